What follows belongs to an exercise in optimizing a design on an open flow for small area and a short achievable clock period; a production flow would make more cautious choices.
RTL that was checked went through simulation tests only; none was proved equivalent to the original.
Order is by start time. A run may have started before the one above it ended, and the first run may already hold edits.
Some runs may be left out. An edit can pass the tests and still lose a function that they never use.
Function not checked in runs 5 and 6: the RTL went through the layout flow alone.

$ cat flow/run.sh
#!/bin/bash
# synth_recipe.tcl (not shown) runs the flow's synth.tcl, then flattens the netlist and writes it again
# the make line also repeats each setting of config.mk as NAME=value (left out here)
make -C /OpenROAD-flow-scripts/flow DESIGN_CONFIG=/design/flow/config.mk WORK_HOME=/design/flow/orfs CLKGATE_MAP_FILE= SYNTH_SCRIPT=/design/flow/synth_recipe.tcl finish
$ cat flow/config.mk
export PLATFORM = sky130hd
export DESIGN_NAME = ArquitecturaHybridARMIPS
export DESIGN_NICKNAME = ArquitecturaHybridARMIPS
export VERILOG_FILES = /design/flow/design.v
export SDC_FILE = /design/flow/constraint.sdc
export NUM_CORES = 4
export LEC_CHECK = 0
export CAP_MARGIN = 20
export CORE_MARGIN = 5
export CORE_UTILIZATION = 40
export SLEW_MARGIN = 20
$ cat flow/constraint.sdc
create_clock -name core_clock -period 14.0 [get_ports {clk}]
set_input_delay 2.8000 -clock core_clock [delete_from_list [all_inputs] [get_ports {clk}]]
set_output_delay 2.8000 -clock core_clock [all_outputs]
set_load 0.01 [all_outputs]
$ cat flow/design.v
module fullAdder(input logic a,b,cin,
					  output logic out,cout);
	assign out = (a ^ b) ^ cin;
	assign cout = ( b & cin) | (a & b) | (a & cin);
endmodule
module nBitsADD #(parameter N=32)
					  (input logic [N-1:0] a,b,
					   input logic cin,
					   output logic [N-1:0] out,
					   output logic overflow,cout);
	logic [N-1:0] carry;  
   genvar i;
   generate 
		for(i=0;i<N;i=i+1)
			begin: generateNbitAdder
				if(i==0)
					fullAdder f(a[0],b[0],cin,out[0],carry[0]); 
				else
					fullAdder f(a[i],b[i],carry[i-1],out[i],carry[i]);
			end
   endgenerate
	assign cout = carry[N-1];
	assign overflow = (carry[N-1] ^ carry[N-2]) | 1'b0;  
endmodule 
module Register #(parameter N=32)
					  (input logic [N-1:0] in,
						input logic clk, rst, enable,
						output logic [N-1:0] out);
	always_ff @ (posedge clk) begin
		if (rst) out<={N{1'b0}};
		else if (enable) out<=in;
		else out<=out;
	end	
endmodule 
module mux4 #(parameter N=32)
				 (input logic [N-1:0]in0,in1,in2,in3,in4,in5,in6,in7,in8,in9,in10,in11,in12,in13,in14,in15,
				  input logic [3:0] sel,
				  output logic [N-1:0]out);
	assign out=(sel == 4'b0)? in0 : (sel == 4'b1)? in1 : (sel == 4'b10)? in2 : (sel == 4'b11)? in3 :
				  (sel == 4'b100)? in4 : (sel == 4'b101)? in5 : (sel == 4'b110)? in6 : (sel == 4'b111)? in7 :
				  (sel == 4'b1000)? in8 : (sel == 4'b1001)? in9 : (sel == 4'b1010)? in10 : (sel == 4'b1011)? in11 :
				  (sel == 4'b1100)? in12 : (sel == 4'b1101)? in13 : (sel == 4'b1110)? in14 : in15;				
endmodule
module nBitsAND #(parameter N=32)
					  (input logic [N-1:0]a,b,
						output logic [N-1:0]out);
	assign out = a & b;
endmodule 
module nBitsOR #(parameter N=32)
					 (input logic [N-1:0]a,b,
					  output logic [N-1:0]out);
	assign out = a | b;
endmodule 
module nBitsNOT #(parameter N=32)
					  (input logic [N-1:0]a,
						output logic [N-1:0]out);
	assign out = ~a;
endmodule 
module nBitsC2 #(parameter N=32)
					 (input logic [N-1:0]a,
					  output logic [N-1:0]out);
	assign out = (~a) + 1'b1;
endmodule 
module nBitsShift	#(parameter N=32)
						 (input logic [N-1:0] a,
						  input logic [N-1:0]shamt,
						  input logic sel,  
						  output logic [N-1:0] out);
	logic [N-1:0] outIzq, outDer;
	assign outDer = a>>shamt;		
	assign outIzq = a<<shamt;
	assign out = (sel == 1'b0) ? outDer : outIzq;
endmodule
module ALU #(parameter N=32)
				(input logic [N-1:0] a, b,
				 input logic [3:0] sel,
				 output logic z, n, v,  
				 output logic [N-1:0] result);
	logic [N-1:0] outAND, outOR, outADD, selB, outC2, outShift, nLO, nHI, Ra, Rb;
	logic HI, LO, selShift, cout; 
	assign HI = 1'b1;
	assign LO = 1'b0;
	assign nLO = {N{LO}};
	assign nHI = {N{HI}};
	assign selShift = (sel == 4'b11) ? HI : LO;  
	assign selB = (sel == 4'b1) ? Rb : outC2;  
	assign n = result[N-1];
	assign z = (result == nLO) ? 1'b1 : 1'b0;
	assign Ra = (sel != 4'b1001)? a : b;
	assign Rb = (sel != 4'b1001)? b : a;
	nBitsAND #(N) AND (Ra, Rb, outAND);
	nBitsADD #(N) ADD (Ra, selB, LO, outADD, v, cout);
	nBitsOR #(N) OR (Ra, Rb, outOR);
	nBitsC2 #(N) C2 (Rb, outC2);
	nBitsShift #(N) SHIFT (Ra, Rb, selShift, outShift);
	mux4 #(N) MUX (nLO, outADD, outADD, outShift, outShift, outAND, outOR, Rb, Ra, outADD, nHI, nHI, nHI, nHI, nHI, nHI,
						sel, result);
endmodule
module AverageUnit #(parameter N=32)
						  (input logic [N-1:0] pixel,
							output logic [N-1:0] out);
	logic [9:0] outADD1, outADD2, etapa1, etapa2, etapa3;
	nBitsADD #(10) ADD1 ({2'b0,pixel[7:0]},{2'b0,pixel[15:8]},1'b0,outADD1);
	nBitsADD #(10) ADD2 ({2'b0,pixel[23:16]}, outADD1, 1'b0, outADD2);
	nBitsADD #(10) ADD3 (outADD2, outADD2>>2'b10, 1'b0, etapa1);
	nBitsADD #(10) ADD4 (etapa1, etapa1>>3'b100, 1'b0, etapa2);
	nBitsADD #(10) ADD5 (etapa2, etapa2>>4'b1000, 1'b0, etapa3);
	assign out = etapa3>>2'b10;
endmodule 
module UmbralUnit #(parameter N=32)
						 (input logic [N-1:0] pixel,
						  input logic [N-1:0] umbral,
						  output logic  out);
	assign out = (pixel[7:0]>=umbral)? 1 : 0;
endmodule 
module PAU #(parameter N=32)
				(input logic [N-1:0] pix, umbral,
				 input logic sel,
				 output logic [N-1:0] out);
	logic [N-1:0] outProm, outUmb;
	logic umb;
	AverageUnit #(N) Prom (pix, outProm);
	UmbralUnit #(N) Umb (pix, umbral, umb);
	assign outUmb = {{(N-1){1'b0}}, umb};  
	assign out = (sel)?  outUmb : outProm;  
endmodule 
module mux3 #(parameter N=32)
				 (input logic [N-1:0] in1, in2, in3, in4, in5, in6, in7, in8,
				  input logic [2:0] sel,
				  output logic [N-1:0] out);
	assign out = (sel == 3'b0) ? in1 : (sel == 3'b1) ? in2 : (sel == 3'b10) ? in3 : (sel == 3'b11) ? in4 : 
					 (sel == 3'b100) ? in5 : (sel == 3'b101) ? in6 : (sel == 3'b110) ? in7 : in8;
endmodule
module ConditionalUnit (input logic z, v, n, enable1, enable2, clk, rst,  
								input logic [2:0] cond,  
								output logic out);  
	logic [2:0] regMem, regFlags;
	logic outCond;
	assign regFlags[0]=z;
	assign regFlags[1]=v;
	assign regFlags[2]=n;
	Register #(3) REG (regFlags, clk, rst, enable1, regMem);
	mux3 #(1) MUX (regMem[0] & 1'b1,  
					 ~(regMem[0] ^ 1'b0),  
					 ~(regMem[2] ^ regMem[1]),  
						regMem[2] ^ regMem[1],  
					 ~(regMem[0] ^ 1'b0) & ~(regMem[2] ^ regMem[1]),  
						(regMem[0] & 1'b1) | (regMem[2] ^ regMem[1]),  
						1'b0,  
						1'b1,  
						cond, outCond);
	assign out = (enable2) ? outCond : 1'b0 ;
endmodule 
module ControlUnit(input logic [9:0] InstHeader,
						 output logic RnSrc, ImmSrc, RsSrc, ResultSrc, IOFlag, PAUOp, ImmExt, FlagWrite, ALUSrc, BranchInst, MemWrite, RegWrite, MemPWrite,
						 output logic [3:0] ALUControl,
						 output logic [2:0] CondFlag,
						 output logic [1:0] MemToReg);
	always_comb begin
		if (InstHeader[6:5] == 2'b0) begin  
			if (InstHeader[4]) begin  
				if(InstHeader[3:0] == 4'b1) begin  
					RnSrc = 1'b0;
					ImmSrc = 1'b0;
					ImmExt = 1'b1;
					RegWrite = 1'b1;
					RsSrc = 1'b0;
					PAUOp = 1'b0;
					FlagWrite = 1'b0;
					ALUSrc = 1'b1;
					BranchInst = 1'b0;
					ALUControl = 4'b10;
					CondFlag = InstHeader[9:7];  
					ResultSrc = 1'b0;
					MemWrite = 1'b0;
					MemPWrite = 1'b0;
					IOFlag = 1'b0;
					MemToReg = 2'b1;
				end
				else if(InstHeader[3:0] == 4'b10) begin  
					RnSrc = 1'b0;
					ImmSrc = 1'b0;
					ImmExt = 1'b1;
					RegWrite = 1'b1;
					RsSrc = 1'b0;
					PAUOp = 1'b0;
					FlagWrite = 1'b0;
					ALUSrc = 1'b1;
					BranchInst = 1'b0;
					ALUControl = 4'b1;
					CondFlag = InstHeader[9:7];  
					ResultSrc = 1'b0;
					MemWrite = 1'b0;
					MemPWrite = 1'b0;
					IOFlag = 1'b0;
					MemToReg = 2'b1;
				end
				else if(InstHeader[3:0] == 4'b11) begin 
					RnSrc = 1'b0;
					ImmSrc = 1'b0;
					ImmExt = 1'b1;
					RegWrite = 1'b1;
					RsSrc = 1'b0;
					PAUOp = 1'b0;
					FlagWrite = 1'b0;
					ALUSrc = 1'b1;
					BranchInst = 1'b0;
					ALUControl = 4'b0111;
					CondFlag = InstHeader[9:7];  
					ResultSrc = 1'b0;
					MemWrite = 1'b0;
					MemPWrite = 1'b0;
					IOFlag = 1'b0;
					MemToReg = 2'b01;
				end
				else if(InstHeader[3:0] == 4'b110) begin 
					RnSrc = 1'b0;
					ImmSrc = 1'b0;
					ImmExt = 1'b0;
					RegWrite = 1'b1;
					RsSrc = 1'b0;
					PAUOp = 1'b0;
					FlagWrite = 1'b0;
					ALUSrc = 1'b1;
					BranchInst = 1'b0;
					ALUControl = 4'b110;
					CondFlag = InstHeader[9:7];  
					ResultSrc = 1'b0;
					MemWrite = 1'b0;
					MemPWrite = 1'b0;
					IOFlag = 1'b0;
					MemToReg = 2'b1;
				end
				else if(InstHeader[3:0] == 4'b111) begin 
					RnSrc = 1'b1;
					ImmSrc = 1'b0;
					ImmExt = 1'b1;
					RegWrite = 1'b0;
					RsSrc = 1'b0;
					PAUOp = 1'b0;
					FlagWrite = 1'b1;
					ALUSrc = 1'b1;
					BranchInst = 1'b0;
					ALUControl = 4'b10;
					CondFlag = InstHeader[9:7];  
					ResultSrc = 1'b0;
					MemWrite = 1'b0;
					MemPWrite = 1'b0;
					IOFlag = 1'b0;
					MemToReg = 2'b01;
				end
				else if(InstHeader[3:0] == 4'b1000) begin 
					RnSrc = 1'b0;
					ImmSrc = 1'b0;
					ImmExt = 1'b0;
					RegWrite = 1'b1;
					RsSrc = 1'b0;
					PAUOp = 1'b0;
					FlagWrite = 1'b0;
					ALUSrc = 1'b1;
					BranchInst = 1'b0;
					ALUControl = 4'b11;
					CondFlag = InstHeader[9:7];  
					ResultSrc = 1'b0;
					MemWrite = 1'b0;
					MemPWrite = 1'b0;
					IOFlag = 1'b0;
					MemToReg = 2'b1;
				end
				else if(InstHeader[3:0] == 4'b1001) begin 
					RnSrc = 1'b0;
					ImmSrc = 1'b0;
					ImmExt = 1'b0;
					RegWrite = 1'b1;
					RsSrc = 1'b0;
					PAUOp = 1'b0;
					FlagWrite = 1'b0;
					ALUSrc = 1'b1;
					BranchInst = 1'b0;
					ALUControl = 4'b100;
					CondFlag = InstHeader[9:7];  
					ResultSrc = 1'b0;
					MemWrite = 1'b0;
					MemPWrite = 1'b0;
					IOFlag = 1'b0;
					MemToReg = 2'b1;
				end
				else begin 
					RnSrc = 1'b0;
					ImmSrc = 1'b0;
					ImmExt = 1'b0;
					RegWrite = 1'b0;
					RsSrc = 1'b0;
					PAUOp = 1'b0;
					FlagWrite = 1'b0;
					ALUSrc = 1'b0;
					BranchInst = 1'b0;
					ALUControl = 4'b0;
					CondFlag = 3'b0;
					ResultSrc = 1'b0;
					MemWrite = 1'b0;
					MemPWrite = 1'b0;
					IOFlag = 1'b0;
					MemToReg = 2'b0;
				end
			end
			else begin  
				if(InstHeader[3:0] == 4'b1) begin  
					RnSrc = 1'b0;
					ImmSrc = 1'b0;
					ImmExt = 1'b0;
					RegWrite = 1'b1;
					RsSrc = 1'b0;
					PAUOp = 1'b0;
					FlagWrite = 1'b0;
					ALUSrc = 1'b0;
					BranchInst = 1'b0;
					ALUControl = 4'b10;
					CondFlag = InstHeader[9:7];  
					ResultSrc = 1'b0;
					MemWrite = 1'b0;
					MemPWrite = 1'b0;
					IOFlag = 1'b0;
					MemToReg = 2'b1;
				end
				else if(InstHeader[3:0] == 4'b10) begin  
					RnSrc = 1'b0;
					ImmSrc = 1'b0;
					ImmExt = 1'b0;
					RegWrite = 1'b1;
					RsSrc = 1'b0;
					PAUOp = 1'b0;
					FlagWrite = 1'b0;
					ALUSrc = 1'b0;
					BranchInst = 1'b0;
					ALUControl = 4'b1;
					CondFlag = InstHeader[9:7];  
					ResultSrc = 1'b0;
					MemWrite = 1'b0;
					MemPWrite = 1'b0;
					IOFlag = 1'b0;
					MemToReg = 2'b1;
				end
				else if (InstHeader[3:0] == 4'b11) begin  
					RnSrc = 1'b0;
					ImmSrc = 1'b0;
					ImmExt = 1'b0;
					RegWrite = 1'b1;
					RsSrc = 1'b1;
					PAUOp = 1'b0;
					FlagWrite = 1'b0;
					ALUSrc = 1'b0;
					BranchInst = 1'b0;
					ALUControl = 4'b1000;
					CondFlag = InstHeader[9:7];  
					ResultSrc = 1'b0;
					MemWrite = 1'b0;
					MemPWrite = 1'b0;
					IOFlag = 1'b0;
					MemToReg = 2'b01;
				end
				else if (InstHeader[3:0] == 4'b110) begin  
					RnSrc = 1'b0;
					ImmSrc = 1'b0;
					ImmExt = 1'b0;
					RegWrite = 1'b1;
					RsSrc = 1'b0;
					PAUOp = 1'b0;
					FlagWrite = 1'b0;
					ALUSrc = 1'b0;
					BranchInst = 1'b0;
					ALUControl = 4'b110;
					CondFlag = InstHeader[9:7];  
					ResultSrc = 1'b0;
					MemWrite = 1'b0;
					MemPWrite = 1'b0;
					IOFlag = 1'b0;
					MemToReg = 2'b1;
				end
				else if (InstHeader[3:0] == 4'b111) begin  
					RnSrc = 1'b0;
					ImmSrc = 1'b0;
					ImmExt = 1'b0;
					RegWrite = 1'b0;
					RsSrc = 1'b1;
					PAUOp = 1'b0;
					FlagWrite = 1'b1;
					ALUSrc = 1'b0;
					BranchInst = 1'b0;
					ALUControl = 4'b1001;
					CondFlag = InstHeader[9:7];  
					ResultSrc = 1'b0;
					MemWrite = 1'b0;
					MemPWrite = 1'b0;
					IOFlag = 1'b0;
					MemToReg = 2'b0;
				end
				else if (InstHeader[3:0] == 4'b1000) begin  
					RnSrc = 1'b0;
					ImmSrc = 1'b0;
					ImmExt = 1'b0;
					RegWrite = 1'b1;
					RsSrc = 1'b0;
					PAUOp = 1'b0;
					FlagWrite = 1'b0;
					ALUSrc = 1'b0;
					BranchInst = 1'b0;
					ALUControl = 4'b11;
					CondFlag = InstHeader[9:7];  
					ResultSrc = 1'b0;
					MemWrite = 1'b0;
					MemPWrite = 1'b0;
					IOFlag = 1'b0;
					MemToReg = 2'b1;
				end
				else if (InstHeader[3:0] == 4'b1001) begin  
					RnSrc = 1'b0;
					ImmSrc = 1'b0;
					ImmExt = 1'b0;
					RegWrite = 1'b1;
					RsSrc = 1'b0;
					PAUOp = 1'b0;
					FlagWrite = 1'b0;
					ALUSrc = 1'b0;
					BranchInst = 1'b0;
					ALUControl = 4'b100;
					CondFlag = InstHeader[9:7];  
					ResultSrc = 1'b0;
					MemWrite = 1'b0;
					MemPWrite = 1'b0;
					IOFlag = 1'b0;
					MemToReg = 2'b1;
				end
				else if (InstHeader[3:0] == 4'b1010) begin  
					RnSrc = 1'b0;
					ImmSrc = 1'b0;
					ImmExt = 1'b0;
					RegWrite = 1'b1;
					RsSrc = 1'b0;
					PAUOp = 1'b0;
					FlagWrite = 1'b0;
					ALUSrc = 1'b0;
					BranchInst = 1'b0;
					ALUControl = 4'b0;
					CondFlag = InstHeader[9:7];  
					ResultSrc = 1'b1;
					MemWrite = 1'b0;
					MemPWrite = 1'b0;
					IOFlag = 1'b0;
					MemToReg = 2'b1;
				end
				else if (InstHeader[3:0] == 4'b1011) begin  
					RnSrc = 1'b0;
					ImmSrc = 1'b0;
					ImmExt = 1'b0;
					RegWrite = 1'b1;
					RsSrc = 1'b0;
					PAUOp = 1'b1;
					FlagWrite = 1'b0;
					ALUSrc = 1'b0;
					BranchInst = 1'b0;
					ALUControl = 4'b0;
					CondFlag = InstHeader[9:7];  
					ResultSrc = 1'b1;
					MemWrite = 1'b0;
					MemPWrite = 1'b0;
					IOFlag = 1'b0;
					MemToReg = 2'b1;
				end
				else begin  
					RnSrc = 1'b0;
					ImmSrc = 1'b0;
					ImmExt = 1'b0;
					RegWrite = 1'b0;
					RsSrc = 1'b0;
					PAUOp = 1'b0;
					FlagWrite = 1'b0;
					ALUSrc = 1'b0;
					BranchInst = 1'b0;
					ALUControl = 4'b0;
					CondFlag = 3'b0;
					ResultSrc = 1'b0;
					MemWrite = 1'b0;
					MemPWrite = 1'b0;
					IOFlag = 1'b0;
					MemToReg = 2'b0;
				end
			end
		end
		else if(InstHeader[6:5] == 2'b1) begin  
			if (InstHeader[4:3] == 2'b0) begin  
				RnSrc = 1'b0;
				ImmSrc = 1'b0;
				ImmExt = 1'b1;
				RegWrite = 1'b0;
				RsSrc = 1'b1;
				PAUOp = 1'b0;
				FlagWrite = 1'b0;
				ALUSrc = 1'b1;
				BranchInst = 1'b0;
				ALUControl = 4'b1;
				CondFlag = 3'b0;
				ResultSrc = 1'b0;
				MemWrite = 1'b1;
				MemPWrite = 1'b0;
				IOFlag = 1'b0;
				MemToReg = 2'b0;
			end
			else if (InstHeader[4:3] == 2'b1) begin  
				RnSrc = 1'b0;
				ImmSrc = 1'b0;
				ImmExt = 1'b0;
				RegWrite = 1'b1;
				RsSrc = 1'b1;
				PAUOp = 1'b0;
				FlagWrite = 1'b0;
				ALUSrc = 1'b0;
				BranchInst = 1'b0;
				ALUControl = 4'b1000;
				CondFlag = InstHeader[9:7];  
				ResultSrc = 1'b0;
				MemWrite = 1'b0;
				MemPWrite = 1'b0;
				IOFlag = 1'b0;
				MemToReg = 2'b10;
			end
			else if (InstHeader[4:3] == 2'b10) begin  
				RnSrc = 1'b0;
				ImmSrc = 1'b0;
				ImmExt = 1'b0;
				RegWrite = 1'b0;
				RsSrc = 1'b1;
				PAUOp = 1'b0;
				FlagWrite = 1'b0;
				ALUSrc = 1'b0;
				BranchInst = 1'b0;
				ALUControl = 4'b1000;
				CondFlag = InstHeader[9:7];  
				ResultSrc = 1'b0;
				MemWrite = 1'b0;
				MemPWrite = 1'b1;
				IOFlag = 1'b0;
				MemToReg = 2'b1;
			end
			else if (InstHeader[4:3] == 2'b11) begin  
				RnSrc = 1'b0;
				ImmSrc = 1'b0;
				ImmExt = 1'b1;
				RegWrite = 1'b1;
				RsSrc = 1'b1;
				PAUOp = 1'b0;
				FlagWrite = 1'b0;
				ALUSrc = 1'b1;
				BranchInst = 1'b0;
				ALUControl = 4'b1;
				CondFlag = InstHeader[9:7];  
				ResultSrc = 1'b0;
				MemWrite = 1'b0;
				MemPWrite = 1'b0;
				IOFlag = 1'b0;
				MemToReg = 2'b0;
			end
			else begin  
				RnSrc = 1'b0;
				ImmSrc = 1'b0;
				ImmExt = 1'b0;
				RegWrite = 1'b0;
				RsSrc = 1'b0;
				PAUOp = 1'b0;
				FlagWrite = 1'b0;
				ALUSrc = 1'b0;
				BranchInst = 1'b0;
				ALUControl = 4'b0;
				CondFlag = 3'b0;
				ResultSrc = 1'b0;
				MemWrite = 1'b0;
				MemPWrite = 1'b0;
				IOFlag = 1'b0;
				MemToReg = 2'b0;
			end
		end
		else if (InstHeader[6:5] == 2'b10) begin  
			RnSrc = 1'b0;
			ImmSrc = 1'b1;
			ImmExt = 1'b0;
			RegWrite = 1'b0;
			RsSrc = 1'b0;
			PAUOp = 1'b0;
			FlagWrite = 1'b0;
			ALUSrc = 1'b1;
			BranchInst = 1'b1;
			ALUControl = 4'b111;
			CondFlag = InstHeader[9:7];
			ResultSrc = 1'b0;
			MemWrite = 1'b0;
			MemPWrite = 1'b0;
			IOFlag = 1'b0;
			MemToReg = 2'b1;
		end
		else begin  
			RnSrc = 1'b0;
			ImmSrc = 1'b0;
			ImmExt = 1'b0;
			RegWrite = 1'b0;
			RsSrc = 1'b0;
			PAUOp = 1'b0;
			FlagWrite = 1'b0;
			ALUSrc = 1'b0;
			BranchInst = 1'b0;
			ALUControl = 4'b0;
			CondFlag = 3'b0;
			ResultSrc = 1'b0;
			MemWrite = 1'b0;
			MemPWrite = 1'b0;
			IOFlag = 1'b0;
			MemToReg = 2'b0;
		end
	end 
endmodule 
module Extend (input logic [26:0] imm,
					input logic ImmSrc, ImmExt,
					output logic [31:0] ExtImm);
	logic [31:0] ext14, ext27;
	assign ext14 = (ImmExt) ? { {18{ imm[13] }} , imm[13:0]} : { {18{ 1'b0 }} , imm[13:0]};  
	assign ext27 = (ImmExt) ? { {5{ imm[26] }} , imm} : { {5{ 1'b0 }} , imm };  
	assign ExtImm = (ImmSrc) ? ext27 : ext14;
endmodule 
module RegisterFile #(parameter N=4, M=32)
			(input logic clk,
			input logic rst,
			input logic WE3,
			input logic [N-1:0] A1,
			input logic [N-1:0] A2,
			input logic [N-1:0] A3,
			input logic [M-1:0] WD3,
			input logic [M-1:0] R15,
			output logic [M-1:0] RD1,
			output logic [M-1:0] RD2);
logic [31:0]rf[16];  
logic [31:0] rd1f, rd2f;
always_ff@(posedge clk)
	if (rst) begin
		for (int k = 0; k < 16; k++) rf[k] <= 32'b0;
	end
	else if (WE3) rf[A3] <= WD3;
	assign rd1f = (WE3 && A3 == A1) ? WD3 : rf[A1];
	assign rd2f = (WE3 && A3 == A2) ? WD3 : rf[A2];
	assign RD1 = (A1==4'b1111)? R15:rd1f;
	assign RD2 = (A1==4'b1111)? R15:rd2f;
endmodule
module Fetch #(parameter N = 32)
              (input  logic clk, rst, PCsrc,
		  		   input  logic [N-1:0] PCalu,
				   input  logic [N-1:0] imem_rdata,
				   output logic [N-1:0] inst,
					output logic [N-1:0] PCout);
	logic [N-1:0] PCin, PCplus1;
	Register #(N) PC (PCin, clk, rst, 1'b1, PCout);
	nBitsADD #(N) Sumador (PCout, 32'b1, 1'b0, PCplus1);
	assign inst = imem_rdata;  
	assign PCin = (PCsrc)? PCalu : PCplus1;
endmodule
module Decode #(parameter N=32)
					(input logic [N-1:0] inst, PC, DataWrite,
					 input logic [3:0] Rd,
					 input logic clk, rst, RegWrite,
					 output logic [N-1:0] Ra, Rb, ExtImm,
					 output logic [3:0] RdOut,
					 output logic MemPWrite, RegWriteOut, MemWrite, BranchInst, ALUSrc, FlagWrite, PAUOp, IOFlag, ResultSrc,
					 output logic [3:0] ALUControl,
					 output logic [2:0] CondFlag,
					 output logic [1:0] MemToReg);
	logic RnSrc, ImmSrc, RsSrc, ImmExt;
	logic [3:0] A1, A2;
	logic [26:0] ImmMux;
	ControlUnit UnidadControl (inst[31:22], RnSrc, ImmSrc, RsSrc, ResultSrc, IOFlag, PAUOp, ImmExt, FlagWrite, ALUSrc, 
										BranchInst, MemWrite, RegWriteOut, MemPWrite, ALUControl, CondFlag, MemToReg);
	RegisterFile #(4, N) BancoRegistro (clk, rst, RegWrite, A1, A2, Rd,	DataWrite, PC, Ra, Rb);
	Extend Extension (ImmMux, ImmSrc, ImmExt, ExtImm);
	assign ImmMux = (ImmSrc) ? inst[26:0] : { {13{1'b0}},inst[13:0]};
	assign A1 = (RnSrc) ? inst[17:14] : inst[21:18];
	assign A2 = (RsSrc) ? inst[17:14] : inst[13:10];
	assign RdOut = inst[17:14];
endmodule 
module Execute #(parameter N=32)
					(input logic MemPWrite, RegWrite, MemWrite, BranchInst, ALUSrc, FlagWrite, PAUOp, IOFlag, ResultSrc, clk, rst,
					 input logic [1:0] MemToReg,
					 input logic [3:0] ALUControl,
					 input logic [2:0] CondFlag,
					 input logic [31:0] Ra, Rb, ExtIm,
					 input logic [3:0] Rd,
					 output logic PCSrc, RegWriteOut, MemWriteOut, MemPWriteOut, IOFlagOut,
					 output logic [1:0] MemToRegOut,
					 output logic [N-1:0] ALUResult, WriteData, 
					 output logic [3:0] RdOut);
	logic z, v, n, enable2, condi;
	logic [31:0] ALUOut, APUout, RbMux;
	assign MemPWriteOut = MemPWrite;
	assign MemToRegOut = MemToReg;
	assign MemWriteOut = MemWrite;
	assign IOFlagOut = IOFlag;
	assign RdOut = Rd;
	assign WriteData = Rb;
	assign enable2 = BranchInst | RegWrite;  
	assign RegWriteOut = condi & RegWrite;  
	assign PCSrc = condi & BranchInst;  
	ConditionalUnit UniCondicion (z, v, n, FlagWrite, enable2, clk, rst, CondFlag, condi);
	ALU #(32) ALUnit (Ra, RbMux, ALUControl, z, n, v, ALUOut);
	PAU #(32) PAUnit (Ra, Rb,PAUOp, APUout);
	assign RbMux = (ALUSrc) ? ExtIm : Rb;
	assign ALUResult = (ResultSrc) ? APUout : ALUOut;
endmodule 
module MemoryStage #(parameter N = 32) 
						  (input logic clk, MEMWrite, MemPWrite, PCSrc, RegWrite, IOFlag,
							input logic [1:0] MemToReg,
							input logic [N-1:0] address, WriteData,
							input logic [3:0] RdIn,
							input logic [N-1:0] dmem_rdata,
							input logic [1:0] pmem_rdata,
							output logic [N-1:0] ReadDataDataMem, ReadDataPixMem, ALUresultOut,
							output logic [3:0]  RdOut,
							output logic PCSrcOut, RegWriteOut, IOFlagOut,
							output logic [1:0] MemToRegOut);
	assign ReadDataDataMem = dmem_rdata;
	assign ReadDataPixMem = {{(N-2){1'b0}}, pmem_rdata};
	assign ALUresultOut = address;
	assign RdOut = RdIn;
	assign PCSrcOut = PCSrc;
	assign RegWriteOut = RegWrite;
	assign IOFlagOut = IOFlag;
	assign MemToRegOut = MemToReg;
endmodule
module WriteBack #(parameter N=32)
						(input logic PCSrc, RegWrite, IOFlag,
						 input logic [1:0] MemToReg,
						 input logic [N-1:0] IOIn, ReadData, ReadDataP, ALUOut, 
						 input logic [3:0] Rd,
						 output logic [N-1:0] OutData, 
						 output logic [3:0] RdOut,
						 output logic PCSrcOut, RegWriteOut);
	logic [N-1:0] Result;
	assign Result = (MemToReg == 2'b0) ? ReadData : (MemToReg == 2'b1) ? ALUOut : (MemToReg == 2'b10) ? ReadDataP : 32'b0;
	assign OutData = (IOFlag) ? IOIn : Result;
	assign PCSrcOut = PCSrc;
	assign RegWriteOut = RegWrite;
	assign RdOut = Rd;
endmodule   
module ArquitecturaHybridARMIPS(input logic clk, reset,
										  output logic [31:0] imem_addr,
										  input logic [31:0] imem_rdata,
										  output logic [31:0] mem_addr,
										  output logic dmem_we,
										  output logic [31:0] dmem_wdata,
										  input logic [31:0] dmem_rdata,
										  output logic pmem_we,
										  output logic [1:0] pmem_wdata,
										  input logic [1:0] pmem_rdata,
										  output logic rf_we,
										  output logic [3:0] rf_waddr,
										  output logic [31:0] rf_wdata);
	logic enable;
	logic [31:0] inDE, PC, DataWrite, PCalu, IOIn, outFE;
	logic [3:0] Rd;
	logic PCSrc, RegWrite;
	logic [117:0] outDE, inEXE;
	logic [74:0] outEXE, inMEM;
	logic [104:0] outMEM, inWB;
	assign enable = 1'b1;
	assign IOIn = 32'b0;
	assign imem_addr = PC;
	assign mem_addr = inMEM[31:0];
	assign dmem_we = inMEM[72];
	assign dmem_wdata = inMEM[63:32];
	assign pmem_we = inMEM[73];
	assign pmem_wdata = inMEM[33:32];
	assign rf_we = RegWrite;
	assign rf_waddr = Rd;
	assign rf_wdata = DataWrite;
	Fetch #(32) IF (clk, reset, PCSrc,
		  		   DataWrite,
				   imem_rdata,
				   outFE, PC);
	Decode #(32) DE (inDE, PC, DataWrite,
					 Rd,
					 clk, reset, RegWrite,
					 outDE[95:64], outDE[63:32], outDE[31:0],  
					 outDE[99:96],  
					 outDE[100], outDE[101], outDE[102], outDE[103], outDE[104],  
					 outDE[105], outDE[106], outDE[107], outDE[108],   
					 outDE[112:109],  
					 outDE[115:113],  
					 outDE[117:116]);  
	Execute #(32) EXE (inEXE[100], inEXE[101], inEXE[102], inEXE[103], inEXE[104],  
					  inEXE[105], inEXE[106], inEXE[107], inEXE[108],  
					  clk, reset,
					  inEXE[117:116],  
					  inEXE[112:109],  
					  inEXE[115:113],  
					  inEXE[95:64], inEXE[63:32], inEXE[31:0],  
					  inEXE[99:96],  
					  outEXE[70], outEXE[71], outEXE[72], outEXE[73], outEXE[74],  
					  outEXE[69:68],  
					  outEXE[31:0], outEXE[63:32],  
					  outEXE[67:64]);  
	MemoryStage #(32) MEM (clk,
							inMEM[72], inMEM[73], inMEM[70], inMEM[71], inMEM[74],  
							inMEM[69:68],  
							inMEM[31:0], inMEM[63:32],  
							inMEM[67:64],  
							dmem_rdata, pmem_rdata,
							outMEM[31:0], outMEM[63:32], outMEM[95:64],  
							outMEM[99:96],  
							outMEM[102], outMEM[103], outMEM[104],  
							outMEM[101:100]);  
	WriteBack #(32) WB (inWB[102], inWB[103], inWB[104],  
						 inWB[101:100],  
						 IOIn, inWB[31:0], inWB[63:32], inWB[95:64],  
						 inWB[99:96],  
						 DataWrite, 
						 Rd,
						 PCSrc, RegWrite);
	Register #(32) IF_DE (outFE, clk, reset, enable, inDE);
	Register #(118) DE_EXE (outDE, clk, reset, enable, inEXE);
	Register #(75) EXE_MEM (outEXE, clk, reset, enable, inMEM);
	Register #(105) MEM_WB (outMEM, clk, reset, enable, inWB);
endmodule
==> out/qor.json, run 1 <==
{
  "routed_wirelength": {"value": 237, "unit": "mm"},
  "max_clock_freq": {"value": 74.1, "unit": "MHz"},
  "rows": {"value": 129},
  "finalCritPeriodShare": {"value": 0.965},
  "synth_flop_cell": {"value": "edfxtp_1"},
  "syn_avg_cell_area": {"value": 9.37, "unit": "sq um"},
  "number_of_enable_type_register_cells_in_the_synthesized_netlist": {"value": 512},
  "rd_place_congestion": {"value": 1.05},
  "route.vias.total": {"value": 44700},
  "design.core.area": {"value": 0.124, "unit": "sq mm"},
  "synth-async-reset-ratio": {"value": 0},
  "grt_pass1_wl": {"value": 328, "unit": "mm"},
  "worstSkewPairLatency": {"value": 0.74, "unit": "ns"},
  "critPathCaptureType": {"value": "flop"},
  "synth_area": {"value": 0.0499, "unit": "sq mm"},
  "cp_slowest_cell": {"value": "fa_1"},
  "timing.critical_path.from_type": {"value": "flop"},
  "grt_max_degree": {"value": 131},
  "depth_of_the_cts_h_tree": {"value": 3},
  "finClkSkew": {"value": 0.0498, "unit": "ns"},
  "cpMostUsedCell": {"value": "fa_1"},
  "synth.yosys.seq_area_share": {"value": 0.440},
  "setup_viol": {"value": 0},
  "regToRegSetupSlack": {"value": 0.50, "unit": "ns"},
  "critPathArrivalTime": {"value": 14.16, "unit": "ns"},
  "worst_pin_slew": {"value": 1.31, "unit": "ns"},
  "fillers": {"value": 11800},
  "clkSlewWorstSetupHoldPaths": {"value": 0.07, "unit": "ns"},
  "preCtsSetupSlack": {"value": 0.195, "unit": "ns"},
  "cts_buffers": {"value": 93},
  "floorplan.die.width": {"value": 363, "unit": "microns"},
  "ys_seq_elements": {"value": 840},
  "synth_cells": {"value": 5322},
  "area.growth.synth_to_final": {"value": 12.4, "unit": "%"},
  "slowest_delay": {"value": 0.44, "unit": "ns"},
  "critical_path_required": {"value": 14.66, "unit": "ns"},
  "unique_cell_type_count_in_the_yosys_netlist": {"value": 90},
  "hold-path-endpoint": {"value": "DE_EXE.out[113]"},
  "min_from": {"value": "IF_DE.out[29]"},
  "drtIter0Drc": {"value": 6063},
  "drive_gt1_frac": {"value": 0.122},
  "setup_total_negative_slack": {"value": 0, "unit": "ns"},
  "final-hold-violation-count": {"value": 0},
  "fp.dieH": {"value": 363, "unit": "microns"},
  "gr-usage-all-layers": {"value": 0.348},
  "crit-reg2reg-capture": {"value": "EXE.UniCondicion.REG.out[0]"},
  "ctsHoldBuffers": {"value": 0},
  "regToRegStartpoint": {"value": "DE_EXE.out[110]"},
  "outcome": {"value": "timing/DRC/antenna clean"},
  "clock_tree_from_tritoncts": {"value": "done"},
  "criticalPathCategory": {"value": "reg2reg"},
  "finalWorstPathRequiredPeriod": {"value": 13.50, "unit": "ns"},
  "grt_remaining_overflow": {"value": 0},
  "crit_path_max_fanout": {"value": 5},
  "worstHoldPathType": {"value": "reg2reg"},
  "timing.final.max_slew_violations": {"value": 0},
  "die_area": {"value": 0.132, "unit": "sq mm"},
  "drc": {"value": 0},
  "clk_root_buffer_cell": {"value": "clkbuf_16"},
  "first_global_vias": {"value": 42800},
  "postRouteAntennaNets": {"value": 0},
  "dr.pass1.iters": {"value": 6},
  "count_of_input_and_output_buffers": {"value": 204},
  "worst-r2r-cell-count": {"value": 48},
  "nets": {"value": 5415},
  "hpwlAfterDp": {"value": 162, "unit": "mm"},
  "unrepaired_setup_endpoints_after_global_routing": {"value": "no"},
  "postSynthNetCount": {"value": 5507},
  "grt_antenna_before_repair": {"value": 24},
  "floorplan.initialDensity": {"value": 0.403},
  "timing.max_slew.rel_slack": {"value": 0.119},
  "via_per_inst": {"value": 6.41},
  "clock_sinks": {"value": 840},
  "boundaryPins": {"value": 205},
  "route.detailed.wl_per_inst": {"value": 34.0, "unit": "microns"},
  "fin_ws": {"value": 0.496, "unit": "ns"},
  "max-cap-violations": {"value": 0},
  "clockBufferDepth": {"value": 3},
  "synth-warning-count": {"value": 7},
  "worstHoldPathCells": {"value": 2}
}
-- registers in the layout, summed over array words and instances, names as in the netlist --
name,cells
DE.BancoRegistro.rf,512
DE_EXE.out,113
IF_DE.out,32
MEM_WB.out,74
IF.PC.out,32
EXE.UniCondicion.REG.out,3
EXE_MEM.out,74
-- Yosys cell counts (all sizes together) (23+ instances only) --
cell type	n	share of area
mux4	147	0.066
a311oi	102	0.018
or2	35	0.0044
nor2b	169	0.021
buf	228	0.028
and2	49	0.0061
a31oi	92	0.012
nor2	796	0.060
xnor2	23	0.0040
nand2	755	0.057
mux2	48	0.011
o21bai	35	0.0053
fa	58	0.023
nor4	25	0.0031
mux2i	209	0.044
o22ai	48	0.0060
inv	119	0.0090
and3	72	0.0090
ha	59	0.015
nand3	175	0.018
o32ai	30	0.0056
dfxtp	328	0.13
nand2b	37	0.0046
o211ai	23	0.0035
a211oi	97	0.015
o21ai	139	0.014
edfxtp	512	0.31
nor3	93	0.0093
clkbuf	347	0.026
a21oi	239	0.024
-- layout make-up --
cell class	instances	area (sq um)	area share
diodes	21	52.6	0.000937
well taps	1637	2050	0.0365
clock inverters	39	358	0.00638
clock buffers	134	2640	0.0471
multi-input cells	3787	25100	0.448
repair buffers	388	3450	0.0616
flip-flops and latches	840	21900	0.391
inverters	120	450	0.00803
-- worst max-delay path by stage --
| stage | start | end | slack, ns | cells after the start |
|---|---|---|---|---|
| after detailed placement | DE_EXE.out[104] | EXE.UniCondicion.REG.out[0] | 0.19 | 47 |
| after global placement | DE_EXE.out[104] | EXE.UniCondicion.REG.out[0] | 0.39 | 47 |
| final | DE_EXE.out[110] | EXE.UniCondicion.REG.out[0] | 0.50 | 48 |
| after CTS | DE_EXE.out[104] | EXE.UniCondicion.REG.out[0] | 0.20 | 47 |
| after global routing | DE_EXE.out[110] | EXE.UniCondicion.REG.out[0] | 0.03 | 48 |
| after floorplan | DE_EXE.out[104] | EXE.UniCondicion.REG.out[0] | 0.02 | 53 |
-- layout by cell type (no fill, tap or decap), types with 42 or more instances in the layout --
cell type	synthesis	routed
clkdlybuf4s50_1	0	203
mux4_2	147	147
a31oi_1	92	92
a311oi_1	102	102
nor2b_1	169	168
edfxtp_1	512	512
nor2_1	796	795
o22ai_1	48	48
nand2_1	754	752
dfxtp_1	328	323
o21ai_0	135	130
buf_4	111	182
inv_1	118	118
nor3_1	93	92
nand3_1	175	171
mux2_2	45	42
mux2i_1	198	183
a211oi_1	97	97
a21oi_1	239	237
and3_1	72	72
fa_1	58	46
ha_1	59	59
clkbuf_16	0	95
and2_1	48	48
-- timing repair --
| action | CTS | global route |
|---|---|---|
| gates resized for setup | 0 | 12 |
| endpoints found under the setup margin | 0 | 2 |
| setup buffers | 0 | 3 |
-- kinds of logic after synthesis --
kind of cell	count (synthesis)	share of synthesized area
xor gates and xnor gates	45	0.00790
DFF	840	0.440
muxes	404	0.121
buffers and inverters	695	0.0634
and+or+nand+nor	2256	0.200
AOI/OAI and AO/OA	965	0.129
adders and majority gates	117	0.0381
-- worst max-delay path: cells and delay by family (launching register included) --
family                   cells  cell delay [ns]
flip-flops                   1             0.34
multiplexers                 1             0.25
buffers and inverters        7             0.49
adder cells (fa/ha/maj)     32            10.73
AND/OR/NAND/NOR              3             0.69
AO/OA/AOI/OAI                5             0.92
-- layer usage --
| layer | vias to the layer above | GRT usage | share of wire |
|---|---|---|---|
| met4 | 10 | 0.245 | 0.084 |
| li1 | 18800 | - | - |
| met2 | 3195 | 0.540 | 0.44 |
| met3 | 803 | 0.0858 | 0.11 |
| met1 | 21900 | 0.428 | 0.36 |
| met5 | - | 0 | 0.00029 |
-- per-stage QoR --
step                      cells  area [sq um]  utilization  hold slack, ns
after global routing       6960         56100        0.453           0.425
after global placement     6769         53000        0.428           0.403
after detailed placement   6769         53000        0.428           0.407
final                      6966         56100        0.453           0.411
after floorplan            5322         50000            -           0.394
after CTS                  6942         56000        0.452           0.416
Power of run 1 is not shown: the default activity estimate is doubtful for this run.
==> run 2: changes to the inputs <==
==> flow/design.v (replaced) <==
module ArquitecturaHybridARMIPS(input logic clk, reset,
										  output logic [31:0] imem_addr,
										  input logic [31:0] imem_rdata,
										  output logic [31:0] mem_addr,
										  output logic dmem_we,
										  output logic [31:0] dmem_wdata,
										  input logic [31:0] dmem_rdata,
										  output logic pmem_we,
										  output logic [1:0] pmem_wdata,
										  input logic [1:0] pmem_rdata,
										  output logic rf_we,
										  output logic [3:0] rf_waddr,
										  output logic [31:0] rf_wdata);
	logic [31:0] pc, pc_d;             
	logic [31:0] ir;                   
	logic        ir_v;
	logic [3:0]  e_a1, e_a2, e_rd;
	logic        e_a_en, e_pc, e_pca, e_bimm, e_br2, e_sub;
	logic        e_add, e_shl, e_shr, e_or, e_avr, e_cum;
	logic        e_rw, e_br, e_cmp, e_mw, e_mpw, e_ldr, e_lpx;
	logic [2:0]  e_cond;
	logic [13:0] e_imm_lo;
	logic [12:0] e_imm_mid;
	logic        e_imm_top;
	logic [31:0] m_res, m_wd;
	logic [3:0]  m_rd;
	logic        m_rw, m_br, m_mw, m_mpw, m_ldr, m_lpx, m_cmp, m_a31, m_nb31;
	logic [31:0] w_res;
	logic [3:0]  w_rd;
	logic        w_rw, w_br;
	logic        f_z, f_n, f_v;
	logic [31:0] rf [16];
	logic [15:0] rf_v;
	always_ff @(posedge clk) begin
		if (reset) pc <= 32'b0;
		else if (w_br) pc <= w_res;
		else pc <= pc + 32'd1;
		pc_d <= pc;
		ir <= imem_rdata;
		ir_v <= ~reset;
	end
	assign imem_addr = pc;
	logic [1:0] cls;
	logic       immf;
	logic [3:0] op, Rn, Rd, Rs;
	logic       isD, isM, isB;
	logic       dSUB, dADD, dMOV, dORR, dCMP, dLSL, dLSR, dAVR, dCUM;
	logic       mSTR, mLPX, mSPX, mLDR;
	logic       d_sx;
	assign cls  = ir[28:27];
	assign immf = ir[26];
	assign op   = ir[25:22];
	assign Rn   = ir[21:18];
	assign Rd   = ir[17:14];
	assign Rs   = ir[13:10];
	assign isD  = ir_v & (cls == 2'd0);
	assign isM  = ir_v & (cls == 2'd1);
	assign isB  = ir_v & (cls == 2'd2);
	assign dSUB = isD & (op == 4'd1);
	assign dADD = isD & (op == 4'd2);
	assign dMOV = isD & (op == 4'd3);
	assign dORR = isD & (op == 4'd6);
	assign dCMP = isD & (op == 4'd7);
	assign dLSL = isD & (op == 4'd8);
	assign dLSR = isD & (op == 4'd9);
	assign dAVR = isD & ~immf & (op == 4'd10);
	assign dCUM = isD & ~immf & (op == 4'd11);
	assign mSTR = isM & (ir[26:25] == 2'd0);
	assign mLPX = isM & (ir[26:25] == 2'd1);
	assign mSPX = isM & (ir[26:25] == 2'd2);
	assign mLDR = isM & (ir[26:25] == 2'd3);
	assign d_sx = ~(dORR | dLSL | dLSR);
	always_ff @(posedge clk) begin
		e_a1   <= dCMP ? Rd : Rn;
		e_a2   <= isM ? Rd : ((dCMP & ~immf) ? Rn : Rs);
		e_rd   <= Rd;
		e_pc   <= ((dCMP & immf) ? Rd : Rn) == 4'hf;
		e_pca  <= (((dCMP & immf) ? Rd : Rn) == 4'hf) & ~((dMOV & immf) | isB);
		e_a_en <= ~((dMOV & immf) | isB);
		e_bimm <= (immf & (dSUB | dADD | dMOV | dORR | dCMP | dLSL | dLSR)) | mSTR | mLDR | isB;
		e_br2  <= ~immf & (dSUB | dADD | dORR | dCMP | dLSL | dLSR);
		e_sub  <= dSUB | dCMP;
		e_imm_lo  <= ir[13:0];
		e_imm_mid <= (cls == 2'd2) ? ir[26:14] : {13{d_sx & ir[13]}};
		e_imm_top <= (cls != 2'd2) & d_sx & ir[13];
		e_cond <= ir[31:29];
		e_ldr  <= mLDR;
		e_lpx  <= mLPX;
		if (reset) begin
			e_add <= 1'b0; e_shl <= 1'b0; e_shr <= 1'b0; e_or <= 1'b0;
			e_avr <= 1'b0; e_cum <= 1'b0;
			e_rw <= 1'b0; e_br <= 1'b0; e_cmp <= 1'b0; e_mw <= 1'b0; e_mpw <= 1'b0;
		end else begin
			e_add <= dSUB | dADD | dMOV | dCMP | isM | isB;
			e_shl <= dLSL;
			e_shr <= dLSR;
			e_or  <= dORR;
			e_avr <= dAVR;
			e_cum <= dCUM;
			e_rw  <= dSUB | dADD | dMOV | dORR | dLSL | dLSR | dAVR | dCUM | mLPX | mLDR;
			e_br  <= isB;
			e_cmp <= dCMP;
			e_mw  <= mSTR;
			e_mpw <= mSPX;
		end
	end
	logic [31:0] R1, R2, b, bx, imm32, sum, shl, shr, res;
	logic [9:0]  s0, e1, e2, e3;
	logic        cum, big, nb31;
	logic        z, n, v, condi;
	assign imm32 = {{5{e_imm_top}}, e_imm_mid, e_imm_lo};
	always_comb begin
		R1 = e_pca ? pc_d : 32'b0;
		R2 = e_pc ? pc_d : 32'b0;
		for (int k = 0; k < 16; k++) begin
			if (e_a_en && !e_pc && rf_v[k] && e_a1 == k[3:0]) R1 = R1 | rf[k];
			if (!e_pc && rf_v[k] && e_a2 == k[3:0]) R2 = R2 | rf[k];
		end
	end
	assign b   = (e_bimm ? imm32 : 32'b0) | (e_br2 ? R2 : 32'b0);
	assign bx  = b ^ {32{e_sub}};
	assign sum = R1 + bx + {31'b0, e_sub};
	assign big = |b[31:5];
	assign shl = big ? 32'b0 : (R1 << b[4:0]);
	assign shr = big ? 32'b0 : (R1 >> b[4:0]);
	assign s0  = {2'b0, R1[7:0]} + {2'b0, R1[15:8]} + {2'b0, R1[23:16]};
	assign e1  = s0 + (s0 >> 2);
	assign e2  = e1 + (e1 >> 4);
	assign e3  = e2 + (e2 >> 8);
	assign cum = (R2[31:8] == 24'b0) & (R1[7:0] >= R2[7:0]);
	assign nb31 = (b[30:0] == 31'b0) ? b[31] : ~b[31];
	logic g;
	assign g = ~reset;
	assign res = ((g & e_add) ? sum : 32'b0)
	           | ((g & e_shl) ? shl : 32'b0)
	           | ((g & e_shr) ? shr : 32'b0)
	           | ((g & e_or)  ? (R1 | b) : 32'b0)
	           | ((g & e_avr) ? {24'b0, e3[9:2]} : 32'b0)
	           | ((g & e_cum) ? {31'b0, cum} : 32'b0);
	assign z = m_cmp ? (m_res == 32'b0) : f_z;
	assign n = m_cmp ? m_res[31] : f_n;
	assign v = m_cmp ? ((m_a31 == m_nb31) & (m_res[31] != m_a31)) : f_v;
	always_comb
		case (e_cond)
			3'd0: condi = z;
			3'd1: condi = ~z;
			3'd2: condi = (n == v);
			3'd3: condi = (n != v);
			3'd4: condi = ~z & (n == v);
			3'd5: condi = z | (n != v);
			3'd6: condi = 1'b0;
			default: condi = 1'b1;
		endcase
	always_ff @(posedge clk) begin
		m_res  <= res;
		m_wd   <= R2;
		m_rd   <= e_rd;
		m_ldr  <= e_ldr;
		m_lpx  <= e_lpx;
		m_a31  <= R1[31];
		m_nb31 <= nb31;
		if (reset) begin
			m_rw <= 1'b0; m_br <= 1'b0; m_mw <= 1'b0; m_mpw <= 1'b0; m_cmp <= 1'b0;
			f_z <= 1'b0; f_n <= 1'b0; f_v <= 1'b0;
		end else begin
			m_rw  <= e_rw & condi;
			m_br  <= e_br & condi;
			m_mw  <= e_mw;
			m_mpw <= e_mpw;
			m_cmp <= e_cmp;
			f_z <= z; f_n <= n; f_v <= v;
		end
	end
	assign mem_addr   = m_res;
	assign dmem_we    = m_mw;
	assign dmem_wdata = m_wd;
	assign pmem_we    = m_mpw;
	assign pmem_wdata = m_wd[1:0];
	always_ff @(posedge clk) begin
		w_res <= m_ldr ? dmem_rdata : (m_lpx ? {30'b0, pmem_rdata} : m_res);
		w_rd  <= m_rd;
		if (reset) begin
			w_rw <= 1'b0; w_br <= 1'b0;
		end else begin
			w_rw <= m_rw;
			w_br <= m_br;
		end
	end
	assign rf_we    = w_rw;
	assign rf_waddr = w_rd;
	assign rf_wdata = w_res;
	always_ff @(posedge clk) begin
		for (int k = 0; k < 16; k++)
			if (w_rw && w_rd == k[3:0]) rf[k] <= w_res;
		if (reset) rf_v <= 16'b0;
		else for (int k = 0; k < 16; k++)
			if (w_rw && w_rd == k[3:0]) rf_v[k] <= 1'b1;
	end
endmodule
==> run 2 against run 1 <==
Still clean on timing, DRC and antenna; worst hold slack got worse by 0.087 ns; synthesized area is 18% lower; global-route usage grew 3.8 points; count of clock-buffer cells in the layout decreased by 29; die area shrank 18%; sequential cell count shrank 35; critical path type unchanged; critical endpoint is now m_res[6].
==> out/qor.json, run 2 <==
{
  "outcome": {"value": "timing/DRC/antenna clean"},
  "grt_remaining_overflow": {"value": 0},
  "drive_gt1_frac": {"value": 0.107},
  "route.layer.met1.wl": {"value": 82.3, "unit": "mm"},
  "syn_avg_cell_area": {"value": 10.9, "unit": "sq um"},
  "ys_seq_elements": {"value": 805},
  "clockBufferDepth": {"value": 3},
  "unique_cell_type_count_in_the_yosys_netlist": {"value": 111},
  "worst_pin_slew": {"value": 1.30, "unit": "ns"},
  "grt_antenna_before_repair": {"value": 20},
  "met3_length": {"value": 31.7, "unit": "mm"},
  "finalCritPeriodShare": {"value": 0.755},
  "largest_register_ff_count": {"value": 512},
  "critical_path_required": {"value": 14.59, "unit": "ns"},
  "timing.final.max_slew_violations": {"value": 0},
  "layout_common_cells": {"value": "512 x edfxtp_1, 284 x dfxtp_1, 253 x nand2_1"},
  "first_global_vias": {"value": 35000},
  "synthTopCellsByCount": {"value": "512 x edfxtp_1, 293 x dfxtp_1, 253 x nand2_1, 246 x nor2_1, 229 x a22oi_1"},
  "fillers": {"value": 9445},
  "synth.yosys.seq_area_share": {"value": 0.521},
  "setup_total_negative_slack": {"value": 0, "unit": "ns"},
  "drc": {"value": 0},
  "number_of_enable_type_register_cells_in_the_synthesized_netlist": {"value": 512},
  "postSynthNetCount": {"value": 3899},
  "timing.critical_path.from_type": {"value": "flop"},
  "worstHoldPathType": {"value": "reg2reg"},
  "mostFrequentLayoutCell": {"value": "edfxtp_1"},
  "cts_buffers": {"value": 88},
  "route.detailed.wl_per_inst": {"value": 40.5, "unit": "microns"},
  "critPathCaptureType": {"value": "flop"},
  "drtIter0Drc": {"value": 7511},
  "grt_max_degree": {"value": 65},
  "synthTopCellsByArea": {"value": "edfxtp_1 38%, dfxtp_1 14%, a22oi_1 4.2%"},
  "met2_length": {"value": 86.8, "unit": "mm"},
  "hpwlAfterDp": {"value": 149, "unit": "mm"},
  "depth_of_the_cts_h_tree": {"value": 3},
  "postCtsResizedCells": {"value": 0},
  "rd_place_congestion": {"value": 1.03},
  "rows": {"value": 117},
  "cts_post_setup_buffers_inserted": {"value": 0},
  "final-hold-violation-count": {"value": 0},
  "floorplan.initialDensity": {"value": 0.402},
  "critical-path-top-delay-family": {"value": "compound AO/OA/AOI/OAI gates"},
  "slowest_delay": {"value": 0.77, "unit": "ns"},
  "synth_flop_cell": {"value": "edfxtp_1"},
  "unrepaired_setup_endpoints_after_global_routing": {"value": "no"},
  "clk_root_buffer_cell": {"value": "clkbuf_16"},
  "netlist.area_leader.share": {"value": 0.377},
  "setup_viol": {"value": 0},
  "fp.dieH": {"value": 329, "unit": "microns"},
  "finalWorstPathRequiredPeriod": {"value": 10.57, "unit": "ns"},
  "criticalPathCategory": {"value": "reg2reg"},
  "nets": {"value": 4058},
  "area.growth.synth_to_final": {"value": 16.5, "unit": "%"},
  "clkSlewWorstSetupHoldPaths": {"value": 0.06, "unit": "ns"},
  "synth_area": {"value": 0.0408, "unit": "sq mm"},
  "postRouteAntennaNets": {"value": 0},
  "synth-warning-count": {"value": 2},
  "crit_path_max_fanout": {"value": 57},
  "synth-async-reset-ratio": {"value": 0},
  "boundaryPins": {"value": 205},
  "critPathArrivalTime": {"value": 11.16, "unit": "ns"},
  "synth_top_area_cell": {"value": "edfxtp_1"},
  "timing.critical_path.buf_inv": {"value": 7},
  "gr-usage-all-layers": {"value": 0.386},
  "cpMostUsedCell": {"value": "inv_1"},
  "max_clock_freq": {"value": 94.6, "unit": "MHz"},
  "timing.max_slew.rel_slack": {"value": 0.111},
  "max-cap-violations": {"value": 0},
  "ctsHoldBuffers": {"value": 0},
  "count_of_input_and_output_buffers": {"value": 204},
  "route.vias.total": {"value": 38000},
  "clock_sinks": {"value": 805},
  "clock_tree_from_tritoncts": {"value": "done"},
  "cp_slowest_cell": {"value": "and3_1"},
  "routed_wirelength": {"value": 218, "unit": "mm"},
  "via_per_inst": {"value": 7.07},
  "dr.pass1.iters": {"value": 10},
  "die_area": {"value": 0.108, "unit": "sq mm"},
  "floorplan.die.width": {"value": 329, "unit": "microns"},
  "maxUsedRoutingLayer": {"value": "met5"},
  "design.core.area": {"value": 0.102, "unit": "sq mm"},
  "synth_most_common_cell": {"value": "edfxtp_1"},
  "finClkSkew": {"value": 0.0407, "unit": "ns"},
  "grt_pass1_wl": {"value": 291, "unit": "mm"},
  "worstSkewPairLatency": {"value": 0.69, "unit": "ns"},
  "regMostFlops": {"value": "rf"},
  "synth_cells": {"value": 3759}
}
==> run 2: cell types whose count changed after synthesis, sizes merged, moves of 97 or more <==
cell and delta:
nor2 -550, nand2 -501, a22oi +212, clkbuf -190, nor2b -141, mux4 -139, a311oi -101, buf -97
==> run 2: kinds of logic (layout without fill, tap and decap cells) <==
family	Yosys count	in the layout	share of synthesized area
AOI/OAI and AO/OA	1030	1030	0.185
xor gates and xnor gates	115	115	0.0247
adders and majority gates	74	74	0.0248
buffers and inverters	344	575	0.0392
DFF	805	805	0.521
muxes	176	176	0.0467
other	0	22	0
and+or+nand+nor	1215	1215	0.159
==> run 2: metal layers <==
metal  vias to the layer above  global-route usage
met5                         -                   0
met4                         8               0.238
met3                       864               0.126
met2                      3607               0.537
met1                     18600               0.519
li1                      14900                   -
==> run 2: final timing paths <==
path / from / to / slack (ns) / depth (start not counted)
max: e_a1[3] / m_res[6] / 3.43 / 34
min reg2reg: ir[8] / e_imm_lo[8] / 0.32 / 0
min: ir[8] / e_imm_lo[8] / 0.32 / 0
max reg2reg: e_a1[3] / m_res[6] / 3.43 / 34
==> run 2: stage by stage <==
step,setup WS [ns],cells,utilization,hold slack [ns],instance area [sq um]
3_3_place_gp,3.94,5195,0.438,0.311,44500
3_5_place_dp,3.69,5195,0.438,0.312,44500
5_1_grt,3.01,5361,0.467,0.331,47500
6_report,3.43,5380,0.468,0.323,47500
2_1_floorplan,5.87,3759,-,0.310,40800
4_1_cts,3.68,5357,0.467,0.322,47400
==> run 2: cell type report <==
type	instances	area (sq um)	share of cell area
Tap cell	1368	1710	0.0360
Inverter	56	210	0.00442
Clock inverter	57	548	0.0115
Sequential cell	805	21300	0.447
Multi-Input combinational cell	2610	18200	0.383
Clock buffer	105	2340	0.0493
Timing Repair Buffer	357	3190	0.0672
Antenna cell	22	55.1	0.00116
==> run 2: worst register-to-register path, delay by kind of cell (launching register included) <==
kind	cells	cell delay, ns
buf+inv	7	1.56
xor+xnor	2	0.31
simple gates	6	2.00
fa+ha+maj	8	2.94
flops	1	0.72
compound gates	11	2.96
Power of run 2 is not shown: the default activity estimate is doubtful for this run.
==> run 3: changes to the inputs <==
--- a/flow/design.v
+++ b/flow/design.v
@@ -1,2 +1,40 @@
+module AverageUnit (input logic [9:0] s,
+                    output logic [7:0] out);
+	localparam logic [8191:0] TABLE = {
+		256'h4343434242424141414040403f3f3e3e3e3d3d3d3c3c3c3c3b3b3a3a3a393939,
+		256'h383838383737363636353535343434343333333232313131303030302f2f2f2e,
+		256'h2e2d2d2d2c2c2c2c2b2b2b2a2a29292928282828272727262625252524242424,
+		256'h2323232222222121202020201f1f1f1e1e1e1d1d1c1c1c1c1b1b1b1a1a1a1919,
+		256'h181818181717171616161515141414141313131212121111111010100f0f0f0e,
+		256'h0e0e0d0d0d0c0c0c0b0b0b0a0a0a090909080808070707060606050505040404,
+		256'h0303030202020101010000000f0f0f0e0e0e0d0d0d0c0c0c0b0b0b0a0a0a0909,
+		256'h09080808070707060606050505040404030303020202010101000000000000ff,
+		256'hfffefefefdfdfdfdfcfcfcfbfbfafafaf9f9f9f9f8f8f8f7f7f6f6f6f5f5f5f5,
+		256'hf4f4f4f3f3f3f2f2f1f1f1f1f0f0f0efefefeeeeededededecececebebebeaea,
+		256'he9e9e9e9e8e8e8e7e7e7e6e6e5e5e5e5e4e4e4e3e3e3e2e2e2e1e1e1e0e0e0df,
+		256'hdfdfdedededddddddcdcdcdbdbdbdadadad9d9d9d8d8d8d7d7d7d6d6d6d5d5d5,
+		256'hd4d4d4d3d3d3d2d2d2d1d1d1d0d0d0cfcfcfcecececdcdcdcccccccbcbcbcaca,
+		256'hcac9c9c9c8c8c8c7c7c7c6c6c6c5c5c5c4c4c4c3c3c3c2c2c2c1c1c1c0c0c0bf,
+		256'hbfbebebebdbdbdbdbcbcbcbbbbbababab9b9b9b9b8b8b8b7b7b6b6b6b5b5b5b5,
+		256'hb4b4b4b3b3b3b2b2b1b1b1b1b0b0b0afafafaeaeadadadadacacacabababaaaa,
+		256'ha9a9a9a9a8a8a8a7a7a7a6a6a5a5a5a5a4a4a4a3a3a3a2a2a2a1a1a1a0a0a09f,
+		256'h9f9f9e9e9e9d9d9d9c9c9c9b9b9b9a9a9a999999989898979797969696959595,
+		256'h9494949393939292929191919090908f8f8f8e8e8e8d8d8d8c8c8c8b8b8b8a8a,
+		256'h8a8989898888888787878686868585858484848383838282828181818080807f,
+		256'h7f7e7e7e7d7d7d7d7c7c7c7b7b7a7a7a79797979787878777776767675757575,
+		256'h7474747373737272717171717070706f6f6f6e6e6d6d6d6d6c6c6c6b6b6b6a6a,
+		256'h696969696868686767676666656565656464646363636262626161616060605f,
+		256'h5f5f5e5e5e5d5d5d5c5c5c5b5b5b5a5a5a595959585858575757565656555555,
+		256'h5454545353535252525151515050504f4f4f4e4e4e4d4d4d4c4c4c4b4b4b4a4a,
+		256'h4a4949494848484747474646464545454444444343434242424141414040403f,
+		256'h3f3e3e3e3d3d3d3d3c3c3c3b3b3a3a3a39393939383838373736363635353535,
+		256'h3434343333333232313131313030302f2f2f2e2e2d2d2d2d2c2c2c2b2b2b2a2a,
+		256'h292929292828282727272626252525252424242323232222222121212020201f,
+		256'h1f1f1e1e1e1d1d1d1c1c1c1b1b1b1a1a1a191919181818171717161616151515,
+		256'h1414141313131212121111111010100f0f0f0e0e0e0d0d0d0c0c0c0b0b0b0a0a,
+		256'h0a09090908080807070706060605050504040403030302020201010100000000
+	};
+	assign out = TABLE[{s, 3'b000} +: 8];
+endmodule
 module ArquitecturaHybridARMIPS(input logic clk, reset,
 										  output logic [31:0] imem_addr,
@@ -12,15 +50,13 @@
 										  output logic [3:0] rf_waddr,
 										  output logic [31:0] rf_wdata);
-	logic [31:0] pc, pc_d;             
+	logic [31:0] pc;                   
 	logic [31:0] ir;                   
 	logic        ir_v;
-	logic [3:0]  e_a1, e_a2, e_rd;
-	logic        e_a_en, e_pc, e_pca, e_bimm, e_br2, e_sub;
+	logic [31:0] e_a, e_b, e_wd;
+	logic [3:0]  e_rd;
+	logic        e_sub;
 	logic        e_add, e_shl, e_shr, e_or, e_avr, e_cum;
 	logic        e_rw, e_br, e_cmp, e_mw, e_mpw, e_ldr, e_lpx;
 	logic [2:0]  e_cond;
-	logic [13:0] e_imm_lo;
-	logic [12:0] e_imm_mid;
-	logic        e_imm_top;
 	logic [31:0] m_res, m_wd;
 	logic [3:0]  m_rd;
@@ -36,5 +72,4 @@
 		else if (w_br) pc <= w_res;
 		else pc <= pc + 32'd1;
-		pc_d <= pc;
 		ir <= imem_rdata;
 		ir_v <= ~reset;
@@ -43,9 +78,11 @@
 	logic [1:0] cls;
 	logic       immf;
-	logic [3:0] op, Rn, Rd, Rs;
+	logic [3:0] op, Rn, Rd, Rs, p1, p2;
 	logic       isD, isM, isB;
 	logic       dSUB, dADD, dMOV, dORR, dCMP, dLSL, dLSR, dAVR, dCUM;
 	logic       mSTR, mLPX, mSPX, mLDR;
-	logic       d_sx;
+	logic       d_sx, pcq, a_en, bimm, br2, sub;
+	logic [31:0] imm32, R1, R2, B;
+	logic [7:0]  cs_s, cs_c;
 	assign cls  = ir[28:27];
 	assign immf = ir[26];
@@ -71,17 +108,35 @@
 	assign mLDR = isM & (ir[26:25] == 2'd3);
 	assign d_sx = ~(dORR | dLSL | dLSR);
-	always_ff @(posedge clk) begin
-		e_a1   <= dCMP ? Rd : Rn;
-		e_a2   <= isM ? Rd : ((dCMP & ~immf) ? Rn : Rs);
+	assign imm32 = (cls == 2'd2) ? {5'b0, ir[26:0]} : {{18{d_sx & ir[13]}}, ir[13:0]};
+	assign p1  = dCMP ? Rd : Rn;
+	assign p2  = isM ? Rd : ((dCMP & ~immf) ? Rn : Rs);
+	assign pcq = ((dCMP & immf) ? Rd : Rn) == 4'hf;
+	always_comb begin
+		R1 = 32'b0;
+		R2 = 32'b0;
+		for (int k = 0; k < 16; k++) begin
+			if (rf_v[k] && p1 == k[3:0]) R1 = R1 | rf[k];
+			if (rf_v[k] && p2 == k[3:0]) R2 = R2 | rf[k];
+		end
+		if (w_rw && w_rd == p1) R1 = w_res;
+		if (w_rw && w_rd == p2) R2 = w_res;
+		if (pcq) begin
+			R1 = pc;
+			R2 = pc;
+		end
+	end
+	assign a_en = ~((dMOV & immf) | isB);
+	assign bimm = (immf & (dSUB | dADD | dMOV | dORR | dCMP | dLSL | dLSR)) | mSTR | mLDR | isB;
+	assign br2  = (~immf & (dSUB | dADD | dORR | dCMP | dLSL | dLSR)) | dCUM;
+	assign sub  = dSUB | dCMP;
+	assign cs_s = R1[7:0] ^ R1[15:8] ^ R1[23:16];
+	assign cs_c = (R1[7:0] & R1[15:8]) | (R1[7:0] & R1[23:16]) | (R1[15:8] & R1[23:16]);
+	assign B = (bimm ? imm32 : 32'b0) | (br2 ? R2 : 32'b0) | (dAVR ? {16'b0, cs_c, cs_s} : 32'b0);
+	always_ff @(posedge clk) begin
+		e_a    <= a_en ? R1 : 32'b0;
+		e_b    <= B ^ {32{sub}};
+		e_wd   <= R2;
+		e_sub  <= sub;
 		e_rd   <= Rd;
-		e_pc   <= ((dCMP & immf) ? Rd : Rn) == 4'hf;
-		e_pca  <= (((dCMP & immf) ? Rd : Rn) == 4'hf) & ~((dMOV & immf) | isB);
-		e_a_en <= ~((dMOV & immf) | isB);
-		e_bimm <= (immf & (dSUB | dADD | dMOV | dORR | dCMP | dLSL | dLSR)) | mSTR | mLDR | isB;
-		e_br2  <= ~immf & (dSUB | dADD | dORR | dCMP | dLSL | dLSR);
-		e_sub  <= dSUB | dCMP;
-		e_imm_lo  <= ir[13:0];
-		e_imm_mid <= (cls == 2'd2) ? ir[26:14] : {13{d_sx & ir[13]}};
-		e_imm_top <= (cls != 2'd2) & d_sx & ir[13];
 		e_cond <= ir[31:29];
 		e_ldr  <= mLDR;
@@ -105,29 +160,17 @@
 		end
 	end
-	logic [31:0] R1, R2, b, bx, imm32, sum, shl, shr, res;
-	logic [9:0]  s0, e1, e2, e3;
+	logic [31:0] sum, shl, shr, res;
+	logic [9:0]  csum;
+	logic [7:0]  avr;
 	logic        cum, big, nb31;
 	logic        z, n, v, condi;
-	assign imm32 = {{5{e_imm_top}}, e_imm_mid, e_imm_lo};
-	always_comb begin
-		R1 = e_pca ? pc_d : 32'b0;
-		R2 = e_pc ? pc_d : 32'b0;
-		for (int k = 0; k < 16; k++) begin
-			if (e_a_en && !e_pc && rf_v[k] && e_a1 == k[3:0]) R1 = R1 | rf[k];
-			if (!e_pc && rf_v[k] && e_a2 == k[3:0]) R2 = R2 | rf[k];
-		end
-	end
-	assign b   = (e_bimm ? imm32 : 32'b0) | (e_br2 ? R2 : 32'b0);
-	assign bx  = b ^ {32{e_sub}};
-	assign sum = R1 + bx + {31'b0, e_sub};
-	assign big = |b[31:5];
-	assign shl = big ? 32'b0 : (R1 << b[4:0]);
-	assign shr = big ? 32'b0 : (R1 >> b[4:0]);
-	assign s0  = {2'b0, R1[7:0]} + {2'b0, R1[15:8]} + {2'b0, R1[23:16]};
-	assign e1  = s0 + (s0 >> 2);
-	assign e2  = e1 + (e1 >> 4);
-	assign e3  = e2 + (e2 >> 8);
-	assign cum = (R2[31:8] == 24'b0) & (R1[7:0] >= R2[7:0]);
-	assign nb31 = (b[30:0] == 31'b0) ? b[31] : ~b[31];
+	assign sum  = e_a + e_b + {31'b0, e_sub};
+	assign big  = |e_b[31:5];
+	assign shl  = big ? 32'b0 : (e_a << e_b[4:0]);
+	assign shr  = big ? 32'b0 : (e_a >> e_b[4:0]);
+	assign csum = {2'b0, e_b[7:0]} + {1'b0, e_b[15:8], 1'b0};
+	AverageUnit avg (csum, avr);
+	assign cum  = (e_b[31:8] == 24'b0) & (e_a[7:0] >= e_b[7:0]);
+	assign nb31 = (e_b[30:0] == {31{1'b1}}) ? ~e_b[31] : e_b[31];
 	logic g;
 	assign g = ~reset;
@@ -135,6 +178,6 @@
 	           | ((g & e_shl) ? shl : 32'b0)
 	           | ((g & e_shr) ? shr : 32'b0)
-	           | ((g & e_or)  ? (R1 | b) : 32'b0)
-	           | ((g & e_avr) ? {24'b0, e3[9:2]} : 32'b0)
+	           | ((g & e_or)  ? (e_a | e_b) : 32'b0)
+	           | ((g & e_avr) ? {24'b0, avr} : 32'b0)
 	           | ((g & e_cum) ? {31'b0, cum} : 32'b0);
 	assign z = m_cmp ? (m_res == 32'b0) : f_z;
@@ -154,9 +197,9 @@
 	always_ff @(posedge clk) begin
 		m_res  <= res;
-		m_wd   <= R2;
+		m_wd   <= e_wd;
 		m_rd   <= e_rd;
 		m_ldr  <= e_ldr;
 		m_lpx  <= e_lpx;
-		m_a31  <= R1[31];
+		m_a31  <= e_a[31];
 		m_nb31 <= nb31;
 		if (reset) begin
==> run 3 against run 2 <==
Count of clock-buffer cells in the layout is 2 higher; sequential share of layout area shrank 0.36 points; synthesized cell count is 4.5% higher; synthesized area grew 2.4%; sequential cell count up 23; non-clock buffer count down 17; first-iteration DRC count is 16% lower; final cell count grew 2.6%; register-to-register slack gained 4.3 ns; critical path depth is 20 lower; via count down 3.3%.
==> out/qor.json, run 3 <==
{
  "preCtsSetupSlack": {"value": 8.17, "unit": "ns"},
  "setup_viol": {"value": 0},
  "count_of_input_and_output_buffers": {"value": 204},
  "post_dp_cell_area": {"value": 0.0458, "unit": "sq mm"},
  "clockBufferDepth": {"value": 3},
  "route.vias.total": {"value": 36800},
  "floorplan.initialDensity": {"value": 0.403},
  "unrepaired_setup_endpoints_after_global_routing": {"value": "no"},
  "hpwlAfterDp": {"value": 117, "unit": "mm"},
  "worstHoldPathType": {"value": "reg2reg"},
  "grt_antenna_before_repair": {"value": 7},
  "finalCritPeriodShare": {"value": 0.451},
  "clk_root_buffer_cell": {"value": "clkbuf_16"},
  "outcome": {"value": "timing/DRC/antenna clean"},
  "largest_register_ff_count": {"value": 512},
  "area.growth.synth_to_final": {"value": 17.1, "unit": "%"},
  "postRouteAntennaNets": {"value": 0},
  "grt_remaining_overflow": {"value": 0},
  "fp.dieH": {"value": 333, "unit": "microns"},
  "layout_common_cells": {"value": "512 x edfxtp_1, 337 x nor2_1, 311 x dfxtp_1"},
  "synth_cells": {"value": 3928},
  "finished_core_util": {"value": 0.472},
  "layout.cell_area.non_filler": {"value": 0.0489, "unit": "sq mm"},
  "drc": {"value": 0},
  "routed_wirelength": {"value": 178, "unit": "mm"},
  "unique_cell_type_count_in_the_yosys_netlist": {"value": 95},
  "cp_slowest_cell": {"value": "nor4_1"},
  "finalWorstPathRequiredPeriod": {"value": 6.32, "unit": "ns"},
  "clkSlewWorstSetupHoldPaths": {"value": 0.06, "unit": "ns"},
  "postCtsResizedCells": {"value": 0},
  "fillers": {"value": 9525},
  "final-hold-violation-count": {"value": 0},
  "regMostFlops": {"value": "rf"},
  "floorplan.die.width": {"value": 333, "unit": "microns"},
  "worst_pin_slew": {"value": 1.26, "unit": "ns"},
  "drive_gt1_frac": {"value": 0.103},
  "critPathCaptureType": {"value": "flop"},
  "grt_max_degree": {"value": 79},
  "netlist.area_leader.share": {"value": 0.368},
  "rows": {"value": 118},
  "critical_path_required": {"value": 14.54, "unit": "ns"},
  "drtIter0Drc": {"value": 6314},
  "synth_most_common_cell": {"value": "edfxtp_1"},
  "dr.pass1.iters": {"value": 10},
  "grt_pass1_wl": {"value": 251, "unit": "mm"},
  "timing.final.max_slew_violations": {"value": 0},
  "max-cap-violations": {"value": 0},
  "worstSkewPairLatency": {"value": 0.69, "unit": "ns"},
  "boundaryPins": {"value": 205},
  "design.core.area": {"value": 0.104, "unit": "sq mm"},
  "ctsHoldBuffers": {"value": 0},
  "crit_path_max_fanout": {"value": 23},
  "cp_cell_sequence": {"value": "nand3b_1 > o21ai_0 > nand2_1 > buf_4 > and2_1 > a221oi_1 > nand3_1 > nor4_1 > o21ai_0 > fa_1 > a22o_1 > a21oi_1 > o31ai_1 > xnor2_1"},
  "criticalPathCategory": {"value": "reg2reg"},
  "critical-path-top-delay-family": {"value": "simple AND/OR/NAND/NOR gates"},
  "number_of_enable_type_register_cells_in_the_synthesized_netlist": {"value": 512},
  "nets": {"value": 4221},
  "depth_of_the_cts_h_tree": {"value": 3},
  "postSynthNetCount": {"value": 4086},
  "synth-async-reset-ratio": {"value": 0},
  "timing.critical_path.from_type": {"value": "flop"},
  "ant_diodes": {"value": 0},
  "timing.critical_path.buf_inv": {"value": 1},
  "setup_total_negative_slack": {"value": 0, "unit": "ns"},
  "syn_avg_cell_area": {"value": 10.6, "unit": "sq um"},
  "gr-usage-all-layers": {"value": 0.305},
  "critPathArrivalTime": {"value": 6.86, "unit": "ns"},
  "timing.max_slew.rel_slack": {"value": 0.154},
  "cpMostUsedCell": {"value": "o21ai_0"},
  "max_clock_freq": {"value": 158, "unit": "MHz"},
  "die_area": {"value": 0.111, "unit": "sq mm"},
  "clock_sinks": {"value": 828},
  "fin_ws": {"value": 7.68, "unit": "ns"},
  "first_global_vias": {"value": 35000},
  "route.detailed.wl_per_inst": {"value": 32.3, "unit": "microns"},
  "rd_place_congestion": {"value": 0.955},
  "cts_buffers": {"value": 90},
  "synth_flop_cell": {"value": "edfxtp_1"},
  "mostFrequentLayoutCell": {"value": "edfxtp_1"},
  "cts_post_setup_buffers_inserted": {"value": 0},
  "ys_seq_elements": {"value": 828},
  "synth-warning-count": {"value": 2},
  "via_per_inst": {"value": 6.66},
  "clock_tree_from_tritoncts": {"value": "done"},
  "synth.yosys.seq_area_share": {"value": 0.520},
  "finClkSkew": {"value": 0.0438, "unit": "ns"},
  "synthTopCellsByArea": {"value": "edfxtp_1 37%, dfxtp_1 15%, a22oi_1 5.1%"},
  "synthTopCellsByCount": {"value": "512 x edfxtp_1, 350 x nor2_1, 316 x dfxtp_1, 285 x a22oi_1, 262 x nand2_1"},
  "slowest_delay": {"value": 0.96, "unit": "ns"},
  "synth_area": {"value": 0.0418, "unit": "sq mm"},
  "synth_top_area_cell": {"value": "edfxtp_1"}
}
==> run 3: logic make-up after synthesis <==
logic type	count (synthesis)	share of synthesized area
adders and majority gates	93	0.0297
buffers and inverters	398	0.0383
AOI/OAI and AO/OA	1294	0.224
xor gates and xnor gates	109	0.0230
muxes	119	0.0415
and+or+nand+nor	1087	0.124
DFF	828	0.520
==> run 3: worst paths after layout <==
check                             start  endpoint  slack (ns)  cells past startpoint
worst max-delay path             ir[23]    e_b[3]        7.68                     14
worst min-delay path            e_rd[1]   m_rd[1]        0.32                      0
worst max register to register   ir[23]    e_b[3]        7.68                     14
worst min register to register  e_rd[1]   m_rd[1]        0.32                      0
==> run 3: metal layers <==
metal | global-route usage | vias to the layer above | wire, microns
li1 | - | 15600 | -
met1 | 0.386 | 17700 | 65700
met2 | 0.483 | 2852 | 79800
met3 | 0.0827 | 605 | 21800
met4 | 0.153 | 6 | 10700
met5 | 0 | - | 45
==> run 3: layout make-up <==
cell class | instances | area [sq um] | area share
sequential | 828 | 21700 | 0.444
multi-input combinational | 2702 | 18900 | 0.386
timing repair buffer | 340 | 3060 | 0.0625
clock buffer | 107 | 2410 | 0.0492
tap | 1380 | 1730 | 0.0353
clock inverter | 62 | 737 | 0.0151
inverter | 101 | 379 | 0.00775
==> run 3: through the flow <==
| step | std cells | hold WS (ns) |
|---|---|---|
| finish | 5520 | 0.323 |
| CTS | 5520 | 0.323 |
| floorplan | 3928 | 0.310 |
| global route | 5520 | 0.329 |
| detailed placement | 5351 | 0.312 |
| global placement | 5351 | 0.311 |
Power of run 3 is not shown: the default activity estimate is doubtful for this run.
==> run 4: changes to the inputs <==
--- a/flow/design.v
+++ b/flow/design.v
@@ -119,6 +119,4 @@
 			if (rf_v[k] && p2 == k[3:0]) R2 = R2 | rf[k];
 		end
-		if (w_rw && w_rd == p1) R1 = w_res;
-		if (w_rw && w_rd == p2) R2 = w_res;
 		if (pcq) begin
 			R1 = pc;
@@ -173,12 +171,10 @@
 	assign cum  = (e_b[31:8] == 24'b0) & (e_a[7:0] >= e_b[7:0]);
 	assign nb31 = (e_b[30:0] == {31{1'b1}}) ? ~e_b[31] : e_b[31];
-	logic g;
-	assign g = ~reset;
-	assign res = ((g & e_add) ? sum : 32'b0)
-	           | ((g & e_shl) ? shl : 32'b0)
-	           | ((g & e_shr) ? shr : 32'b0)
-	           | ((g & e_or)  ? (e_a | e_b) : 32'b0)
-	           | ((g & e_avr) ? {24'b0, avr} : 32'b0)
-	           | ((g & e_cum) ? {31'b0, cum} : 32'b0);
+	assign res = (e_add ? sum : 32'b0)
+	           | (e_shl ? shl : 32'b0)
+	           | (e_shr ? shr : 32'b0)
+	           | (e_or  ? (e_a | e_b) : 32'b0)
+	           | (e_avr ? {24'b0, avr} : 32'b0)
+	           | (e_cum ? {31'b0, cum} : 32'b0);
 	assign z = m_cmp ? (m_res == 32'b0) : f_z;
 	assign n = m_cmp ? m_res[31] : f_n;
@@ -196,5 +192,4 @@
 		endcase
 	always_ff @(posedge clk) begin
-		m_res  <= res;
 		m_wd   <= e_wd;
 		m_rd   <= e_rd;
@@ -204,7 +199,9 @@
 		m_nb31 <= nb31;
 		if (reset) begin
+			m_res <= 32'b0;
 			m_rw <= 1'b0; m_br <= 1'b0; m_mw <= 1'b0; m_mpw <= 1'b0; m_cmp <= 1'b0;
 			f_z <= 1'b0; f_n <= 1'b0; f_v <= 1'b0;
 		end else begin
+			m_res <= res;
 			m_rw  <= e_rw & condi;
 			m_br  <= e_br & condi;
@@ -220,6 +217,8 @@
 	assign pmem_we    = m_mpw;
 	assign pmem_wdata = m_wd[1:0];
-	always_ff @(posedge clk) begin
-		w_res <= m_ldr ? dmem_rdata : (m_lpx ? {30'b0, pmem_rdata} : m_res);
+	logic [31:0] m_out;
+	assign m_out = m_ldr ? dmem_rdata : (m_lpx ? {30'b0, pmem_rdata} : m_res);
+	always_ff @(posedge clk) begin
+		w_res <= m_out;
 		w_rd  <= m_rd;
 		if (reset) begin
@@ -235,8 +234,8 @@
 	always_ff @(posedge clk) begin
 		for (int k = 0; k < 16; k++)
-			if (w_rw && w_rd == k[3:0]) rf[k] <= w_res;
+			if (m_rw && m_rd == k[3:0]) rf[k] <= m_out;
 		if (reset) rf_v <= 16'b0;
 		else for (int k = 0; k < 16; k++)
-			if (w_rw && w_rd == k[3:0]) rf_v[k] <= 1'b1;
+			if (m_rw && m_rd == k[3:0]) rf_v[k] <= 1'b1;
 	end
 endmodule
==> run 4 against run 3 <==
Clock skew grew 0.0020 ns; critical path depth is 1 lower; register-to-register slack better by 0.71 ns; non-clock buffer count fell by 11; routed wire length rose by 0.25%; final cell count fell by 2.9%; sequential cell count did not move; synthesized area down 2.4%; maximum frequency up 13%; critical path type unchanged; critical endpoint unchanged.
==> out/qor.json, run 4 <==
{
  "outcome": {"value": "timing/DRC/antenna clean"},
  "synth_cells": {"value": 3785},
  "worstSkewPairLatency": {"value": 0.69, "unit": "ns"},
  "drtIter0Drc": {"value": 6397},
  "area.growth.synth_to_final": {"value": 16.4, "unit": "%"},
  "synth-async-reset-ratio": {"value": 0},
  "postSynthNetCount": {"value": 3943},
  "clock_tree_from_tritoncts": {"value": "done"},
  "unrepaired_setup_endpoints_after_global_routing": {"value": "no"},
  "postRouteAntennaNets": {"value": 0},
  "synth_flop_cell": {"value": "edfxtp_1"},
  "floorplan.die.width": {"value": 329, "unit": "microns"},
  "rows": {"value": 117},
  "synthTopCellsByArea": {"value": "edfxtp_1 38%, dfxtp_1 16%, a22oi_1 5.9%"},
  "ctsHoldBuffers": {"value": 0},
  "clk_root_buffer_cell": {"value": "clkbuf_16"},
  "cts_post_setup_buffers_inserted": {"value": 0},
  "finalCritPeriodShare": {"value": 0.401},
  "clock_sinks": {"value": 828},
  "timing.critical_path.from_type": {"value": "flop"},
  "dr.pass1.iters": {"value": 12},
  "layout_common_cells": {"value": "512 x edfxtp_1, 361 x nor2_1, 323 x a22oi_1"},
  "ys_seq_elements": {"value": 828},
  "synth_area": {"value": 0.0408, "unit": "sq mm"},
  "critPathCaptureType": {"value": "flop"},
  "synthTopCellsByCount": {"value": "512 x edfxtp_1, 373 x nor2_1, 323 x a22oi_1, 316 x dfxtp_1, 254 x a21oi_1"},
  "postCtsResizedCells": {"value": 0},
  "fin_hold_ws": {"value": 0.324, "unit": "ns"},
  "fp.dieH": {"value": 329, "unit": "microns"},
  "setup_total_negative_slack": {"value": 0, "unit": "ns"},
  "routed_wirelength": {"value": 179, "unit": "mm"},
  "drive_gt1_frac": {"value": 0.104},
  "number_of_enable_type_register_cells_in_the_synthesized_netlist": {"value": 512},
  "criticalPathCategory": {"value": "reg2reg"},
  "clkSlewWorstSetupHoldPaths": {"value": 0.06, "unit": "ns"},
  "boundaryPins": {"value": 205},
  "cp_cell_sequence": {"value": "or3b_1 > nor3_4 > a31oi_4 > buf_4 > and3b_2 > a22oi_1 > o2111ai_1 > nor3_1 > a21oi_1 > fa_1 > a22o_1 > a21oi_1 > xnor2_1"},
  "route.detailed.wl_per_inst": {"value": 33.3, "unit": "microns"},
  "worst-r2r-cell-count": {"value": 13},
  "rd_place_congestion": {"value": 1.00},
  "area_occupied_by_multi_input_gates": {"value": 0.0177, "unit": "sq mm"},
  "depth_of_the_cts_h_tree": {"value": 3},
  "critPathArrivalTime": {"value": 6.14, "unit": "ns"},
  "finalWorstPathRequiredPeriod": {"value": 5.61, "unit": "ns"},
  "nets": {"value": 4069},
  "syn_avg_cell_area": {"value": 10.8, "unit": "sq um"},
  "max-cap-violations": {"value": 0},
  "setup_viol": {"value": 0},
  "worst_pin_slew": {"value": 1.30, "unit": "ns"},
  "cp_slowest_cell": {"value": "and3b_2"},
  "design.core.area": {"value": 0.101, "unit": "sq mm"},
  "first_global_vias": {"value": 33800},
  "mostFrequentLayoutCell": {"value": "edfxtp_1"},
  "cpMostUsedCell": {"value": "a21oi_1"},
  "register_area": {"value": 0.0217, "unit": "sq mm"},
  "netlist.area_leader.share": {"value": 0.377},
  "grt_max_degree": {"value": 76},
  "drc": {"value": 0},
  "regMostFlops": {"value": "rf"},
  "grt_remaining_overflow": {"value": 0},
  "finClkSkew": {"value": 0.0458, "unit": "ns"},
  "synth-warning-count": {"value": 2},
  "clockBufferDepth": {"value": 3},
  "synth.yosys.seq_area_share": {"value": 0.532},
  "slowest_delay": {"value": 1.19, "unit": "ns"},
  "unique_cell_type_count_in_the_yosys_netlist": {"value": 103},
  "cts_buffers": {"value": 87},
  "route.vias.total": {"value": 35900},
  "gr-usage-all-layers": {"value": 0.314},
  "grt_antenna_before_repair": {"value": 8},
  "via_per_inst": {"value": 6.70},
  "count_of_input_and_output_buffers": {"value": 204},
  "synth_most_common_cell": {"value": "edfxtp_1"},
  "synth_top_area_cell": {"value": "edfxtp_1"},
  "largest_register_ff_count": {"value": 512},
  "max_clock_freq": {"value": 178, "unit": "MHz"},
  "floorplan.initialDensity": {"value": 0.402},
  "timing.final.max_slew_violations": {"value": 0},
  "hpwlAfterDp": {"value": 116, "unit": "mm"},
  "timing.max_slew.rel_slack": {"value": 0.134},
  "grt_pass1_wl": {"value": 247, "unit": "mm"},
  "worstHoldPathCells": {"value": 0},
  "final-hold-violation-count": {"value": 0},
  "fillers": {"value": 9252},
  "worstHoldPathType": {"value": "reg2reg"},
  "die_area": {"value": 0.108, "unit": "sq mm"},
  "critical_path_required": {"value": 14.53, "unit": "ns"},
  "crit_path_max_fanout": {"value": 32}
}
[run 4: changes by cell type after synthesis, moves of 24 or more]
cell,previous run,this run
o221ai_1,32,8
o21ai_0,228,171
nand2_1,262,191
and2_1,17,41
a22oi_1,285,323
nand4_1,71,40
nor2b_1,49,23
a21oi_1,166,254
o31ai_1,45,10
[run 4: metrics by stage]
| stage | cells | utilization | setup slack [ns] | instance area [sq um] |
|---|---|---|---|---|
| floorplan | 3785 | - | 10.09 | 40800 |
| global placement | 5189 | 0.438 | 8.78 | 44500 |
| detailed placement | 5190 | 0.439 | 8.64 | 44500 |
| CTS | 5353 | 0.467 | 8.61 | 47400 |
| global route | 5353 | 0.467 | 8.34 | 47400 |
| finish | 5362 | 0.467 | 8.39 | 47400 |
[run 4: path summary, 6_finish.rpt]
| check | start | to | slack, ns |
|---|---|---|---|
| max | ir_v | e_b[3] | 8.39 |
| min | e_ldr | m_ldr | 0.32 |
| max reg2reg | ir_v | e_b[3] | 8.39 |
| min reg2reg | e_ldr | m_ldr | 0.32 |
[run 4: per-layer routing]
layer | vias up | GRT usage | wire [microns]
li1 | 14900 | - | -
met1 | 17200 | 0.392 | 64400
met3 | 790 | 0.0908 | 22900
met4 | 0 | 0.190 | 13100
met2 | 3048 | 0.485 | 78100
met5 | - | 0 | 0
[run 4: cell type report]
class,instances,share of cell area
multi-input combinational,2563,0.374
clock buffer,121,0.0538
sequential,828,0.458
timing repair buffer,329,0.0628
antenna,9,0.000475
clock inverter,42,0.00733
inverter,102,0.00807
tap,1368,0.0361
[run 4: worst max-delay path: cells and delay by family, from the launching register on]
family	cells	cell delay [ns]
AOI/OAI and AO/OA	6	1.35
DFF	1	0.45
buffers and inverters	1	0.34
adders and majority gates	1	0.51
and+or+nand+nor	4	2.69
xor gates and xnor gates	1	0.10
[run 4: kinds of logic after synthesis]
group	synth area share
AOI/OAI and AO/OA	0.217
xor gates and xnor gates	0.0228
buffers and inverters	0.0402
and+or+nand+nor	0.122
DFF	0.532
muxes	0.0351
adders and majority gates	0.0304
Power of run 4 is not shown: the default activity estimate is doubtful for this run.
==> run 5: changes to the inputs <==
--- a/flow/design.v
+++ b/flow/design.v
@@ -53,4 +53,6 @@
 	logic [31:0] ir;                   
 	logic        ir_v;
+	logic [15:0] ir_s1, ir_s2;         
+	logic        ir_pc;                
 	logic [31:0] e_a, e_b, e_wd;
 	logic [3:0]  e_rd;
@@ -74,13 +76,25 @@
 		ir <= imem_rdata;
 		ir_v <= ~reset;
+		for (int k = 0; k < 16; k++) begin
+			ir_s1[k] <= ~f_pcq & (f_p1 == k[3:0]);
+			ir_s2[k] <= ~f_pcq & (f_p2 == k[3:0]);
+		end
+		ir_pc <= f_pcq;
 	end
 	assign imem_addr = pc;
+	logic [3:0] f_p1, f_p2;
+	logic       f_cmp, f_pcq;
+	assign f_cmp = (imem_rdata[28:27] == 2'd0) & (imem_rdata[25:22] == 4'd7);
+	assign f_p1  = f_cmp ? imem_rdata[17:14] : imem_rdata[21:18];
+	assign f_p2  = (imem_rdata[28:27] == 2'd1) ? imem_rdata[17:14] :
+	               ((f_cmp & ~imem_rdata[26]) ? imem_rdata[21:18] : imem_rdata[13:10]);
+	assign f_pcq = ((f_cmp & imem_rdata[26]) ? imem_rdata[17:14] : imem_rdata[21:18]) == 4'hf;
 	logic [1:0] cls;
 	logic       immf;
-	logic [3:0] op, Rn, Rd, Rs, p1, p2;
+	logic [3:0] op, Rn, Rd, Rs;
 	logic       isD, isM, isB;
 	logic       dSUB, dADD, dMOV, dORR, dCMP, dLSL, dLSR, dAVR, dCUM;
 	logic       mSTR, mLPX, mSPX, mLDR;
-	logic       d_sx, pcq, a_en, bimm, br2, sub;
+	logic       d_sx, a_en, bimm, br2, sub;
 	logic [31:0] imm32, R1, R2, B;
 	logic [7:0]  cs_s, cs_c;
@@ -109,17 +123,14 @@
 	assign d_sx = ~(dORR | dLSL | dLSR);
 	assign imm32 = (cls == 2'd2) ? {5'b0, ir[26:0]} : {{18{d_sx & ir[13]}}, ir[13:0]};
-	assign p1  = dCMP ? Rd : Rn;
-	assign p2  = isM ? Rd : ((dCMP & ~immf) ? Rn : Rs);
-	assign pcq = ((dCMP & immf) ? Rd : Rn) == 4'hf;
 	always_comb begin
 		R1 = 32'b0;
 		R2 = 32'b0;
 		for (int k = 0; k < 16; k++) begin
-			if (rf_v[k] && p1 == k[3:0]) R1 = R1 | rf[k];
-			if (rf_v[k] && p2 == k[3:0]) R2 = R2 | rf[k];
-		end
-		if (pcq) begin
-			R1 = pc;
-			R2 = pc;
+			if (rf_v[k] && ir_s1[k]) R1 = R1 | rf[k];
+			if (rf_v[k] && ir_s2[k]) R2 = R2 | rf[k];
+		end
+		if (ir_pc) begin
+			R1 = R1 | pc;
+			R2 = R2 | pc;
 		end
 	end
==> flow/flow/run.sh (new file) <==
#!/bin/bash
# The standard synthesis and layout (standard.sh), with two changes in
# how the layout is made:
#  - timing repair aims at a tighter setup target (a slack margin) than the
#    clock period alone asks for;
#  - the port buffers are plain buf_2 cells instead of delay buffers.
set -o pipefail
bash standard.sh SETUP_SLACK_MARGIN=10 "BUFFER_PORTS_ARGS=-buffer_cell sky130_fd_sc_hd__buf_2" finish > standard.log 2>&1
==> flow/standard.sh (new file) <==
#!/bin/bash
# synth_recipe.tcl (not shown) runs the flow's synth.tcl, then flattens the netlist and writes it again
# the make line also repeats each setting of config.mk as NAME=value (left out here)
make -C /OpenROAD-flow-scripts/flow DESIGN_CONFIG=/design/flow/config.mk WORK_HOME=/design/flow/orfs CLKGATE_MAP_FILE= SYNTH_SCRIPT=/design/flow/synth_recipe.tcl "${@:-finish}"
removed: flow/run.sh
==> run 5 against run 4 <==
Still clean on timing, DRC and antenna; maximum frequency is 37% higher; register-to-register slack better by 1.6 ns; first-iteration DRC count is 3.1% lower; setup slack better by 1.5 ns; synthesized cell count is 0.50% lower; critical endpoint is now ir_s2[1]; highest routed layer unchanged.
==> out/qor.json, run 5 <==
{
  "route.vias.total": {"value": 35700},
  "gr-usage-met1": {"value": 0.407},
  "finClkSkew": {"value": 0.0646, "unit": "ns"},
  "number_of_enable_type_register_cells_in_the_synthesized_netlist": {"value": 512},
  "worstHoldPathType": {"value": "reg2reg"},
  "syn_avg_cell_area": {"value": 10.9, "unit": "sq um"},
  "grt_max_degree": {"value": 73},
  "setup_total_negative_slack": {"value": 0, "unit": "ns"},
  "cts_buffers": {"value": 92},
  "drc": {"value": 0},
  "dp_cells": {"value": 5170},
  "synth_top_area_cell": {"value": "edfxtp_1"},
  "critPathArrivalTime": {"value": 4.68, "unit": "ns"},
  "boundaryPins": {"value": 205},
  "synth_area": {"value": 0.0410, "unit": "sq mm"},
  "timing.critical_path.from_type": {"value": "input port"},
  "regToRegStartpoint": {"value": "e_b[0]"},
  "postSynthNetCount": {"value": 3924},
  "unrepaired_setup_endpoints_after_global_routing": {"value": "yes"},
  "grt_remaining_overflow": {"value": 0},
  "netlist.area_leader.share": {"value": 0.375},
  "clkSlewWorstSetupHoldPaths": {"value": 0.06, "unit": "ns"},
  "fin_hold_ws": {"value": 0.304, "unit": "ns"},
  "fp.dieH": {"value": 330, "unit": "microns"},
  "die_area": {"value": 0.109, "unit": "sq mm"},
  "final-hold-violation-count": {"value": 0},
  "synth.yosys.seq_area_share": {"value": 0.545},
  "unique_cell_type_count_in_the_yosys_netlist": {"value": 99},
  "synth-warning-count": {"value": 2},
  "critical_path_required": {"value": 14.58, "unit": "ns"},
  "drive_gt1_frac": {"value": 0.198},
  "clock_sinks": {"value": 861},
  "setup_viol": {"value": 0},
  "postRouteAntennaNets": {"value": 0},
  "floorplan.initialDensity": {"value": 0.403},
  "ys_seq_elements": {"value": 861},
  "via_per_inst": {"value": 6.58},
  "largest_register_ff_count": {"value": 512},
  "dr.pass1.iters": {"value": 9},
  "rd_place_congestion": {"value": 0.989},
  "count_of_input_and_output_buffers": {"value": 204},
  "synth-async-reset-ratio": {"value": 0},
  "grt_antenna_before_repair": {"value": 6},
  "outcome": {"value": "timing/DRC/antenna clean"},
  "routed_wirelength": {"value": 177, "unit": "mm"},
  "synthTopCellsByCount": {"value": "512 x edfxtp_1, 372 x nor2_1, 349 x dfxtp_1, 323 x a22oi_1, 257 x nand2_1"},
  "timing.critical_path.from": {"value": "imem_rdata[25]"},
  "crit_path_max_fanout": {"value": 4},
  "design.core.area": {"value": 0.102, "unit": "sq mm"},
  "grtUsageMet3": {"value": 0.0798},
  "rows": {"value": 117},
  "hpwlAfterDp": {"value": 109, "unit": "mm"},
  "stdcell_count": {"value": 5427},
  "clockBufferDepth": {"value": 3},
  "floorplan.die.width": {"value": 330, "unit": "microns"},
  "clk_root_buffer_cell": {"value": "clkbuf_16"},
  "grtUsageMet2": {"value": 0.487},
  "synth_flop_cell": {"value": "edfxtp_1"},
  "min_from": {"value": "e_wd[13]"},
  "first_global_vias": {"value": 33800},
  "regMostFlops": {"value": "rf"},
  "mostFrequentLayoutCell": {"value": "edfxtp_1"},
  "timing.final.max_slew_violations": {"value": 0},
  "grt_pass1_wl": {"value": 246, "unit": "mm"},
  "synth_most_common_cell": {"value": "edfxtp_1"},
  "drtIter0Drc": {"value": 6200},
  "criticalPathCategory": {"value": "in2reg"},
  "clock_tree_from_tritoncts": {"value": "done"},
  "nets": {"value": 4131},
  "depth_of_the_cts_h_tree": {"value": 3},
  "synthTopCellsByArea": {"value": "edfxtp_1 37%, dfxtp_1 17%, a22oi_1 5.9%"},
  "timing.max_slew.rel_slack": {"value": 0.221},
  "global_route.peak_usage_layer": {"value": "met2"},
  "finalCritPeriodShare": {"value": 0.292},
  "finalWorstPathRequiredPeriod": {"value": 4.09, "unit": "ns"},
  "synth_cells": {"value": 3766},
  "route.detailed.wl_per_inst": {"value": 32.6, "unit": "microns"},
  "worstSkewPairLatency": {"value": 0.69, "unit": "ns"},
  "max-cap-violations": {"value": 0},
  "area.growth.synth_to_final": {"value": 17.8, "unit": "%"},
  "worst_pin_slew": {"value": 1.17, "unit": "ns"},
  "gr-usage-all-layers": {"value": 0.311},
  "critPathCaptureType": {"value": "flop"},
  "layout_common_cells": {"value": "512 x edfxtp_1, 353 x nor2_1, 323 x a22oi_1"},
  "max_clock_freq": {"value": 244, "unit": "MHz"}
}
run 5: area by class of cell:
cell class,instances,area (sq um)
antenna,6,15.0
timing repair buffer,379,2720
inverter,110,420
sequential,861,22600
clock inverter,47,579
multi-input combinational,2529,17600
tap,1368,1710
clock buffer,127,2600
fill,9273,53400
run 5: cells by family (layout without fill, tap and decap cells):
logic type | count (synthesis) | count (layout) | share of synthesized area
compound gates | 1130 | 1130 | 0.200
simple gates | 1095 | 1095 | 0.125
flops | 861 | 861 | 0.545
buf+inv | 377 | 663 | 0.0362
mux | 120 | 120 | 0.0434
fa+ha+maj | 92 | 92 | 0.0300
xor+xnor | 91 | 92 | 0.0205
other cells | 0 | 6 | 0
run 5: critical path: stages:
cell      delay (ns)
buf_6           0.09
nand4b_1        0.17
buf_6           0.15
or3_4           0.35
nor2_4          0.18
mux2i_2         0.25
o21ai_2         0.08
or3_4           0.43
nor3b_2         0.18
run 5: stage by stage:
step	setup WS, ns	area (sq um)	util
global route	9.85	48300	0.475
finish	9.91	48300	0.475
CTS	9.91	47900	0.471
detailed placement	8.93	43700	0.430
global placement	9.04	43700	0.429
floorplan	9.57	41000	-
run 5: final timing paths:
| kind | end | slack (ns) | cells past startpoint |
|---|---|---|---|
| worst max-delay path | ir_s2[1] | 9.91 | 9 |
| worst min register to register | m_wd[13] | 0.30 | 0 |
| worst min-delay path | m_wd[13] | 0.30 | 0 |
| worst max register to register | m_res[0] | 9.99 | 9 |
run 5: timing repair:
| item | CTS | global route |
|---|---|---|
| setup endpoints to repair | 114 | 46 |
| resized for setup | 209 | 40 |
| gates cloned | 1 | 1 |
| pin swaps | 6 | 17 |
| setup buffers | 59 | 13 |
| hold buffers | 0 | 0 |
run 5: layer usage:
metal	part of all wire	vias up
met4	0.056	0
met3	0.13	565
met1	0.37	17400
met2	0.45	2749
met5	0	-
li1	-	15000
Power of run 5 is not shown: the default activity estimate is doubtful for this run.
==> run 6: changes to the inputs <==
--- a/flow/config.mk
+++ b/flow/config.mk
@@ -8,4 +8,4 @@
 export CAP_MARGIN = 20
 export CORE_MARGIN = 5
-export CORE_UTILIZATION = 40
+export CORE_UTILIZATION = 65
 export SLEW_MARGIN = 20
==> run 6 against run 5 <==
First-iteration DRC count increased by 38%; global-route usage grew 17 points; final cell count shrank 10%; sequential cell count unchanged; worst hold slack improved by 0.021 ns; register-to-register slack improved by 0.06 ns; critical path depth unchanged; count of clock-buffer cells in the layout is 14 lower; die area down 37%.
==> out/qor.json, run 6 <==
{
  "worst_pin_slew": {"value": 1.33, "unit": "ns"},
  "layout_common_cells": {"value": "512 x edfxtp_1, 347 x nor2_1, 323 x a22oi_1"},
  "postRouteAntennaNets": {"value": 0},
  "crit_path_max_fanout": {"value": 7},
  "timing.critical_path.from": {"value": "imem_rdata[25]"},
  "clk_root_buffer_cell": {"value": "clkbuf_16"},
  "dr.pass1.iters": {"value": 13},
  "clockBufferDepth": {"value": 3},
  "synth_cells": {"value": 3766},
  "number_of_enable_type_register_cells_in_the_synthesized_netlist": {"value": 512},
  "ys_seq_elements": {"value": 861},
  "cts_buffers": {"value": 83},
  "design.core.area": {"value": 0.0627, "unit": "sq mm"},
  "clock_tree_from_tritoncts": {"value": "done"},
  "grt_max_degree": {"value": 72},
  "area.growth.synth_to_final": {"value": 14.5, "unit": "%"},
  "grt_pass1_wl": {"value": 242, "unit": "mm"},
  "clkSlewWorstSetupHoldPaths": {"value": 0.06, "unit": "ns"},
  "timing.final.max_slew_violations": {"value": 0},
  "drc": {"value": 0},
  "grt_antenna_before_repair": {"value": 13},
  "critical_path_required": {"value": 14.58, "unit": "ns"},
  "regToRegSetupSlack": {"value": 10.05, "unit": "ns"},
  "floorplan.die.width": {"value": 261, "unit": "microns"},
  "rows": {"value": 92},
  "outcome": {"value": "timing/DRC/antenna clean"},
  "synthTopCellsByArea": {"value": "edfxtp_1 37%, dfxtp_1 17%, a22oi_1 5.9%"},
  "worst-r2r-cell-count": {"value": 9},
  "criticalPathCategory": {"value": "in2reg"},
  "synth_area": {"value": 0.0410, "unit": "sq mm"},
  "regMostFlops": {"value": "rf"},
  "fillers": {"value": 3873},
  "finished_core_util": {"value": 0.749},
  "depth_of_the_cts_h_tree": {"value": 3},
  "worstSkewPairLatency": {"value": 0.65, "unit": "ns"},
  "preCtsSetupSlack": {"value": 8.79, "unit": "ns"},
  "finalWorstPathRequiredPeriod": {"value": 4.26, "unit": "ns"},
  "route.vias.total": {"value": 38400},
  "synth-async-reset-ratio": {"value": 0},
  "postSynthNetCount": {"value": 3924},
  "unique_cell_type_count_in_the_yosys_netlist": {"value": 99},
  "finalCritPeriodShare": {"value": 0.304},
  "max_clock_freq": {"value": 235, "unit": "MHz"},
  "routed_wirelength": {"value": 174, "unit": "mm"},
  "floorplan.initialDensity": {"value": 0.654},
  "worstHoldPathType": {"value": "reg2reg"},
  "count_of_input_and_output_buffers": {"value": 204},
  "critPathArrivalTime": {"value": 4.83, "unit": "ns"},
  "fp.dieH": {"value": 261, "unit": "microns"},
  "unrepaired_setup_endpoints_after_global_routing": {"value": "yes"},
  "synth_most_common_cell": {"value": "edfxtp_1"},
  "boundaryPins": {"value": 205},
  "area_occupied_by_multi_input_gates": {"value": 0.0177, "unit": "sq mm"},
  "mostFrequentLayoutCell": {"value": "edfxtp_1"},
  "setup_viol": {"value": 0},
  "critPathCaptureType": {"value": "flop"},
  "timing.critical_path.from_type": {"value": "input port"},
  "synth_top_area_cell": {"value": "edfxtp_1"},
  "nets": {"value": 4106},
  "netlist.area_leader.share": {"value": 0.375},
  "rd_place_congestion": {"value": 1.05},
  "drive_gt1_frac": {"value": 0.181},
  "synth_flop_cell": {"value": "edfxtp_1"},
  "syn_avg_cell_area": {"value": 10.9, "unit": "sq um"},
  "fin_ws": {"value": 9.74, "unit": "ns"},
  "first_global_vias": {"value": 36400},
  "clock_sinks": {"value": 861},
  "synth-warning-count": {"value": 2},
  "drtIter0Drc": {"value": 8564},
  "gr-usage-all-layers": {"value": 0.484},
  "grt_remaining_overflow": {"value": 0},
  "final-hold-violation-count": {"value": 0},
  "synth.yosys.seq_area_share": {"value": 0.545},
  "crit-reg2reg-capture": {"value": "m_rw"},
  "hpwlAfterDp": {"value": 104, "unit": "mm"},
  "die_area": {"value": 0.0682, "unit": "sq mm"},
  "regToRegStartpoint": {"value": "m_res[28]"},
  "setup_total_negative_slack": {"value": 0, "unit": "ns"},
  "ctsHoldBuffers": {"value": 0},
  "via_per_inst": {"value": 7.89},
  "synthTopCellsByCount": {"value": "512 x edfxtp_1, 372 x nor2_1, 349 x dfxtp_1, 323 x a22oi_1, 257 x nand2_1"},
  "timing.max_slew.rel_slack": {"value": 0.105},
  "max-cap-violations": {"value": 0},
  "largest_register_ff_count": {"value": 512},
  "finClkSkew": {"value": 0.0331, "unit": "ns"},
  "endpoint": {"value": "ir_s2[0]"},
  "route.detailed.wl_per_inst": {"value": 35.7, "unit": "microns"},
  "register_area": {"value": 0.0226, "unit": "sq mm"}
}
[run 6: cell counts after synthesis]
Identical to the previous run, type by type.
[run 6: kinds of logic (layout without fill, tap and decap cells)]
logic type | count (synthesis) | count (layout) | share of synthesized area
simple gates | 1095 | 1095 | 0.125
other cells | 0 | 4 | 0
xor+xnor | 91 | 93 | 0.0205
compound gates | 1130 | 1130 | 0.200
buf+inv | 377 | 627 | 0.0362
flops | 861 | 861 | 0.545
mux | 120 | 120 | 0.0434
fa+ha+maj | 92 | 92 | 0.0300
[run 6: metal layers]
| layer | part of all wire | track usage | vias up |
|---|---|---|---|
| li1 | - | - | 14900 |
| met1 | 0.31 | 0.591 | 17600 |
| met2 | 0.41 | 0.702 | 4413 |
| met3 | 0.18 | 0.207 | 1423 |
| met4 | 0.096 | 0.324 | 18 |
| met5 | 0.00073 | 0 | - |
[run 6: critical path, cell delays in order]
cell and delay (ns):
buf_6 0.09, nand4b_1 0.32, buf_4 0.25, nor3_4 0.29, nand2_1 0.12, mux2_4 0.29, inv_2 0.07, or3_4 0.41
nor3_2 0.18
[run 6: what timing repair did]
| action | 4_1_cts | 5_1_grt |
|---|---|---|
| gates cloned | 2 | 2 |
| setup buffers | 37 | 13 |
| resized for setup | 137 | 74 |
| setup endpoints to repair | 114 | 70 |
| pin swaps | 17 | 17 |
[run 6: cell type report]
type / count / area share
timing repair inverter: 1 / 0.000107
antenna: 4 / 0.000213
clock inverter: 42 / 0.0118
multi-input combinational: 2530 / 0.378
tap: 846 / 0.0225
clock buffer: 113 / 0.0482
timing repair buffer: 361 / 0.0503
inverter: 110 / 0.00903
sequential: 861 / 0.480
[run 6: through the flow]
step / area [sq um] / instances / hold WS, ns
floorplan: 41000 / 3766 / 0.310
global placement: 43000 / 4654 / 0.311
detailed placement: 43000 / 4654 / 0.312
CTS: 46500 / 4848 / 0.326
global route: 47000 / 4865 / 0.332
finish: 47000 / 4868 / 0.325
[run 6: worst min path at each step]
stage | slack, ns | cells past startpoint | end | from
after floorplan | 0.31 | 0 | e_cond[0] | ir[29]
after global placement | 0.31 | 0 | m_rd[2] | e_rd[2]
after detailed placement | 0.31 | 0 | m_ldr | e_ldr
after CTS | 0.33 | 0 | m_ldr | e_ldr
after global routing | 0.33 | 0 | m_wd[24] | e_wd[24]
final | 0.33 | 0 | m_wd[12] | e_wd[12]
Power of run 6 is not shown: the default activity estimate is doubtful for this run.
==> run 7: changes to the inputs <==
--- a/flow/design.v
+++ b/flow/design.v
@@ -77,6 +77,6 @@
 		ir_v <= ~reset;
 		for (int k = 0; k < 16; k++) begin
-			ir_s1[k] <= ~f_pcq & (f_p1 == k[3:0]);
-			ir_s2[k] <= ~f_pcq & (f_p2 == k[3:0]);
+			ir_s1[k] <= rf_v_next[k] & ~f_pcq & (f_p1 == k[3:0]);
+			ir_s2[k] <= rf_v_next[k] & ~f_pcq & (f_p2 == k[3:0]);
 		end
 		ir_pc <= f_pcq;
@@ -127,6 +127,6 @@
 		R2 = 32'b0;
 		for (int k = 0; k < 16; k++) begin
-			if (rf_v[k] && ir_s1[k]) R1 = R1 | rf[k];
-			if (rf_v[k] && ir_s2[k]) R2 = R2 | rf[k];
+			if (ir_s1[k]) R1 = R1 | rf[k];
+			if (ir_s2[k]) R2 = R2 | rf[k];
 		end
 		if (ir_pc) begin
@@ -182,10 +182,12 @@
 	assign cum  = (e_b[31:8] == 24'b0) & (e_a[7:0] >= e_b[7:0]);
 	assign nb31 = (e_b[30:0] == {31{1'b1}}) ? ~e_b[31] : e_b[31];
-	assign res = (e_add ? sum : 32'b0)
-	           | (e_shl ? shl : 32'b0)
-	           | (e_shr ? shr : 32'b0)
-	           | (e_or  ? (e_a | e_b) : 32'b0)
-	           | (e_avr ? {24'b0, avr} : 32'b0)
-	           | (e_cum ? {31'b0, cum} : 32'b0);
+	logic g;
+	assign g = ~reset;
+	assign res = ((g & e_add) ? sum : 32'b0)
+	           | ((g & e_shl) ? shl : 32'b0)
+	           | ((g & e_shr) ? shr : 32'b0)
+	           | ((g & e_or)  ? (e_a | e_b) : 32'b0)
+	           | ((g & e_avr) ? {24'b0, avr} : 32'b0)
+	           | ((g & e_cum) ? {31'b0, cum} : 32'b0);
 	assign z = m_cmp ? (m_res == 32'b0) : f_z;
 	assign n = m_cmp ? m_res[31] : f_n;
@@ -203,4 +205,5 @@
 		endcase
 	always_ff @(posedge clk) begin
+		m_res  <= res;
 		m_wd   <= e_wd;
 		m_rd   <= e_rd;
@@ -210,9 +213,7 @@
 		m_nb31 <= nb31;
 		if (reset) begin
-			m_res <= 32'b0;
 			m_rw <= 1'b0; m_br <= 1'b0; m_mw <= 1'b0; m_mpw <= 1'b0; m_cmp <= 1'b0;
 			f_z <= 1'b0; f_n <= 1'b0; f_v <= 1'b0;
 		end else begin
-			m_res <= res;
 			m_rw  <= e_rw & condi;
 			m_br  <= e_br & condi;
@@ -243,10 +244,12 @@
 	assign rf_waddr = w_rd;
 	assign rf_wdata = w_res;
+	logic [15:0] rf_v_next;
+	always_comb
+		for (int k = 0; k < 16; k++)
+			rf_v_next[k] = ~reset & (rf_v[k] | (m_rw && m_rd == k[3:0]));
 	always_ff @(posedge clk) begin
 		for (int k = 0; k < 16; k++)
 			if (m_rw && m_rd == k[3:0]) rf[k] <= m_out;
-		if (reset) rf_v <= 16'b0;
-		else for (int k = 0; k < 16; k++)
-			if (m_rw && m_rd == k[3:0]) rf_v[k] <= 1'b1;
+		rf_v <= rf_v_next;
 	end
 endmodule
==> run 7 against run 6 <==
Still clean; sequential share of layout area rose by 0.56 points; non-clock buffer count rose by 6; sequential cell count did not move; die area fell by 1.8%; design area fell by 1.1%.
==> out/qor.json, run 7 <==
{
  "cts_buffers": {"value": 84},
  "rd_place_congestion": {"value": 1.03},
  "crit-reg2reg-capture": {"value": "m_res[2]"},
  "clkSlewWorstSetupHoldPaths": {"value": 0.07, "unit": "ns"},
  "depth_of_the_cts_h_tree": {"value": 3},
  "rows": {"value": 91},
  "stdcell_count": {"value": 4617},
  "grt_antenna_before_repair": {"value": 11},
  "synthTopCellsByArea": {"value": "edfxtp_1 38%, dfxtp_1 17%, a22oi_1 3.4%"},
  "synth_cells": {"value": 3553},
  "synthMuxAreaShare": {"value": 0.0384},
  "setup_viol": {"value": 0},
  "outcome": {"value": "timing/DRC/antenna clean"},
  "largest_register_ff_count": {"value": 512},
  "timing.max_slew.rel_slack": {"value": 0.149},
  "min_from": {"value": "e_wd[23]"},
  "synth_most_common_cell": {"value": "edfxtp_1"},
  "crit_path_max_fanout": {"value": 4},
  "synthTopCellsByCount": {"value": "512 x edfxtp_1, 349 x dfxtp_1, 293 x nor2_1, 214 x nand2_1, 193 x clkbuf_1"},
  "die_area": {"value": 0.0670, "unit": "sq mm"},
  "max_clock_freq": {"value": 244, "unit": "MHz"},
  "unrepaired_setup_endpoints_after_global_routing": {"value": "yes"},
  "hold-path-endpoint": {"value": "m_wd[23]"},
  "grt_max_degree": {"value": 65},
  "first_global_vias": {"value": 35100},
  "postSynthNetCount": {"value": 3711},
  "worstSkewPairLatency": {"value": 0.66, "unit": "ns"},
  "postRouteAntennaNets": {"value": 0},
  "register_area": {"value": 0.0226, "unit": "sq mm"},
  "fillers": {"value": 3902},
  "synth_adder_area_share": {"value": 0.0305},
  "critical_path_required": {"value": 14.59, "unit": "ns"},
  "clockBufferDepth": {"value": 3},
  "finalCritPeriodShare": {"value": 0.292},
  "count_of_input_and_output_buffers": {"value": 204},
  "synth_flop_cell": {"value": "edfxtp_1"},
  "hpwlAfterDp": {"value": 103, "unit": "mm"},
  "synth.yosys.seq_area_share": {"value": 0.555},
  "fin_ws": {"value": 9.91, "unit": "ns"},
  "grt_remaining_overflow": {"value": 0},
  "drive_gt1_frac": {"value": 0.199},
  "netlist.area_leader.share": {"value": 0.382},
  "clock_tree_from_tritoncts": {"value": "done"},
  "timing.critical_path.from_type": {"value": "input port"},
  "worst_pin_slew": {"value": 1.27, "unit": "ns"},
  "layout_common_cells": {"value": "512 x edfxtp_1, 270 x nor2_1, 266 x dfxtp_1"},
  "worstHoldPathCells": {"value": 0},
  "timing.final.max_slew_violations": {"value": 0},
  "syn_avg_cell_area": {"value": 11.3, "unit": "sq um"},
  "regMostFlops": {"value": "rf"},
  "critPathCaptureType": {"value": "flop"},
  "gr-usage-all-layers": {"value": 0.474},
  "unique_cell_type_count_in_the_yosys_netlist": {"value": 91},
  "drc": {"value": 0},
  "route.detailed.wl_per_inst": {"value": 36.1, "unit": "microns"},
  "preCtsSetupSlack": {"value": 8.21, "unit": "ns"},
  "regToRegStartpoint": {"value": "e_b[2]"},
  "critPathArrivalTime": {"value": 4.68, "unit": "ns"},
  "synth-warning-count": {"value": 2},
  "grt_pass1_wl": {"value": 235, "unit": "mm"},
  "fp.dieH": {"value": 259, "unit": "microns"},
  "worst-r2r-cell-count": {"value": 14},
  "finClkSkew": {"value": 0.0383, "unit": "ns"},
  "number_of_enable_type_register_cells_in_the_synthesized_netlist": {"value": 512},
  "worstHoldPathType": {"value": "reg2reg"},
  "synth_area": {"value": 0.0403, "unit": "sq mm"},
  "clock_sinks": {"value": 861},
  "ys_seq_elements": {"value": 861},
  "regToRegSetupSlack": {"value": 10.10, "unit": "ns"},
  "synth_top_area_cell": {"value": "edfxtp_1"},
  "post_synthesis_compound_gate_area_fraction": {"value": 0.211},
  "dp_cells": {"value": 4395},
  "max-cap-violations": {"value": 0},
  "synth-async-reset-ratio": {"value": 0},
  "post_synth_xor_area_fraction": {"value": 0.0215},
  "main_combinational_cell_family_by_area_after_synthesis": {"value": "compound AO/OA/AOI/OAI gates"},
  "criticalPathCategory": {"value": "in2reg"},
  "final-hold-violation-count": {"value": 0},
  "design.core.area": {"value": 0.0615, "unit": "sq mm"},
  "synth_simple_gate_area_share": {"value": 0.109},
  "routed_wirelength": {"value": 167, "unit": "mm"},
  "nets": {"value": 3911},
  "dr.pass1.iters": {"value": 10},
  "floorplan.initialDensity": {"value": 0.655},
  "drtIter0Drc": {"value": 7791},
  "via_per_inst": {"value": 7.96},
  "boundaryPins": {"value": 205},
  "setup_total_negative_slack": {"value": 0, "unit": "ns"},
  "finalWorstPathRequiredPeriod": {"value": 4.09, "unit": "ns"},
  "mostFrequentLayoutCell": {"value": "edfxtp_1"},
  "route.vias.total": {"value": 36800},
  "floorplan.die.width": {"value": 259, "unit": "microns"},
  "clk_root_buffer_cell": {"value": "clkbuf_16"},
  "area_occupied_by_multi_input_gates": {"value": 0.0170, "unit": "sq mm"},
  "area.growth.synth_to_final": {"value": 15.4, "unit": "%"}
}
run 7: layout make-up:
cell class	count	share of cell area
timing repair buffer	367	0.0536
sequential	861	0.486
inverter	98	0.00813
clock buffer	117	0.0542
antenna	4	0.000215
tap	790	0.0213
clock inverter	39	0.0100
multi-input combinational	2341	0.367
run 7: timing repair:
| action | CTS | global route |
|---|---|---|
| gates cloned | 1 | 3 |
| pin swaps | 11 | 13 |
| gates resized for setup | 175 | 58 |
| hold buffers | 0 | 0 |
| hold endpoints to repair | 0 | 0 |
| endpoints found under the setup margin | 139 | 57 |
| buffers inserted | 43 | 15 |
run 7: metrics by stage:
stage                     area (sq um)  hold slack (ns)  utilization
final                            46500            0.300        0.756
after global routing             46500            0.315        0.756
after CTS                        46000            0.318        0.748
after detailed placement         42200            0.312        0.687
after global placement           42200            0.312        0.686
after floorplan                  40300            0.310            -
run 7: cells by family after synthesis:
logic type | after synthesis
AOI/OAI and AO/OA | 1131
muxes | 113
and+or+nand+nor | 910
buffers and inverters | 352
adders and majority gates | 92
xor gates and xnor gates | 94
DFF | 861
run 7: critical path: stages:
cell      delay (ns)
buf_6           0.10
nand4b_1        0.18
or3_4           0.45
nor2_4          0.18
mux2i_1         0.29
o21ai_2         0.15
nor3_2          0.31
and3_1          0.21
run 7: per-layer routing:
layer | global-route usage | share of wire | wire, microns | up-vias
li1 | - | - | - | 14400
met1 | 0.598 | 0.32 | 53700 | 17200
met2 | 0.694 | 0.41 | 68900 | 4061
met3 | 0.185 | 0.18 | 29600 | 1133
met4 | 0.286 | 0.087 | 14500 | 6
met5 | 0 | 0.00035 | 58 | -
run 7: how the worst max path moves through the flow:
stage,startpoint,end,slack [ns],cells after the start
2_1_floorplan,imem_rdata[25],ir_s2[10],9.67,8
3_3_place_gp,reset,m_res[1],8.30,10
3_5_place_dp,reset,m_res[1],8.21,10
4_1_cts,imem_rdata[25],ir_s2[3],9.92,8
5_1_grt,imem_rdata[25],ir_s2[0],9.88,8
6_report,imem_rdata[25],ir_s2[3],9.91,8
Power of run 7 is not shown: the default activity estimate is doubtful for this run.
==> run 8: changes to the inputs <==
--- a/flow/design.v
+++ b/flow/design.v
@@ -76,18 +76,22 @@
 		ir <= imem_rdata;
 		ir_v <= ~reset;
+		ir_s1 <= rf_v_next & ~{16{f_pcq}} & f_s1;
+		ir_s2 <= rf_v_next & ~{16{f_pcq}} & f_s2;
+		ir_pc <= f_pcq;
+	end
+	assign imem_addr = pc;
+	logic [15:0] f_rn, f_rd, f_rs, f_s1, f_s2;
+	logic        f_cmp, f_mem, f_pcq;
+	always_comb
 		for (int k = 0; k < 16; k++) begin
-			ir_s1[k] <= rf_v_next[k] & ~f_pcq & (f_p1 == k[3:0]);
-			ir_s2[k] <= rf_v_next[k] & ~f_pcq & (f_p2 == k[3:0]);
-		end
-		ir_pc <= f_pcq;
-	end
-	assign imem_addr = pc;
-	logic [3:0] f_p1, f_p2;
-	logic       f_cmp, f_pcq;
+			f_rn[k] = imem_rdata[21:18] == k[3:0];
+			f_rd[k] = imem_rdata[17:14] == k[3:0];
+			f_rs[k] = imem_rdata[13:10] == k[3:0];
+		end
 	assign f_cmp = (imem_rdata[28:27] == 2'd0) & (imem_rdata[25:22] == 4'd7);
-	assign f_p1  = f_cmp ? imem_rdata[17:14] : imem_rdata[21:18];
-	assign f_p2  = (imem_rdata[28:27] == 2'd1) ? imem_rdata[17:14] :
-	               ((f_cmp & ~imem_rdata[26]) ? imem_rdata[21:18] : imem_rdata[13:10]);
-	assign f_pcq = ((f_cmp & imem_rdata[26]) ? imem_rdata[17:14] : imem_rdata[21:18]) == 4'hf;
+	assign f_mem = imem_rdata[28:27] == 2'd1;
+	assign f_s1  = f_cmp ? f_rd : f_rn;
+	assign f_s2  = f_mem ? f_rd : ((f_cmp & ~imem_rdata[26]) ? f_rn : f_rs);
+	assign f_pcq = (f_cmp & imem_rdata[26]) ? f_rd[15] : f_rn[15];
 	logic [1:0] cls;
 	logic       immf;
--- a/flow/config.mk
+++ b/flow/config.mk
@@ -8,4 +8,7 @@
 export CAP_MARGIN = 20
 export CORE_MARGIN = 5
-export CORE_UTILIZATION = 65
+export CORE_UTILIZATION = 50
+export CTS_BUF_LIST = sky130_fd_sc_hd__clkbuf_16
+export CTS_CLUSTER_DIAMETER = 80
+export CTS_CLUSTER_SIZE = 30
 export SLEW_MARGIN = 20
==> run 8 against run 7 <==
Synthesized area increased by 1.2%; sequential cell count unchanged; non-clock buffer count increased by 22; routed wire length increased by 8.0%; clock skew increased by 0.024 ns; still clean on timing, DRC and antenna; synthesized cell count increased by 1.4%; via count decreased by 3.2%; register-to-register slack got worse by 0.10 ns; maximum frequency increased by 1.3%.
==> out/qor.json, run 8 <==
{
  "outcome": {"value": "timing/DRC/antenna clean"},
  "critPathCaptureType": {"value": "primary output"},
  "timing.critical_path.from_type": {"value": "flop"},
  "route.detailed.wl_per_inst": {"value": 36.9, "unit": "microns"},
  "via_per_inst": {"value": 7.29},
  "clockBufferDepth": {"value": 3},
  "regToRegSetupSlack": {"value": 10.00, "unit": "ns"},
  "floorplan.die.width": {"value": 295, "unit": "microns"},
  "dr.pass1.iters": {"value": 9},
  "hold-path-endpoint": {"value": "m_wd[20]"},
  "fillers": {"value": 6911},
  "timing.max_slew.rel_slack": {"value": 0.190},
  "worstHoldPathType": {"value": "reg2reg"},
  "rows": {"value": 104},
  "drtIter0Drc": {"value": 6317},
  "crit-reg2reg-capture": {"value": "m_res[23]"},
  "unrepaired_setup_endpoints_after_global_routing": {"value": "yes"},
  "grt_max_degree": {"value": 64},
  "met2_length": {"value": 78.2, "unit": "mm"},
  "crit_path_max_fanout": {"value": 2},
  "cpMostUsedCell": {"value": "buf_6"},
  "drc": {"value": 0},
  "synth_most_common_cell": {"value": "edfxtp_1"},
  "setup_viol": {"value": 0},
  "synthTopCellsByCount": {"value": "512 x edfxtp_1, 363 x nor2_1, 349 x dfxtp_1, 194 x nand2_1, 191 x clkbuf_1"},
  "synth-async-reset-ratio": {"value": 0},
  "synth-warning-count": {"value": 2},
  "finalCritPeriodShare": {"value": 0.289},
  "boundaryPins": {"value": 205},
  "critical_path_required": {"value": 11.20, "unit": "ns"},
  "clock_tree_from_tritoncts": {"value": "done"},
  "grt_pass1_wl": {"value": 248, "unit": "mm"},
  "worst-r2r-cell-count": {"value": 12},
  "number_of_enable_type_register_cells_in_the_synthesized_netlist": {"value": 512},
  "cts_buffers": {"value": 42},
  "synth_top_area_cell": {"value": "edfxtp_1"},
  "met3_length": {"value": 25.0, "unit": "mm"},
  "grt_antenna_before_repair": {"value": 9},
  "clock_sinks": {"value": 861},
  "routed_wirelength": {"value": 180, "unit": "mm"},
  "nets": {"value": 3946},
  "syn_avg_cell_area": {"value": 11.3, "unit": "sq um"},
  "clkSlewWorstSetupHoldPaths": {"value": 0.11, "unit": "ns"},
  "design.core.area": {"value": 0.0807, "unit": "sq mm"},
  "final-hold-violation-count": {"value": 0},
  "finClkSkew": {"value": 0.0622, "unit": "ns"},
  "clk_root_buffer_cell": {"value": "clkbuf_16"},
  "worst_pin_slew": {"value": 1.22, "unit": "ns"},
  "regToRegStartpoint": {"value": "e_b[1]"},
  "largest_register_ff_count": {"value": 512},
  "route.layer.met1.wl": {"value": 64.7, "unit": "mm"},
  "synth.yosys.seq_area_share": {"value": 0.549},
  "maxUsedRoutingLayer": {"value": "met4"},
  "ys_seq_elements": {"value": 861},
  "layout_common_cells": {"value": "512 x edfxtp_1, 345 x nor2_1, 246 x dfxtp_1"},
  "fp.dieH": {"value": 295, "unit": "microns"},
  "setup_total_negative_slack": {"value": 0, "unit": "ns"},
  "worstSkewPairLatency": {"value": 0.65, "unit": "ns"},
  "regMostFlops": {"value": "rf"},
  "rd_place_congestion": {"value": 1.00},
  "postRouteAntennaNets": {"value": 0},
  "depth_of_the_cts_h_tree": {"value": 2},
  "hpwlAfterDp": {"value": 112, "unit": "mm"},
  "mostFrequentLayoutCell": {"value": "edfxtp_1"},
  "floorplan.initialDensity": {"value": 0.505},
  "grt_remaining_overflow": {"value": 0},
  "critPathArrivalTime": {"value": 1.24, "unit": "ns"},
  "gr-usage-all-layers": {"value": 0.392},
  "max-cap-violations": {"value": 0},
  "drive_gt1_frac": {"value": 0.187},
  "first_global_vias": {"value": 33700},
  "unique_cell_type_count_in_the_yosys_netlist": {"value": 96},
  "max_clock_freq": {"value": 247, "unit": "MHz"},
  "cp_cell_sequence": {"value": "buf_6 > buf_6"},
  "fin_hold_ws": {"value": 0.334, "unit": "ns"},
  "die_area": {"value": 0.0873, "unit": "sq mm"},
  "finalWorstPathRequiredPeriod": {"value": 4.04, "unit": "ns"},
  "criticalPathCategory": {"value": "reg2out"},
  "timing.final.max_slew_violations": {"value": 0},
  "postSynthNetCount": {"value": 3761},
  "synthTopCellsByArea": {"value": "edfxtp_1 38%, dfxtp_1 17%, nor2_1 3.3%"},
  "area.growth.synth_to_final": {"value": 12.4, "unit": "%"},
  "worstHoldPathCells": {"value": 0},
  "synth_area": {"value": 0.0407, "unit": "sq mm"},
  "synth_cells": {"value": 3603},
  "netlist.area_leader.share": {"value": 0.377},
  "synth_flop_cell": {"value": "edfxtp_1"},
  "route.vias.total": {"value": 35600},
  "min_from": {"value": "e_wd[20]"},
  "slowest_delay": {"value": 0.33, "unit": "ns"},
  "cp_slowest_cell": {"value": "dfxtp_2"},
  "count_of_input_and_output_buffers": {"value": 204}
}
[run 8: changes by cell type after synthesis, sizes merged, moves of 17 or more]
| cell | change |
|---|---|
| o21ai | -19 |
| o211a | -18 |
| mux4 | +17 |
| a22oi | -25 |
| and3 | -17 |
| nor2 | +71 |
| nand2 | -18 |
| nor3 | +22 |
[run 8: cell families (layout without fill, tap and decap cells)]
kind of cell	count (synthesis)	count (layout)	share of synthesized area
AOI/OAI and AO/OA	1138	1138	0.210
xor gates and xnor gates	91	91	0.0197
DFF	861	861	0.549
adders and majority gates	93	93	0.0304
and+or+nand+nor	969	970	0.114
other	0	5	0
muxes	114	114	0.0431
buffers and inverters	337	551	0.0340
[run 8: per-layer routing]
layer  vias up  track usage
met5         -            0
met3       706        0.124
met4         0        0.208
met1     17300        0.508
li1      14500            -
met2      3031        0.593
[run 8: how the worst max path moves through the flow]
stage / startpoint / to / slack (ns) / cells after the start
final: pc[17] / imem_addr[17] / 9.96 / 2
after global routing: pc[17] / imem_addr[17] / 9.94 / 2
after CTS: pc[17] / imem_addr[17] / 9.95 / 2
after detailed placement: reset / m_res[0] / 8.69 / 9
after global placement: reset / m_res[0] / 8.71 / 9
after floorplan: imem_rdata[25] / ir_s2[8] / 9.91 / 7
[run 8: layout make-up]
type                    count  area, sq um  area share
inverters                  88          338     0.00737
well taps                1060         1330      0.0289
flip-flops and latches    861        22600       0.494
diodes                      5         12.5    0.000273
repair buffers            389         2710      0.0592
multi-input cells        2406        17400       0.380
clock buffers              42         1050      0.0229
clock inverters            32          359     0.00784
[run 8: metrics by stage]
| stage | instances | cell area (sq um) | setup slack (ns) | util |
|---|---|---|---|---|
| 3_5_place_dp | 4744 | 43100 | 8.69 | 0.535 |
| 4_1_cts | 4867 | 45500 | 9.95 | 0.564 |
| 6_report | 4883 | 45800 | 9.96 | 0.568 |
| 3_3_place_gp | 4744 | 43100 | 8.71 | 0.535 |
| 5_1_grt | 4878 | 45800 | 9.94 | 0.568 |
| 2_1_floorplan | 3603 | 40800 | 9.91 | - |
[run 8: critical path, delay by kind of cell, from the launching register on]
kind     cells  cell delay, ns
flops        1            0.33
buf+inv      2            0.25
[run 8: what timing repair did]
| action | CTS | global route |
|---|---|---|
| setup buffers | 49 | 8 |
| endpoints found under the hold margin | 0 | 0 |
| cloned | 0 | 3 |
| hold buffers | 0 | 0 |
| gates resized for setup | 218 | 37 |
| pin swaps | 1 | 6 |
| endpoints found under the setup margin | 156 | 53 |
Power of run 8 is not shown: the default activity estimate is doubtful for this run.
==> run 9: changes to the inputs <==
--- a/flow/design.v
+++ b/flow/design.v
@@ -76,22 +76,18 @@
 		ir <= imem_rdata;
 		ir_v <= ~reset;
-		ir_s1 <= rf_v_next & ~{16{f_pcq}} & f_s1;
-		ir_s2 <= rf_v_next & ~{16{f_pcq}} & f_s2;
+		for (int k = 0; k < 16; k++) begin
+			ir_s1[k] <= rf_v_next[k] & ~f_pcq & (f_p1 == k[3:0]);
+			ir_s2[k] <= rf_v_next[k] & ~f_pcq & (f_p2 == k[3:0]);
+		end
 		ir_pc <= f_pcq;
 	end
 	assign imem_addr = pc;
-	logic [15:0] f_rn, f_rd, f_rs, f_s1, f_s2;
-	logic        f_cmp, f_mem, f_pcq;
-	always_comb
-		for (int k = 0; k < 16; k++) begin
-			f_rn[k] = imem_rdata[21:18] == k[3:0];
-			f_rd[k] = imem_rdata[17:14] == k[3:0];
-			f_rs[k] = imem_rdata[13:10] == k[3:0];
-		end
+	logic [3:0] f_p1, f_p2;
+	logic       f_cmp, f_pcq;
 	assign f_cmp = (imem_rdata[28:27] == 2'd0) & (imem_rdata[25:22] == 4'd7);
-	assign f_mem = imem_rdata[28:27] == 2'd1;
-	assign f_s1  = f_cmp ? f_rd : f_rn;
-	assign f_s2  = f_mem ? f_rd : ((f_cmp & ~imem_rdata[26]) ? f_rn : f_rs);
-	assign f_pcq = (f_cmp & imem_rdata[26]) ? f_rd[15] : f_rn[15];
+	assign f_p1  = f_cmp ? imem_rdata[17:14] : imem_rdata[21:18];
+	assign f_p2  = (imem_rdata[28:27] == 2'd1) ? imem_rdata[17:14] :
+	               ((f_cmp & ~imem_rdata[26]) ? imem_rdata[21:18] : imem_rdata[13:10]);
+	assign f_pcq = ((f_cmp & imem_rdata[26]) ? imem_rdata[17:14] : imem_rdata[21:18]) == 4'hf;
 	logic [1:0] cls;
 	logic       immf;
==> run 9 against run 8 <==
Global-route usage shrank 1.2 points; largest cell class unchanged; via count shrank 2.2%; critical endpoint is now ir_s2[12]; synthesized area shrank 1.2%; maximum frequency shrank 0.60%; final cell count shrank 1.2%; still clean on timing, DRC and antenna.
==> out/qor.json, run 9 <==
{
  "design.core.area": {"value": 0.0802, "unit": "sq mm"},
  "synthTopCellsByArea": {"value": "edfxtp_1 38%, dfxtp_1 17%, a22oi_1 3.4%"},
  "max-cap-violations": {"value": 0},
  "finalWorstPathRequiredPeriod": {"value": 4.07, "unit": "ns"},
  "number_of_enable_type_register_cells_in_the_synthesized_netlist": {"value": 512},
  "via_per_inst": {"value": 7.21},
  "crit_path_max_fanout": {"value": 6},
  "postSynthNetCount": {"value": 3711},
  "grt_pass1_wl": {"value": 239, "unit": "mm"},
  "grt_max_degree": {"value": 71},
  "regMostFlops": {"value": "rf"},
  "ys_seq_elements": {"value": 861},
  "postRouteAntennaNets": {"value": 0},
  "synth-async-reset-ratio": {"value": 0},
  "route.detailed.wl_per_inst": {"value": 35.6, "unit": "microns"},
  "critical_path_required": {"value": 14.58, "unit": "ns"},
  "fp.dieH": {"value": 294, "unit": "microns"},
  "timing.critical_path.from": {"value": "imem_rdata[25]"},
  "worst-r2r-cell-count": {"value": 14},
  "floorplan.die.width": {"value": 294, "unit": "microns"},
  "critPathCaptureType": {"value": "flop"},
  "slowest_delay": {"value": 0.47, "unit": "ns"},
  "timing.max_slew.rel_slack": {"value": 0.243},
  "boundaryPins": {"value": 205},
  "grt_remaining_overflow": {"value": 0},
  "synthTopCellsByCount": {"value": "512 x edfxtp_1, 349 x dfxtp_1, 293 x nor2_1, 214 x nand2_1, 193 x clkbuf_1"},
  "unrepaired_setup_endpoints_after_global_routing": {"value": "yes"},
  "worstSkewPairLatency": {"value": 0.66, "unit": "ns"},
  "syn_avg_cell_area": {"value": 11.3, "unit": "sq um"},
  "timing.critical_path.from_type": {"value": "input port"},
  "synth_top_area_cell": {"value": "edfxtp_1"},
  "finalCritPeriodShare": {"value": 0.290},
  "critPathArrivalTime": {"value": 4.65, "unit": "ns"},
  "clkSlewWorstSetupHoldPaths": {"value": 0.11, "unit": "ns"},
  "clk_root_buffer_cell": {"value": "clkbuf_16"},
  "unique_cell_type_count_in_the_yosys_netlist": {"value": 91},
  "finClkSkew": {"value": 0.0646, "unit": "ns"},
  "clock_sinks": {"value": 861},
  "crit_cells": {"value": 9},
  "setup_total_negative_slack": {"value": 0, "unit": "ns"},
  "max_clock_freq": {"value": 246, "unit": "MHz"},
  "regToRegSetupSlack": {"value": 10.18, "unit": "ns"},
  "rd_place_congestion": {"value": 1.07},
  "area.growth.synth_to_final": {"value": 12.5, "unit": "%"},
  "worstHoldPathType": {"value": "reg2reg"},
  "timing.critical_path.buf_inv": {"value": 1},
  "critical-path-top-delay-family": {"value": "simple AND/OR/NAND/NOR gates"},
  "depth_of_the_cts_h_tree": {"value": 2},
  "synth.yosys.seq_area_share": {"value": 0.555},
  "nets": {"value": 3887},
  "hpwlAfterDp": {"value": 109, "unit": "mm"},
  "netlist.area_leader.share": {"value": 0.382},
  "synth_most_common_cell": {"value": "edfxtp_1"},
  "clock_tree_from_tritoncts": {"value": "done"},
  "synth_cells": {"value": 3553},
  "criticalPathCategory": {"value": "in2reg"},
  "clockBufferDepth": {"value": 3},
  "die_area": {"value": 0.0863, "unit": "sq mm"},
  "cp_cell_sequence": {"value": "buf_6 > nand4b_1 > or3_4 > nor2_4 > mux2i_2 > o21ai_2 > nand2b_1 > nand2b_2 > nor2_1"},
  "setup_viol": {"value": 0},
  "finished_core_util": {"value": 0.565},
  "endpoint": {"value": "ir_s2[12]"},
  "routed_wirelength": {"value": 172, "unit": "mm"},
  "crit-reg2reg-capture": {"value": "m_res[30]"},
  "regToRegStartpoint": {"value": "e_b[1]"},
  "gr-usage-all-layers": {"value": 0.380},
  "drc": {"value": 0},
  "cts_buffers": {"value": 41},
  "drive_gt1_frac": {"value": 0.182},
  "timing.final.max_slew_violations": {"value": 0},
  "worst_pin_slew": {"value": 1.14, "unit": "ns"},
  "largest_register_ff_count": {"value": 512},
  "synth_area": {"value": 0.0403, "unit": "sq mm"},
  "mostFrequentLayoutCell": {"value": "edfxtp_1"},
  "grt_antenna_before_repair": {"value": 13},
  "floorplan.initialDensity": {"value": 0.502},
  "rows": {"value": 104},
  "first_global_vias": {"value": 33000},
  "outcome": {"value": "timing/DRC/antenna clean"},
  "layout_common_cells": {"value": "512 x edfxtp_1, 271 x nor2_1, 271 x dfxtp_1"},
  "synth_flop_cell": {"value": "edfxtp_1"},
  "final-hold-violation-count": {"value": 0},
  "count_of_input_and_output_buffers": {"value": 204},
  "cp_slowest_cell": {"value": "or3_4"},
  "synth-warning-count": {"value": 2},
  "dr.pass1.iters": {"value": 10},
  "route.vias.total": {"value": 34800},
  "drtIter0Drc": {"value": 5888}
}
==> run 9: cell types whose count changed in the layout (fill, tap and decap cells not counted), moves of 15 or more <==
cell,change
nor2_1,-74
dfxtp_1,+25
a22oi_1,+24
dfxtp_2,-20
nand2_1,+20
o211a_1,+18
and3_1,+17
mux4_2,-17
nor2b_1,-17
nor3_1,-16
xnor2_1,+15
==> run 9: kinds of logic (layout without fill, tap and decap cells) <==
logic type                 Yosys count  after routing  synth area share
AOI/OAI and AO/OA                 1131           1131             0.211
and+or+nand+nor                    910            910             0.109
DFF                                861            861             0.555
buffers and inverters              352            557            0.0345
muxes                              113            113            0.0384
xor gates and xnor gates            94             94            0.0215
adders and majority gates           92             92            0.0305
other                                0              8                 0
==> run 9: what timing repair did <==
item / CTS / global route
hold buffers: 0 / 0
setup endpoints to repair: 134 / 52
hold endpoints to repair: 0 / 0
gates resized for setup: 186 / 41
buffers inserted: 43 / 18
pin swaps: 5 / 20
gates cloned: 3 / 0
==> run 9: worst min path at each step <==
stage                   from         to  slack, ns  depth (start not counted)
floorplan             ir[29]  e_cond[0]       0.31                          0
global placement      ir[31]  e_cond[2]       0.31                          0
detailed placement  e_wd[21]   m_wd[21]       0.31                          0
CTS                  e_wd[9]    m_wd[9]       0.34                          0
global route         e_rd[0]    m_rd[0]       0.33                          0
finish              e_wd[16]   m_wd[16]       0.34                          0
==> run 9: area by class of cell <==
type | count | area [sq um]
Sequential cell | 861 | 22600
Clock buffer | 41 | 1030
Timing Repair Buffer | 386 | 2650
Antenna cell | 8 | 20.0
Clock inverter | 31 | 352
Multi-Input combinational cell | 2340 | 17000
Tap cell | 1060 | 1330
Inverter | 98 | 379
Fill cell | 6897 | 34800
Timing Repair inverter | 1 | 5.00
==> run 9: per-layer routing <==
metal | GRT usage | share of wire | up-vias
met4 | 0.183 | 0.063 | 2
met2 | 0.583 | 0.44 | 2787
met5 | 0.0111 | 0.00080 | -
li1 | - | - | 14300
met1 | 0.502 | 0.37 | 17000
met3 | 0.105 | 0.13 | 681
==> run 9: stage by stage <==
stage                     worst slack (ns)  instances  hold WS [ns]  area [sq um]
after global routing                  9.87       4821         0.333         45300
final                                 9.93       4826         0.335         45300
after global placement                7.79       4678         0.311         42600
after floorplan                       9.67       3553         0.310         40300
after CTS                             9.88       4798         0.337         44900
after detailed placement              7.76       4680         0.312         42700
Power of run 9 is not shown: the default activity estimate is doubtful for this run.
==> run 10: changes to the inputs <==
--- a/flow/config.mk
+++ b/flow/config.mk
@@ -8,5 +8,5 @@
 export CAP_MARGIN = 20
 export CORE_MARGIN = 5
-export CORE_UTILIZATION = 50
+export CORE_UTILIZATION = 40
 export CTS_BUF_LIST = sky130_fd_sc_hd__clkbuf_16
 export CTS_CLUSTER_DIAMETER = 80
==> run 10 against run 9 <==
Still clean on timing, DRC and antenna; synthesized cell count stayed put; final cell count increased by 4.9%; die area is 24% higher; synthesized area stayed put; critical path depth down 1; maximum frequency grew 0.58%; non-clock buffer count fell by 7; global-route usage decreased by 7.0 points.
==> out/qor.json, run 10 <==
{
  "outcome": {"value": "timing/DRC/antenna clean"},
  "crit_path_max_fanout": {"value": 4},
  "post_dp_cell_area": {"value": 0.0429, "unit": "sq mm"},
  "ys_seq_elements": {"value": 861},
  "mostFrequentLayoutCell": {"value": "edfxtp_1"},
  "clk_root_buffer_cell": {"value": "clkbuf_16"},
  "boundaryPins": {"value": 205},
  "design.core.area": {"value": 0.100, "unit": "sq mm"},
  "global_route.peak_usage_layer": {"value": "met2"},
  "grtUsageMet3": {"value": 0.0887},
  "cp_slowest_cell": {"value": "or3_4"},
  "first_global_vias": {"value": 32600},
  "worstHoldPathType": {"value": "reg2reg"},
  "depth_of_the_cts_h_tree": {"value": 2},
  "postRouteAntennaNets": {"value": 0},
  "max-cap-violations": {"value": 0},
  "unique_cell_type_count_in_the_yosys_netlist": {"value": 91},
  "unrepaired_setup_endpoints_after_global_routing": {"value": "yes"},
  "fin_ws": {"value": 9.96, "unit": "ns"},
  "worstSkewPairLatency": {"value": 0.64, "unit": "ns"},
  "synth_area": {"value": 0.0403, "unit": "sq mm"},
  "synth.yosys.seq_area_share": {"value": 0.555},
  "netlist.area_leader.share": {"value": 0.382},
  "critical_path_required": {"value": 14.58, "unit": "ns"},
  "route.detailed.wl_per_inst": {"value": 34.5, "unit": "microns"},
  "cts_buffers": {"value": 41},
  "gr-usage-met1": {"value": 0.401},
  "routed_wirelength": {"value": 175, "unit": "mm"},
  "synth-async-reset-ratio": {"value": 0},
  "die_area": {"value": 0.107, "unit": "sq mm"},
  "timing.critical_path.buf_inv": {"value": 1},
  "critPathArrivalTime": {"value": 4.62, "unit": "ns"},
  "area.growth.synth_to_final": {"value": 13.4, "unit": "%"},
  "fp.dieH": {"value": 327, "unit": "microns"},
  "synthTopCellsByArea": {"value": "edfxtp_1 38%, dfxtp_1 17%, a22oi_1 3.4%"},
  "finalCritPeriodShare": {"value": 0.289},
  "largest_register_ff_count": {"value": 512},
  "layout_common_cells": {"value": "512 x edfxtp_1, 274 x nor2_1, 250 x dfxtp_1"},
  "dr.pass1.iters": {"value": 10},
  "floorplan.die.width": {"value": 327, "unit": "microns"},
  "cp_cell_sequence": {"value": "buf_6 > nand4b_1 > or3_4 > nor2_4 > mux2i_1 > o21ai_2 > nor3b_2 > and3_1"},
  "clock_sinks": {"value": 861},
  "drc": {"value": 0},
  "timing.critical_path.from_type": {"value": "input port"},
  "slowest_delay": {"value": 0.44, "unit": "ns"},
  "drtIter0Drc": {"value": 6023},
  "drive_gt1_frac": {"value": 0.189},
  "max_clock_freq": {"value": 247, "unit": "MHz"},
  "critical-path-top-delay-family": {"value": "simple AND/OR/NAND/NOR gates"},
  "clockBufferDepth": {"value": 3},
  "critPathCaptureType": {"value": "flop"},
  "clock_tree_from_tritoncts": {"value": "done"},
  "synth-warning-count": {"value": 2},
  "hpwlAfterDp": {"value": 108, "unit": "mm"},
  "grt_max_degree": {"value": 67},
  "floorplan.initialDensity": {"value": 0.403},
  "worst_pin_slew": {"value": 1.29, "unit": "ns"},
  "regMostFlops": {"value": "rf"},
  "rd_place_congestion": {"value": 1.01},
  "grt_pass1_wl": {"value": 241, "unit": "mm"},
  "setup_viol": {"value": 0},
  "postSynthNetCount": {"value": 3711},
  "nets": {"value": 3880},
  "setup_total_negative_slack": {"value": 0, "unit": "ns"},
  "synth_flop_cell": {"value": "edfxtp_1"},
  "count_of_input_and_output_buffers": {"value": 204},
  "synth_top_area_cell": {"value": "edfxtp_1"},
  "finalWorstPathRequiredPeriod": {"value": 4.04, "unit": "ns"},
  "gr-usage-all-layers": {"value": 0.310},
  "criticalPathCategory": {"value": "in2reg"},
  "finished_core_util": {"value": 0.457},
  "finClkSkew": {"value": 0.0381, "unit": "ns"},
  "number_of_enable_type_register_cells_in_the_synthesized_netlist": {"value": 512},
  "layout.cell_area.non_filler": {"value": 0.0457, "unit": "sq mm"},
  "grt_antenna_before_repair": {"value": 12},
  "synthTopCellsByCount": {"value": "512 x edfxtp_1, 349 x dfxtp_1, 293 x nor2_1, 214 x nand2_1, 193 x clkbuf_1"},
  "clkSlewWorstSetupHoldPaths": {"value": 0.11, "unit": "ns"},
  "via_per_inst": {"value": 6.82},
  "timing.max_slew.rel_slack": {"value": 0.138},
  "synth_most_common_cell": {"value": "edfxtp_1"},
  "route.vias.total": {"value": 34500},
  "grtUsageMet2": {"value": 0.484},
  "preCtsSetupSlack": {"value": 8.36, "unit": "ns"},
  "timing.final.max_slew_violations": {"value": 0},
  "syn_avg_cell_area": {"value": 11.3, "unit": "sq um"},
  "rows": {"value": 116},
  "grt_remaining_overflow": {"value": 0},
  "synth_cells": {"value": 3553},
  "final-hold-violation-count": {"value": 0}
}
-- run 10: cell families (layout without fill, tap and decap cells) --
kind of cell | count (synthesis) | count (layout) | share of synthesized area
AO/OA/AOI/OAI | 1131 | 1131 | 0.211
AND/OR/NAND/NOR | 910 | 910 | 0.109
flip-flops | 861 | 861 | 0.555
buffers and inverters | 352 | 554 | 0.0345
multiplexers | 113 | 113 | 0.0384
XOR/XNOR | 94 | 94 | 0.0215
adder cells (fa/ha/maj) | 92 | 92 | 0.0305
other | 0 | 9 | 0
-- run 10: path summary, 6_finish.rpt --
path,endpoint,start,depth (start not counted),slack [ns]
worst max-delay path,ir_s2[9],imem_rdata[25],8,9.96
worst min-delay path,m_wd[13],e_wd[13],0,0.33
worst max register to register,m_res[2],e_b[8],12,10.11
worst min register to register,m_wd[13],e_wd[13],0,0.33
-- run 10: what timing repair did --
action | 4_1_cts | 5_1_grt
setup buffers | 49 | 20
endpoints found under the setup margin | 135 | 39
pin swaps | 10 | 13
hold buffers | 0 | 0
gates resized for setup | 191 | 46
cloned | 2 | 2
-- run 10: per-layer routing --
| metal | share of wire | routed length (microns) | vias up |
|---|---|---|---|
| li1 | - | - | 14300 |
| met1 | 0.36 | 63600 | 16800 |
| met2 | 0.44 | 76700 | 2750 |
| met3 | 0.14 | 23600 | 599 |
| met4 | 0.061 | 10600 | 8 |
| met5 | 0.00036 | 63 | - |
-- run 10: through the flow --
stage / hold WS [ns] / std cells
after floorplan: 0.310 / 3553
after global placement: 0.311 / 4903
after detailed placement: 0.312 / 4904
after CTS: 0.333 / 5031
after global routing: 0.336 / 5056
final: 0.335 / 5062
-- run 10: final cells by class --
| class | instances | area, sq um |
|---|---|---|
| antenna | 9 | 22.5 |
| clock buffer | 43 | 1080 |
| clock inverter | 33 | 314 |
| fill | 9110 | 54300 |
| inverter | 98 | 382 |
| multi-input combinational | 2340 | 17000 |
| sequential | 861 | 22600 |
| tap | 1298 | 1620 |
| timing repair buffer | 379 | 2630 |
| timing repair inverter | 1 | 5.00 |
Power of run 10 is not shown: the default activity estimate is doubtful for this run.
==> run 11: changes to the inputs <==
--- a/flow/flow/run.sh
+++ b/flow/flow/run.sh
@@ -6,3 +6,3 @@
 #  - the port buffers are plain buf_2 cells instead of delay buffers.
 set -o pipefail
-bash standard.sh SETUP_SLACK_MARGIN=10 "BUFFER_PORTS_ARGS=-buffer_cell sky130_fd_sc_hd__buf_2" finish > standard.log 2>&1
+bash standard.sh SETUP_SLACK_MARGIN=10.5 "BUFFER_PORTS_ARGS=-buffer_cell sky130_fd_sc_hd__buf_2" finish > standard.log 2>&1
==> run 11 against run 10 <==
Die area stayed put; via count rose by 2.0%; global-route usage grew 0.32 points; utilization grew 2.6 points.
==> out/qor.json, run 11 <==
{
  "clock_sinks": {"value": 861},
  "cts_buffers": {"value": 41},
  "worstHoldPathCells": {"value": 0},
  "fp.dieH": {"value": 327, "unit": "microns"},
  "grt_max_degree": {"value": 71},
  "synth_top_area_cell": {"value": "edfxtp_1"},
  "synth_most_common_cell": {"value": "edfxtp_1"},
  "critPathCaptureType": {"value": "flop"},
  "critPathArrivalTime": {"value": 4.64, "unit": "ns"},
  "routed_wirelength": {"value": 178, "unit": "mm"},
  "ys_seq_elements": {"value": 861},
  "setup_total_negative_slack": {"value": 0, "unit": "ns"},
  "worst-r2r-cell-count": {"value": 9},
  "synth-async-reset-ratio": {"value": 0},
  "unique_cell_type_count_in_the_yosys_netlist": {"value": 91},
  "final-hold-violation-count": {"value": 0},
  "depth_of_the_cts_h_tree": {"value": 2},
  "layout.cell_area.non_filler": {"value": 0.0482, "unit": "sq mm"},
  "max-cap-violations": {"value": 0},
  "area.growth.synth_to_final": {"value": 19.8, "unit": "%"},
  "gr-usage-all-layers": {"value": 0.313},
  "grt_antenna_before_repair": {"value": 21},
  "cp_slowest_cell": {"value": "or3_4"},
  "synth_area": {"value": 0.0403, "unit": "sq mm"},
  "count_of_input_and_output_buffers": {"value": 204},
  "syn_avg_cell_area": {"value": 11.3, "unit": "sq um"},
  "postSynthNetCount": {"value": 3711},
  "drive_gt1_frac": {"value": 0.249},
  "post_dp_cell_area": {"value": 0.0431, "unit": "sq mm"},
  "synthTopCellsByArea": {"value": "edfxtp_1 38%, dfxtp_1 17%, a22oi_1 3.4%"},
  "rows": {"value": 116},
  "timing.critical_path.from_type": {"value": "input port"},
  "critical_path_required": {"value": 14.60, "unit": "ns"},
  "grt_pass1_wl": {"value": 244, "unit": "mm"},
  "synth_flop_cell": {"value": "edfxtp_1"},
  "netlist.area_leader.share": {"value": 0.382},
  "nets": {"value": 3976},
  "clk_root_buffer_cell": {"value": "clkbuf_16"},
  "worstSkewPairLatency": {"value": 0.66, "unit": "ns"},
  "clock_tree_from_tritoncts": {"value": "done"},
  "floorplan.die.width": {"value": 327, "unit": "microns"},
  "design.core.area": {"value": 0.100, "unit": "sq mm"},
  "floorplan.initialDensity": {"value": 0.403},
  "timing.final.max_slew_violations": {"value": 0},
  "layout_common_cells": {"value": "512 x edfxtp_1, 263 x nor2_1, 228 x buf_4"},
  "drc": {"value": 0},
  "synthTopCellsByCount": {"value": "512 x edfxtp_1, 349 x dfxtp_1, 293 x nor2_1, 214 x nand2_1, 193 x clkbuf_1"},
  "rd_place_congestion": {"value": 1.01},
  "worst_pin_slew": {"value": 1.23, "unit": "ns"},
  "synth-warning-count": {"value": 2},
  "route.detailed.wl_per_inst": {"value": 34.6, "unit": "microns"},
  "hpwlAfterDp": {"value": 107, "unit": "mm"},
  "finalCritPeriodShare": {"value": 0.289},
  "finalWorstPathRequiredPeriod": {"value": 4.05, "unit": "ns"},
  "via_per_inst": {"value": 6.82},
  "mostFrequentLayoutCell": {"value": "edfxtp_1"},
  "dr.pass1.iters": {"value": 10},
  "number_of_enable_type_register_cells_in_the_synthesized_netlist": {"value": 512},
  "route.vias.total": {"value": 35200},
  "slowest_delay": {"value": 0.48, "unit": "ns"},
  "clockBufferDepth": {"value": 3},
  "setup_viol": {"value": 0},
  "outcome": {"value": "timing/DRC/antenna clean"},
  "boundaryPins": {"value": 205},
  "drtIter0Drc": {"value": 5691},
  "largest_register_ff_count": {"value": 512},
  "unrepaired_setup_endpoints_after_global_routing": {"value": "yes"},
  "finClkSkew": {"value": 0.0515, "unit": "ns"},
  "regMostFlops": {"value": "rf"},
  "postRouteAntennaNets": {"value": 0},
  "max_clock_freq": {"value": 247, "unit": "MHz"},
  "criticalPathCategory": {"value": "in2reg"},
  "synth.yosys.seq_area_share": {"value": 0.555},
  "first_global_vias": {"value": 32800},
  "fillers": {"value": 8925},
  "die_area": {"value": 0.107, "unit": "sq mm"},
  "timing.max_slew.rel_slack": {"value": 0.174},
  "cp_cell_sequence": {"value": "buf_6 > nand4b_1 > or3_4 > nor2_4 > mux2i_2 > o21ai_4 > nor3_2 > and3_1"},
  "synth_cells": {"value": 3553},
  "ctsHoldBuffers": {"value": 0},
  "clkSlewWorstSetupHoldPaths": {"value": 0.11, "unit": "ns"},
  "grt_remaining_overflow": {"value": 0},
  "crit_path_max_fanout": {"value": 4},
  "worstHoldPathType": {"value": "reg2reg"}
}
-- run 11: cell counts after synthesis --
No cell type changed its count.
-- run 11: cell type report --
type                            instances  area, sq um  share of cell area
Clock inverter                         34          365             0.00757
Tap cell                             1298         1620              0.0337
Multi-Input combinational cell       2341        17700               0.367
Antenna cell                           11         27.5            0.000571
Timing Repair inverter                  1         5.00            0.000104
Timing Repair Buffer                  474         4310              0.0894
Sequential cell                       861        22800               0.472
Clock buffer                           42         1050              0.0218
Inverter                               98          415             0.00861
-- run 11: worst paths after layout --
kind,startpoint,to,slack [ns]
min reg2reg,e_wd[8],m_wd[8],0.33
max reg2reg,e_b[11],m_res[18],10.42
min,e_wd[8],m_wd[8],0.33
max,imem_rdata[25],ir_s2[2],9.95
-- run 11: kinds of logic after synthesis --
group,count (synthesis),synth area share
buffers and inverters,352,0.0345
flip-flops,861,0.555
AO/OA/AOI/OAI,1131,0.211
XOR/XNOR,94,0.0215
multiplexers,113,0.0384
adder cells (fa/ha/maj),92,0.0305
AND/OR/NAND/NOR,910,0.109
-- run 11: per-stage QoR --
stage,setup slack [ns],utilization,hold WS [ns],instances
global route,9.89,0.482,0.334,5149
floorplan,9.67,-,0.310,3553
CTS,9.96,0.471,0.332,5095
finish,9.95,0.482,0.328,5160
detailed placement,8.91,0.431,0.312,4895
global placement,8.97,0.431,0.311,4895
-- run 11: worst max-delay path: cells and delay by family --
| family | cells | cell delay (ns) |
|---|---|---|
| buffers and inverters | 1 | 0.09 |
| AO/OA/AOI/OAI | 1 | 0.13 |
| AND/OR/NAND/NOR | 5 | 1.31 |
| multiplexers | 1 | 0.31 |
-- run 11: timing repair --
item | 4_1_cts | 5_1_grt
setup buffers | 116 | 49
endpoints found under the setup margin | 213 | 204
pin swaps | 24 | 42
gates cloned | 8 | 5
gates resized for setup | 422 | 140
-- run 11: routing by layer --
metal | share of wire | global-route usage
met1 | 0.36 | 0.401
met5 | 0.00029 | 0
met2 | 0.45 | 0.494
met4 | 0.057 | 0.137
met3 | 0.13 | 0.0935
Power of run 11 is not shown: the default activity estimate is doubtful for this run.
==> run 12: changes to the inputs <==
--- a/flow/design.v
+++ b/flow/design.v
@@ -76,18 +76,22 @@
 		ir <= imem_rdata;
 		ir_v <= ~reset;
+		ir_s1 <= rf_v_next & ~{16{f_pcq}} & f_s1;
+		ir_s2 <= rf_v_next & ~{16{f_pcq}} & f_s2;
+		ir_pc <= f_pcq;
+	end
+	assign imem_addr = pc;
+	logic [15:0] f_rn, f_rd, f_rs, f_s1, f_s2;
+	logic        f_cmp, f_mem, f_pcq;
+	always_comb
 		for (int k = 0; k < 16; k++) begin
-			ir_s1[k] <= rf_v_next[k] & ~f_pcq & (f_p1 == k[3:0]);
-			ir_s2[k] <= rf_v_next[k] & ~f_pcq & (f_p2 == k[3:0]);
-		end
-		ir_pc <= f_pcq;
-	end
-	assign imem_addr = pc;
-	logic [3:0] f_p1, f_p2;
-	logic       f_cmp, f_pcq;
+			f_rn[k] = imem_rdata[21:18] == k[3:0];
+			f_rd[k] = imem_rdata[17:14] == k[3:0];
+			f_rs[k] = imem_rdata[13:10] == k[3:0];
+		end
 	assign f_cmp = (imem_rdata[28:27] == 2'd0) & (imem_rdata[25:22] == 4'd7);
-	assign f_p1  = f_cmp ? imem_rdata[17:14] : imem_rdata[21:18];
-	assign f_p2  = (imem_rdata[28:27] == 2'd1) ? imem_rdata[17:14] :
-	               ((f_cmp & ~imem_rdata[26]) ? imem_rdata[21:18] : imem_rdata[13:10]);
-	assign f_pcq = ((f_cmp & imem_rdata[26]) ? imem_rdata[17:14] : imem_rdata[21:18]) == 4'hf;
+	assign f_mem = imem_rdata[28:27] == 2'd1;
+	assign f_s1  = f_cmp ? f_rd : f_rn;
+	assign f_s2  = f_mem ? f_rd : ((f_cmp & ~imem_rdata[26]) ? f_rn : f_rs);
+	assign f_pcq = (f_cmp & imem_rdata[26]) ? f_rd[15] : f_rn[15];
 	logic [1:0] cls;
 	logic       immf;
==> run 12 against run 11 <==
Final cell count grew 2.3%; critical path type is now reg2out; non-clock buffer count shrank 3; first-iteration DRC count grew 9.7%; utilization grew 0.34 points; maximum frequency grew 1.1%.
==> out/qor.json, run 12 <==
{
  "outcome": {"value": "timing/DRC/antenna clean"},
  "mostFrequentLayoutCell": {"value": "edfxtp_1"},
  "dr.pass1.iters": {"value": 9},
  "first_global_vias": {"value": 33900},
  "postRouteAntennaNets": {"value": 0},
  "timing.critical_path.from_type": {"value": "flop"},
  "gr-usage-all-layers": {"value": 0.316},
  "synth-warning-count": {"value": 2},
  "worst-r2r-cell-count": {"value": 14},
  "nets": {"value": 4035},
  "largest_register_ff_count": {"value": 512},
  "timing.max_slew.rel_slack": {"value": 0.193},
  "clock_tree_from_tritoncts": {"value": "done"},
  "synthTopCellsByCount": {"value": "512 x edfxtp_1, 363 x nor2_1, 349 x dfxtp_1, 194 x nand2_1, 191 x clkbuf_1"},
  "count_of_input_and_output_buffers": {"value": 204},
  "drtIter0Drc": {"value": 6242},
  "ys_seq_elements": {"value": 861},
  "synth_top_area_cell": {"value": "edfxtp_1"},
  "criticalPathCategory": {"value": "reg2out"},
  "final-hold-violation-count": {"value": 0},
  "area.growth.synth_to_final": {"value": 21.0, "unit": "%"},
  "max_clock_freq": {"value": 250, "unit": "MHz"},
  "synth.yosys.seq_area_share": {"value": 0.549},
  "synth_area": {"value": 0.0407, "unit": "sq mm"},
  "drive_gt1_frac": {"value": 0.260},
  "fp.dieH": {"value": 329, "unit": "microns"},
  "layout_common_cells": {"value": "512 x edfxtp_1, 328 x nor2_1, 211 x buf_4"},
  "route.vias.total": {"value": 35600},
  "synth_most_common_cell": {"value": "edfxtp_1"},
  "postSynthNetCount": {"value": 3761},
  "synth_flop_cell": {"value": "edfxtp_1"},
  "clkSlewWorstSetupHoldPaths": {"value": 0.11, "unit": "ns"},
  "dp_cells": {"value": 5024},
  "grt_pass1_wl": {"value": 249, "unit": "mm"},
  "critPathCaptureType": {"value": "primary output"},
  "boundaryPins": {"value": 205},
  "fillers": {"value": 9123},
  "routed_wirelength": {"value": 179, "unit": "mm"},
  "finalCritPeriodShare": {"value": 0.286},
  "hpwlAfterDp": {"value": 107, "unit": "mm"},
  "preCtsSetupSlack": {"value": 8.35, "unit": "ns"},
  "critPathArrivalTime": {"value": 1.20, "unit": "ns"},
  "depth_of_the_cts_h_tree": {"value": 2},
  "setup_viol": {"value": 0},
  "worstSkewPairLatency": {"value": 0.66, "unit": "ns"},
  "worstHoldPathType": {"value": "reg2reg"},
  "worstHoldPathCells": {"value": 0},
  "grt_antenna_before_repair": {"value": 5},
  "route.detailed.wl_per_inst": {"value": 34.0, "unit": "microns"},
  "clock_sinks": {"value": 861},
  "via_per_inst": {"value": 6.74},
  "syn_avg_cell_area": {"value": 11.3, "unit": "sq um"},
  "timing.final.max_slew_violations": {"value": 0},
  "number_of_enable_type_register_cells_in_the_synthesized_netlist": {"value": 512},
  "worst_pin_slew": {"value": 1.21, "unit": "ns"},
  "grt_max_degree": {"value": 65},
  "clockBufferDepth": {"value": 3},
  "regMostFlops": {"value": "rf"},
  "rows": {"value": 117},
  "die_area": {"value": 0.108, "unit": "sq mm"},
  "critical_path_required": {"value": 11.20, "unit": "ns"},
  "synthTopCellsByArea": {"value": "edfxtp_1 38%, dfxtp_1 17%, nor2_1 3.3%"},
  "max-cap-violations": {"value": 0},
  "fin_ws": {"value": 10.0, "unit": "ns"},
  "finalWorstPathRequiredPeriod": {"value": 4.00, "unit": "ns"},
  "finClkSkew": {"value": 0.0456, "unit": "ns"},
  "grt_remaining_overflow": {"value": 0},
  "stdcell_count": {"value": 5281},
  "synth_cells": {"value": 3603},
  "register_area": {"value": 0.0228, "unit": "sq mm"},
  "finished_core_util": {"value": 0.486},
  "floorplan.initialDensity": {"value": 0.402},
  "crit_path_max_fanout": {"value": 2},
  "floorplan.die.width": {"value": 329, "unit": "microns"},
  "drc": {"value": 0},
  "clk_root_buffer_cell": {"value": "clkbuf_16"},
  "unrepaired_setup_endpoints_after_global_routing": {"value": "yes"},
  "synth-async-reset-ratio": {"value": 0},
  "rd_place_congestion": {"value": 0.962},
  "design.core.area": {"value": 0.101, "unit": "sq mm"},
  "netlist.area_leader.share": {"value": 0.377},
  "area_occupied_by_multi_input_gates": {"value": 0.0184, "unit": "sq mm"},
  "cts_buffers": {"value": 44},
  "unique_cell_type_count_in_the_yosys_netlist": {"value": 96},
  "setup_total_negative_slack": {"value": 0, "unit": "ns"}
}
[run 12: changes by cell type in the layout (fill, tap and decap cells not counted), moves of 15 or more]
cell	before	now
xnor2_1	59	43
nor2_1	263	328
a22oi_1	180	154
o211a_1	23	5
buf_4	228	211
nand2_4	4	25
nand2_1	203	165
mux4_2	31	48
nor2_2	5	20
nor2b_1	14	32
[run 12: critical path, cell delays in order, from the launching register on]
cell     delay (ns)
dfxtp_2        0.33
buf_6          0.12
buf_6          0.11
[run 12: logic make-up (layout without fill, tap and decap cells)]
logic type	count (synthesis)	after routing	share of synthesized area
adders and majority gates	93	93	0.0304
buffers and inverters	337	639	0.0340
DFF	861	861	0.549
other	0	2	0
and+or+nand+nor	969	974	0.114
AOI/OAI and AO/OA	1138	1138	0.210
muxes	114	114	0.0431
xor gates and xnor gates	91	92	0.0197
[run 12: area by class of cell]
type,count,area share
diodes,2,0.000102
clock buffers,46,0.0234
clock inverters,34,0.00822
repair buffers,471,0.0901
flip-flops and latches,861,0.462
multi-input cells,2411,0.374
inverters,88,0.00746
well taps,1368,0.0347
[run 12: worst paths after layout]
path                                from      endpoint  slack [ns]
worst max-delay path               pc[3]  imem_addr[3]        10.0
worst min-delay path            e_wd[27]      m_wd[27]        0.33
worst max register to register    e_b[2]      m_res[0]       10.48
worst min register to register  e_wd[27]      m_wd[27]        0.33
[run 12: routing by layer]
layer  wire, microns  global-route usage  vias up
met1           65000               0.408    17200
met5              13                   0        -
li1                -                   -    14700
met2           78300               0.488     3026
met4           10500               0.138        2
met3           25600               0.105      645
[run 12: repair_timing]
action	4_1_cts	5_1_grt
pin swaps	66	44
cloned	14	4
hold buffers	0	0
endpoints found under the setup margin	221	187
resized for setup	512	117
buffers inserted	129	28
[run 12: through the flow]
| stage | hold WS, ns | cell area [sq um] |
|---|---|---|
| final | 0.331 | 49300 |
| after detailed placement | 0.312 | 43600 |
| after CTS | 0.330 | 48400 |
| after global placement | 0.311 | 43600 |
| after global routing | 0.337 | 49300 |
| after floorplan | 0.310 | 41100 |
Power of run 12 is not shown: the default activity estimate is doubtful for this run.
==> run 13: changes to the inputs <==
--- a/flow/design.v
+++ b/flow/design.v
@@ -76,22 +76,18 @@
 		ir <= imem_rdata;
 		ir_v <= ~reset;
-		ir_s1 <= rf_v_next & ~{16{f_pcq}} & f_s1;
-		ir_s2 <= rf_v_next & ~{16{f_pcq}} & f_s2;
+		for (int k = 0; k < 16; k++) begin
+			ir_s1[k] <= rf_v_next[k] & ~f_pcq & (f_p1 == k[3:0]);
+			ir_s2[k] <= rf_v_next[k] & ~f_pcq & (f_p2 == k[3:0]);
+		end
 		ir_pc <= f_pcq;
 	end
 	assign imem_addr = pc;
-	logic [15:0] f_rn, f_rd, f_rs, f_s1, f_s2;
-	logic        f_cmp, f_mem, f_pcq;
-	always_comb
-		for (int k = 0; k < 16; k++) begin
-			f_rn[k] = imem_rdata[21:18] == k[3:0];
-			f_rd[k] = imem_rdata[17:14] == k[3:0];
-			f_rs[k] = imem_rdata[13:10] == k[3:0];
-		end
+	logic [3:0] f_p1, f_p2;
+	logic       f_cmp, f_pcq;
 	assign f_cmp = (imem_rdata[28:27] == 2'd0) & (imem_rdata[25:22] == 4'd7);
-	assign f_mem = imem_rdata[28:27] == 2'd1;
-	assign f_s1  = f_cmp ? f_rd : f_rn;
-	assign f_s2  = f_mem ? f_rd : ((f_cmp & ~imem_rdata[26]) ? f_rn : f_rs);
-	assign f_pcq = (f_cmp & imem_rdata[26]) ? f_rd[15] : f_rn[15];
+	assign f_p1  = f_cmp ? imem_rdata[17:14] : imem_rdata[21:18];
+	assign f_p2  = (imem_rdata[28:27] == 2'd1) ? imem_rdata[17:14] :
+	               ((f_cmp & ~imem_rdata[26]) ? imem_rdata[21:18] : imem_rdata[13:10]);
+	assign f_pcq = ((f_cmp & imem_rdata[26]) ? imem_rdata[17:14] : imem_rdata[21:18]) == 4'hf;
 	logic [1:0] cls;
 	logic       immf;
--- a/flow/flow/run.sh
+++ b/flow/flow/run.sh
@@ -6,3 +6,3 @@
 #  - the port buffers are plain buf_2 cells instead of delay buffers.
 set -o pipefail
-bash standard.sh SETUP_SLACK_MARGIN=10.5 "BUFFER_PORTS_ARGS=-buffer_cell sky130_fd_sc_hd__buf_2" finish > standard.log 2>&1
+bash standard.sh SETUP_SLACK_MARGIN=9.9 "BUFFER_PORTS_ARGS=-buffer_cell sky130_fd_sc_hd__buf_2" finish > standard.log 2>&1
==> run 13 against run 12 <==
Worst hold slack hardly changed; final cell count is 5.2% lower; register-to-register slack worse by 0.38 ns; critical path depth is 7 higher; critical endpoint is now m_res[2]; setup slack worse by 0.11 ns; count of clock-buffer cells in the layout is 4 lower; critical path type is now in2reg.
==> out/qor.json, run 13 <==
{
  "depth_of_the_cts_h_tree": {"value": 2},
  "fp.dieH": {"value": 327, "unit": "microns"},
  "grt_remaining_overflow": {"value": 0},
  "postRouteAntennaNets": {"value": 0},
  "mostFrequentLayoutCell": {"value": "edfxtp_1"},
  "count_of_input_and_output_buffers": {"value": 204},
  "drtIter0Drc": {"value": 6069},
  "ys_seq_elements": {"value": 861},
  "floorplan.initialDensity": {"value": 0.403},
  "largest_register_ff_count": {"value": 512},
  "routed_wirelength": {"value": 173, "unit": "mm"},
  "ctsHoldBuffers": {"value": 0},
  "rows": {"value": 116},
  "max-cap-violations": {"value": 0},
  "crit_path_max_fanout": {"value": 32},
  "layout_common_cells": {"value": "512 x edfxtp_1, 277 x nor2_1, 276 x dfxtp_1"},
  "cp_cell_sequence": {"value": "buf_6 > clkinvlp_4 > buf_4 > buf_12 > nand2_1 > buf_6 > o22ai_1 > a21oi_1 > nand4_1"},
  "setup_total_negative_slack": {"value": 0, "unit": "ns"},
  "final-hold-violation-count": {"value": 0},
  "synthTopCellsByCount": {"value": "512 x edfxtp_1, 349 x dfxtp_1, 293 x nor2_1, 214 x nand2_1, 193 x clkbuf_1"},
  "synth_flop_cell": {"value": "edfxtp_1"},
  "worstHoldPathType": {"value": "reg2reg"},
  "area.growth.synth_to_final": {"value": 11.5, "unit": "%"},
  "critPathCaptureType": {"value": "flop"},
  "synth_cells": {"value": 3553},
  "finalWorstPathRequiredPeriod": {"value": 4.12, "unit": "ns"},
  "design.core.area": {"value": 0.100, "unit": "sq mm"},
  "drc": {"value": 0},
  "floorplan.die.width": {"value": 327, "unit": "microns"},
  "area_occupied_by_multi_input_gates": {"value": 0.0169, "unit": "sq mm"},
  "clkSlewWorstSetupHoldPaths": {"value": 0.12, "unit": "ns"},
  "synth_top_area_cell": {"value": "edfxtp_1"},
  "grt_pass1_wl": {"value": 239, "unit": "mm"},
  "worst_pin_slew": {"value": 1.24, "unit": "ns"},
  "register_area": {"value": 0.0225, "unit": "sq mm"},
  "fillers": {"value": 9279},
  "synth.yosys.seq_area_share": {"value": 0.555},
  "outcome": {"value": "timing/DRC/antenna clean"},
  "criticalPathCategory": {"value": "in2reg"},
  "hpwlAfterDp": {"value": 109, "unit": "mm"},
  "clockBufferDepth": {"value": 3},
  "clock_sinks": {"value": 861},
  "synth_most_common_cell": {"value": "edfxtp_1"},
  "synthTopCellsByArea": {"value": "edfxtp_1 38%, dfxtp_1 17%, a22oi_1 3.4%"},
  "max_clock_freq": {"value": 243, "unit": "MHz"},
  "finalCritPeriodShare": {"value": 0.294},
  "clk_root_buffer_cell": {"value": "clkbuf_16"},
  "timing.final.max_slew_violations": {"value": 0},
  "fin_hold_ws": {"value": 0.331, "unit": "ns"},
  "syn_avg_cell_area": {"value": 11.3, "unit": "sq um"},
  "synth-warning-count": {"value": 2},
  "critical_path_required": {"value": 14.48, "unit": "ns"},
  "boundaryPins": {"value": 205},
  "worstSkewPairLatency": {"value": 0.64, "unit": "ns"},
  "timing.critical_path.from_type": {"value": "input port"},
  "slowest_delay": {"value": 0.37, "unit": "ns"},
  "route.vias.total": {"value": 34000},
  "dr.pass1.iters": {"value": 10},
  "cts_buffers": {"value": 41},
  "clock_tree_from_tritoncts": {"value": "done"},
  "cpMostUsedCell": {"value": "buf_6"},
  "cp_slowest_cell": {"value": "a21oi_1"},
  "grt_antenna_before_repair": {"value": 13},
  "unrepaired_setup_endpoints_after_global_routing": {"value": "yes"},
  "first_global_vias": {"value": 32000},
  "gr-usage-all-layers": {"value": 0.307},
  "grt_max_degree": {"value": 71},
  "nets": {"value": 3831},
  "setup_viol": {"value": 0},
  "unique_cell_type_count_in_the_yosys_netlist": {"value": 91},
  "regMostFlops": {"value": "rf"},
  "rd_place_congestion": {"value": 1.00},
  "die_area": {"value": 0.107, "unit": "sq mm"},
  "netlist.area_leader.share": {"value": 0.382},
  "drive_gt1_frac": {"value": 0.167},
  "layout.cell_area.non_filler": {"value": 0.0449, "unit": "sq mm"},
  "route.detailed.wl_per_inst": {"value": 34.5, "unit": "microns"},
  "synth_area": {"value": 0.0403, "unit": "sq mm"},
  "number_of_enable_type_register_cells_in_the_synthesized_netlist": {"value": 512},
  "via_per_inst": {"value": 6.79},
  "postSynthNetCount": {"value": 3711},
  "critPathArrivalTime": {"value": 4.60, "unit": "ns"},
  "post_dp_cell_area": {"value": 0.0429, "unit": "sq mm"},
  "synth-async-reset-ratio": {"value": 0},
  "finClkSkew": {"value": 0.0536, "unit": "ns"},
  "timing.max_slew.rel_slack": {"value": 0.165}
}
run 13: changes by cell type after synthesis, sizes merged, moves of 15 or more:
| cell | delta |
|---|---|
| nor3 | -22 |
| o211a | +18 |
| nand2 | +18 |
| nor2 | -71 |
| and3 | +17 |
| o21ai | +19 |
| nor2b | -16 |
| mux4 | -17 |
| xnor2 | +15 |
| a22oi | +25 |
run 13: logic make-up (layout without fill, tap and decap cells):
logic type      count (synthesis)  in the layout  share of synthesized area
xor+xnor                       94             94                     0.0215
simple gates                  910            910                      0.109
mux                           113            113                     0.0384
fa+ha+maj                      92             92                     0.0305
other cells                     0              5                          0
buf+inv                       352            504                     0.0345
flops                         861            861                      0.555
compound gates               1131           1131                      0.211
run 13: metrics by stage:
step / worst slack (ns) / cells / util
3_3_place_gp: 8.53 / 4906 / 0.429
6_report: 9.88 / 5008 / 0.449
3_5_place_dp: 8.56 / 4906 / 0.429
4_1_cts: 9.85 / 4991 / 0.446
5_1_grt: 9.86 / 5006 / 0.449
2_1_floorplan: 9.67 / 3553 / -
run 13: repair_timing:
action,4_1_cts,5_1_grt
pin swaps,2,4
hold endpoints to repair,0,0
setup endpoints to repair,107,32
resized for setup,84,41
cloned,1,1
buffers inserted,9,11
run 13: path summary, 6_finish.rpt:
path	from	cells past startpoint	slack, ns	to
min reg2reg	e_rd[0]	0	0.33	m_rd[0]
min	e_rd[0]	0	0.33	m_rd[0]
max	reset	9	9.88	m_res[2]
max reg2reg	e_b[8]	12	10.10	m_res[1]
run 13: worst max-delay path, delay by kind of cell:
family                 cells  cell delay, ns
buffers and inverters      5            0.98
AOI/OAI and AO/OA          2            0.54
and+or+nand+nor            2            0.20
run 13: area by class of cell:
class                   count  share of cell area
flip-flops and latches    861               0.501
diodes                      5            0.000279
well taps                1298              0.0362
repair inverters            1            0.000111
multi-input cells        2340               0.376
clock buffers              42              0.0234
inverters                  98             0.00836
repair buffers            330              0.0468
clock inverters            33             0.00744
run 13: per-layer routing:
layer / routed length (microns) / part of all wire / up-vias / track usage
met5: 51 / 0.00029 / - / 0
met4: 10000 / 0.058 / 8 / 0.140
met2: 75700 / 0.44 / 2629 / 0.473
met3: 23400 / 0.14 / 573 / 0.0888
met1: 63800 / 0.37 / 16600 / 0.402
li1: - / - / 14200 / -
Power of run 13 is not shown: the default activity estimate is doubtful for this run.

static timing again, ports no longer ideal:
Ports are ideal in the flow. The routed layouts listed here were re-timed in OpenROAD. Step 1: set_driving_cell puts a clkbuf_16 on clk and a buf_2 on each other input, an assumption about the parent block. Step 2 times the ports against the registers' clock, not the clock port: input delays grow and output delays shrink by t, the midpoint of the rising clock arrivals with the driver on. a / b / c = ideal ports / drivers / drivers and shift; a / b = the first two.
| run | t, ns | setup WS [ns] | hold slack, ns | latest minus earliest clock arrival (ns) | slew at the worst register clock pin (ns) |
|---|---|---|---|---|---|
| run 1 | 0.783 | 0.496 / 0.496 / 0.496 | 0.411 / 0.411 / 0.411 | 0.058 / 0.058 | 0.07 / 0.07 |
| run 2 | 0.752 | 3.426 / 3.426 / 3.426 | 0.323 / 0.323 / 0.323 | 0.041 / 0.041 | 0.07 / 0.07 |
| run 3 | 0.741 | 7.680 / 7.680 / 7.680 | 0.323 / 0.323 / 0.323 | 0.044 / 0.044 | 0.07 / 0.07 |
| run 4 | 0.732 | 8.391 / 8.391 / 8.391 | 0.324 / 0.324 / 0.324 | 0.046 / 0.046 | 0.07 / 0.07 |
| run 5 | 0.728 | 9.905 / 9.896 / 9.206 | 0.304 / 0.304 / 0.304 | 0.065 / 0.065 | 0.07 / 0.07 |
| run 6 | 0.693 | 9.743 / 9.765 / 9.072 | 0.325 / 0.325 / 0.325 | 0.035 / 0.034 | 0.07 / 0.07 |
| run 7 | 0.711 | 9.905 / 9.894 / 9.183 | 0.300 / 0.300 / 0.300 | 0.040 / 0.040 | 0.07 / 0.07 |
| run 8 | 0.701 | 9.958 / 9.886 / 9.403 | 0.334 / 0.334 / 0.334 | 0.075 / 0.074 | 0.12 / 0.12 |
| run 9 | 0.692 | 9.934 / 9.928 / 9.263 | 0.335 / 0.335 / 0.335 | 0.066 / 0.066 | 0.12 / 0.12 |
| run 10 | 0.689 | 9.957 / 9.827 / 9.138 | 0.335 / 0.335 / 0.335 | 0.040 / 0.040 | 0.12 / 0.12 |
| run 11 | 0.706 | 9.954 / 9.898 / 9.289 | 0.328 / 0.328 / 0.328 | 0.052 / 0.052 | 0.12 / 0.12 |
| run 12 | 0.710 | 9.998 / 9.925 / 9.399 | 0.331 / 0.331 / 0.331 | 0.052 / 0.052 | 0.12 / 0.12 |
| run 13 | 0.691 | 9.883 / 9.838 / 9.225 | 0.331 / 0.331 / 0.331 | 0.057 / 0.057 | 0.12 / 0.12 |
After both steps setup and hold are still met in every run listed. For run 10, which loses most, drivers alone change the setup slack by -0.130 ns; drivers and shift together by -0.819 ns.
